From an optimization exercise on the open Yosys and OpenROAD flow, aimed at small area; shortcuts taken in it are not production practice. At most, simulation tests tie the RTL to the original design; equivalence was not proved. Order is by start time. A run may have started before the one above it ended, and the first run may already hold edits. Not every run is shown, and edits may drop behaviour that the tests do not exercise. Only the layout flow was run in run 8; the RTL was not checked for function there. Power and IR drop assume default switching activity.

<file path="design/flow/config.mk">
export PLATFORM = sky130hd
export DESIGN_NAME = uart_ctrl
export DESIGN_NICKNAME = uart_ctrl
export VERILOG_FILES = /design/flow/design.v
export SDC_FILE = /design/flow/constraint.sdc
export NUM_CORES = 4
export LEC_CHECK = 0
export CAP_MARGIN = 20
export CORE_MARGIN = 2
export CORE_UTILIZATION = 40
export SLEW_MARGIN = 20
</file>
<file path="design/flow/design.v">
localparam int unsigned BAUD_1900_RATE   = 1900;
localparam int unsigned BAUD_19200_RATE  = 19200;
localparam int unsigned BAUD_57600_RATE  = 57600;
localparam int unsigned BAUD_115200_RATE = 115200;
module baud_gen #(
  parameter  int unsigned ClockFrequency   = 50_000_000,
  parameter  int unsigned OverSampleRate   = 16,
  localparam int unsigned Baud1900Divsor   = ClockFrequency / (BAUD_1900_RATE   * OverSampleRate),
  localparam int unsigned Baud19200Divsor  = ClockFrequency / (BAUD_19200_RATE  * OverSampleRate),
  localparam int unsigned Baud57600Divsor  = ClockFrequency / (BAUD_57600_RATE  * OverSampleRate),
  localparam int unsigned Baud115200Divsor = ClockFrequency / (BAUD_115200_RATE * OverSampleRate),
  localparam int unsigned MinDivsorWidth   = $clog2(Baud1900Divsor)
) (
  input  logic       clk_i,
  input  logic       rst_i,
  input  logic       rx_busy_i,
  input  logic       tx_busy_i,
  input  logic [1:0] baud_sel_i,
  output logic       baud_clk_o
);
  logic  busy;
  assign busy = (tx_busy_i || rx_busy_i);
  logic [MinDivsorWidth-1:0] next_divsor;
  logic [MinDivsorWidth-1:0] divsor_reg;
  logic [MinDivsorWidth-1:0] next_count;
  logic [MinDivsorWidth-1:0] count_reg;
  always_comb begin
    unique case (baud_sel_i)
        2'b00: next_divsor = MinDivsorWidth'(Baud1900Divsor);
        2'b01: next_divsor = MinDivsorWidth'(Baud19200Divsor);
        2'b10: next_divsor = MinDivsorWidth'(Baud57600Divsor);
        2'b11: next_divsor = MinDivsorWidth'(Baud115200Divsor);
    endcase
    baud_clk_o = 1'b0;
    if ((next_divsor != divsor_reg) && !busy) begin
      next_count     = '0;
    end else if (count_reg == (divsor_reg-1)) begin
      next_count     = '0;
      baud_clk_o = 1'b1;
    end else next_count = count_reg + 1;
  end
  always_ff @(posedge clk_i or posedge rst_i) begin
    if (rst_i) begin
      count_reg   <= '0;
      divsor_reg  <= MinDivsorWidth'(Baud1900Divsor);
    end else begin
      count_reg   <= next_count;
      if (!busy) divsor_reg <= next_divsor;
    end
  end
endmodule 
module fifo #(
  parameter  int unsigned DataWidth    = 32,
  parameter  int unsigned Depth        = 16,  
  localparam int unsigned PointerWidth = $clog2(Depth)
) (
  input logic                  clk_i,
  input logic                  rst_i,
  input logic                  rd_en_i,
  input logic                  wr_en_i,
  input logic [DataWidth-1:0]  wdata_i,
  output logic                 full_o,
  output logic                 empty_o,
  output logic [DataWidth-1:0] rdata_o
);
  logic [PointerWidth:0] rd_ptr, wr_ptr;
  logic [DataWidth-1:0]  mem [Depth-1:0];
  logic  rd_valid , wr_valid;
  assign rd_valid = (rd_en_i && !empty_o);
  assign wr_valid = (wr_en_i && !full_o);
  assign empty_o = (rd_ptr == wr_ptr);
  assign full_o  = (rd_ptr == {~wr_ptr[PointerWidth], wr_ptr[PointerWidth-1:0]});
  assign rdata_o = mem[rd_ptr[PointerWidth-1:0]];
  always_ff @(posedge clk_i or posedge rst_i) begin
    if(rst_i) begin
      rd_ptr    <= '0;
      wr_ptr    <= '0;
    end 
    else begin
      if (rd_valid) begin
        rd_ptr    <= rd_ptr + 1;
      end
      if (wr_valid) begin
        wr_ptr                        <= wr_ptr + 1;
      end 
    end
  end
  always_ff @(posedge clk_i) begin
    if (wr_valid) begin
      mem[wr_ptr[PointerWidth-1:0]] <= wdata_i;
    end
  end
endmodule
module uart_rx #(
  parameter  int unsigned DataWidth      = 8,
  parameter  int unsigned OverSampleRate = 16,
  localparam int unsigned CountWidth     = $clog2(DataWidth),
  localparam int unsigned TickWidth      = $clog2(OverSampleRate)
  ) (
  input  logic                 clk_i,
  input  logic                 rst_i,
  input  logic                 baud_clk_i,
  input  logic                 rxd_i,
  output logic                 valid_o,
  output logic                 busy_o,
  output logic [DataWidth-1:0] data_o
);
  logic rxd_r;
  logic rxd;
  always_ff @(posedge clk_i or posedge rst_i) begin
    if (rst_i) begin
      rxd_r <= 1'b1;
      rxd   <= 1'b1;
    end else begin
      rxd_r <= rxd_i;
      rxd   <= rxd_r;
    end
  end
  typedef enum { 
    Idle, StartBit, DataBits, StopBit 
  } uart_state_e;
  uart_state_e state_reg;
  uart_state_e next_state;
  logic [DataWidth-1:0] sbuff_reg;
  logic [DataWidth-1:0] next_sbuff;
  logic [CountWidth-1:0] count_reg;
  logic [CountWidth-1:0] next_count;
  logic [TickWidth-1:0] tick_reg;
  logic [TickWidth-1:0] next_tick;
  logic  sbuff_full;
  assign sbuff_full = (count_reg == CountWidth'(DataWidth-1));
  logic  mid_bit, end_bit;
  assign mid_bit = (tick_reg == TickWidth'(OverSampleRate/2 - 1));
  assign end_bit = (tick_reg == TickWidth'(OverSampleRate - 1));
  assign data_o  = sbuff_reg;
  always_ff @(posedge clk_i or posedge rst_i) begin : memory_block
    if (rst_i) begin
      state_reg <= Idle;
      sbuff_reg <= '0;
      count_reg <= '0;
      tick_reg  <= '0;
    end else begin
      state_reg <= next_state;
      count_reg <= next_count;
      sbuff_reg <= next_sbuff;
      tick_reg  <= next_tick;
    end
  end
  always_comb begin : next_state_logic
    next_state = state_reg;
    next_count = count_reg;
    next_sbuff = sbuff_reg;
    next_tick  = tick_reg;
    valid_o = 1'b0;
    busy_o  = (state_reg != Idle);
    if (baud_clk_i) begin
      unique case (state_reg)    
        Idle: begin
          if (!rxd) begin
            next_state = StartBit;
            next_tick  = '0;
          end
        end
        StartBit: begin
          if (mid_bit) begin
            next_tick  = '0;
            next_count = '0;
            next_state = rxd ? Idle : DataBits;
          end else next_tick = tick_reg + 1;
        end
        DataBits: begin
          if (end_bit) begin
            next_tick  = '0;
            next_sbuff = {rxd, sbuff_reg[DataWidth-1:1]};
            next_count = count_reg + 1;
            if (sbuff_full) next_state = StopBit;
          end else next_tick = tick_reg + 1;
        end
        StopBit: begin 
          if (end_bit) begin
            next_tick  = '0;
            next_state = Idle;
            valid_o    = rxd;
          end else next_tick = tick_reg + 1;
        end
        default: ;
      endcase
    end 
  end
endmodule
module uart_tx #(
  parameter  int unsigned DataWidth      = 8,
  parameter  int unsigned OverSampleRate = 16,
  localparam int unsigned CountWidth     = $clog2(DataWidth),
  localparam int unsigned TickWidth      = $clog2(OverSampleRate)
  ) (
  input  logic                 clk_i,
  input  logic                 rst_i,
  input  logic                 baud_clk_i,
  input  logic                 valid_i,
  input  logic [DataWidth-1:0] data_i,
  output logic                 txd_o,
  output logic                 busy_o
);
  typedef enum { 
    Idle, StartBit, DataBits, StopBit 
  } uart_state_e;
  uart_state_e state_reg;
  uart_state_e next_state;
  logic [DataWidth-1:0] sbuff_reg;
  logic [DataWidth-1:0] next_sbuff;
  logic [CountWidth-1:0] count_reg;
  logic [CountWidth-1:0] next_count;
  logic [TickWidth-1:0] tick_reg;
  logic [TickWidth-1:0] next_tick;
  always_ff @(posedge clk_i or posedge rst_i) begin : memory_block
    if (rst_i) begin
      state_reg <= Idle;
      sbuff_reg <= '0;
      count_reg <= '0;
      tick_reg  <= '0;
    end else begin
      state_reg <= next_state;
      count_reg <= next_count;
      sbuff_reg <= next_sbuff;
      tick_reg  <= next_tick;
    end
  end
  logic  sbuff_empty;
  assign sbuff_empty = (count_reg == CountWidth'(DataWidth-1));
  logic  end_bit;
  assign end_bit = (tick_reg == TickWidth'(OverSampleRate - 1));
  always_comb begin : next_state_logic
    next_state = state_reg;
    next_count = count_reg;
    next_sbuff = sbuff_reg;
    next_tick  = tick_reg;
    txd_o     = 1'b1;
    busy_o    = (state_reg != Idle);
    unique case (state_reg)    
      Idle: begin
        if (valid_i) begin
          next_sbuff = data_i;
          next_tick  = '0;
          next_state = StartBit;
        end
      end
      StartBit: begin
        txd_o = 1'b0;
        if (baud_clk_i) begin
          if (end_bit) begin
            next_tick  = '0;
            next_count = '0;
            next_state = DataBits;
          end else next_tick = tick_reg + 1;
        end
      end
      DataBits: begin
        txd_o = sbuff_reg[0];
        if (baud_clk_i) begin
          if (end_bit) begin
            next_tick  = '0;
            next_sbuff = sbuff_reg >> 1;
            next_count = count_reg + 1;
            if (sbuff_empty) next_state = StopBit;
          end else next_tick = tick_reg + 1;
        end
      end
      StopBit: begin 
        txd_o = 1'b1;
        if (baud_clk_i) begin
          if (end_bit) begin
            next_tick  = '0;
            next_state = Idle;
          end else next_tick = tick_reg + 1;
        end
      end
      default: ;
    endcase
  end
endmodule
module uart_ctrl #(
  parameter int unsigned UartDataWidth  = 8,
  parameter int unsigned BusDataWidth   = 32,
  parameter int unsigned FifoDepth      = 16,
  parameter int unsigned ClockFrequency = 50_000_000,
  parameter int unsigned OverSampleRate = 16
) (
  input  logic                    clk_i,
  input  logic                    rst_i,
  input  logic                    rxd_i,
  input  logic                    bus_wr_en_i,
  input  logic [BusDataWidth-1:0] bus_addr_i,
  input  logic [BusDataWidth-1:0] bus_wdata_i,
  output logic                    txd_o,
  output logic [BusDataWidth-1:0] bus_rdata_o
);
  logic baud_clk;
  logic rx_valid;
  logic [UartDataWidth-1:0] rx_data;
  logic rx_fifo_rd_en;
  logic rx_fifo_full;
  logic rx_fifo_empty;
  logic tx_valid;
  logic tx_fifo_wr_en;
  logic tx_fifo_rd_en;
  logic tx_fifo_full;
  logic tx_fifo_empty;
  logic [UartDataWidth-1:0] tx_fifo_rdata;
  assign tx_valid = ~tx_fifo_empty;
  assign tx_fifo_rd_en = ~tx_busy;
  logic rx_busy, rx_busy_r, tx_busy;
  always_ff @(posedge clk_i or posedge rst_i) begin
    if (rst_i) begin
      rx_busy <= 1'b0;
    end else begin
      rx_busy <= rx_busy_r;
    end
  end
  logic [1:0] baud_rate_d;
  logic [1:0] baud_rate_q;
  logic [6:0] status_reg;
  assign status_reg = {tx_fifo_empty, tx_fifo_full, rx_fifo_full, ~rx_fifo_empty,
                       tx_busy, rx_busy, rx_valid};
  logic [UartDataWidth-1:0] rx_fifo_rdata; 
  always_ff @(posedge clk_i or posedge rst_i) begin
    if (rst_i) begin
      baud_rate_q <= 2'b00;
    end else begin
      baud_rate_q <= baud_rate_d;
    end
  end
  always_comb begin 
    rx_fifo_rd_en = 1'b0;
    tx_fifo_wr_en = 1'b0;
    baud_rate_d = baud_rate_q;
    bus_rdata_o = '0;
    unique case (bus_addr_i[1:0])
      2'b00: begin 
        if (bus_wr_en_i) begin
          baud_rate_d      = bus_wdata_i[1:0]; 
        end else begin
          bus_rdata_o[1:0] = baud_rate_q;
        end
      end
      2'b01: if (!bus_wr_en_i) bus_rdata_o = BusDataWidth'(status_reg);
      2'b10: begin
        if (!bus_wr_en_i) begin
          rx_fifo_rd_en = 1'b1;
          if (!rx_fifo_empty) bus_rdata_o = BusDataWidth'(rx_fifo_rdata);
        end
      end
      2'b11: begin 
        if (bus_wr_en_i) begin
          tx_fifo_wr_en = 1'b1; 
        end
      end
      default: ;
    endcase
  end
  baud_gen #(
    .ClockFrequency(ClockFrequency),
    .OverSampleRate(OverSampleRate)
  ) baud_generator (
    .clk_i(clk_i),
    .rst_i(rst_i),
    .rx_busy_i(rx_busy),
    .tx_busy_i(tx_busy),
    .baud_sel_i(baud_rate_q),
    .baud_clk_o(baud_clk)
  );
  uart_rx #(
    .DataWidth(UartDataWidth),
    .OverSampleRate(OverSampleRate)
  ) uart_reciever (
    .clk_i(clk_i),
    .rst_i(rst_i),
    .baud_clk_i(baud_clk),
    .rxd_i(rxd_i),
    .valid_o(rx_valid),
    .busy_o(rx_busy_r),
    .data_o(rx_data)
  );
  fifo #(
    .DataWidth(UartDataWidth),
    .Depth(FifoDepth)
  ) recieve_fifo (
    .clk_i(clk_i),
    .rst_i(rst_i),
    .rd_en_i(rx_fifo_rd_en),
    .wr_en_i(rx_valid),
    .wdata_i(rx_data),
    .full_o(rx_fifo_full),
    .empty_o(rx_fifo_empty),
    .rdata_o(rx_fifo_rdata) 
  );
  fifo #(
    .DataWidth(UartDataWidth),
    .Depth(FifoDepth)
  ) transmit_fifo (
    .clk_i(clk_i),
    .rst_i(rst_i),
    .rd_en_i(tx_fifo_rd_en), 
    .wr_en_i(tx_fifo_wr_en),                    
    .wdata_i(bus_wdata_i[UartDataWidth-1:0]),
    .full_o(tx_fifo_full),
    .empty_o(tx_fifo_empty),
    .rdata_o(tx_fifo_rdata)
  );
  uart_tx #(
    .DataWidth(UartDataWidth),
    .OverSampleRate(OverSampleRate)
  ) uart_transmitter (
    .clk_i(clk_i),
    .rst_i(rst_i),
    .baud_clk_i(baud_clk),
    .valid_i(tx_valid),
    .data_i(tx_fifo_rdata),
    .txd_o(txd_o), 
    .busy_o(tx_busy)
  );
endmodule
</file>
<file path="design/flow/constraint.sdc">
create_clock -name core_clock -period 20.0 [get_ports {clk_i}]
set_input_delay 4.0000 -clock core_clock [delete_from_list [all_inputs] [get_ports {clk_i}]]
set_output_delay 4.0000 -clock core_clock [all_outputs]
set_load 0.01 [all_outputs]
</file>
<file path="design/flow/run.sh">
#!/bin/bash
# synth_recipe.tcl (not shown) runs the flow's synth.tcl, then flattens the netlist and writes it again
# the make line also repeats each setting of config.mk as NAME=value (left out here)
make -C /OpenROAD-flow-scripts/flow DESIGN_CONFIG=/design/flow/config.mk WORK_HOME=/design/flow/orfs CLKGATE_MAP_FILE= SYNTH_SCRIPT=/design/flow/synth_recipe.tcl finish
</file>
==> reports/summary.md, run 1 <==
The tools report the sequential group share of total power as 0.458. During synthesis, Yosys emitted a total of 5 warnings. The count of buffers added by post-CTS timing repair for setup was 0. After detailed routing, the average wire length per cell comes to 20.24 um.

The category of the worst setup path launch point is an input port. The logs give 16.00 ns for the required time reported for the critical path endpoint and 0 for the number of max-slew violations in the final report. Setup repair after global routing left no endpoint under its margin. TritonCTS built the clock tree. Across all hold checks on the routed design, the worst slack comes to 0.3473 ns.

The wire-length estimate of the detail-placed layout is 18480 um. For the normalized max-slew margin, the log shows 0.3488. The clock edge transition at the registers on the reported setup and hold paths is 0.06 ns. Gates resized during post-CTS repair numbered 0.

The logs give 14630 um^2 for the combined area of all synthesized cells and 334 for the clock sink total. The global-route wire length before repair was 45800 um; the worst clock skew on the final layout was 0.02853 ns. Summing all non-filler instances in the final layout gives an area of 16460 um^2. The count of hold-fix buffers inserted at cts is 0, and the count of routing violations after the opening detailed-route iteration is 461. Initial core utilization: 0.4025. The insertion delay to the later sink of the worst-skew pair was 0.54 ns. Dividing total power by cell area gives a power density of 116.1 nW/um^2.

The total CTS buffers was 36. Timing would allow up to 100.1 MHz. The synthesized netlist contains 61 unique library cells.

The vertical extent of the die came out at 195.2 um. The proportion of synthesized flip-flops having asynchronous set or reset is 0.2335. The placeable core region is 36350 um^2, and the synthesized instance count is 917. The tree is rooted in a sky130_fd_sc_hd__clkbuf_16. Main flop type after synthesis: sky130_fd_sc_hd__edfxtp_1. In the routed design, unresolved DRC markers number 0. The fraction of final layout cells with drive strength greater than 1 works out to 0.1737.

The total track usage was 0.1567; the detailed-router iteration count before antenna repair was 5. The detail-routed via count per cell was 5.317; the initial antenna violation count was 1. The critical path in this run is classified as input port to output port. Setup total negative slack on the finished layout was measured at 0 ns. The post-route minimum period was 9.988 ns; the multi-input gate area in the final layout was 4634 um^2. The area taken by flip-flops and latches came out at 9651 um^2. The net switching power figure is 0.5520 mW, and the switching power share of the total is 0.2888. Relative to the synthesized area, the layout overhead comes to 12.55%. The final wirelength is 29160 um. The leakage power was 5.535 nW. 0 antenna diodes ended up in the layout. For this block, the via count after detailed routing is 7662.

For the remaining global-route overflow, the log shows 0. The final-report hold violation count was 0; the maximum fanout encountered on the critical timing path was 6. Synthesis inferred 334 register bits. The tools report the number of global-route vias before repair as 7716. The nature of the critical path endpoint is an output port. The tools report the count of H-tree levels built during CTS as 2. In this run the remaining antenna-violating nets after routing total 0.

The sequential-to-total area share from yosys stat was 0.6594; the share of the clock period used by the worst path after layout was 0.4994. The run gives 0.198 as the combinational share of power. The final setup violation count was 0; the total cell area at the placement stage was 15270 um^2. The maximum root-to-sink buffer count was 3; the number of buffers added on ports was 22. The area of the die was 38120 um^2; the count of maximum capacitance violations was 0. From left edge to right edge, the die measures 195.2 um.

Final RePlAce weighted congestion: 0.8012. The clock network power share was 0.345. The kind of path behind the tightest hold check was register to register. At the pin with the least slew margin, the transition time is 0.9768 ns.

After floorplanning, the core was divided into 70 placement rows. For the setup slack of the most critical reg-to-reg path, the log shows 16.06 ns. The layout has 3113 filler cells. Entering global routing, the biggest net connects 73 pins. The data arrival time of the worst path is 5.99 ns.

The count of nets after finishing is 1044. The run finished with no timing, DRC or antenna violations. The number of ports placed on the die boundary was 101. The internal power component is 1.359 mW, and the count of flip-flops with a built-in enable after synthesis is 256. For the peak supply drop, the log shows 75.33 uV. The average cell area after synthesis came out at 15.95 um^2.
-- worst max-delay path, stage by stage --
cell                              delay, ns
sky130_fd_sc_hd__clkdlybuf4s50_1       0.48
sky130_fd_sc_hd__nor2_1                0.25
sky130_fd_sc_hd__nand2_1               0.21
sky130_fd_sc_hd__o31ai_1               0.42
sky130_fd_sc_hd__clkdlybuf4s50_1       0.62
-- synth_stat cells, types with 3 or more instances --
master                     count  area (um^2)
sky130_fd_sc_hd__and2_1        7        43.79
sky130_fd_sc_hd__a221o_1       8        80.08
sky130_fd_sc_hd__o31ai_1       6        45.04
sky130_fd_sc_hd__buf_1         9        33.78
sky130_fd_sc_hd__nand2b_1      7        43.79
sky130_fd_sc_hd__dfrtp_1      72         1802
sky130_fd_sc_hd__a22o_1        8        70.07
sky130_fd_sc_hd__buf_4        25        187.7
sky130_fd_sc_hd__dfstp_2       6        157.7
sky130_fd_sc_hd__nor2b_1       8        50.05
sky130_fd_sc_hd__nor3_1       23        115.1
sky130_fd_sc_hd__edfxtp_1    256         7687
sky130_fd_sc_hd__ha_1         30        375.4
sky130_fd_sc_hd__nand3_1      21        105.1
sky130_fd_sc_hd__a21oi_1       8        40.04
sky130_fd_sc_hd__nand4_1      11        68.82
sky130_fd_sc_hd__or3_1         3        18.77
sky130_fd_sc_hd__and3_1       18        112.6
sky130_fd_sc_hd__buf_2         6        30.03
sky130_fd_sc_hd__o21ai_0      29        145.1
sky130_fd_sc_hd__inv_1        22        82.58
sky130_fd_sc_hd__and4_1        3        26.28
sky130_fd_sc_hd__xnor2_1      21        183.9
sky130_fd_sc_hd__mux2_2       15        168.9
sky130_fd_sc_hd__nor4_1        6        37.54
sky130_fd_sc_hd__nor3b_1       3        22.52
sky130_fd_sc_hd__mux2i_1      18        180.2
sky130_fd_sc_hd__clkbuf_1     26        97.59
sky130_fd_sc_hd__nor2_1       52        195.2
sky130_fd_sc_hd__mux4_2       73         1644
sky130_fd_sc_hd__xor2_1       26        227.7
sky130_fd_sc_hd__a21o_1        4        30.03
sky130_fd_sc_hd__nand2_1      51        191.4
sky130_fd_sc_hd__nand3b_1      3        22.52
-- layout make-up --
class,instances,area share
repair buffers,35,0.01930
multi-input cells,517,0.2815
clock buffers,48,0.05867
flip-flops and latches,334,0.5861
well taps,468,0.03557
clock inverters,17,0.01375
inverters,22,0.005092
-- per-layer routing --
layer,track usage,part of all wire
met4,0.04043,0.020
met2,0.2571,0.48
met5,0,0
met1,0.2209,0.45
met3,0.02263,0.044
-- worst paths after layout --
| kind | from | endpoint | cells after the start |
|---|---|---|---|
| hold / removal | uart_reciever.rxd_r | uart_reciever.rxd | 0 |
| min in group asynchronous | rst_i | uart_reciever.sbuff_reg[6] | 2 |
| setup reg to reg | baud_generator.divsor_reg[0] | recieve_fifo.mem[11][4] | 8 |
| hold reg to reg | uart_reciever.rxd_r | uart_reciever.rxd | 0 |
| max in group asynchronous | rst_i | transmit_fifo.rd_ptr[1] | 3 |
| setup / recovery | bus_addr_i[1] | bus_rdata_o[5] | 5 |
-- through the flow --
| step | power (mW) | util | cells | setup WS [ns] |
|---|---|---|---|---|
| floorplan | 1.178 | - | 940 | 11.01 |
| global placement | 1.267 | 0.4201 | 1376 | 9.958 |
| detailed placement | 1.271 | 0.4201 | 1376 | 9.978 |
| CTS | 1.937 | 0.4529 | 1441 | 9.962 |
| global route | 2.011 | 0.4530 | 1441 | 9.836 |
| finish | 1.911 | 0.4530 | 1441 | 10.01 |
-- cells in the final DEF, fill, tap and decap left out, types with 10 or more instances in the layout --
cell	netlist	layout
sky130_fd_sc_hd__o21ai_0	29	29
sky130_fd_sc_hd__nand4_1	11	11
sky130_fd_sc_hd__nor3_1	23	23
sky130_fd_sc_hd__mux4_2	73	73
sky130_fd_sc_hd__xor2_1	26	26
sky130_fd_sc_hd__buf_4	25	13
sky130_fd_sc_hd__nand2_1	51	51
sky130_fd_sc_hd__and3_1	18	18
sky130_fd_sc_hd__clkbuf_16	0	36
sky130_fd_sc_hd__nand3_1	21	21
sky130_fd_sc_hd__dfrtp_1	72	69
sky130_fd_sc_hd__clkbuf_1	26	10
sky130_fd_sc_hd__clkdlybuf4s50_1	0	22
sky130_fd_sc_hd__mux2i_1	18	18
sky130_fd_sc_hd__mux2_2	15	15
sky130_fd_sc_hd__nor2_1	52	51
sky130_fd_sc_hd__ha_1	30	30
sky130_fd_sc_hd__xnor2_1	21	21
sky130_fd_sc_hd__edfxtp_1	256	256
sky130_fd_sc_hd__inv_1	22	21
sky130_fd_sc_hd__conb_1	1	24
-- power by group through the flow --
stage	clock [mW]	sequential [mW]	combinational [mW]
floorplan	0	0.829	0.349
global placement	0	0.889	0.378
detailed placement	0	0.889	0.381
CTS	0.678	0.876	0.383
global route	0.707	0.886	0.418
finish	0.659	0.875	0.378
-- kinds of logic after synthesis --
kind of cell             after synthesis  synth area share
flip-flops                           334            0.6594
AND/OR/NAND/NOR                      228           0.07997
multiplexers                         106            0.1362
buffers and inverters                 89           0.03028
AO/OA/AOI/OAI                         82           0.04003
XOR/XNOR                              47           0.02814
adder cells (fa/ha/maj)               30           0.02566
other                                  1         0.0002563
==> inputs of run 2 (changes only) <==
==> design/flow/design.v (replaced) <==
localparam int unsigned BAUD_1900_RATE   = 1900;
localparam int unsigned BAUD_19200_RATE  = 19200;
localparam int unsigned BAUD_57600_RATE  = 57600;
localparam int unsigned BAUD_115200_RATE = 115200;
module baud_gen #(
  parameter  int unsigned ClockFrequency   = 50_000_000,
  parameter  int unsigned OverSampleRate   = 16,
  localparam int unsigned Baud1900Divsor   = ClockFrequency / (BAUD_1900_RATE   * OverSampleRate),
  localparam int unsigned Baud19200Divsor  = ClockFrequency / (BAUD_19200_RATE  * OverSampleRate),
  localparam int unsigned Baud57600Divsor  = ClockFrequency / (BAUD_57600_RATE  * OverSampleRate),
  localparam int unsigned Baud115200Divsor = ClockFrequency / (BAUD_115200_RATE * OverSampleRate),
  localparam int unsigned W                = $clog2(Baud1900Divsor)
) (
  input  logic       clk_i,
  input  logic       rst_i,
  input  logic       busy_i,
  input  logic [1:0] baud_sel_i,
  output logic       baud_clk_o
);
  localparam logic [W-1:0] L0 = W'(Baud1900Divsor   - 1);
  localparam logic [W-1:0] L1 = W'(Baud19200Divsor  - 1);
  localparam logic [W-1:0] L2 = W'(Baud57600Divsor  - 1);
  localparam logic [W-1:0] L3 = W'(Baud115200Divsor - 1);
  logic [1:0]   sel_q;
  logic [W-1:0] count_q;
  logic [W-1:0] lim;
  logic         adopt, hit;
  always_comb begin
    case (sel_q)
      2'd0:    lim = L0;
      2'd1:    lim = L1;
      2'd2:    lim = L2;
      default: lim = L3;
    endcase
  end
  assign adopt      = (baud_sel_i != sel_q) && !busy_i;
  assign hit        = ((count_q & lim) == lim);
  assign baud_clk_o = hit && !adopt;
  always_ff @(posedge clk_i or posedge rst_i) begin
    if (rst_i) begin
      count_q <= '0;
      sel_q   <= 2'd0;
    end else begin
      count_q <= (adopt || hit) ? '0 : count_q + W'(1);
      if (!busy_i) sel_q <= baud_sel_i;
    end
  end
endmodule
module fifo (
  input  logic       clk_i,
  input  logic       rst_i,
  input  logic       rd_en_i,
  input  logic       wr_en_i,
  input  logic [7:0] wdata_i,
  output logic       full_o,
  output logic       empty_o,
  output logic [7:0] rdata_o
);
  logic [4:0] rd_ptr, wr_ptr;
  logic [7:0] mem [16];
  assign empty_o = (rd_ptr == wr_ptr);
  assign full_o  = (rd_ptr == {~wr_ptr[4], wr_ptr[3:0]});
  assign rdata_o = mem[rd_ptr[3:0]];
  always_ff @(posedge clk_i or posedge rst_i) begin
    if (rst_i) begin
      rd_ptr <= '0;
      wr_ptr <= '0;
    end else begin
      if (rd_en_i && !empty_o) rd_ptr <= rd_ptr + 5'd1;
      if (wr_en_i && !full_o)  wr_ptr <= wr_ptr + 5'd1;
    end
  end
  always_ff @(posedge clk_i) begin
    if (wr_en_i && !full_o) mem[wr_ptr[3:0]] <= wdata_i;
  end
endmodule
module rx_fifo (
  input  logic       clk_i,
  input  logic       rst_i,
  input  logic       rd_en_i,
  input  logic       wr_en_i,
  input  logic [7:0] wdata_i,
  output logic       full_o,
  output logic       empty_o,
  output logic [7:0] rdata_o
);
  logic [127:0] ring_q;
  logic [4:0]   rd_ptr, wr_ptr;
  logic         pend_q;
  logic         commit, rd_valid, wr_valid;
  logic [4:0]   rd_next1;
  assign empty_o  = (rd_ptr == wr_ptr);
  assign full_o   = (rd_ptr == {~wr_ptr[4], wr_ptr[3:0]});
  assign rd_valid = rd_en_i && !empty_o;
  assign wr_valid = wr_en_i && !full_o;
  assign commit   = pend_q && (wr_ptr[3:0] == 4'd0);
  assign rd_next1 = rd_ptr + 5'd1;
  assign rdata_o = (pend_q && (rd_next1 == wr_ptr)) ? wdata_i
                                                     : ring_q[rd_ptr[3:0]*8 +: 8];
  always_ff @(posedge clk_i or posedge rst_i) begin
    if (rst_i) begin
      rd_ptr <= '0;
      wr_ptr <= '0;
      pend_q <= 1'b0;
    end else begin
      rd_ptr <= rd_valid ? rd_ptr + 5'd2 : rd_next1;
      wr_ptr <= wr_valid ? wr_ptr + 5'd2 : wr_ptr + 5'd1;
      if (wr_valid)    pend_q <= 1'b1;
      else if (commit) pend_q <= 1'b0;
    end
  end
  always_ff @(posedge clk_i) begin
    ring_q <= {ring_q[119:0], commit ? wdata_i : ring_q[127:120]};
  end
endmodule
module uart_rx (
  input  logic       clk_i,
  input  logic       rst_i,
  input  logic       baud_clk_i,
  input  logic       rxd_i,
  output logic       valid_o,
  output logic       busy_o,
  output logic [7:0] data_o
);
  logic rxd_r, rxd;
  always_ff @(posedge clk_i or posedge rst_i) begin
    if (rst_i) begin
      rxd_r <= 1'b1;
      rxd   <= 1'b1;
    end else begin
      rxd_r <= rxd_i;
      rxd   <= rxd_r;
    end
  end
  logic       act_q;     
  logic       start_q;   
  logic [3:0] tick_q;
  logic [8:0] sb_q;      
  logic end_bit;
  assign end_bit = start_q ? (tick_q[2:0] == 3'd7) : (tick_q == 4'd15);
  assign busy_o  = act_q;
  assign data_o  = sb_q[8:1];
  assign valid_o = baud_clk_i && act_q && !start_q && sb_q[0] && end_bit && rxd;
  always_ff @(posedge clk_i or posedge rst_i) begin
    if (rst_i) begin
      act_q   <= 1'b0;
      start_q <= 1'b0;
      tick_q  <= '0;
    end else if (baud_clk_i) begin
      if (!act_q) begin
        if (!rxd) begin
          act_q   <= 1'b1;
          start_q <= 1'b1;
        end
      end else begin
        tick_q <= {tick_q[3] ^ (&tick_q[2:0]) & !start_q, tick_q[2:0] + 3'd1};
        if (end_bit) begin
          start_q <= 1'b0;
          if (start_q) act_q <= !rxd;
          else if (sb_q[0]) act_q <= 1'b0;
        end
      end
    end
  end
  always_ff @(posedge clk_i) begin
    if (baud_clk_i && act_q && end_bit) begin
      if (start_q) sb_q <= 9'h100;
      else if (!sb_q[0]) sb_q <= {rxd, sb_q[8:1]};
    end
  end
endmodule
module uart_tx (
  input  logic       clk_i,
  input  logic       rst_i,
  input  logic       baud_clk_i,
  input  logic       valid_i,
  input  logic [7:0] data_i,
  output logic       txd_o,
  output logic       busy_o
);
  logic [9:0] sh_q;
  logic [3:0] tick_q;
  logic       idle;
  assign idle   = (sh_q == '0);
  assign busy_o = !idle;
  assign txd_o  = idle || sh_q[0];
  always_ff @(posedge clk_i or posedge rst_i) begin
    if (rst_i) begin
      sh_q   <= '0;
      tick_q <= '0;
    end else begin
      if (idle) begin
        if (valid_i) sh_q <= {1'b1, data_i, 1'b0};
      end else if (baud_clk_i) begin
        tick_q <= tick_q + 4'd1;
        if (tick_q == 4'd15) sh_q <= {1'b0, sh_q[9:1]};
      end
    end
  end
endmodule
module uart_ctrl #(
  parameter int unsigned UartDataWidth  = 8,
  parameter int unsigned BusDataWidth   = 32,
  parameter int unsigned FifoDepth      = 16,
  parameter int unsigned ClockFrequency = 50_000_000,
  parameter int unsigned OverSampleRate = 16
) (
  input  logic                    clk_i,
  input  logic                    rst_i,
  input  logic                    rxd_i,
  input  logic                    bus_wr_en_i,
  input  logic [BusDataWidth-1:0] bus_addr_i,
  input  logic [BusDataWidth-1:0] bus_wdata_i,
  output logic                    txd_o,
  output logic [BusDataWidth-1:0] bus_rdata_o
);
  logic       baud_clk;
  logic       rx_valid, rx_busy_r, rx_busy, tx_busy;
  logic [7:0] rx_data, rx_fifo_rdata, tx_fifo_rdata;
  logic       rx_fifo_full, rx_fifo_empty, tx_fifo_full, tx_fifo_empty;
  logic [1:0] baud_rate_q;
  logic rd_sel, wr_sel;
  assign rd_sel = !bus_wr_en_i;
  assign wr_sel =  bus_wr_en_i;
  always_ff @(posedge clk_i or posedge rst_i) begin
    if (rst_i) begin
      rx_busy     <= 1'b0;
      baud_rate_q <= 2'b00;
    end else begin
      rx_busy <= rx_busy_r;
      if (wr_sel && bus_addr_i[1:0] == 2'b00) baud_rate_q <= bus_wdata_i[1:0];
    end
  end
  always_comb begin
    bus_rdata_o = '0;
    if (rd_sel) begin
      case (bus_addr_i[1:0])
        2'b00: bus_rdata_o[1:0] = baud_rate_q;
        2'b01: bus_rdata_o[6:0] = {tx_fifo_empty, tx_fifo_full, rx_fifo_full, ~rx_fifo_empty,
                                   tx_busy, rx_busy, rx_valid};
        2'b10: if (!rx_fifo_empty) bus_rdata_o[7:0] = rx_fifo_rdata;
        default: ;
      endcase
    end
  end
  baud_gen #(
    .ClockFrequency(ClockFrequency),
    .OverSampleRate(OverSampleRate)
  ) baud_generator (
    .clk_i(clk_i),
    .rst_i(rst_i),
    .busy_i(rx_busy || tx_busy),
    .baud_sel_i(baud_rate_q),
    .baud_clk_o(baud_clk)
  );
  uart_rx uart_reciever (
    .clk_i(clk_i),
    .rst_i(rst_i),
    .baud_clk_i(baud_clk),
    .rxd_i(rxd_i),
    .valid_o(rx_valid),
    .busy_o(rx_busy_r),
    .data_o(rx_data)
  );
  rx_fifo recieve_fifo (
    .clk_i(clk_i),
    .rst_i(rst_i),
    .rd_en_i(rd_sel && bus_addr_i[1:0] == 2'b10),
    .wr_en_i(rx_valid),
    .wdata_i(rx_data),
    .full_o(rx_fifo_full),
    .empty_o(rx_fifo_empty),
    .rdata_o(rx_fifo_rdata)
  );
  fifo transmit_fifo (
    .clk_i(clk_i),
    .rst_i(rst_i),
    .rd_en_i(!tx_busy),
    .wr_en_i(wr_sel && bus_addr_i[1:0] == 2'b11),
    .wdata_i(bus_wdata_i[7:0]),
    .full_o(tx_fifo_full),
    .empty_o(tx_fifo_empty),
    .rdata_o(tx_fifo_rdata)
  );
  uart_tx uart_transmitter (
    .clk_i(clk_i),
    .rst_i(rst_i),
    .baud_clk_i(baud_clk),
    .valid_i(!tx_fifo_empty),
    .data_i(tx_fifo_rdata),
    .txd_o(txd_o),
    .busy_o(tx_busy)
  );
endmodule
==> run 2 against run 1 <==
  * Combinational power down 46%
  * Worst setup slack lost 0.42 ns
  * Die area is 13% lower
  * Still clean on timing, DRC and antenna
  * Maximum frequency fell by 4.1%
  * Via count is 16% lower
  * Final area is 13% lower
  * Sequential power fell by 13%
  * Critical path depth increased by 3
  * Worst hold slack worse by 0.017 ns
  * Flip-flop and latch count fell by 10
  * Global-route usage fell by 0.95 points
==> reports/summary.md, run 2 <==
The flow ran to the end and the layout has no timing, DRC or antenna violations. The proportion of synthesized flip-flops having asynchronous set or reset was 0.1821 (-0.05143); the synthesized instance count was 802 (-13%). Sorting the synthesized cells by area gives the leading types as sky130_fd_sc_hd__edfxtp_1 33%, sky130_fd_sc_hd__dfxtp_1 20%, sky130_fd_sc_hd__mux4_2 11%. The number of max-slew violations in the final report is 0 (unchanged), and the power density over the cells is 111.2 nW/um^2 (-4.2%).

The leading cell type by number of instances after synthesis was sky130_fd_sc_hd__edfxtp_1. The run gives 0 (unchanged) as the count of maximum capacitance violations. Ranked by instance count, the synthesized netlist is headed by 137 x sky130_fd_sc_hd__edfxtp_1, 128 x sky130_fd_sc_hd__dfxtp_1, 64 x sky130_fd_sc_hd__mux4_2, 57 x sky130_fd_sc_hd__dfrtp_1, 29 x sky130_fd_sc_hd__buf_4. Count of antenna-violating nets left after detailed routing: 0 (unchanged).

The tools report the detailed-router iteration count before antenna repair as 4 (-1). The final standard cell count with taps included and fillers excluded is 1266 (-12%), and the final total negative setup slack is 0 ns (unchanged). For the distinct cell type count of the synthesized netlist, the log shows 70 (+15%).

The tools report the number of diodes as 0 (unchanged). The nature of the critical path endpoint was an output port. The placed wire-length estimate came out at 14690 um (-21%).

The area of the die came out at 33030 um^2 (-13%). The count of flip-flops with a built-in enable after synthesis is 137 (-46%). The fraction of final layout cells with drive strength greater than 1 works out to 0.1979 (+0.02423). The maximum fanout encountered on the critical timing path came out at 5 (-1). The longest individual stage delay on the worst path is 0.57 ns (-0.05 ns). The slew at the pin closest to its max-slew limit works out to 0.7849 ns (-0.1919 ns). The tools report the global-route wire length before repair as 37740 um (-18%). The worst clock skew on the final layout was 0.01962 ns (-0.008909 ns); the required time reported for the critical path endpoint was 16.00 ns (about the same). The combined area of all synthesized cells is 12640 um^2 (-14%), and the count of buffers added by post-CTS timing repair for setup is 0 (unchanged). Initial antenna violation count: 0 (-1).

The net switching power figure was 0.4151 mW (-25%). The worst hold path belongs to the class register to register. The sequential group share of total power is 0.477 (+0.019). The tools report the final setup violation count as 0 (unchanged). The post-route minimum period is 10.41 ns (+0.4249 ns), and the synthesis-to-finish area growth is 13.30%. The peak supply drop is 71.02 uV (-5.7%), and the clock edge transition at the registers on the reported setup and hold paths is 0.06 ns (about the same). In the synthesized netlist the dominant register cell turns out to be sky130_fd_sc_hd__edfxtp_1. The count of hold-fix buffers inserted at cts is 0 (unchanged). The maximum clock frequency was 96.04 MHz (-4.1%); the maximum number of pins on one net before global-route repair was 60 (-18%).

Gate family responsible for the most delay along the worst path: buffers and inverters. The post-layout utilization of the core was 0.4573 (+0.004285). The final-report hold violation count came out at 0 (unchanged). The signal on the critical path passes through clkdlybuf4s50_1 > inv_1 > ha_1 > nor2b_1 > nand3_1 > nor2_1 > a221o_1 > clkdlybuf4s50_1. The tools report the final RePlAce weighted congestion as 0.7269 (-9.3%). The tree is rooted in a sky130_fd_sc_hd__clkbuf_16. For the initial core utilization, the log shows 0.4036 (+0.001118). The combinational share of power came out at 0.130 (-0.068).

The critical path start-end classification was input port to output port. The library cells used most frequently in the layout, excluding fill and tap cells, are 137 x sky130_fd_sc_hd__edfxtp_1, 128 x sky130_fd_sc_hd__dfxtp_1, 64 x sky130_fd_sc_hd__mux4_2. The clock sink total was 324 (-3.0%).

The total of flip-flops plus latches after synthesis is 324 (-3.0%). The maximum root-to-sink buffer count is 3 (unchanged), and the worst-case hold slack is 0.3306 ns (-0.01667 ns). The average cell area after synthesis came out at 15.76 um^2 (-1.2%).

The insertion delay to the later sink of the worst-skew pair came out at 0.51 ns (-0.03 ns). The placeable core region was 31310 um^2 (-14%); the detail-routed via count per cell was 5.080 (-4.5%). The remaining global-route overflow was 0 (unchanged). The count of nets after finishing is 931 (-11%).

The library cell used most frequently in the layout, excluding fill and tap cells, is sky130_fd_sc_hd__edfxtp_1. The library cell occupying the most area in the post-synthesis netlist was sky130_fd_sc_hd__edfxtp_1. The total instance count after detailed placement is 1204 (-13%), and the share of the clock period used by the worst path after layout is 0.5206 (+0.02124). The number of cell rows is 65 (-7.1%), and the total track usage is 0.1472 (-0.009541). Total CTS buffers: 36 (unchanged). Highest-delay cell along the critical path: sky130_fd_sc_hd__clkdlybuf4s50_1. For the sequential-to-total area share from yosys stat, the log shows 0.6453 (-0.01408).

The detailed-route via count came out at 6431 (-16%). The switching power share of the total works out to 0.2608 (-0.02802). Post-cts resize count: 0 (unchanged).

The internal power component came out at 1.177 mW (-13%). Count of routing violations after the opening detailed-route iteration: 350 (-24%). Number of buffer and inverter instances along the worst setup path: 3 (+1). Number of global-route vias before repair: 6746 (-13%).

STA classifies the critical path startpoint as an input port. The post-route DRC violation count was 0 (unchanged). TritonCTS built the clock tree. For the clock network power share, the log shows 0.394 (+0.049). The overall die width is 181.7 um (-6.9%), and the final routed wire length divided by cell count is 18.66 um (-7.8%).

The fraction of post-synthesis cell area in the top cell type by area was 0.3255 (-0.1999); the normalized max-slew margin was 0.4767 (+0.1279). The number of ports placed on the die boundary is 101 (unchanged). Counting stages on the worst path, the most repeated cell is sky130_fd_sc_hd__clkdlybuf4s50_1. The final wirelength is 23620 um (-19%).

The data arrival time of the worst path is 6.41 ns (+0.42 ns), and the number of buffers added on ports is 22 (unchanged). The run gives 5.277 nW (-4.7%) as the leakage power. The run gives 6 (+1) as the total number of yosys warnings. The vertical extent of the die works out to 181.7 um (-6.9%).

The count of H-tree levels built during CTS is 2 (unchanged). Setup repair after global routing left no endpoint under its margin. Total chip power: 1.592 mW (-17%).
run 2: cells by family (layout without fill, tap and decap cells):
group	Yosys count	count (layout)	synth area share
flops	324	324	0.6453
simple gates	144	144	0.06564
mux	105	105	0.1486
compound gates	83	83	0.05050
buf+inv	77	116	0.03386
xor+xnor	45	45	0.03297
fa+ha+maj	23	23	0.02277
other cells	1	24	0.0002967
run 2: per-layer routing:
| layer | track usage | vias to the layer above | wire length [um] |
|---|---|---|---|
| met2 | 0.2408 | 112 | 11160 |
| met3 | 0.02627 | 42 | 760 |
| met4 | 0.04878 | 0 | 603 |
| met1 | 0.1997 | 3245 | 11090 |
| li1 | - | 3032 | - |
| met5 | 0 | - | 0 |
run 2: layout make-up:
type | instances | area [um^2]
clock inverter | 18 | 168.9
multi-input combinational | 424 | 4140
inverter | 20 | 75.07
fill | 2710 | 16990
clock buffer | 44 | 962.2
timing repair buffer | 34 | 310.3
sequential | 324 | 8158
tap | 402 | 503.0
run 2: stage by stage:
step,cell area (um^2),setup WS [ns]
final,14320,9.588
after global routing,14320,9.460
after CTS,14320,9.591
after detailed placement,13190,9.615
after global placement,13190,9.635
after floorplan,12720,10.93
run 2: final timing paths:
path / startpoint / to / slack (ns) / cells after the start
worst min-delay path: recieve_fifo.ring_q[77] / recieve_fifo.ring_q[85] / 0.33 / 0
worst max register to register: baud_generator.sel_q[0] / uart_reciever.sb_q[7] / 16.97 / 7
worst min register to register: recieve_fifo.ring_q[77] / recieve_fifo.ring_q[85] / 0.33 / 0
worst max-delay path: bus_addr_i[0] / bus_rdata_o[5] / 9.59 / 8
min in group asynchronous: rst_i / baud_generator.count_q[1] / 4.04 / 3
max in group asynchronous: rst_i / recieve_fifo.rd_ptr[0] / 15.38 / 3
run 2: power by group through the flow:
stage	Clock, mW	Sequential [mW]	Combinational [mW]
after floorplan	0	0.746	0.182
after global placement	0	0.772	0.205
after detailed placement	0	0.772	0.208
after CTS	0.643	0.759	0.210
after global routing	0.669	0.765	0.228
final	0.627	0.759	0.206
run 2: worst reg2reg max path, cell delays in order, from the launching register on:
cell and delay, ns:
sky130_fd_sc_hd__dfrtp_1 0.43, sky130_fd_sc_hd__inv_1 0.10, sky130_fd_sc_hd__ha_1 0.29, sky130_fd_sc_hd__a21oi_1 0.04, sky130_fd_sc_hd__a2111o_1 0.53, sky130_fd_sc_hd__a2111o_1 0.43
sky130_fd_sc_hd__or2_1 0.30, sky130_fd_sc_hd__nor2_1 0.55
==> inputs of run 3 (changes only) <==
--- a/design/flow/design.v
+++ b/design/flow/design.v
@@ -47,32 +47,4 @@
   end
 endmodule
-module fifo (
-  input  logic       clk_i,
-  input  logic       rst_i,
-  input  logic       rd_en_i,
-  input  logic       wr_en_i,
-  input  logic [7:0] wdata_i,
-  output logic       full_o,
-  output logic       empty_o,
-  output logic [7:0] rdata_o
-);
-  logic [4:0] rd_ptr, wr_ptr;
-  logic [7:0] mem [16];
-  assign empty_o = (rd_ptr == wr_ptr);
-  assign full_o  = (rd_ptr == {~wr_ptr[4], wr_ptr[3:0]});
-  assign rdata_o = mem[rd_ptr[3:0]];
-  always_ff @(posedge clk_i or posedge rst_i) begin
-    if (rst_i) begin
-      rd_ptr <= '0;
-      wr_ptr <= '0;
-    end else begin
-      if (rd_en_i && !empty_o) rd_ptr <= rd_ptr + 5'd1;
-      if (wr_en_i && !full_o)  wr_ptr <= wr_ptr + 5'd1;
-    end
-  end
-  always_ff @(posedge clk_i) begin
-    if (wr_en_i && !full_o) mem[wr_ptr[3:0]] <= wdata_i;
-  end
-endmodule
 module rx_fifo (
   input  logic       clk_i,
@@ -96,6 +68,14 @@
   assign commit   = pend_q && (wr_ptr[3:0] == 4'd0);
   assign rd_next1 = rd_ptr + 5'd1;
-  assign rdata_o = (pend_q && (rd_next1 == wr_ptr)) ? wdata_i
-                                                     : ring_q[rd_ptr[3:0]*8 +: 8];
+  logic [15:0] rsel;
+  logic [7:0]  head;
+  always_comb begin
+    head = '0;
+    for (int i = 0; i < 16; i++) begin
+      rsel[i] = (rd_ptr[3:0] == 4'(i));
+      head    = head | ({8{rsel[i]}} & ring_q[i*8 +: 8]);
+    end
+  end
+  assign rdata_o = (pend_q && (rd_next1 == wr_ptr)) ? wdata_i : head;
   always_ff @(posedge clk_i or posedge rst_i) begin
     if (rst_i) begin
@@ -174,28 +154,70 @@
   input  logic       rst_i,
   input  logic       baud_clk_i,
-  input  logic       valid_i,
-  input  logic [7:0] data_i,
+  input  logic       wr_en_i,
+  input  logic [7:0] wdata_i,
+  output logic       full_o,
+  output logic       empty_o,
   output logic       txd_o,
   output logic       busy_o
 );
-  logic [9:0] sh_q;
+  localparam int unsigned Rows = 17;
+  function automatic logic [4:0] inc17(input logic [4:0] p);
+    inc17 = (p == 5'd16) ? 5'd0 : p + 5'd1;
+  endfunction
+  logic [7:0] row_q [Rows];
+  logic [4:0] rd_ptr, wr_ptr, rd_next1, wr_next1;
+  logic       wr_valid, pop;
+  logic [3:0] ph_q;
   logic [3:0] tick_q;
-  logic       idle;
-  assign idle   = (sh_q == '0);
-  assign busy_o = !idle;
-  assign txd_o  = idle || sh_q[0];
+  logic       txd_q, nxt_q;
+  logic       bit_end;
+  assign rd_next1 = inc17(rd_ptr);
+  assign wr_next1 = inc17(wr_ptr);
+  assign empty_o  = (rd_ptr == wr_ptr);
+  assign full_o   = (rd_ptr == wr_next1);
+  assign wr_valid = wr_en_i && !full_o;
+  assign busy_o   = (ph_q != 4'd0);
+  assign pop      = !busy_o && !empty_o;
+  assign bit_end  = busy_o && baud_clk_i && (tick_q == 4'd15);
+  assign txd_o    = txd_q;
   always_ff @(posedge clk_i or posedge rst_i) begin
     if (rst_i) begin
-      sh_q   <= '0;
+      rd_ptr <= '0;
+      wr_ptr <= '0;
+      ph_q   <= '0;
       tick_q <= '0;
+      txd_q  <= 1'b1;
     end else begin
-      if (idle) begin
-        if (valid_i) sh_q <= {1'b1, data_i, 1'b0};
-      end else if (baud_clk_i) begin
-        tick_q <= tick_q + 4'd1;
-        if (tick_q == 4'd15) sh_q <= {1'b0, sh_q[9:1]};
+      rd_ptr <= pop      ? inc17(rd_next1) : rd_next1;
+      wr_ptr <= wr_valid ? inc17(wr_next1) : wr_next1;
+      if (busy_o && baud_clk_i) tick_q <= tick_q + 4'd1;
+      if (pop) begin
+        ph_q  <= 4'd6;
+        txd_q <= 1'b0;
+      end else if (bit_end) begin
+        ph_q  <= ph_q + 4'd1;
+        txd_q <= (ph_q[3:1] == 3'b111) ? 1'b1 : nxt_q;
+      end
+    end
+  end
+  always_ff @(posedge clk_i) begin
+    for (int q = 0; q < Rows; q++) begin
+      if (q == 0) begin
+        if (wr_valid && wr_ptr == 5'(Rows - 1)) row_q[q] <= wdata_i;
+        else                                   row_q[q] <= row_q[Rows-1];
+      end else if (q % 2 == 1) begin
+        if (wr_valid && wr_ptr == 5'(q - 1)) row_q[q] <= ~wdata_i;
+        else                                 row_q[q] <= ~row_q[q-1];
+      end else begin
+        if (wr_valid && wr_ptr == 5'(q - 1)) row_q[q] <= wdata_i;
+        else                                 row_q[q] <= ~row_q[q-1];
       end
     end
   end
+  logic [2:0] bsel;
+  assign bsel = ph_q[2:0] + 3'd2;
+  always_ff @(posedge clk_i) begin
+    if (rd_ptr == 5'd0) nxt_q <= row_q[Rows-1][bsel];
+  end
 endmodule
 module uart_ctrl #(
@@ -217,5 +239,5 @@
   logic       baud_clk;
   logic       rx_valid, rx_busy_r, rx_busy, tx_busy;
-  logic [7:0] rx_data, rx_fifo_rdata, tx_fifo_rdata;
+  logic [7:0] rx_data, rx_fifo_rdata;
   logic       rx_fifo_full, rx_fifo_empty, tx_fifo_full, tx_fifo_empty;
   logic [1:0] baud_rate_q;
@@ -273,20 +295,12 @@
     .rdata_o(rx_fifo_rdata)
   );
-  fifo transmit_fifo (
+  uart_tx uart_transmitter (
     .clk_i(clk_i),
     .rst_i(rst_i),
-    .rd_en_i(!tx_busy),
+    .baud_clk_i(baud_clk),
     .wr_en_i(wr_sel && bus_addr_i[1:0] == 2'b11),
     .wdata_i(bus_wdata_i[7:0]),
     .full_o(tx_fifo_full),
     .empty_o(tx_fifo_empty),
-    .rdata_o(tx_fifo_rdata)
-  );
-  uart_tx uart_transmitter (
-    .clk_i(clk_i),
-    .rst_i(rst_i),
-    .baud_clk_i(baud_clk),
-    .valid_i(!tx_fifo_empty),
-    .data_i(tx_fifo_rdata),
     .txd_o(txd_o),
     .busy_o(tx_busy)
--- a/design/flow/config.mk
+++ b/design/flow/config.mk
@@ -9,3 +9,6 @@
 export CORE_MARGIN = 2
 export CORE_UTILIZATION = 40
+export CTS_BUF_LIST = sky130_fd_sc_hd__clkbuf_8
+export CTS_CLUSTER_DIAMETER = 50
+export CTS_CLUSTER_SIZE = 15
 export SLEW_MARGIN = 20
==> run 3 against run 2 <==
  * Still clean on timing, DRC and antenna
  * Final area is 5.6% lower
  * Worst hold slack improved by 0.014 ns
  * Die area is 2.3% lower
  * Final cell count up 16%
  * Combinational power up 63%
  * Core utilization shrank 1.4 points
  * Total power about the same
  * Non-clock buffer count is 3 lower
  * Clock power fell by 29%
  * Wire length is 4.5% higher
  * Critical endpoint is now bus_rdata_o[7]
  * Largest cell class unchanged
  * Highest routed layer unchanged
==> reports/summary.md, run 3 <==
The worst-case hold slack is 0.3450 ns (+0.01434 ns). More flip-flops sit in one register than any other, and that register is uart_transmitter.row_q. The run finished with no timing, DRC or antenna violations. The number of buffers added on ports was 22 (unchanged); the placed wire-length estimate was 15510 um (+5.6%). The leakage power was 6.156 nW (+17%).

Fraction of final layout cells with drive strength greater than 1: 0.1156 (-0.08235). The register with the most flip-flops in the layout has 136 of them. The run gives 0 (unchanged) as the initial antenna violation count. The detail-routed via count per cell came out at 5.020 (-1.2%).

In the layout the commonest cells are 264 x sky130_fd_sc_hd__dfxtp_1, 137 x sky130_fd_sc_hd__mux2i_1, 50 x sky130_fd_sc_hd__dfrtp_1. The final standard cell count with taps included and fillers excluded is 1469 (+16%), and the maximum root-to-sink buffer count is 3 (unchanged). The number of diodes was 0 (unchanged); the count of antenna-violating nets left after detailed routing was 0 (unchanged). The maximum fanout encountered on the critical timing path came out at 7 (+2). The number of cell rows was 64 (-1.5%). The logs give 0 (unchanged) for the count of hold-fix buffers inserted at cts and 30 (-17%) for the total CTS buffers. The share of the clock period used by the worst path after layout is 0.5200 (-0.0006165), and the overall die width is 179.6 um (-1.2%). The commonest cells after synthesis are 264 x sky130_fd_sc_hd__dfxtp_1, 137 x sky130_fd_sc_hd__mux2i_1, 51 x sky130_fd_sc_hd__dfrtp_1, 47 x sky130_fd_sc_hd__nand2_1, 37 x sky130_fd_sc_hd__inv_1. The vertical extent of the die was 179.6 um (-1.2%).

The maximum clock frequency came out at 96.15 MHz (+0.12%). The final-report hold violation count was 0 (unchanged). The filler cell count is 2814 (+3.8%), and the final routed wire length divided by cell count is 16.80 um (-10%).

The tools report the global-route wire length before repair as 39900 um (+5.7%). Ranked by total cell area, the synthesized netlist is headed by sky130_fd_sc_hd__dfxtp_1 43%, sky130_fd_sc_hd__mux2i_1 11%, sky130_fd_sc_hd__dfrtp_1 10%. The post-cts resize count is 0 (unchanged), and the normalized max-slew margin is 0.3281 (-0.1487). The combined area of all synthesized cells came out at 12340 um^2 (-2.4%). STA classifies the critical path startpoint as an input port. Average cell area after synthesis: 11.85 um^2 (-25%). The data arrival time of the worst path was 6.40 ns (about the same). Setup repair after global routing left no endpoint under its margin.

The number of max-slew violations in the final report is 0 (unchanged), and the count of maximum capacitance violations is 0 (unchanged). TritonCTS built the clock tree. Post-route DRC violation count: 0 (unchanged). The count of flip-flops with a built-in enable after synthesis came out at 10 (-93%).

The placeable core region was 30510 um^2 (-2.6%). Clock edge transition at the registers on the reported setup and hold paths: 0.09 ns (+0.03 ns). The final wirelength was 24680 um (+4.5%); the worst clock skew on the final layout was 0.04327 ns (+0.02365 ns).

For the initial core utilization, the log shows 0.4044 (+0.0007671). The worst hold path belongs to the class register to register. Sequential-to-total area share from yosys stat: 0.5626 (-0.08277).

The count of routing violations after the opening detailed-route iteration was 351 (+0.29%); the length in cells of the worst reg-to-reg path was 10 (+3). The peak supply drop was 68.12 uV (-4.1%). The tools report the final setup violation count as 0 (unchanged). The tools report the count of nets after finishing as 1156 (+24%). The total chip power was 1.591 mW (about the same); the synthesized instance count was 1041 (+30%). The synthesis-to-finish area growth works out to 9.554%. The final total negative setup slack was 0 ns (unchanged); the detailed-router iteration count before antenna repair was 6 (+2). The tools report the count of buffers added by post-CTS timing repair for setup as 0 (unchanged).

The slew at the pin closest to its max-slew limit works out to 1.008 ns (+0.2230 ns). Summed over all instances, the cell type with the most area after synthesis is sky130_fd_sc_hd__dfxtp_1. The area of the die was 32260 um^2 (-2.3%); the required time reported for the critical path endpoint was 16.00 ns (about the same).

The detailed-route via count was 7374 (+15%); the power density over the cells was 117.7 nW/um^2 (+5.9%). In the post-synthesis netlist, the cell with the most instances is sky130_fd_sc_hd__dfxtp_1. The distinct cell type count of the synthesized netlist is 72 (+2.9%).

The most frequent standard cell in the layout excluding fill and tap cells was sky130_fd_sc_hd__dfxtp_1. The total of flip-flops plus latches after synthesis works out to 328 (+1.2%). The buffer cell driving the clock tree root was sky130_fd_sc_hd__clkbuf_8. The run gives 0.1505 (+0.003296) as the total track usage. The count of H-tree levels built during CTS came out at 1 (-1). The logs give 0.7905 (+8.7%) for the final RePlAce weighted congestion and 328 (+1.2%) for the clock sink total. The maximum number of pins on one net before global-route repair came out at 55 (-8.3%). STA classifies the critical path endpoint as an output port. The proportion of synthesized flip-flops having asynchronous set or reset works out to 0.1646 (-0.01746). The worst setup path is of the input port to output port kind. The remaining global-route overflow was 0 (unchanged).

For the total instance count after detailed placement, the log shows 1417 (+18%). The number of ports placed on the die boundary came out at 101 (unchanged). For the number of global-route vias before repair, the log shows 7417 (+9.9%).

Main flop type after synthesis: sky130_fd_sc_hd__dfxtp_1. The tools report the total number of yosys warnings as 6 (unchanged). The post-route minimum period was 10.40 ns (-0.01233 ns).

The cell depth of the worst min-delay path came out at 0 (unchanged). The fraction of post-synthesis cell area in the top cell type by area works out to 0.4284 (+0.1029). Insertion delay to the later sink of the worst-skew pair: 0.61 ns (+0.10 ns).
==> run 3: cell count changes after synthesis, sizes merged, moves of 26 or more <==
| cell | before | now |
|---|---|---|
| dfxtp | 128 | 264 |
| edfxtp | 137 | 10 |
| nand3 | 11 | 39 |
| o21ai | 7 | 33 |
| mux2i | 20 | 137 |
| mux4 | 64 | 3 |
==> run 3: layout make-up <==
class	count	area, um^2	share of cell area
Inverter	38	142.6	0.01055
Clock buffer	34	467.9	0.03462
Tap cell	396	495.5	0.03666
Clock inverter	18	214.0	0.01583
Sequential cell	328	6942	0.5136
Multi-Input combinational cell	624	4966	0.3674
Timing Repair Buffer	31	287.8	0.02129
==> run 3: final timing paths <==
path,from,to,slack (ns)
min in group asynchronous,rst_i,uart_reciever.tick_q[3],3.92
worst max-delay path,bus_addr_i[0],bus_rdata_o[7],9.60
max in group asynchronous,rst_i,recieve_fifo.rd_ptr[3],15.54
worst min register to register,recieve_fifo.ring_q[30],recieve_fifo.ring_q[38],0.34
worst min-delay path,recieve_fifo.ring_q[30],recieve_fifo.ring_q[38],0.34
worst max register to register,uart_transmitter.wr_ptr[0],uart_transmitter.row_q[13][1],16.12
==> run 3: stage by stage <==
stage	cell area, um^2	setup slack [ns]	util
6_report	13520	9.600	0.4430
5_1_grt	13520	9.410	0.4430
4_1_cts	13510	9.566	0.4427
3_5_place_dp	12830	9.562	0.4204
3_3_place_gp	12830	9.525	0.4204
2_1_floorplan	12420	11.00	-
==> run 3: kinds of logic after synthesis <==
logic type | Yosys count | share of synthesized area
flops | 328 | 0.5626
simple gates | 206 | 0.1017
mux | 173 | 0.1468
compound gates | 142 | 0.07820
buf+inv | 112 | 0.04371
xor+xnor | 44 | 0.03124
fa+ha+maj | 35 | 0.03550
other cells | 1 | 0.0003040
==> run 3: per-layer routing <==
layer  part of all wire  track usage
met5                  0            0
met4              0.018      0.03545
met3              0.035      0.02472
met2               0.45       0.2455
met1               0.50       0.2094
==> run 3: report_power, final <==
part	total (mW)	internal, mW	switching, mW
clock	0.443	0.212	0.230
combinational	0.335	0.138	0.197
sequential	0.814	0.739	0.0744
total	1.59	1.09	0.502
==> run 3: worst max-delay path: stages <==
cell and delay, ns:
sky130_fd_sc_hd__clkdlybuf4s50_1 0.47, sky130_fd_sc_hd__inv_1 0.11, sky130_fd_sc_hd__ha_1 0.19, sky130_fd_sc_hd__nor3b_2 0.51
sky130_fd_sc_hd__inv_1 0.16, sky130_fd_sc_hd__a311oi_1 0.34, sky130_fd_sc_hd__clkdlybuf4s50_1 0.62
==> inputs of run 4 (changes only) <==
--- a/design/flow/config.mk
+++ b/design/flow/config.mk
@@ -10,5 +10,5 @@
 export CORE_UTILIZATION = 40
 export CTS_BUF_LIST = sky130_fd_sc_hd__clkbuf_8
-export CTS_CLUSTER_DIAMETER = 50
-export CTS_CLUSTER_SIZE = 15
+export CTS_CLUSTER_DIAMETER = 60
+export CTS_CLUSTER_SIZE = 20
 export SLEW_MARGIN = 20
==> run 4 against run 3 <==
  * Non-clock buffer count is the same
  * Combinational power is essentially flat
  * Total power shrank 3.1%
  * Maximum frequency grew 0.16%
  * Clock skew grew 0.0026 ns
  * Clock power shrank 11%
  * Sequential power is essentially flat
  * Core utilization shrank 0.37 points
  * Final area shrank 0.84%
  * Register-to-register slack is essentially flat
  * Critical path depth is the same
  * Worst hold slack lost 0.0048 ns
  * Largest cell class unchanged
  * Highest routed layer unchanged
==> reports/summary.md, run 4 <==
Setup repair after global routing left no endpoint under its margin. The buffer cell driving the clock tree root is sky130_fd_sc_hd__clkbuf_8. The most critical setup path has its endpoint at bus_rdata_o[7]. The maximum clock frequency is 96.31 MHz (+0.16%), and the global routing met2 resource utilization is 0.2452 (-0.0003065). Ranked by instance count, the synthesized netlist is headed by 264 x sky130_fd_sc_hd__dfxtp_1, 137 x sky130_fd_sc_hd__mux2i_1, 51 x sky130_fd_sc_hd__dfrtp_1, 47 x sky130_fd_sc_hd__nand2_1, 37 x sky130_fd_sc_hd__inv_1.

The run gives 0.1496 (-0.0009041) as the total track usage. The total instance count after detailed placement was 1417 (unchanged). The proportion of synthesized flip-flops having asynchronous set or reset was 0.1646 (unchanged).

The normalized max-slew margin is 0.3271 (-0.0009620). The total of flip-flops plus latches after synthesis came out at 328 (unchanged). The final total negative setup slack is 0 ns (unchanged), and the fraction of met3 tracks used by global routing is 0.02229 (-0.002431). The detailed-router iteration count before antenna repair came out at 5 (-1).

The tools report the count of hold-fix buffers inserted at cts as 0 (unchanged). Leaving out fill and tap cells, the most frequent cell in the layout is sky130_fd_sc_hd__dfxtp_1. The placeable core region was 30510 um^2 (unchanged). For the leakage power, the log shows 6.085 nW (-1.2%). The critical path start-end classification was input port to output port. For the total cell area at the placement stage, the log shows 12830 um^2 (unchanged).

The met1 track utilization from global routing is 0.2092 (about the same), and the fraction of post-synthesis cell area in the top cell type by area is 0.4284 (unchanged). The maximum number of pins on one net before global-route repair is 55 (unchanged), and the synthesis-to-finish area growth is 8.631%. In the layout the commonest cells are 264 x sky130_fd_sc_hd__dfxtp_1, 137 x sky130_fd_sc_hd__mux2i_1, 50 x sky130_fd_sc_hd__dfrtp_1. The detail-routed via count per cell was 5.027 (+0.14%); the number of global-route vias before repair was 7330 (-1.2%). The post-route minimum period was 10.38 ns (-0.01689 ns).

Kind of path behind the tightest hold check: register to register. The post-cts resize count is 0 (unchanged), and the distinct cell type count of the synthesized netlist is 72 (unchanged). The detailed-route via count was 7349 (-0.34%); the number of ports placed on the die boundary was 101 (unchanged). The final routed wire length divided by cell count is 16.82 um (+0.12%), and the count of buffers added by post-CTS timing repair for setup is 0 (unchanged). The average cell area after synthesis is 11.85 um^2 (unchanged). Of all cell types, the one taking the most synthesized area is sky130_fd_sc_hd__dfxtp_1. The count of routing violations after the opening detailed-route iteration came out at 317 (-9.7%).

The tools report the final wirelength as 24590 um (-0.36%). The number of max-slew violations in the final report was 0 (unchanged). The run gives 2820 (+0.21%) as the filler cell count.

The nature of the critical path endpoint was an output port. The register ranked first by flip-flop count was uart_transmitter.row_q. The run gives 0.4044 (unchanged) as the initial core utilization. The logs give 0.4393 (-0.003732) for the post-layout utilization of the core and 26 (-13%) for the total CTS buffers. The peak supply drop was 70.19 uV (+3.0%); the global-route wire length before repair was 39680 um (-0.55%). The logs give 6942 um^2 (unchanged) for the area taken by flip-flops and latches and 1152 (-0.35%) for the count of nets after finishing.

The power density over the cells was 115.0 nW/um^2 (-2.3%); the clock sink total was 328 (unchanged). The tools report the timing startpoint of the critical path as bus_addr_i[0]. The share of the clock period used by the worst path after layout was 0.5192 (-0.0008445). Busiest metal layer after global routing: met2. The sequential-to-total area share from yosys stat came out at 0.5626 (unchanged). The number of buffers added on ports is 22 (unchanged). The maximum fanout encountered on the critical timing path works out to 7 (unchanged). The capturing point of the worst reg2reg path was uart_transmitter.row_q[13][1]. The area of the die was 32260 um^2 (unchanged); the slew at the pin closest to its max-slew limit was 1.009 ns (+0.001443 ns). For the total chip power, the log shows 1.542 mW (-3.1%). STA classifies the critical path startpoint as an input port. The final standard cell count with taps included and fillers excluded is 1462 (-0.48%). The tools report the placed wire-length estimate as 15510 um (unchanged). For the initial antenna violation count, the log shows 0 (unchanged). Main flop type after synthesis: sky130_fd_sc_hd__dfxtp_1.

The length in cells of the worst reg-to-reg path is 10 (unchanged), and the overall die width is 179.6 um (unchanged). The data arrival time of the worst path is 6.38 ns (-0.02 ns), and the number of diodes is 0 (unchanged). The final setup violation count was 0 (unchanged).

The vertical extent of the die was 179.6 um (unchanged). For the synthesized instance count, the log shows 1041 (unchanged). Final-report hold violation count: 0 (unchanged). The number of cell rows was 64 (unchanged); the count of flip-flops with a built-in enable after synthesis was 10 (unchanged). The run gives 0 (unchanged) as the count of antenna-violating nets left after detailed routing. The startpoint identified for the worst register-to-register timing path is uart_transmitter.wr_ptr[0]. TritonCTS built the clock tree.

In the post-synthesis netlist, the cell with the most instances is sky130_fd_sc_hd__dfxtp_1. The clock edge transition at the registers on the reported setup and hold paths is 0.11 ns (+0.02 ns), and the post-route DRC violation count is 0 (unchanged). The required time reported for the critical path endpoint was 16.00 ns (about the same).

The setup slack of the most critical reg-to-reg path was 16.11 ns (about the same); the combined area of all synthesized cells was 12340 um^2 (unchanged). The final RePlAce weighted congestion was 0.7905 (unchanged). Multi-input gate area in the final layout: 4966 um^2 (unchanged). Sorting the synthesized cells by area gives the leading types as sky130_fd_sc_hd__dfxtp_1 43%, sky130_fd_sc_hd__mux2i_1 11%, sky130_fd_sc_hd__dfrtp_1 10%. The count of H-tree levels built during CTS is 1 (unchanged), and the fraction of final layout cells with drive strength greater than 1 is 0.1107 (-0.004870). The flip-flop count of the largest register, all copies and words added works out to 136 (unchanged).

The flow ran to the end and the layout has no timing, DRC or antenna violations. The insertion delay to the later sink of the worst-skew pair was 0.61 ns (about the same). The total number of yosys warnings is 6 (unchanged). The tools report the count of maximum capacitance violations as 0 (unchanged).

The remaining global-route overflow was 0 (unchanged); the maximum root-to-sink buffer count was 3 (unchanged). The worst clock skew on the final layout is 0.04586 ns (+0.002589 ns), and the post-route cell area is 13400 um^2 (-0.84%).
-- run 4: metal layers --
layer	vias to the layer above	share of wire	wire, um
met3	30	0.030	740
met5	-	0	0
li1	3650	-	-
met1	3580	0.50	12270
met2	89	0.45	11150
met4	0	0.018	433
-- run 4: how the worst min path moves through the flow --
stage                                       start                       to  slack [ns]  depth (start not counted)
after floorplan            recieve_fifo.ring_q[1]   recieve_fifo.ring_q[9]        0.32                          0
after global placement     recieve_fifo.ring_q[1]   recieve_fifo.ring_q[9]        0.33                          0
after detailed placement   recieve_fifo.ring_q[1]   recieve_fifo.ring_q[9]        0.33                          0
after CTS                 recieve_fifo.ring_q[30]  recieve_fifo.ring_q[38]        0.35                          0
after global routing      recieve_fifo.ring_q[53]  recieve_fifo.ring_q[61]        0.35                          0
final                     recieve_fifo.ring_q[30]  recieve_fifo.ring_q[38]        0.34                          0
-- run 4: logic make-up (layout without fill, tap and decap cells) --
| kind of cell | Yosys count | after routing | synth area share |
|---|---|---|---|
| AOI/OAI and AO/OA | 142 | 142 | 0.07820 |
| xor gates and xnor gates | 44 | 44 | 0.03124 |
| DFF | 328 | 328 | 0.5626 |
| muxes | 173 | 173 | 0.1468 |
| buffers and inverters | 112 | 114 | 0.04371 |
| and+or+nand+nor | 206 | 206 | 0.1017 |
| adders and majority gates | 35 | 35 | 0.03550 |
| other | 1 | 24 | 0.0003040 |
-- run 4: worst max-delay path, stage by stage --
cell,delay [ns]
sky130_fd_sc_hd__clkdlybuf4s50_1,0.47
sky130_fd_sc_hd__inv_1,0.11
sky130_fd_sc_hd__ha_1,0.19
sky130_fd_sc_hd__nor3b_2,0.49
sky130_fd_sc_hd__inv_1,0.15
sky130_fd_sc_hd__a311oi_1,0.34
sky130_fd_sc_hd__clkdlybuf4s50_1,0.62
-- run 4: cell type report --
cell class / instances / share of cell area
flip-flops and latches: 328 / 0.5180
multi-input cells: 624 / 0.3706
well taps: 396 / 0.03697
clock buffers: 26 / 0.02670
repair buffers: 31 / 0.02147
clock inverters: 19 / 0.01568
inverters: 38 / 0.01064
-- run 4: power by group --
part           leakage [nW]  total (mW)  internal [mW]  switching, mW
clock network         0.292       0.393          0.151          0.242
registers              2.93       0.814          0.739         0.0745
logic                  2.86       0.335          0.138          0.197
total                  6.09        1.54           1.03          0.514
-- run 4: stage by stage --
step	hold WS, ns	worst slack [ns]
2_1_floorplan	0.3232	11.00
3_3_place_gp	0.3278	9.525
3_5_place_dp	0.3321	9.562
4_1_cts	0.3505	9.566
5_1_grt	0.3455	9.410
6_report	0.3402	9.617
==> inputs of run 5 (changes only) <==
--- a/design/flow/config.mk
+++ b/design/flow/config.mk
@@ -9,6 +9,6 @@
 export CORE_MARGIN = 2
 export CORE_UTILIZATION = 40
-export CTS_BUF_LIST = sky130_fd_sc_hd__clkbuf_8
-export CTS_CLUSTER_DIAMETER = 60
-export CTS_CLUSTER_SIZE = 20
+export CTS_BUF_LIST = sky130_fd_sc_hd__clkbuf_16
+export CTS_CLUSTER_DIAMETER = 80
+export CTS_CLUSTER_SIZE = 24
 export SLEW_MARGIN = 20
==> run 5 against run 4 <==
  * Non-clock buffer count stayed put
  * Largest power group unchanged
  * Still clean
  * Clock skew is 0.026 ns lower
  * Worst setup slack better by 0.00090 ns
  * First-iteration DRC count is 13% higher
  * Clock power is 2% lower
  * Sequential share of layout area is 0.16 points higher
  * Via count is 0.68% lower
  * Final area is 0.30% lower
  * Combinational power hardly changed
  * Maximum frequency hardly changed
  * Register-to-register slack hardly changed
  * Sequential power hardly changed
==> reports/summary.md, run 5 <==
The maximum clock frequency was 96.32 MHz (about the same); the final RePlAce weighted congestion was 0.7905 (unchanged). The placeable core region is 30510 um^2 (unchanged). The top cell types in the final layout, fill and taps aside, are 264 x sky130_fd_sc_hd__dfxtp_1, 137 x sky130_fd_sc_hd__mux2i_1, 50 x sky130_fd_sc_hd__dfrtp_1.

The clock edge transition at the registers on the reported setup and hold paths is 0.09 ns (-0.02 ns). Total CTS buffers: 18 (-31%). The count of nets after finishing is 1144 (-0.69%). The sequential-to-total area share from yosys stat is 0.5626 (unchanged).

For the clock sink total, the log shows 328 (unchanged). The number of diodes came out at 0 (unchanged). The maximum number of pins on one net before global-route repair was 55 (unchanged). The normalized max-slew margin is 0.3304 (+0.003354), and the longest individual stage delay on the worst path is 0.62 ns (about the same). The number of max-slew violations in the final report came out at 0 (unchanged). The remaining global-route overflow is 0 (unchanged), and the fraction of final layout cells with drive strength greater than 1 is 0.09542 (-0.01527). Slew at the pin closest to its max-slew limit: 1.004 ns (-0.005032 ns). Ranked by flip-flop count, first place goes to uart_transmitter.row_q. The met1 track utilization from global routing was 0.2087 (-0.0005436); the post-route minimum period was 10.38 ns (-0.0009000 ns). The data arrival time of the worst path is 6.38 ns (about the same), and the fraction of post-synthesis cell area in the top cell type by area is 0.4284 (unchanged).

The run gives 358 (+13%) as the count of routing violations after the opening detailed-route iteration. The count of flip-flops with a built-in enable after synthesis was 10 (unchanged). The count of maximum capacitance violations came out at 0 (unchanged). Critical path start-end classification: input port to output port.

The logs give 7256 (-1.0%) for the number of global-route vias before repair and 0 (unchanged) for the post-cts resize count. The nature of the critical path endpoint is an output port. The initial core utilization was 0.4044 (unchanged); the total track usage was 0.1487 (-0.0008343).

Setup repair after global routing left no endpoint under its margin. The detail-routed via count per cell was 5.055 (+0.56%). Number of ports placed on the die boundary: 101 (unchanged). Insertion delay to the later sink of the worst-skew pair: 0.51 ns (-0.10 ns). The average cell area after synthesis is 11.85 um^2 (unchanged).

The total chip power was 1.535 mW (-0.41%); the total number of yosys warnings was 6 (unchanged). The maximum fanout encountered on the critical timing path was 7 (unchanged); the final total negative setup slack was 0 ns (unchanged). Count of buffers added by post-CTS timing repair for setup: 0 (unchanged).

Share of the clock period used by the worst path after layout: 0.5191 (about the same). The flow ran to the end and the layout has no timing, DRC or antenna violations. The largest total area in the synthesized netlist belongs to sky130_fd_sc_hd__dfxtp_1. For the area of the die, the log shows 32260 um^2 (unchanged).

The root buffer cell chosen for the clock tree is sky130_fd_sc_hd__clkbuf_16. The global routing met2 resource utilization is 0.2467 (+0.001533). By area the synthesized netlist is led by sky130_fd_sc_hd__dfxtp_1 43%, sky130_fd_sc_hd__mux2i_1 11%, sky130_fd_sc_hd__dfrtp_1 10%. For the detailed-route via count, the log shows 7299 (-0.68%). The leakage power was 6.068 nW (-0.28%). The synthesized instance count was 1041 (unchanged).

The distinct cell type count of the synthesized netlist came out at 72 (unchanged). The min-delay analysis places its worst path in the category register to register. Highest-delay cell along the critical path: sky130_fd_sc_hd__clkdlybuf4s50_1. The run gives 15510 um (unchanged) as the placed wire-length estimate.

Traced cell by cell, the critical path runs through clkdlybuf4s50_1 > inv_1 > ha_1 > nor3b_2 > inv_1 > a311oi_1 > clkdlybuf4s50_1. In this run the most used layer during global routing was met2. The number of cell rows is 64 (unchanged).

TritonCTS built the clock tree. The final setup violation count is 0 (unchanged). Yosys instantiated no cell more often than sky130_fd_sc_hd__dfxtp_1. The count of hold-fix buffers inserted at cts is 0 (unchanged).

The logs give 0 (unchanged) for the initial antenna violation count and 63.26 uV (-9.9%) for the peak supply drop. For the detailed-router iteration count before antenna repair, the log shows 5 (unchanged). The required time reported for the critical path endpoint is 16.00 ns (about the same), and the proportion of synthesized flip-flops having asynchronous set or reset is 0.1646 (unchanged).

The library cell used most frequently in the layout, excluding fill and tap cells, is sky130_fd_sc_hd__dfxtp_1. The number of buffers added on ports is 22 (unchanged), and the worst clock skew on the final layout is 0.01952 ns (-0.02634 ns). The commonest cells after synthesis are 264 x sky130_fd_sc_hd__dfxtp_1, 137 x sky130_fd_sc_hd__mux2i_1, 51 x sky130_fd_sc_hd__dfrtp_1, 47 x sky130_fd_sc_hd__nand2_1, 37 x sky130_fd_sc_hd__inv_1. The fraction of met3 tracks used by global routing is 0.01945 (-0.002836).

The power density over the cells came out at 114.9 nW/um^2 (-0.11%). The synthesis-to-finish area growth came out at 8.307%. The final routed wire length divided by cell count was 16.90 um (+0.50%); the total of flip-flops plus latches after synthesis was 328 (unchanged). For the maximum root-to-sink buffer count, the log shows 3 (unchanged). The logs give 24410 um (-0.74%) for the final wirelength and 1 (unchanged) for the count of H-tree levels built during CTS.

The flip-flop count of the largest register, all copies and words added was 136 (unchanged); the filler cell count was 2807 (-0.46%). The post-route DRC violation count came out at 0 (unchanged). The run gives 39460 um (-0.54%) as the global-route wire length before repair. The vertical extent of the die works out to 179.6 um (unchanged). The combined area of all synthesized cells is 12340 um^2 (unchanged), and the count of antenna-violating nets left after detailed routing is 0 (unchanged). The most used flip-flop cell after synthesis is sky130_fd_sc_hd__dfxtp_1.

The worst setup path is launched from an input port. Final-report hold violation count: 0 (unchanged). The overall die width is 179.6 um (unchanged).
==> run 5: changes by cell type in the layout (fill, tap and decap cells not counted), sizes merged <==
cell,delta
clkinv,-2
clkbuf,-7
bufinv,-1
inv,-6
clkinvlp,-2
==> run 5: layout make-up <==
class / count / area, um^2 / area share
sequential: 328 / 6942 / 0.5195
inverter: 38 / 142.6 / 0.01068
clock inverter: 8 / 52.55 / 0.003933
multi-input combinational: 624 / 4966 / 0.3717
timing repair buffer: 31 / 287.8 / 0.02154
clock buffer: 19 / 475.5 / 0.03558
tap: 396 / 495.5 / 0.03708
==> run 5: critical path, delay by kind of cell <==
kind | cells | cell delay (ns)
fa+ha+maj | 1 | 0.20
buf+inv | 4 | 1.35
simple gates | 1 | 0.50
compound gates | 1 | 0.33
==> run 5: metrics by stage <==
step	hold WS, ns	area [um^2]	cells	util	setup slack [ns]
after floorplan	0.3232	12420	1064	-	11.00
after global placement	0.3278	12830	1417	0.4204	9.525
after detailed placement	0.3321	12830	1417	0.4204	9.562
after CTS	0.3476	13350	1444	0.4377	9.566
after global routing	0.3587	13360	1444	0.4380	9.410
final	0.3491	13360	1444	0.4380	9.618
==> run 5: kinds of logic after synthesis <==
kind of cell | Yosys count | share of synthesized area
flip-flops | 328 | 0.5626
AND/OR/NAND/NOR | 206 | 0.1017
multiplexers | 173 | 0.1468
AO/OA/AOI/OAI | 142 | 0.07820
buffers and inverters | 112 | 0.04371
XOR/XNOR | 44 | 0.03124
adder cells (fa/ha/maj) | 35 | 0.03550
other | 1 | 0.0003040
==> run 5: worst paths after layout <==
check                                           start                             to  slack, ns  cells past startpoint
min in group asynchronous                       rst_i        uart_reciever.tick_q[3]       4.01                      3
min                           recieve_fifo.ring_q[22]        recieve_fifo.ring_q[30]       0.35                      0
min reg2reg                   recieve_fifo.ring_q[22]        recieve_fifo.ring_q[30]       0.35                      0
max in group asynchronous                       rst_i         recieve_fifo.rd_ptr[3]      15.46                      3
max reg2reg                uart_transmitter.wr_ptr[0]  uart_transmitter.row_q[13][3]      16.12                     10
max                                     bus_addr_i[0]                 bus_rdata_o[7]       9.62                      7
==> run 5: metal layers <==
layer  wire [um]  part of all wire  vias to the layer above
li1            -                 -                     3621
met1       12180              0.50                     3572
met2       11210              0.46                       80
met3         653             0.027                       26
met4         361             0.015                        0
met5           0                 0                        -
==> run 5: report_power, final <==
part	internal [mW]	switching, mW	total, mW
logic	0.137	0.197	0.335
clock network	0.176	0.212	0.387
registers	0.739	0.0743	0.814
==> inputs of run 6 (changes only) <==
==> design/flow/flow/run.sh (new file) <==
#!/bin/bash
# Layout flow: the standard ORFS flow (standard.sh) with three changes:
#  - clock tree synthesis without dummy loads, clkbuf_16 clusters of up to 24 sinks;
#  - port buffers are buf_1 cells;
#  - after placement repair, a power-recovery pass of repair_timing downsizes
#    cells on paths with slack (flow/recover.tcl).
# Each step's full output goes to the ORFS logs under orfs/logs/; make's own
# output goes to flow_make.log in the work folder.
set -euo pipefail
W=$(pwd)
CTS="-sink_clustering_enable -repair_clock_nets -dont_use_dummy_load -sink_clustering_size 24 -sink_clustering_max_diameter 80 -buf_list sky130_fd_sc_hd__clkbuf_16"
bash "$W/standard.sh" \
  "CTS_ARGS=$CTS" \
  "BUFFER_PORTS_ARGS=-buffer_cell sky130_fd_sc_hd__buf_1" \
  "POST_RESIZE_TCL=$W/flow/recover.tcl" \
  finish > "$W/flow_make.log" 2>&1
==> design/flow/flow/recover.tcl (new file) <==
puts "AREA before recover: [rsz::design_area]"
repair_timing -recover_power 100 -verbose
puts "AREA after recover: [rsz::design_area]"
==> design/flow/standard.sh (new file) <==
#!/bin/bash
# synth_recipe.tcl (not shown) runs the flow's synth.tcl, then flattens the netlist and writes it again
# the make line also repeats each setting of config.mk as NAME=value (left out here)
make -C /OpenROAD-flow-scripts/flow DESIGN_CONFIG=/design/flow/config.mk WORK_HOME=/design/flow/orfs CLKGATE_MAP_FILE= SYNTH_SCRIPT=/design/flow/synth_recipe.tcl "${@:-finish}"
--- a/design/flow/config.mk
+++ b/design/flow/config.mk
@@ -9,6 +9,3 @@
 export CORE_MARGIN = 2
 export CORE_UTILIZATION = 40
-export CTS_BUF_LIST = sky130_fd_sc_hd__clkbuf_16
-export CTS_CLUSTER_DIAMETER = 80
-export CTS_CLUSTER_SIZE = 24
 export SLEW_MARGIN = 20
removed: design/flow/run.sh
==> run 6 against run 5 <==
  * Sequential share of layout area increased by 1.3 points
  * Worst hold slack got worse by 0.0079 ns
  * Synthesized area unchanged
  * Total power decreased by 2.9%
  * Core utilization is 1.1 points lower
  * First-iteration DRC count grew 8.4%
  * Clock power is 7.5% lower
==> reports/summary.md, run 6 <==
The required time reported for the critical path endpoint was 16.00 ns (about the same); the final-report hold violation count was 0 (unchanged). The power density over the cells is 114.4 nW/um^2 (-0.44%). The signal on the critical path passes through buf_1 > inv_1 > ha_1 > nor3b_2 > inv_1 > a311oi_1 > buf_1. The leading cell type by number of instances after synthesis was sky130_fd_sc_hd__dfxtp_1. The combined area of all synthesized cells was 12340 um^2 (unchanged). The maximum clock frequency came out at 103.6 MHz (+7.5%). The flow ran to the end and the layout has no timing, DRC or antenna violations.

The maximum number of pins on one net before global-route repair is 55 (unchanged). The average cell area after synthesis was 11.85 um^2 (unchanged); the post-route minimum period was 9.654 ns (-0.7286 ns). Data arrival time of the worst path: 5.65 ns (-0.73 ns). The slew at the pin closest to its max-slew limit was 0.9342 ns (-0.07009 ns); the proportion of synthesized flip-flops having asynchronous set or reset was 0.1646 (unchanged). Setup repair after global routing left no endpoint under its margin.

The initial antenna violation count is 0 (unchanged), and the number of buffer and inverter instances along the worst setup path is 4 (unchanged). Main flop type after synthesis: sky130_fd_sc_hd__dfxtp_1. The run gives 12510 um^2 (-2.5%) as the total cell area at the placement stage.

The tools report the total number of yosys warnings as 6 (unchanged). TritonCTS built the clock tree. The insertion delay to the later sink of the worst-skew pair is 0.53 ns (+0.02 ns). For the peak supply drop, the log shows 66.44 uV (+5.0%).

The count of routing violations after the opening detailed-route iteration came out at 388 (+8.4%). The top cell types in the final layout, fill and taps aside, are 264 x sky130_fd_sc_hd__dfxtp_1, 137 x sky130_fd_sc_hd__mux2i_1, 50 x sky130_fd_sc_hd__dfrtp_1. The count of nets after finishing is 1147 (+0.26%). The count of antenna-violating nets left after detailed routing is 0 (unchanged), and the maximum fanout encountered on the critical timing path is 7 (unchanged).

The slowest stage of the critical path is the sky130_fd_sc_hd__nor3b_2 cell. The vertical extent of the die is 179.6 um (unchanged), and the total track usage is 0.1496 (+0.0008758). Placed wire-length estimate: 15520 um (about the same).

The tools report the final setup violation count as 0 (unchanged). The run gives 0.4044 (unchanged) as the initial core utilization. Category of the worst setup path launch point: an input port. The logs give 0.05846 ns (+0.03894 ns) for the worst clock skew on the final layout and 0.7772 (-1.7%) for the final RePlAce weighted congestion. The share of the clock period used by the worst path after layout came out at 0.4827 (-0.03643). By area the synthesized netlist is led by sky130_fd_sc_hd__dfxtp_1 43%, sky130_fd_sc_hd__mux2i_1 11%, sky130_fd_sc_hd__dfrtp_1 10%.

The count of hold-fix buffers inserted at cts is 0 (unchanged). Grouping stages by cell kind, the critical path spends the most delay in simple AND/OR/NAND/NOR gates. The worst setup path is captured at an output port. The leakage power is 5.946 nW (-2.0%). The number of diodes is 0 (unchanged), and the total CTS buffers is 18 (unchanged). Count of H-tree levels built during CTS: 1 (unchanged). By count the netlist is led by 264 x sky130_fd_sc_hd__dfxtp_1, 137 x sky130_fd_sc_hd__mux2i_1, 51 x sky130_fd_sc_hd__dfrtp_1, 47 x sky130_fd_sc_hd__nand2_1, 37 x sky130_fd_sc_hd__inv_1. The run gives 0 (unchanged) as the number of max-slew violations in the final report.

The global-route wire length before repair was 39530 um (+0.17%). The tools report the sequential-to-total area share from yosys stat as 0.5626 (unchanged). The logs give 30510 um^2 (unchanged) for the placeable core region and 0 (unchanged) for the count of maximum capacitance violations. The final total negative setup slack is 0 ns (unchanged).

The total of flip-flops plus latches after synthesis came out at 328 (unchanged). The distinct cell type count of the synthesized netlist came out at 72 (unchanged). More flip-flops sit in one register than any other, and that register is uart_transmitter.row_q. The number of global-route vias before repair is 7173 (-1.1%), and the count of buffers added by post-CTS timing repair for setup is 0 (unchanged). The fraction of post-synthesis cell area in the top cell type by area works out to 0.4284 (unchanged). The most frequent standard cell in the layout excluding fill and tap cells was sky130_fd_sc_hd__dfxtp_1. The number of cell rows was 64 (unchanged); the overall die width was 179.6 um (unchanged). The detailed-route via count was 7256 (-0.59%); the detail-routed via count per cell was 5.046 (-0.17%).

Longest individual stage delay on the worst path: 0.54 ns (-0.08 ns). The maximum root-to-sink buffer count is 3 (unchanged). sky130_fd_sc_hd__dfxtp_1 takes more of the synthesized area than any other cell.

The area of the die is 32260 um^2 (unchanged), and the synthesized instance count is 1041 (unchanged). The final routed wire length divided by cell count is 16.91 um (about the same), and the remaining global-route overflow is 0 (unchanged). The buffer cell driving the clock tree root is sky130_fd_sc_hd__clkbuf_16.

The critical path start-end classification is input port to output port. The kind of path behind the tightest hold check was register to register. Fraction of final layout cells with drive strength greater than 1: 0.07486 (-0.02056).

The flip-flop count of the largest register, all copies and words added is 136 (unchanged), and the post-cts resize count is 0 (unchanged). Clock edge transition at the registers on the reported setup and hold paths: 0.09 ns (about the same). The clock sink total is 328 (unchanged). The detailed-router iteration count before antenna repair is 5 (unchanged), and the count of flip-flops with a built-in enable after synthesis is 10 (unchanged). The synthesis-to-finish area growth came out at 5.649%.

The normalized max-slew margin is 0.3753 (+0.04487), and the number of buffers added on ports is 22 (unchanged). The tools report the post-route cell area as 13030 um^2 (-2.5%). For the number of ports placed on the die boundary, the log shows 101 (unchanged). For the post-route DRC violation count, the log shows 0 (unchanged). The tools report the final wirelength as 24310 um (-0.39%).
==> run 6: path summary, 6_finish.rpt <==
| kind | startpoint | end | cells after the start | slack (ns) |
|---|---|---|---|---|
| max reg2reg | uart_transmitter.wr_ptr[0] | uart_transmitter.row_q[11][0] | 10 | 16.17 |
| max in group asynchronous | rst_i | uart_transmitter.txd_q | 4 | 16.09 |
| min | recieve_fifo.ring_q[1] | recieve_fifo.ring_q[9] | 0 | 0.34 |
| min reg2reg | recieve_fifo.ring_q[1] | recieve_fifo.ring_q[9] | 0 | 0.34 |
| min in group asynchronous | rst_i | uart_transmitter.rd_ptr[2] | 4 | 3.61 |
| max | bus_addr_i[0] | bus_rdata_o[7] | 7 | 10.35 |
==> run 6: layout make-up <==
| cell class | instances | area (um^2) |
|---|---|---|
| fill | 2878 | 17480 |
| sequential | 328 | 6942 |
| multi-input combinational | 624 | 4808 |
| tap | 396 | 495.5 |
| clock buffer | 18 | 450.4 |
| timing repair buffer | 34 | 195.2 |
| inverter | 38 | 142.6 |
==> run 6: per-stage QoR <==
stage	worst slack (ns)	power, mW	utilization	hold WS, ns	cells
final	10.35	1.491	0.4272	0.3412	1438
after global routing	10.19	1.578	0.4272	0.3514	1438
after CTS	9.867	1.506	0.4247	0.3405	1435
after detailed placement	9.866	1.145	0.4099	0.3292	1417
after global placement	10.29	1.161	0.4162	0.3292	1417
after floorplan	11.00	1.071	-	0.3232	1064
==> run 6: where the power goes <==
| group | switching [mW] | internal, mW |
|---|---|---|
| logic | 0.201 | 0.134 |
| registers | 0.0581 | 0.740 |
| clock network | 0.197 | 0.161 |
| total | 0.457 | 1.03 |
==> run 6: metal layers <==
layer	vias to the layer above	share of wire	track usage
met1	3532	0.50	0.2136
met2	86	0.45	0.2405
li1	3604	-	-
met5	-	0	0
met4	0	0.023	0.03902
met3	34	0.022	0.01844
==> run 6: cell families (layout without fill, tap and decap cells) <==
logic type                 Yosys count  after routing  synth area share
xor gates and xnor gates            44             44           0.03124
adders and majority gates           35             35           0.03550
and+or+nand+nor                    206            206            0.1017
DFF                                328            328            0.5626
buffers and inverters              112             90           0.04371
AOI/OAI and AO/OA                  142            142           0.07820
other                                1             24         0.0003040
muxes                              173            173            0.1468
==> inputs of run 7 (changes only) <==
==> design/flow/flow/run.sh (replaced) <==
#!/bin/bash
# Layout flow: the standard ORFS flow (standard.sh) with three changes:
#  - clock tree synthesis without dummy loads, clkbuf_4 clusters of up to 10 sinks;
#  - port buffers are buf_1 cells;
#  - after placement repair, a power-recovery pass of repair_timing downsizes
#    cells on paths with slack (flow/recover.tcl).
# Each step's full output goes to the ORFS logs under orfs/logs/; make's own
# output goes to flow_make.log in the work folder.
set -euo pipefail
W=$(pwd)
CTS="-sink_clustering_enable -repair_clock_nets -dont_use_dummy_load -sink_clustering_size 10 -sink_clustering_max_diameter 40 -buf_list sky130_fd_sc_hd__clkbuf_4"
bash "$W/standard.sh" \
  "CTS_ARGS=$CTS" \
  "BUFFER_PORTS_ARGS=-buffer_cell sky130_fd_sc_hd__buf_1" \
  "POST_RESIZE_TCL=$W/flow/recover.tcl" \
  finish > "$W/flow_make.log" 2>&1
==> run 7 against run 6 <==
  * Synthesized area unchanged
  * Die area unchanged
  * Clock skew increased by 0.033 ns
  * Global-route usage increased by 0.29 points
  * Combinational power about the same
  * Highest routed layer unchanged
  * Flip-flop and latch count unchanged
==> reports/summary.md, run 7 <==
The maximum fanout encountered on the critical timing path was 7 (unchanged). The combined area of all synthesized cells came out at 12340 um^2 (unchanged). By count the netlist is led by 264 x sky130_fd_sc_hd__dfxtp_1, 137 x sky130_fd_sc_hd__mux2i_1, 51 x sky130_fd_sc_hd__dfrtp_1, 47 x sky130_fd_sc_hd__nand2_1, 37 x sky130_fd_sc_hd__inv_1. Parity-gate share of the synthesized area counting xor and xnor cells: 0.03124 (unchanged). The mux cell area share after synthesis was 0.1468 (unchanged).

For the sequential-to-total area share from yosys stat, the log shows 0.5626 (unchanged). Most frequent standard cell in the layout excluding fill and tap cells: sky130_fd_sc_hd__dfxtp_1. The number of max-slew violations in the final report is 0 (unchanged). The synthesis-to-finish area growth is 4.574%, and the initial antenna violation count is 2 (+2). The worst setup path is launched from an input port. Overall die width: 179.6 um (unchanged). The tools report the clock sink total as 328 (unchanged). Among cell families on the critical path, the largest total delay comes from buffers and inverters. The length in cells of the worst reg-to-reg path works out to 10 (unchanged).

The clock edge transition at the registers on the reported setup and hold paths works out to 0.09 ns (about the same). The run gives 5.917 nW (-0.48%) as the leakage power. Power density over the cells: 110.8 nW/um^2 (-3.2%). The run gives 15520 um (unchanged) as the placed wire-length estimate. The cell depth of the worst min-delay path was 0 (unchanged); the average cell area after synthesis was 11.85 um^2 (unchanged). The worst setup path is of the input port to output port kind. The total CTS buffers came out at 42 (+24). The number of cell rows is 64 (unchanged), and the count of nets after finishing is 1171 (+2.1%).

The detailed-router iteration count before antenna repair was 5 (unchanged); the number of global-route vias before repair was 7358 (+2.6%). The kind of path behind the tightest hold check was register to register. Worst clock skew on the final layout: 0.09138 ns (+0.03292 ns). The final RePlAce weighted congestion is 0.7772 (unchanged). TritonCTS built the clock tree.

The count of antenna-violating nets left after detailed routing came out at 0 (unchanged). The logs give 0 (unchanged) for the post-route DRC violation count and 3 (unchanged) for the maximum root-to-sink buffer count. The maximum clock frequency was 103.7 MHz (about the same); the maximum number of pins on one net before global-route repair was 55 (unchanged).

The post-route minimum period was 9.648 ns (-0.006000 ns). The run gives 2923 (+1.6%) as the filler cell count. The placeable core region is 30510 um^2 (unchanged). The logs give 0.1525 (+0.002881) for the total track usage and 101 (unchanged) for the number of ports placed on the die boundary. The logs give 7414 (+2.2%) for the detailed-route via count and 0.235 (+0.010) for the combinational share of power.

The final setup violation count is 0 (unchanged), and the proportion of synthesized flip-flops having asynchronous set or reset is 0.1646 (unchanged). The longest individual stage delay on the worst path works out to 0.53 ns (about the same). The tools report the worst flop-to-flop path startpoint as uart_transmitter.wr_ptr[0].

uart_transmitter.row_q holds more flip-flops than any other register. Startpoint of the tightest hold check path: recieve_fifo.ring_q[54]. Setup repair after global routing left no endpoint under its margin.

The final routed wire length divided by cell count came out at 16.74 um (-0.99%). The worst setup path is captured at an output port. The run gives 72 (unchanged) as the distinct cell type count of the synthesized netlist. The vertical extent of the die is 179.6 um (unchanged). For the remaining global-route overflow, the log shows 0 (unchanged). The count of routing violations after the opening detailed-route iteration was 366 (-5.7%); the switching power share of the total was 0.3210 (+0.01491). The initial core utilization is 0.4044 (unchanged), and the setup slack of the most critical reg-to-reg path is 16.22 ns (+0.05 ns).

The total of flip-flops plus latches after synthesis is 328 (unchanged), and the net switching power figure is 0.4589 mW (+0.52%). The count of buffers added by post-CTS timing repair for setup is 0 (unchanged), and the count of H-tree levels built during CTS is 2 (+1). For the total number of yosys warnings, the log shows 6 (unchanged). The tools report the internal power component as 0.9705 mW (-6.2%). For the sequential group share of total power, the log shows 0.558 (+0.023). The area of the die was 32260 um^2 (unchanged); the compound-gate portion of the synthesized area was 0.07819 (unchanged). For the total chip power, the log shows 1.429 mW (-4.1%). For the final-report hold violation count, the log shows 0 (unchanged). The fraction of post-synthesis cell area in the top cell type by area came out at 0.4284 (unchanged). Final wirelength: 24490 um (+0.74%). The cell sitting at the root of the clock tree is a sky130_fd_sc_hd__clkbuf_4.

The share of synthesized cell area in and, or, nand and nor gates is 0.1017 (unchanged). The insertion delay to the later sink of the worst-skew pair is 0.66 ns (+0.13 ns), and the synthesized instance count is 1041 (unchanged). The global-route wire length before repair is 40050 um (+1.3%), and the count of flip-flops with a built-in enable after synthesis is 10 (unchanged).

The run gives 16.00 ns (about the same) as the required time reported for the critical path endpoint. The flip-flop count of the largest register, all copies and words added works out to 136 (unchanged). The number of buffer and inverter instances along the worst setup path works out to 4 (unchanged). Highest-delay cell along the critical path: sky130_fd_sc_hd__nor3b_2. Walking the worst path, the cells encountered are buf_1 > inv_1 > ha_1 > nor3b_2 > inv_1 > a311oi_1 > buf_1. The fraction of final layout cells with drive strength greater than 1 was 0.09568 (+0.02083). The post-cts resize count was 0 (unchanged); the detail-routed via count per cell was 5.068 (+0.43%). Yosys attributes the largest share of cell area to sky130_fd_sc_hd__dfxtp_1 43%, sky130_fd_sc_hd__mux2i_1 11%, sky130_fd_sc_hd__dfrtp_1 10%. The final total negative setup slack was 0 ns (unchanged); the peak supply drop was 59.79 uV (-10%). The number of buffers added on ports is 22 (unchanged), and the synthesized-area fraction occupied by adder cells is 0.03550 (unchanged). The worst register-to-register path ends at uart_transmitter.row_q[11][0].

The largest family of logic cells by synthesized area is multiplexers. The path with the worst hold slack has its endpoint at recieve_fifo.ring_q[62]. The slew at the pin closest to its max-slew limit came out at 0.9566 ns (+0.02235 ns). Summed over all instances, the cell type with the most area after synthesis is sky130_fd_sc_hd__dfxtp_1. The data arrival time of the worst path came out at 5.65 ns (about the same). The clock network power share is 0.208 (-0.032). For the normalized max-slew margin, the log shows 0.3604 (-0.01494). Share of the clock period used by the worst path after layout: 0.4824 (about the same). The run finished with no timing, DRC or antenna violations. The run gives 0 (unchanged) as the count of hold-fix buffers inserted at cts. The critical path starts at bus_addr_i[0].

In the layout the commonest cells are 264 x sky130_fd_sc_hd__dfxtp_1, 137 x sky130_fd_sc_hd__mux2i_1, 50 x sky130_fd_sc_hd__dfrtp_1. The count of maximum capacitance violations came out at 0 (unchanged). For the post-layout utilization of the core, the log shows 0.4229 (-0.004347). The most used flip-flop cell after synthesis is sky130_fd_sc_hd__dfxtp_1. Yosys instantiated no cell more often than sky130_fd_sc_hd__dfxtp_1.
[run 7: cell counts after synthesis]
Identical to the previous run, type by type.
[run 7: final cells by class]
cell class / count / area [um^2] / area share
repair buffers: 34 / 195.2 / 0.01513
flip-flops and latches: 328 / 6942 / 0.5381
well taps: 396 / 495.5 / 0.03841
inverters: 38 / 142.6 / 0.01106
multi-input cells: 624 / 4808 / 0.3727
diodes: 1 / 2.502 / 0.0001940
clock buffers: 42 / 315.3 / 0.02444
[run 7: layer usage]
layer	global-route usage	part of all wire	vias up
met5	0	0	-
met4	0.04748	0.027	0
met3	0.02917	0.036	53
met2	0.2385	0.45	127
met1	0.2136	0.49	3568
li1	-	-	3666
[run 7: cells by family after synthesis]
| kind of cell | count (synthesis) |
|---|---|
| AO/OA/AOI/OAI | 142 |
| XOR/XNOR | 44 |
| adder cells (fa/ha/maj) | 35 |
| buffers and inverters | 112 |
| flip-flops | 328 |
| multiplexers | 173 |
| other | 1 |
| AND/OR/NAND/NOR | 206 |
[run 7: worst register-to-register path: stages (launching register included)]
cell and delay, ns:
sky130_fd_sc_hd__dfrtp_1 0.46, sky130_fd_sc_hd__inv_1 0.13, sky130_fd_sc_hd__ha_1 0.30, sky130_fd_sc_hd__nor4bb_1 0.16, sky130_fd_sc_hd__buf_4 0.18, sky130_fd_sc_hd__or3_1 0.33, sky130_fd_sc_hd__and4_1 0.26, sky130_fd_sc_hd__a31oi_4 0.14
sky130_fd_sc_hd__clkbuf_2 0.50, sky130_fd_sc_hd__nand4_1 0.86, sky130_fd_sc_hd__mux2i_1 0.40
[run 7: power groups by stage]
stage,clock network (mW),registers (mW),logic (mW)
after floorplan,0,0.784,0.288
after global placement,0,0.813,0.348
after detailed placement,0,0.812,0.333
after CTS,0.312,0.798,0.335
after global routing,0.336,0.809,0.376
final,0.297,0.797,0.335
[run 7: worst max-delay path by stage]
stage	to	slack, ns	cells after the start
2_1_floorplan	bus_rdata_o[7]	11.00	5
3_3_place_gp	bus_rdata_o[7]	10.29	7
3_5_place_dp	bus_rdata_o[7]	9.87	7
4_1_cts	bus_rdata_o[7]	9.87	7
5_1_grt	bus_rdata_o[7]	10.19	7
6_report	bus_rdata_o[7]	10.35	7
[run 7: through the flow]
stage                     setup WS, ns  cells  area (um^2)  hold WS (ns)
after global routing             10.19   1463        12900        0.2701
after detailed placement         9.866   1417        12510        0.3292
after global placement           10.29   1417        12700        0.3292
final                            10.35   1463        12900        0.2640
after floorplan                  11.00   1064        12420        0.3232
after CTS                        9.867   1459        12820        0.2326
==> inputs of run 8 (changes only) <==
--- a/design/flow/design.v
+++ b/design/flow/design.v
@@ -84,6 +84,6 @@
       pend_q <= 1'b0;
     end else begin
-      rd_ptr <= rd_valid ? rd_ptr + 5'd2 : rd_next1;
-      wr_ptr <= wr_valid ? wr_ptr + 5'd2 : wr_ptr + 5'd1;
+      rd_ptr <= rd_ptr + {3'b000, rd_valid, !rd_valid};
+      wr_ptr <= wr_ptr + {3'b000, wr_valid, !wr_valid};
       if (wr_valid)    pend_q <= 1'b1;
       else if (commit) pend_q <= 1'b0;
@@ -162,6 +162,8 @@
 );
   localparam int unsigned Rows = 17;
-  function automatic logic [4:0] inc17(input logic [4:0] p);
-    inc17 = (p == 5'd16) ? 5'd0 : p + 5'd1;
+  function automatic logic [4:0] step17(input logic [4:0] p, input logic e);
+    logic [4:0] s;
+    s = p + {3'b000, e, !e};
+    step17 = (s[4] && (s[1] || s[0])) ? {4'b0000, s[1]} : s;
   endfunction
   logic [7:0] row_q [Rows];
@@ -172,6 +174,6 @@
   logic       txd_q, nxt_q;
   logic       bit_end;
-  assign rd_next1 = inc17(rd_ptr);
-  assign wr_next1 = inc17(wr_ptr);
+  assign rd_next1 = step17(rd_ptr, 1'b0);
+  assign wr_next1 = step17(wr_ptr, 1'b0);
   assign empty_o  = (rd_ptr == wr_ptr);
   assign full_o   = (rd_ptr == wr_next1);
@@ -189,6 +191,6 @@
       txd_q  <= 1'b1;
     end else begin
-      rd_ptr <= pop      ? inc17(rd_next1) : rd_next1;
-      wr_ptr <= wr_valid ? inc17(wr_next1) : wr_next1;
+      rd_ptr <= step17(rd_ptr, pop);
+      wr_ptr <= step17(wr_ptr, wr_valid);
       if (busy_o && baud_clk_i) tick_q <= tick_q + 4'd1;
       if (pop) begin
==> design/flow/flow/run.sh (replaced) <==
#!/bin/bash
# Layout flow: the standard ORFS flow (standard.sh) with these changes:
#  - synthesis: the standard flow's own synthesis script (synth_recipe.tcl, unchanged) but
#    ABC maps with its default liberty script (no ORFS speed script, so no
#    buffering/upsizing at synthesis) and no separate adder extraction;
#    registers are mapped exactly as in the standard synthesis;
#  - one tie cell drives all constant outputs (no tie fan-out repair);
#  - port buffers are buf_1 cells;
#  - after placement repair, a power-recovery pass of repair_timing downsizes
#    cells on paths with slack (flow/recover.tcl);
#  - clock tree synthesis without dummy loads, clkbuf_4 clusters of up to 10
#    sinks.
# Each step's full output goes to the ORFS logs under orfs/logs/; make's own
# output goes to flow_make.log in the work folder.
set -euo pipefail
W=$(pwd)
cat > "$W/flow_synth.tcl" <<EOT
proc abc {args} {
  set keep {}
  set skip 0
  foreach a \$args {
    if {\$skip} { set skip 0; continue }
    if {\$a eq "-script" || \$a eq "-constr"} { set skip 1; continue }
    lappend keep \$a
  }
  yosys abc {*}\$keep
}
source $W/synth_recipe.tcl
EOT
CTS="-sink_clustering_enable -repair_clock_nets -dont_use_dummy_load -sink_clustering_size 10 -sink_clustering_max_diameter 40 -buf_list sky130_fd_sc_hd__clkbuf_4"
bash "$W/standard.sh" \
  "SYNTH_SCRIPT=$W/flow_synth.tcl" \
  "ADDER_MAP_FILE=" \
  "SKIP_REPAIR_TIE_FANOUT=1" \
  "CTS_ARGS=$CTS" \
  "BUFFER_PORTS_ARGS=-buffer_cell sky130_fd_sc_hd__buf_1" \
  "POST_RESIZE_TCL=$W/flow/recover.tcl" \
  finish > "$W/flow_make.log" 2>&1
==> run 8 against run 7 <==
  * Final cell count is 8.0% lower
  * Worst setup slack better by 0.097 ns
  * Largest power group unchanged
  * Clock power hardly changed
  * Maximum frequency grew 1.0%
  * Highest routed layer unchanged
  * Sequential power up 13%
  * Synthesized area is 11% lower
  * Via count is 3.6% lower
==> reports/summary.md, run 8 <==
The logs give 44 (+4.8%) for the total CTS buffers and 5 (unchanged) for the detailed-router iteration count before antenna repair. The leading cell type by number of instances after synthesis is sky130_fd_sc_hd__dfxtp_1. The maximum fanout encountered on the critical timing path was 7 (unchanged); the power density over the cells was 123.1 nW/um^2 (+11%). The run gives 61.04 uV (+2.1%) as the peak supply drop. The number of max-slew violations in the final report is 0 (unchanged), and the fraction of final layout cells with drive strength greater than 1 is 0.07570 (-0.01999). For the count of routing violations after the opening detailed-route iteration, the log shows 602 (+64%). The setup slack of the critical path after layout was 10.45 ns (+0.09680 ns); the count of buffers added by post-CTS timing repair for setup was 0 (unchanged). The commonest cells after synthesis are 264 x sky130_fd_sc_hd__dfxtp_1, 80 x sky130_fd_sc_hd__nand2_1, 65 x sky130_fd_sc_hd__mux2i_1, 57 x sky130_fd_sc_hd__o21ai_0, 51 x sky130_fd_sc_hd__dfrtp_1. The final setup violation count came out at 0 (unchanged).

The proportion of synthesized flip-flops having asynchronous set or reset is 0.1646 (unchanged). The initial core utilization came out at 0.4082 (+0.003807). The min-delay analysis places its worst path in the category register to register.

The flip-flop count of the largest register, all copies and words added is 136 (unchanged). In the layout the commonest cells are 264 x sky130_fd_sc_hd__dfxtp_1, 80 x sky130_fd_sc_hd__nand2_1, 65 x sky130_fd_sc_hd__mux2i_1. The tools report the detailed-routed wire length on met2 as 10190 um (-6.8%). The area of the die came out at 28840 um^2 (-11%).

STA classifies the critical path endpoint as an output port. The combined area of all synthesized cells was 11000 um^2 (-11%). TritonCTS built the clock tree. Number of global-route vias before repair: 6816 (-7.4%). The most used flip-flop cell after synthesis is sky130_fd_sc_hd__dfxtp_1. The data arrival time of the worst path is 5.55 ns (-0.10 ns). The maximum number of pins on one net before global-route repair is 55 (unchanged). The total of flip-flops plus latches after synthesis works out to 328 (unchanged). The hold path endpoint was recieve_fifo.ring_q[96]. The post-cts resize count came out at 0 (unchanged). CTS placed an instance of sky130_fd_sc_hd__clkbuf_4 at the clock tree root.

More flip-flops sit in one register than any other, and that register is uart_transmitter.row_q. The tools report the normalized max-slew margin as 0.3575 (-0.002860). Setup slack of the most critical reg-to-reg path: 17.08 ns (+0.86 ns). The vertical extent of the die was 169.8 um (-5.4%). The maximum clock frequency was 104.7 MHz (+1.0%).

The maximum root-to-sink buffer count came out at 3 (unchanged). The count of antenna-violating nets left after detailed routing is 0 (unchanged), and the detailed-route via count is 7147 (-3.6%). The total chip power was 1.461 mW (+2.2%); the clock sink total was 328 (unchanged). The average cell area after synthesis is 11.74 um^2 (-0.93%), and the length in cells of the worst reg-to-reg path is 7 (-3). The count of flip-flops with a built-in enable after synthesis was 10 (unchanged); the post-route minimum period was 9.551 ns (-0.09680 ns).

The fraction of post-synthesis cell area in the top cell type by area came out at 0.4804 (+0.05204). The cell depth of the worst min-delay path came out at 0 (unchanged). The global-route wire length before repair is 37010 um (-7.6%).

The run finished with no timing, DRC or antenna violations. Synthesis-to-finish area growth: 7.836%. The run gives 0.1287 ns (+0.03737 ns) as the worst clock skew on the final layout. The remaining global-route overflow was 0 (unchanged).

The tools report the final standard cell count with taps included and fillers excluded as 1346 (-8.0%). Library cell occupying the most area in the post-synthesis netlist: sky130_fd_sc_hd__dfxtp_1. The capturing point of the worst reg2reg path was uart_transmitter.wr_ptr[3]. The post-route DRC violation count was 0 (unchanged); the total track usage was 0.1614 (+0.008916). By area the synthesized netlist is led by sky130_fd_sc_hd__dfxtp_1 48%, sky130_fd_sc_hd__dfrtp_1 12%, sky130_fd_sc_hd__mux2i_1 5.9%. Setup repair after global routing left no endpoint under its margin. The worst setup path is of the input port to output port kind. For the final total negative setup slack, the log shows 0 ns (unchanged). The startpoint of the tightest hold check path was recieve_fifo.ring_q[88]. The final routed wire length divided by cell count was 16.95 um (+1.3%); the share of the clock period used by the worst path after layout was 0.4775 (-0.004840). The top routing layer in use is met4. The length of routed met3 wiring came out at 1169 um (+32%). In this run the critical register-to-register path is launched from uart_transmitter.wr_ptr[1]. The overall die width was 169.8 um (-5.4%). Category of the worst setup path launch point: an input port.

The clock edge transition at the registers on the reported setup and hold paths came out at 0.10 ns (about the same). The run gives 26950 um^2 (-12%) as the placeable core region. The sum of routed wire segments on met1 came out at 11060 um (-7.9%). Required time reported for the critical path endpoint: 16.00 ns (about the same).

The count of nets after finishing is 1074 (-8.3%). The logs give 0.71 ns (+0.05 ns) for the insertion delay to the later sink of the worst-skew pair and 0.6309 (+0.06834) for the sequential-to-total area share from yosys stat. The final wirelength was 22820 um (-6.8%); the leakage power was 4.624 nW (-22%).

The number of buffers added on ports was 22 (unchanged). The run gives 0 (unchanged) as the count of hold-fix buffers inserted at cts. For the worst slack after detailed placement, the log shows 10.45 ns (+0.5817 ns). For the number of ports placed on the die boundary, the log shows 101 (unchanged). Leaving out fill and tap cells, the most frequent cell in the layout is sky130_fd_sc_hd__dfxtp_1. The synthesized instance count was 937 (-10%). The count of maximum capacitance violations is 0 (unchanged), and the slew at the pin closest to its max-slew limit is 0.9637 ns (+0.007143 ns).

Total instance count after detailed placement: 1295 (-8.6%). The worst-case hold slack is 0.2246 ns (-0.03932 ns), and the total number of yosys warnings is 6 (unchanged). For the number of cell rows, the log shows 60 (-6.3%). The run gives 1 (-1) as the initial antenna violation count. The tools report the final RePlAce weighted congestion as 0.7883 (+1.4%). The logs give 14740 um (-5.0%) for the placed wire-length estimate and 0 (unchanged) for the final-report hold violation count.

The detail-routed via count per cell is 5.310 (+4.8%), and the distinct cell type count of the synthesized netlist is 57 (-21%). The run gives 2 (unchanged) as the count of H-tree levels built during CTS.
[run 8: changes by cell type after synthesis, sizes merged, moves of 23 or more]
cell	change
o21ai	+24
nand2	+32
inv	-37
ha	-35
nand3	-23
clkbuf	-34
mux2i	-72
[run 8: worst max path at each step]
stage | startpoint | end | slack [ns] | cells past startpoint
6_report | bus_addr_i[0] | bus_rdata_o[7] | 10.45 | 7
5_1_grt | bus_addr_i[0] | bus_rdata_o[7] | 10.29 | 7
4_1_cts | bus_addr_i[0] | bus_rdata_o[7] | 10.44 | 7
3_5_place_dp | bus_addr_i[0] | bus_rdata_o[7] | 10.45 | 7
3_3_place_gp | bus_addr_i[0] | bus_rdata_o[7] | 10.47 | 7
2_1_floorplan | bus_addr_i[0] | bus_rdata_o[7] | 10.93 | 5
[run 8: cell families (layout without fill, tap and decap cells)]
group | after synthesis | count (layout) | share of synthesized area
compound gates | 181 | 181 | 0.1074
other cells | 1 | 2 | 0.0003409
simple gates | 258 | 258 | 0.1215
mux | 87 | 87 | 0.08371
xor+xnor | 44 | 44 | 0.03503
buf+inv | 38 | 105 | 0.02116
flops | 328 | 328 | 0.6309
[run 8: final cells by class]
cell class,count,area (um^2)
Clock buffer,44,330.3
Sequential cell,328,6940
Inverter,14,52.55
Antenna cell,1,2.502
Multi-Input combinational cell,571,3877
Tap cell,341,426.7
Fill cell,2543,15090
Timing Repair Buffer,47,232.7
[run 8: power breakdown]
group          total [mW]  internal (mW)  switching, mW  leakage, nW
combinational       0.262          0.116          0.145         1.49
clock               0.300          0.101          0.199        0.202
sequential          0.899          0.805         0.0938         2.93
total                1.46           1.02          0.438         4.62
[run 8: critical path, stage by stage]
cell and delay [ns]:
sky130_fd_sc_hd__buf_1 0.12, sky130_fd_sc_hd__nand2b_1 0.17, sky130_fd_sc_hd__a21oi_1 0.42, sky130_fd_sc_hd__nor2b_1 0.37, sky130_fd_sc_hd__o21ai_0 0.15, sky130_fd_sc_hd__a21oi_1 0.15, sky130_fd_sc_hd__buf_1 0.17
[run 8: per-stage QoR]
stage               area [um^2]  utilization
floorplan                 11000            -
global placement          11510       0.4271
detailed placement        11460       0.4252
CTS                       11790       0.4374
global route              11860       0.4402
finish                    11860       0.4402
[run 8: metal layers]
| metal | vias to the layer above | GRT usage |
|---|---|---|
| met5 | - | 0 |
| met4 | 0 | 0.05017 |
| met3 | 38 | 0.03116 |
| met2 | 161 | 0.2492 |
| met1 | 3416 | 0.2295 |
| li1 | 3532 | - |
==> inputs of run 9 (changes only) <==
--- a/design/flow/design.v
+++ b/design/flow/design.v
@@ -18,29 +18,34 @@
   output logic       baud_clk_o
 );
-  localparam logic [W-1:0] L0 = W'(Baud1900Divsor   - 1);
-  localparam logic [W-1:0] L1 = W'(Baud19200Divsor  - 1);
-  localparam logic [W-1:0] L2 = W'(Baud57600Divsor  - 1);
-  localparam logic [W-1:0] L3 = W'(Baud115200Divsor - 1);
-  logic [1:0]   sel_q;
-  logic [W-1:0] count_q;
-  logic [W-1:0] lim;
-  logic         adopt, hit;
+  localparam logic [10:0] Seed = 11'h001;
+  function automatic logic [10:0] lfsr_after(input int unsigned n);
+    logic [10:0] s;
+    s = Seed;
+    for (int unsigned i = 0; i < n; i++) s = {s[9:0], s[10] ^ s[8]};
+    lfsr_after = s;
+  endfunction
+  localparam logic [10:0] L0 = lfsr_after(Baud1900Divsor   - 1);
+  localparam logic [10:0] L1 = lfsr_after(Baud19200Divsor  - 1);
+  localparam logic [10:0] L2 = lfsr_after(Baud57600Divsor  - 1);
+  localparam logic [10:0] L3 = lfsr_after(Baud115200Divsor - 1);
+  logic [1:0]  sel_q;
+  logic [10:0] count_q;
+  logic        adopt, hit;
   always_comb begin
     case (sel_q)
-      2'd0:    lim = L0;
-      2'd1:    lim = L1;
-      2'd2:    lim = L2;
-      default: lim = L3;
+      2'd0:    hit = (count_q == L0);
+      2'd1:    hit = (count_q == L1);
+      2'd2:    hit = (count_q == L2);
+      default: hit = (count_q == L3);
     endcase
   end
   assign adopt      = (baud_sel_i != sel_q) && !busy_i;
-  assign hit        = ((count_q & lim) == lim);
   assign baud_clk_o = hit && !adopt;
   always_ff @(posedge clk_i or posedge rst_i) begin
     if (rst_i) begin
-      count_q <= '0;
+      count_q <= Seed;
       sel_q   <= 2'd0;
     end else begin
-      count_q <= (adopt || hit) ? '0 : count_q + W'(1);
+      count_q <= (adopt || hit) ? Seed : {count_q[9:0], count_q[10] ^ count_q[8]};
       if (!busy_i) sel_q <= baud_sel_i;
     end
@@ -104,12 +109,7 @@
 );
   logic rxd_r, rxd;
-  always_ff @(posedge clk_i or posedge rst_i) begin
-    if (rst_i) begin
-      rxd_r <= 1'b1;
-      rxd   <= 1'b1;
-    end else begin
-      rxd_r <= rxd_i;
-      rxd   <= rxd_r;
-    end
+  always_ff @(posedge clk_i) begin
+    rxd_r <= rxd_i;
+    rxd   <= rxd_r;
   end
   logic       act_q;     
==> run 9 against run 8 <==
  * Synthesized cell count fell by 0.32%
  * Die area shrank 0.95%
  * Final area is 1.8% lower
  * Critical path type unchanged
  * Total power rose by 2.1%
  * Worst setup slack improved by 0.091 ns
  * Global-route usage decreased by 0.26 points
  * Via count down 3.1%
  * Still clean on timing, DRC and antenna
  * Synthesized area shrank 0.97%
  * Core utilization down 0.66 points
  * Critical endpoint unchanged
  * Non-clock buffer count decreased by 15
==> reports/summary.md, run 9 <==
Final standard cell count with taps included and fillers excluded: 1331 (-1.1%). Normalized max-slew margin: 0.3462 (-0.01130). The count of flip-flops with a built-in enable after synthesis was 10 (unchanged); the post-layout utilization of the core was 0.4335 (-0.006638). The run gives 3 (unchanged) as the maximum root-to-sink buffer count. For the post-cts resize count, the log shows 0 (unchanged).

Placeable core region: 26880 um^2 (-0.28%). The total number of yosys warnings is 6 (unchanged), and the fraction of post-synthesis cell area in the top cell type by area is 0.4888 (+0.008365). The maximum number of pins on one net before global-route repair was 53 (-3.6%).

The slew at the pin closest to its max-slew limit came out at 0.9807 ns (+0.01694 ns). Yosys instantiated no cell more often than sky130_fd_sc_hd__dfxtp_1. The vertical extent of the die was 169.0 um (-0.47%). By area, the combinational part of the netlist is dominated by simple AND/OR/NAND/NOR gates.

For the worst slack after detailed placement, the log shows 10.52 ns (+0.07600 ns). The logs give 10.54 ns (+0.09090 ns) for the setup slack of the critical path after layout and 2 (unchanged) for the count of H-tree levels built during CTS. The power density over the cells was 128.0 nW/um^2 (+4.0%); the filler cell count was 2557 (+0.55%).

The required time reported for the critical path endpoint came out at 16.00 ns (about the same). The distinct cell type count of the synthesized netlist came out at 53 (-7.0%). For the global-route wire length before repair, the log shows 36430 um (-1.6%). The flip-flop count of the largest register, all copies and words added is 136 (unchanged).

Main flop type after synthesis: sky130_fd_sc_hd__dfxtp_1. For the worst clock skew on the final layout, the log shows 0.1050 ns (-0.02374 ns). For the initial core utilization, the log shows 0.4054 (-0.002817). Leaving out fill and tap cells, the most frequent cells in the layout are 266 x sky130_fd_sc_hd__dfxtp_1, 106 x sky130_fd_sc_hd__nor2_1, 82 x sky130_fd_sc_hd__a21oi_1. The clock sink total came out at 328 (unchanged). The logs give 44 (unchanged) for the total CTS buffers and 0.7706 (-2.2%) for the final RePlAce weighted congestion. By count the netlist is led by 266 x sky130_fd_sc_hd__dfxtp_1, 106 x sky130_fd_sc_hd__nor2_1, 82 x sky130_fd_sc_hd__a21oi_1, 65 x sky130_fd_sc_hd__mux2i_1, 50 x sky130_fd_sc_hd__dfrtp_1. The clock edge transition at the registers on the reported setup and hold paths works out to 0.10 ns (about the same). Synthesized instance count: 934 (-0.32%). The tree is rooted in a sky130_fd_sc_hd__clkbuf_4. The run gives 0.6360 (+0.005126) as the sequential-to-total area share from yosys stat.

The total instance count after detailed placement is 1282 (-1.0%), and the final routed wire length divided by cell count is 16.72 um (-1.4%). The switching power share of the total was 0.3032 (+0.003073). The internal power component came out at 1.040 mW (+1.7%).

The tools report the number of cell rows as 60 (unchanged). For the count of maximum capacitance violations, the log shows 0 (unchanged). The placed wire-length estimate came out at 14070 um (-4.6%). The critical path start-end classification was input port to output port. The overall die width is 169.0 um (-0.47%), and the peak supply drop is 70.94 uV (+16%). The detailed-route via count is 6925 (-3.1%), and the final wirelength is 22250 um (-2.5%). The total of flip-flops plus latches after synthesis was 328 (unchanged). Number of ports placed on the die boundary: 101 (unchanged). The final-report hold violation count was 0 (unchanged); the proportion of synthesized flip-flops having asynchronous set or reset was 0.1585 (-0.006098). Kind of path behind the tightest hold check: register to register. TritonCTS built the clock tree.

The number of buffers added on ports came out at 22 (unchanged). For the initial antenna violation count, the log shows 1 (unchanged). The run gives 0.4523 mW (+3.2%) as the net switching power figure. The most frequent standard cell in the layout excluding fill and tap cells is sky130_fd_sc_hd__dfxtp_1. The tools report the combined area of all synthesized cells as 10890 um^2 (-0.97%). The count of hold-fix buffers inserted at cts was 0 (unchanged); the detailed-router iteration count before antenna repair was 6 (+1). The share of the clock period used by the worst path after layout is 0.4730 (-0.004545), and the compound-gate portion of the synthesized area is 0.1088 (+0.001393). Post-route DRC violation count: 0 (unchanged). The largest total area in the synthesized netlist belongs to sky130_fd_sc_hd__dfxtp_1. The cell depth of the worst min-delay path was 0 (unchanged); the total chip power was 1.492 mW (+2.1%). The parity-gate share of the synthesized area counting xor and xnor cells came out at 0.03377 (-0.001266). The area growth from synthesis to layout is 6.949%.

The total track usage is 0.1589 (-0.002551), and the number of max-slew violations in the final report is 0 (unchanged). The data arrival time of the worst path was 5.46 ns (-0.09 ns). The tools report the number of global-route vias before repair as 6810 (-0.088%). Category of the worst setup path launch point: an input port. The mux cell area share after synthesis was 0.08453 (+0.0008172). The maximum fanout encountered on the critical timing path is 7 (unchanged), and the share of synthesized cell area in and, or, nand and nor gates is 0.1173 (-0.004212).

The remaining global-route overflow was 0 (unchanged). For the maximum clock frequency, the log shows 105.7 MHz (+0.96%). The combinational share of power was 0.191 (+0.012). The tools report the clock network power share as 0.201 (-0.005). The insertion delay to the later sink of the worst-skew pair was 0.67 ns (-0.04 ns).

The post-route minimum period is 9.460 ns (-0.09090 ns). The run gives 11650 um^2 (-1.8%) as the post-route cell area. The synthesized-area fraction occupied by adder cells was 0 (unchanged); the length in cells of the worst reg-to-reg path was 8 (+1). The fraction of final layout cells with drive strength greater than 1 was 0.05882 (-0.01687). The total cell area at the placement stage is 11290 um^2 (-1.5%).

The run gives 28570 um^2 (-0.95%) as the area of the die. More flip-flops sit in one register than any other, and that register is uart_transmitter.row_q. The average cell area after synthesis was 11.66 um^2 (-0.65%). The tools report the nature of the critical path endpoint as an output port.

The run gives 0.608 (-0.007) as the sequential group share of total power. In the post-synthesis netlist, the biggest area contributors are sky130_fd_sc_hd__dfxtp_1 49%, sky130_fd_sc_hd__dfrtp_1 11%, sky130_fd_sc_hd__mux2i_1 6.0%. Worst-case hold slack: 0.2337 ns (+0.009016 ns). The run finished with no timing, DRC or antenna violations. Setup repair after global routing left no endpoint under its margin. The count of nets after finishing was 1056 (-1.7%). Final setup violation count: 0 (unchanged). For the final total negative setup slack, the log shows 0 ns (unchanged).

Count of antenna-violating nets left after detailed routing: 0 (unchanged). The count of buffers added by post-CTS timing repair for setup was 0 (unchanged). The leakage power is 5.042 nW (+9.0%), and the detail-routed via count per cell is 5.203 (-2.0%). The count of routing violations after the opening detailed-route iteration came out at 549 (-8.8%).
## run 9: changes by cell type in the layout (fill, tap and decap cells not counted), sizes merged, moves of 7 or more
cell	change
a21oi	+41
and2	+15
buf	-9
clkinv	-7
nand2	-43
nor2	+56
nor2b	+12
o21ai	-41
xnor2	-10
xor2	+8
## run 9: layer usage
metal	track usage	vias up	part of all wire
li1	-	3429	-
met4	0.05648	0	0.024
met1	0.2234	3286	0.48
met3	0.03133	50	0.054
met2	0.2443	160	0.44
met5	0	-	0
## run 9: logic make-up after synthesis
| group | count (synthesis) |
|---|---|
| AND/OR/NAND/NOR | 265 |
| other | 1 |
| buffers and inverters | 32 |
| XOR/XNOR | 42 |
| AO/OA/AOI/OAI | 179 |
| multiplexers | 87 |
| flip-flops | 328 |
## run 9: path summary, 6_finish.rpt
check                                           start                           end  slack (ns)
max reg2reg                uart_transmitter.wr_ptr[2]  uart_transmitter.row_q[4][1]       16.71
max in group asynchronous                       rst_i        uart_transmitter.txd_q       16.01
min                          recieve_fifo.ring_q[101]      recieve_fifo.ring_q[109]        0.23
min reg2reg                  recieve_fifo.ring_q[101]      recieve_fifo.ring_q[109]        0.23
min in group asynchronous                       rst_i        recieve_fifo.rd_ptr[0]        3.36
max                                     bus_addr_i[1]                bus_rdata_o[7]       10.54
## run 9: area by class of cell
cell class,count,area [um^2],share of cell area
diodes,4,10.01,0.0008591
well taps,341,426.7,0.03662
repair buffers,32,166.4,0.01428
flip-flops and latches,328,6929,0.5947
multi-input cells,574,3755,0.3223
inverters,8,33.78,0.002899
clock buffers,44,330.3,0.02835
## run 9: worst max-delay path, stage by stage
cell and delay (ns):
sky130_fd_sc_hd__buf_1 0.13, sky130_fd_sc_hd__nor2b_1 0.18, sky130_fd_sc_hd__nor2b_1 0.38, sky130_fd_sc_hd__nor2b_1 0.31, sky130_fd_sc_hd__o21ai_0 0.15, sky130_fd_sc_hd__a21oi_1 0.14
sky130_fd_sc_hd__buf_1 0.16
## run 9: power by group through the flow
| stage | registers [mW] | clock network [mW] | logic (mW) |
|---|---|---|---|
| finish | 0.907 | 0.300 | 0.285 |
| floorplan | 0.890 | 0 | 0.217 |
| global placement | 0.922 | 0 | 0.280 |
| CTS | 0.908 | 0.315 | 0.286 |
| global route | 0.927 | 0.343 | 0.324 |
| detailed placement | 0.921 | 0 | 0.284 |
==> inputs of run 10 (changes only) <==
--- a/design/flow/flow/run.sh
+++ b/design/flow/flow/run.sh
@@ -2,7 +2,8 @@
 # Layout flow: the standard ORFS flow (standard.sh) with these changes:
 #  - synthesis: the standard flow's own synthesis script (synth_recipe.tcl, unchanged) but
-#    ABC maps with its default liberty script (no ORFS speed script, so no
-#    buffering/upsizing at synthesis) and no separate adder extraction;
-#    registers are mapped exactly as in the standard synthesis;
+#    ABC maps the logic for area (strash; dc2; dch -f; amap) instead of
+#    ORFS's speed script (which buffers and upsizes at synthesis), and no
+#    separate adder extraction; registers are mapped exactly as in the
+#    standard synthesis;
 #  - one tie cell drives all constant outputs (no tie fan-out repair);
 #  - port buffers are buf_1 cells;
@@ -24,5 +25,5 @@
     lappend keep \$a
   }
-  yosys abc {*}\$keep
+  yosys abc -script {+strash;dc2;dch,-f;amap} {*}\$keep
 }
 source $W/synth_recipe.tcl
==> run 10 against run 9 <==
  * Combinational power increased by 43%
  * Sequential share of layout area rose by 2.4 points
  * Worst setup slack worse by 0.32 ns
  * Clock power down 1%
  * Still clean
==> reports/summary.md, run 10 <==
The logs give 1 (unchanged) for the initial antenna violation count and 2 (unchanged) for the count of H-tree levels built during CTS. The combinational share of power came out at 0.255 (+0.064). In the post-synthesis netlist, the cell with the most instances is sky130_fd_sc_hd__dfxtp_1. TritonCTS built the clock tree. The kind of path behind the tightest hold check was register to register.

The detail-routed via count per cell came out at 5.512 (+5.9%). The maximum fanout encountered on the critical timing path was 5 (-2); the combined area of all synthesized cells was 10440 um^2 (-4.2%). The slew at the pin closest to its max-slew limit is 1.075 ns (+0.09388 ns), and the count of flip-flops with a built-in enable after synthesis is 10 (unchanged). In the layout the commonest cells are 266 x sky130_fd_sc_hd__dfxtp_1, 155 x sky130_fd_sc_hd__o22ai_1, 111 x sky130_fd_sc_hd__nor2_1. The count of antenna-violating nets left after detailed routing was 0 (unchanged); the normalized max-slew margin was 0.2810 (-0.06523). The insertion delay to the later sink of the worst-skew pair came out at 0.67 ns (about the same).

The flow ran to the end and the layout has no timing, DRC or antenna violations. The clock sink total came out at 328 (unchanged). The category of the worst setup path launch point was an input port.

Clock edge transition at the registers on the reported setup and hold paths: 0.10 ns (about the same). The tools report the sequential group share of total power as 0.560 (-0.048). Nature of the critical path endpoint: an output port. The run gives 0.185 (-0.016) as the clock network power share. The critical path start-end classification was input port to output port.

The tools report the number of max-slew violations in the final report as 0 (unchanged). The total track usage is 0.1846 (+0.02579), and the vertical extent of the die is 165.6 um (-2.0%). The initial core utilization is 0.4041 (-0.001238), and the fraction of post-synthesis cell area in the top cell type by area is 0.5100 (+0.02120). For the area of the die, the log shows 27410 um^2 (-4.1%).

The post-route minimum period works out to 9.779 ns (+0.3193 ns). The logs give 53 (unchanged) for the maximum number of pins on one net before global-route repair and 0 (unchanged) for the final setup violation count. The count of routing violations after the opening detailed-route iteration is 700 (+28%), and the average cell area after synthesis is 10.88 um^2 (-6.8%). The count of hold-fix buffers inserted at cts is 0 (unchanged). For the worst clock skew on the final layout, the log shows 0.1260 ns (+0.02102 ns). Setup repair after global routing left no endpoint under its margin.

Relative to the synthesized area, the layout overhead comes to 7.345%. The placeable core region is 25840 um^2 (-3.9%), and the leakage power is 4.271 nW (-15%). The proportion of synthesized flip-flops having asynchronous set or reset was 0.1585 (unchanged). The remaining global-route overflow was 0 (unchanged); the power density over the cells was 142.6 nW/um^2 (+11%). For the placed wire-length estimate, the log shows 16000 um (+14%). The data arrival time of the worst path came out at 5.78 ns (+0.32 ns).

For the post-layout utilization of the core, the log shows 0.4338 (about the same). The worst slack after detailed placement is 10.31 ns (-0.2128 ns). The share of the clock period used by the worst path after layout came out at 0.4890 (+0.01596). The run gives 24760 um (+11%) as the final wirelength.

The required time reported for the critical path endpoint is 16.00 ns (about the same), and the internal power component is 1.088 mW (+4.7%). The final RePlAce weighted congestion came out at 0.7871 (+2.1%). For the detailed-route via count, the log shows 7458 (+7.7%).

After synthesis, the cell types taking the most area are sky130_fd_sc_hd__dfxtp_1 51%, sky130_fd_sc_hd__dfrtp_1 12%, sky130_fd_sc_hd__o22ai_1 9.3%. The buffer cell driving the clock tree root is sky130_fd_sc_hd__clkbuf_4. The tools report the count of maximum capacitance violations as 0 (unchanged).

The library cell used most frequently in the layout, excluding fill and tap cells, is sky130_fd_sc_hd__dfxtp_1. Number of buffers added on ports: 22 (unchanged). The run gives 960 (+2.8%) as the synthesized instance count. The worst-case hold slack is 0.2836 ns (+0.04995 ns), and the total CTS buffers is 42 (-4.5%). The overall die width was 165.6 um (-2.0%). The sequential-to-total area share from yosys stat was 0.6636 (+0.02759).

The logs give 7238 (+6.3%) for the number of global-route vias before repair and 10.22 ns (-0.3193 ns) for the setup slack of the critical path after layout. The flip-flop count of the largest register, all copies and words added came out at 136 (unchanged). The tools report the post-cts resize count as 0 (unchanged).

Total of flip-flops plus latches after synthesis: 328 (unchanged). Sorting the synthesized cells by how often they occur yields 266 x sky130_fd_sc_hd__dfxtp_1, 155 x sky130_fd_sc_hd__o22ai_1, 111 x sky130_fd_sc_hd__nor2_1, 101 x sky130_fd_sc_hd__clkinv_1, 50 x sky130_fd_sc_hd__dfrtp_1. Register ranked first by flip-flop count: uart_transmitter.row_q.

In the synthesized netlist the dominant register cell turns out to be sky130_fd_sc_hd__dfxtp_1. The peak supply drop is 73.73 uV (+3.9%). The final-report hold violation count was 0 (unchanged); the switching power share of the total was 0.3195 (+0.01629). The library cell occupying the most area in the post-synthesis netlist is sky130_fd_sc_hd__dfxtp_1. For the distinct cell type count of the synthesized netlist, the log shows 45 (-15%).

The net switching power figure is 0.5107 mW (+13%), and the count of nets after finishing is 1087 (+2.9%). The total instance count after detailed placement was 1309 (+2.1%); the final routed wire length divided by cell count was 18.30 um (+9.5%). For the global-route wire length before repair, the log shows 39220 um (+7.7%).

The tools report the number of cell rows as 59 (-1.7%). Post-route DRC violation count: 0 (unchanged). The number of ports placed on the die boundary is 101 (unchanged), and the fraction of final layout cells with drive strength greater than 1 is 0.05998 (+0.001157). The logs give 6 (unchanged) for the detailed-router iteration count before antenna repair and 0 (unchanged) for the count of buffers added by post-CTS timing repair for setup. The final standard cell count with taps included and fillers excluded was 1353 (+1.7%); the maximum root-to-sink buffer count was 3 (unchanged).

The logs give 0 ns (unchanged) for the final total negative setup slack and 6 (unchanged) for the total number of yosys warnings. For the maximum clock frequency, the log shows 102.3 MHz (-3.3%).
[run 10: final timing paths]
check / start / to / slack (ns) / cells after the start
max: bus_addr_i[0] / bus_rdata_o[7] / 10.22 / 9
min: recieve_fifo.ring_q[29] / recieve_fifo.ring_q[37] / 0.28 / 0
max reg2reg: baud_generator.sel_q[1] / recieve_fifo.wr_ptr[4] / 16.23 / 18
min reg2reg: recieve_fifo.ring_q[29] / recieve_fifo.ring_q[37] / 0.28 / 0
max in group asynchronous: rst_i / recieve_fifo.rd_ptr[0] / 15.93 / 3
min in group asynchronous: rst_i / uart_transmitter.wr_ptr[1] / 3.52 / 3
[run 10: metal layers]
layer	vias to the layer above	GRT usage	routed length, um
met3	40	0.04471	1913
met4	0	0.05603	542
met2	250	0.2720	10590
met5	-	0	0
li1	3649	-	-
met1	3519	0.2676	11720
[run 10: cell families after synthesis]
family | Yosys count | synth area share
and+or+nand+nor | 203 | 0.08628
AOI/OAI and AO/OA | 303 | 0.1962
buffers and inverters | 125 | 0.05356
DFF | 328 | 0.6636
other | 1 | 0.0003592
[run 10: through the flow]
stage / area (um^2) / power [mW]
after global routing: 11210 / 1.700
after floorplan: 10440 / 1.183
after global placement: 10890 / 1.304
after CTS: 11190 / 1.604
final: 11210 / 1.599
after detailed placement: 10880 / 1.309
[run 10: worst max-delay path: stages]
cell                       delay, ns
sky130_fd_sc_hd__buf_1          0.13
sky130_fd_sc_hd__clkinv_1       0.10
sky130_fd_sc_hd__nand2_1        0.09
sky130_fd_sc_hd__nor2_1         0.29
sky130_fd_sc_hd__clkinv_1       0.18
sky130_fd_sc_hd__nor2_1         0.34
sky130_fd_sc_hd__o21ai_0        0.26
sky130_fd_sc_hd__a41oi_1        0.23
sky130_fd_sc_hd__buf_1          0.17
[run 10: layout make-up]
cell class / instances / area (um^2)
Antenna cell: 1 / 2.502
Clock buffer: 42 / 315.3
Fill cell: 2486 / 14630
Inverter: 101 / 379.1
Multi-Input combinational cell: 507 / 2959
Sequential cell: 328 / 6929
Tap cell: 335 / 419.2
Timing Repair Buffer: 39 / 203.9
[run 10: power groups by stage]
stage | Combinational [mW] | Clock, mW | Sequential, mW
detailed placement | 0.403 | 0 | 0.906
floorplan | 0.301 | 0 | 0.882
finish | 0.408 | 0.296 | 0.895
global placement | 0.399 | 0 | 0.905
CTS | 0.406 | 0.305 | 0.894
global route | 0.455 | 0.333 | 0.912
==> inputs of run 11 (changes only) <==
--- a/design/flow/flow/run.sh
+++ b/design/flow/flow/run.sh
@@ -2,5 +2,5 @@
 # Layout flow: the standard ORFS flow (standard.sh) with these changes:
 #  - synthesis: the standard flow's own synthesis script (synth_recipe.tcl, unchanged) but
-#    ABC maps the logic for area (strash; dc2; dch -f; amap) instead of
+#    ABC maps the logic for area (strash; dc2; dch -f; amap with 3 area-flow and 10 exact-area passes) instead of
 #    ORFS's speed script (which buffers and upsizes at synthesis), and no
 #    separate adder extraction; registers are mapped exactly as in the
@@ -25,5 +25,5 @@
     lappend keep \$a
   }
-  yosys abc -script {+strash;dc2;dch,-f;amap} {*}\$keep
+  yosys abc -script {+strash;dc2;dch,-f;amap,-F,3,-A,10} {*}\$keep
 }
 source $W/synth_recipe.tcl
==> run 11 against run 10 <==
  * Highest routed layer unchanged
  * First-iteration DRC count is 3.1% lower
  * Clock-buffer cell count is 2 higher
  * Largest power group unchanged
  * Clock skew is 0.0050 ns higher
  * Total power is 12% lower
  * Die area is 0.36% lower
  * Wire length is 1.4% lower
  * Critical endpoint is now bus_rdata_o[5]
  * Critical path depth is 1 lower
  * Maximum frequency is 1.5% higher
  * Sequential power is 4.1% lower
  * Largest cell class unchanged
  * Register-to-register slack worse by 0.25 ns
  * Combinational power is 39% lower
==> reports/summary.md, run 11 <==
The required time reported for the critical path endpoint is 16.00 ns (about the same). The final standard cell count with taps included and fillers excluded came out at 1348 (-0.37%). For the final total negative setup slack, the log shows 0 ns (unchanged). Worst flop-to-flop path startpoint: uart_transmitter.wr_ptr[2]. TritonCTS built the clock tree. The placeable core region is 25760 um^2 (-0.29%), and the leakage power is 4.151 nW (-2.8%). The flow ran to the end and the layout has no timing, DRC or antenna violations.

In the post-synthesis netlist, the biggest area contributors are sky130_fd_sc_hd__dfxtp_1 51%, sky130_fd_sc_hd__dfrtp_1 12%, sky130_fd_sc_hd__o22ai_1 8.8%. The run gives 678 (-3.1%) as the count of routing violations after the opening detailed-route iteration. The setup slack of the most critical reg-to-reg path is 15.98 ns (-0.25 ns). The number of buffers added on ports was 22 (unchanged). The area taken by flip-flops and latches was 6929 um^2 (unchanged); the power density over the cells was 127.2 nW/um^2 (-11%).

For the combined area of all synthesized cells, the log shows 10400 um^2 (-0.37%). The worst slack after detailed placement was 10.43 ns (+0.1188 ns); the total track usage was 0.1837 (-0.0009707). The count of H-tree levels built during CTS came out at 2 (unchanged). The tools report the final wirelength as 24430 um (-1.4%). The tools report the multi-input gate area in the final layout as 2945 um^2 (-0.47%).

The detailed-router iteration count before antenna repair was 7 (+1). The length in cells of the worst reg-to-reg path was 14 (-4); the count of nets after finishing was 1081 (-0.55%). The maximum fanout encountered on the critical timing path works out to 5 (unchanged). The run gives 0.4038 (about the same) as the initial core utilization.

The tools report the startpoint of the tightest hold check path as recieve_fifo.ring_q[110]. The overall die width was 165.3 um (-0.18%). The share of the clock period used by the worst path after layout is 0.4815 (-0.007440), and the clock edge transition at the registers on the reported setup and hold paths is 0.10 ns (about the same).

The vertical extent of the die works out to 165.3 um (-0.18%). Sorting the synthesized cells by how often they occur yields 266 x sky130_fd_sc_hd__dfxtp_1, 147 x sky130_fd_sc_hd__o22ai_1, 117 x sky130_fd_sc_hd__nor2_1, 93 x sky130_fd_sc_hd__clkinv_1, 52 x sky130_fd_sc_hd__nand2_1. The average cell area after synthesis is 10.80 um^2 (-0.68%), and the count of flip-flops with a built-in enable after synthesis is 10 (unchanged). The root buffer cell chosen for the clock tree is sky130_fd_sc_hd__clkbuf_4. The maximum number of pins on one net before global-route repair came out at 53 (unchanged). Setup repair after global routing left no endpoint under its margin.

The count of buffers added by post-CTS timing repair for setup was 0 (unchanged). The worst-case hold slack came out at 0.2727 ns (-0.01088 ns). The slew at the pin closest to its max-slew limit works out to 1.005 ns (-0.06998 ns).

The number of ports placed on the die boundary is 101 (unchanged), and the count of antenna-violating nets left after detailed routing is 0 (unchanged). The total of flip-flops plus latches after synthesis is 328 (unchanged). The peak supply drop was 73.69 uV (about the same). The tools report the post-route DRC violation count as 0 (unchanged). The tools report the initial antenna violation count as 1 (unchanged). The capturing point of the worst reg2reg path is uart_transmitter.row_q[4][7].

The proportion of synthesized flip-flops having asynchronous set or reset was 0.1585 (unchanged); the final setup violation count was 0 (unchanged). The setup slack of the critical path after layout is 10.37 ns (+0.1488 ns), and the worst clock skew on the final layout is 0.1310 ns (+0.005008 ns). The data arrival time of the worst path is 5.63 ns (-0.15 ns), and the number of global-route vias before repair is 7189 (-0.68%).

The tools report the normalized max-slew margin as 0.3278 (+0.04682). The post-route minimum period was 9.631 ns (-0.1488 ns). The category of the worst setup path launch point is an input port. For the post-cts resize count, the log shows 0 (unchanged).

The flip-flop count of the largest register, all copies and words added was 136 (unchanged). The worst setup path is captured at an output port. The worst hold path terminates at recieve_fifo.ring_q[118]. The placed wire-length estimate is 15690 um (-1.9%). The distinct cell type count of the synthesized netlist is 46 (+2.2%). In the post-synthesis netlist, the cell with the most instances is sky130_fd_sc_hd__dfxtp_1. The logs give 7431 (-0.36%) for the detailed-route via count and 0 (unchanged) for the count of hold-fix buffers inserted at cts.

The min-delay analysis places its worst path in the category register to register. The synthesized instance count came out at 963 (+0.31%). The logs give 27310 um^2 (-0.36%) for the area of the die and 1302 (-0.53%) for the total instance count after detailed placement. The library cell used most frequently in the layout, excluding fill and tap cells, is sky130_fd_sc_hd__dfxtp_1.

Fraction of final layout cells with drive strength greater than 1: 0.04847 (-0.01151). The tools report the final-report hold violation count as 0 (unchanged). The maximum root-to-sink buffer count was 3 (unchanged); the fraction of post-synthesis cell area in the top cell type by area was 0.5119 (+0.001902). Ranked by flip-flop count, first place goes to uart_transmitter.row_q. For this run, the leading register cell type out of synthesis is sky130_fd_sc_hd__dfxtp_1. The tools report the insertion delay to the later sink of the worst-skew pair as 0.70 ns (+0.03 ns).

The count of maximum capacitance violations is 0 (unchanged), and the final routed wire length divided by cell count is 18.12 um (-1.0%). The total CTS buffers was 44 (+4.8%). The top cell types in the final layout, fill and taps aside, are 266 x sky130_fd_sc_hd__dfxtp_1, 147 x sky130_fd_sc_hd__o22ai_1, 117 x sky130_fd_sc_hd__nor2_1. The tools report the total number of yosys warnings as 6 (unchanged). The clock sink total was 328 (unchanged); the synthesis-to-finish area growth was 6.652%. Maximum clock frequency: 103.8 MHz (+1.5%).

The worst setup path is of the input port to output port kind. The number of max-slew violations in the final report was 0 (unchanged). The library cell occupying the most area in the post-synthesis netlist was sky130_fd_sc_hd__dfxtp_1. The remaining global-route overflow is 0 (unchanged), and the number of cell rows is 59 (unchanged). For the final RePlAce weighted congestion, the log shows 0.8236 (+4.6%). The filler cell count is 2513 (+1.1%).

The cell depth of the worst min-delay path works out to 0 (unchanged). The total chip power was 1.412 mW (-12%); the detail-routed via count per cell was 5.513 (about the same). The logs give 0.6661 (+0.002474) for the sequential-to-total area share from yosys stat and 38840 um (-0.97%) for the global-route wire length before repair.
==> run 11: layout make-up <==
cell class	instances	area share
Antenna cell	2	0.0004511
Clock buffer	44	0.02977
Tap cell	335	0.03778
Inverter	93	0.03146
Multi-Input combinational cell	518	0.2655
Sequential cell	328	0.6246
Timing Repair Buffer	28	0.01049
==> run 11: metal layers <==
layer	part of all wire	vias up	GRT usage
met2	0.44	266	0.2786
met4	0.027	0	0.07273
met5	0	-	0
li1	-	3601	-
met1	0.47	3508	0.2603
met3	0.064	56	0.03272
==> run 11: power breakdown <==
group	switching [mW]	internal, mW
Sequential	0.0581	0.800
Combinational	0.156	0.0941
Clock	0.202	0.101
==> run 11: critical path: stages <==
cell                       delay (ns)
sky130_fd_sc_hd__buf_1           0.12
sky130_fd_sc_hd__clkinv_1        0.13
sky130_fd_sc_hd__nor3_1          0.40
sky130_fd_sc_hd__clkinv_1        0.25
sky130_fd_sc_hd__a221oi_1        0.37
sky130_fd_sc_hd__a21oi_1         0.08
sky130_fd_sc_hd__nor2_1          0.12
sky130_fd_sc_hd__buf_1           0.16
==> run 11: kinds of logic after synthesis <==
kind of cell / Yosys count / synth area share
flip-flops: 328 / 0.6661
AO/OA/AOI/OAI: 298 / 0.1929
AND/OR/NAND/NOR: 219 / 0.08973
buffers and inverters: 117 / 0.05088
other: 1 / 0.0003605
==> run 11: how the worst max path moves through the flow <==
stage                   from              to  slack [ns]  cells past startpoint
2_1_floorplan  bus_addr_i[1]  bus_rdata_o[2]       10.97                      5
3_3_place_gp   bus_addr_i[1]  bus_rdata_o[5]       10.46                      8
3_5_place_dp   bus_addr_i[1]  bus_rdata_o[5]       10.43                      8
4_1_cts        bus_addr_i[1]  bus_rdata_o[5]       10.43                      8
5_1_grt        bus_addr_i[1]  bus_rdata_o[5]       10.22                      8
6_report       bus_addr_i[1]  bus_rdata_o[5]       10.37                      8
==> run 11: through the flow <==
step                      cell area [um^2]  utilization
after CTS                            11090       0.4303
final                                11090       0.4306
after global placement               10760       0.4178
after global routing                 11090       0.4306
after detailed placement             10760       0.4175
after floorplan                      10400            -

[re-timing with driven ports]
Ports are ideal in the flow. The routed layouts listed here were re-timed in OpenROAD.
Step 1 assumes that a clkbuf_16 drives the clock port and a buf_2 every other input.
Step 2 times the ports against the registers' clock, not the clock port: input delays grow and output delays shrink by t, the midpoint of the rising clock arrivals with the driver on.
Slacks: ideal / step 1 / step 2; pairs: ideal / step 1.
| run | t, ns | setup slack, ns | hold WS [ns] | latest minus earliest clock arrival (ns) | worst register clock-pin slew, ns |
|---|---|---|---|---|---|
| run 1 | 0.571 | 10.013 / 9.983 / 9.983 | 0.347 / 0.347 / 0.347 | 0.033 / 0.032 | 0.06 / 0.06 |
| run 2 | 0.555 | 9.588 / 9.564 / 9.564 | 0.331 / 0.331 / 0.331 | 0.028 / 0.027 | 0.06 / 0.06 |
| run 3 | 0.633 | 9.600 / 9.579 / 9.579 | 0.345 / 0.345 / 0.345 | 0.046 / 0.046 | 0.10 / 0.10 |
| run 4 | 0.633 | 9.617 / 9.596 / 9.596 | 0.340 / 0.340 / 0.340 | 0.046 / 0.047 | 0.12 / 0.12 |
| run 5 | 0.554 | 9.618 / 9.597 / 9.597 | 0.349 / 0.349 / 0.349 | 0.022 / 0.023 | 0.09 / 0.09 |
| run 6 | 0.550 | 10.346 / 10.327 / 10.327 | 0.341 / 0.341 / 0.341 | 0.060 / 0.061 | 0.09 / 0.09 |
| run 7 | 0.658 | 10.352 / 10.333 / 10.333 | 0.264 / 0.264 / 0.264 | 0.100 / 0.099 | 0.11 / 0.11 |
| run 8 | 0.677 | 10.449 / 10.413 / 10.413 | 0.225 / 0.225 / 0.225 | 0.143 / 0.143 | 0.11 / 0.11 |
| run 9 | 0.661 | 10.540 / 10.499 / 10.499 | 0.234 / 0.234 / 0.234 | 0.111 / 0.111 | 0.10 / 0.10 |
| run 10 | 0.654 | 10.221 / 10.197 / 10.197 | 0.284 / 0.284 / 0.284 | 0.137 / 0.137 | 0.11 / 0.11 |
| run 11 | 0.679 | 10.370 / 10.340 / 10.340 | 0.273 / 0.273 / 0.273 | 0.135 / 0.135 | 0.11 / 0.11 |
After both steps every run listed still meets setup and hold. For run 9, which loses most, drivers alone change the setup slack by -0.041 ns; drivers and shift together by -0.041 ns.
